Source: an optimization exercise on an open RTL-to-GDS flow (aim: a short achievable clock period and few clock cycles per item). Production flows keep margins and buffers that such runs may drop. RTL that was checked went through simulation tests only; none was proved equivalent to the original. Runs are listed by start time; runs that overlapped did not see each other's results, and the first one shown may already differ from the original design. Not every run is shown, and edits may drop behaviour that the tests do not exercise. Only the layout flow was run in runs 4 to 6, 10 to 12 and 14 to 18; the RTL was not checked for function there. Power and IR drop assume default switching activity.

<file path="design.v">
`timescale 1ns / 1ps
`timescale 1ns / 1ps
`timescale 1ns / 1ps
`timescale 1ns / 1ps
module RegFile(
    input         clk, reset, wen,
    input  [4:0]  waddr,
    input  [31:0] wdata,
    input  [4:0]  raddr1, raddr2,
    output [31:0] rdata1, rdata2
);
    reg [31:0] regs [0:31];
    reg [31:0] valid;
    always @(posedge clk) begin
        if (reset)
            valid <= 32'd0;
        else if (wen)
            valid[waddr] <= 1'b1;
    end
    always @(posedge clk)
        if (wen)
            regs[waddr] <= wdata;
    assign rdata1 = valid[raddr1] ? regs[raddr1] : 32'd0;
    assign rdata2 = valid[raddr2] ? regs[raddr2] : 32'd0;
endmodule
`timescale 1ns / 1ps
module alu_32(
    input  [31:0] A, B,
    input         op_add, op_sub, op_slt, op_nor, op_or, op_and,
    output [31:0] Y
);
    wire        inv = op_sub | op_slt;
    wire [31:0] sum = A + (inv ? ~B : B) + {31'd0, inv};
    wire        lt  = (A[31] ^ B[31]) ? A[31] : sum[31];
    wire [31:0] orv = A | B;
    assign Y = ({32{op_add | op_sub}} & sum)
             | {31'd0, op_slt & lt}
             | ({32{op_nor}} & ~orv)
             | ({32{op_or}}  & orv)
             | ({32{op_and}} & (A & B));
endmodule
`timescale 1ns / 1ps
module Controller(
    input  [31:0] w,
    output        alu_src, mem2reg, reg_write, mem_write,
    output [31:0] imm,
    output        op_add, op_sub, op_slt, op_nor, op_or, op_and
);
    wire [6:0] opc = w[6:0];
    wire [2:0] f3  = w[14:12];
    wire [6:0] f7  = w[31:25];
    wire is_r  = (opc == 7'b0110011);
    wire is_i  = (opc == 7'b0010011);
    wire is_ld = (opc == 7'b0000011);
    wire is_st = (opc == 7'b0100011);
    wire is_mem = is_ld | is_st;
    assign alu_src   = is_i | is_mem;
    assign mem2reg   = is_ld;
    assign reg_write = is_r | is_i | is_ld;
    assign mem_write = is_st;
    assign imm = is_st ? {{20{w[31]}}, w[31:25], w[11:7]}
               : (is_i | is_ld) ? {{20{w[31]}}, w[31:20]}
               : 32'd0;
    wire f0 = (f3 == 3'd0);
    wire mem_add = (f3 == 3'd2);
    assign op_add = is_mem ? mem_add
                  : f0 & (~is_r | (f7 == 7'h00));
    assign op_sub = ~is_mem & is_r & f0 & (f7 == 7'h20);
    assign op_slt = ~is_mem & (f3 == 3'd2);
    assign op_nor = ~is_mem & (f3 == 3'd4);
    assign op_or  = ~is_mem & (f3 == 3'd6);
    assign op_and = ~(op_add | op_sub | op_slt | op_nor | op_or);
endmodule
`timescale 1ns / 1ps
`timescale 1ns / 1ps
`timescale 1ns / 1ps
module processor
(
    input clk, reset,
    output [5:0]  imem_addr,
    input  [31:0] imem_data,
    output [6:0]  dmem_addr,
    output [31:0] dmem_wdata,
    output        dmem_we,
    input  [31:0] dmem_rdata,
    output        result_valid,
    output [31:0] Result
);
    reg  [5:0] pc;
    always @(posedge clk)
        if (reset) pc <= 6'd0;
        else       pc <= pc + 6'd1;
    assign imem_addr = pc;
    wire [31:0] w = imem_data;
    wire [4:0]  rs1 = w[19:15];
    wire [4:0]  rs2 = w[24:20];
    wire        d_alu_src, d_mem2reg, d_reg_write, d_mem_write;
    wire [31:0] d_imm;
    wire        d_sub, d_slt, d_nor, d_or, d_and, d_add;
    Controller ctrl(
        .w(w), .alu_src(d_alu_src), .mem2reg(d_mem2reg), .reg_write(d_reg_write),
        .mem_write(d_mem_write), .imm(d_imm),
        .op_add(d_add), .op_sub(d_sub), .op_slt(d_slt), .op_nor(d_nor),
        .op_or(d_or), .op_and(d_and) );
    wire        e_wen;
    wire [4:0]  e_rd;
    wire [31:0] e_wdata;
    wire [31:0] rdata1, rdata2;
    RegFile RF(
        .clk(clk), .reset(reset), .wen(e_wen), .waddr(e_rd), .wdata(e_wdata),
        .raddr1(rs1), .raddr2(rs2), .rdata1(rdata1), .rdata2(rdata2) );
    reg        e_valid;
    reg [4:0]  e_rd_q;
    reg        e_reg_write, e_mem_write, e_mem2reg;
    reg        e_add, e_sub, e_slt, e_nor, e_or, e_and;
    reg [31:0] a_q, b_q, sd_q;
    reg        fa_q, fb_q, fsd_q;
    reg [31:0] wb_q;
    reg [31:0] res_q;
    reg        rv_q;
    assign e_rd = e_rd_q;
    wire e_writes = e_valid & e_reg_write;
    wire fa  = e_writes & (e_rd_q == rs1);
    wire fsd = e_writes & (e_rd_q == rs2);
    always @(posedge clk) begin
        if (reset) begin
            e_valid <= 1'b0;
            rv_q    <= 1'b0;
        end else begin
            e_valid <= 1'b1;
            rv_q    <= e_valid;
        end
        e_rd_q      <= w[11:7];
        e_reg_write <= d_reg_write;
        e_mem_write <= d_mem_write;
        e_mem2reg   <= d_mem2reg;
        e_add <= d_add; e_sub <= d_sub; e_slt <= d_slt;
        e_nor <= d_nor; e_or  <= d_or;  e_and <= d_and;
        a_q   <= rdata1;
        b_q   <= d_alu_src ? d_imm : rdata2;
        sd_q  <= rdata2;
        fa_q  <= fa;
        fb_q  <= fsd & ~d_alu_src;
        fsd_q <= fsd;
    end
    wire [31:0] A  = fa_q  ? wb_q : a_q;
    wire [31:0] B  = fb_q  ? wb_q : b_q;
    wire [31:0] SD = fsd_q ? wb_q : sd_q;
    wire [31:0] res;
    alu_32 ALU(
        .A(A), .B(B), .op_add(e_add), .op_sub(e_sub), .op_slt(e_slt),
        .op_nor(e_nor), .op_or(e_or), .op_and(e_and), .Y(res) );
    assign dmem_addr  = res[8:2];
    assign dmem_wdata = SD;
    assign dmem_we    = e_valid & e_mem_write;
    assign e_wdata = e_mem2reg ? dmem_rdata : res;
    assign e_wen   = e_writes & ~reset;
    always @(posedge clk) begin
        wb_q  <= e_wdata;
        res_q <= res;
    end
    assign Result       = res_q;
    assign result_valid = rv_q & ~reset;
endmodule  
</file>
<file path="run.sh">
#!/bin/bash
# synth_recipe.tcl (not shown) runs the flow's synth.tcl, then flattens the netlist and writes it again
# the make line also repeats each setting of config.mk as NAME=value (left out here)
make -C /OpenROAD-flow-scripts/flow DESIGN_CONFIG=/design/flow/config.mk WORK_HOME=/design/flow/orfs CLKGATE_MAP_FILE= SYNTH_SCRIPT=/design/flow/synth_recipe.tcl finish
</file>
<file path="config.mk">
export PLATFORM = sky130hd
export DESIGN_NAME = processor
export DESIGN_NICKNAME = processor
export VERILOG_FILES = /design/flow/design.v
export SDC_FILE = /design/flow/constraint.sdc
export NUM_CORES = 8
export LEC_CHECK = 0
export CAP_MARGIN = 20
export CORE_MARGIN = 2
export CORE_UTILIZATION = 40
export SLEW_MARGIN = 20
</file>
<file path="constraint.sdc">
create_clock -name core_clock -period 11.0 [get_ports {clk}]
set_input_delay 2.2000 -clock core_clock [delete_from_list [all_inputs] [get_ports {clk}]]
set_output_delay 2.2000 -clock core_clock [all_outputs]
set_load 0.01 [all_outputs]
</file>
==> metrics.cfg, run 1 <==
[timing]
slew_violations=0
skew_ps=27.0
post-route-period-util_pct=67.1
setup_viol=0
slew_headroom_pct=25.5
min_period_ps=7380
fmax_ghz=0.135
finalHoldViolCount=0
worstMarginPinSlew_ps=1110
rsz0062_at_grt=no
tns_ps=0

[cts]
clk_path_buf_depth=3
htreeDepth=4
clk_latency_ps=780
clk_pin_slew_ps=60
post_cts_buffers=0
cts_buffers=136
cts_tree=yes
cts_root_buf=clkbuf_16
cts.sinks=1241
cts_resized=0
hold_buffers=0

[synth]
ys_ff_latch=1241
ys_seq_area_share_pct=60.5
synthCells=3147
ys_warn_count=2
async_flop_share_pct=0
synth.avg_cell_area_um2=18.4
syn_nets=3251
synth-main-ff-cell=edfxtp_1
synthesis.area_mm2=0.0580
synth.distinct_cells=70
synth_edf_count=1024

[setup_path]
crit_arrival_ps=5180
worstRegToRegCells=12
r2r_slack_ps=5820
r2r-end=RF.regs[6][24]$_DFFE_PP_
crit_fanout=36
reg2reg_from=fb_q$_DFF_P_
cp-end-kind=output pin
crit_path_start_kind=flop
critPathKind=flop to output pin
cp.required_ps=8800

[power_and_ir_drop]
p_switching_w=0.00230
ir_worst_vdd_mv=0.103
p_comb_share_pct=6.7
power_leakage_nw=21.8
seq_power_share_pct=49.9
power_density_mw_per_mm2=155
clockPowerShare_pct=43.4
swShare_pct=22.4
internal_power_w=0.00796

[grt]
grt_pass1_vias=33400
grt_max_degree=118
grt-ovfl-total=0
antenna_found_initial=8
grt_usage_pct=24.2
grt_first_pass_wirelength_mm=251

[detailed_routing]
drt_iter0_markers=4013
wl_per_cell_um=33.4
drtAntennaViolNets=0
vias=33000
vias_per_cell=6.24
drt-pass1-iter-count=7
route.detailed.drc=0
drt_wl_total_mm=177

[hold_path]
holdPathEnd=pc[0]$_SDFF_PP0_
hold_class=flop to flop
hold_depth=1
hp-start=pc[0]$_SDFF_PP0_

[placed_design]
placed_area_mm2=0.0617
place_congestion=0.872
portBuffers=144
dp_hpwl_mm=99.4

[die]
die_area_mm2=0.148
die_y_um=385
pin_count=145
rows=139
start_util_pct=40.3
die_w_um=385
core_mm2=0.144

[layout]
fillers=12200
layout_common_cells=edfxtp_1, mux4_2, dfxtp_1, nor2_1, clkbuf_16
area_growth_pct=13.8
layout-drive-gt1-share_pct=32.8
finalNetCount=3376
final_cell_area_mm2=0.0660
final_common_cell=edfxtp_1

[job]
drv_cap=0

[outcome]
status=complete, no violations

-- sequential cells by signal, indices dropped and copies added, names as in the netlist, 5 cells and up --
| signal | flops |
|---|---|
| RF.regs | 1024 |
| RF.valid | 32 |
| a_q | 32 |
| b_q | 32 |
| res_q | 32 |
| sd_q | 32 |
| wb_q | 32 |
| pc | 6 |
| e_rd_q | 5 |
-- area by class of cell --
type                    instances  area (um2)  area share [%]
clock buffers                 184        3730            5.65
inverters                      35         131           0.199
repair buffers                216        2040            3.10
diodes                          4        10.0          0.0152
clock inverters                66         549           0.832
well taps                    1903        2380            3.61
flip-flops and latches       1241       35100            53.2
multi-input cells            1642       22000            33.4
-- worst max-delay path by stage --
stage | startpoint | endpoint | slack (ps) | cells past startpoint
after floorplan | fa_q$_DFF_P_ | dmem_addr[6] | 5800 | 12
after global placement | fb_q$_DFF_P_ | dmem_addr[6] | 4550 | 12
after detailed placement | fb_q$_DFF_P_ | dmem_addr[6] | 4550 | 12
after CTS | fb_q$_DFF_P_ | dmem_addr[6] | 3660 | 12
after global routing | fb_q$_DFF_P_ | dmem_addr[6] | 3480 | 12
final | fb_q$_DFF_P_ | dmem_addr[6] | 3620 | 12
-- kinds of logic after synthesis --
group	Yosys count	share of synthesized area (%)
AO/OA/AOI/OAI	243	2.72
XOR/XNOR	72	1.09
adder cells (fa/ha/maj)	38	0.833
buffers and inverters	264	2.01
flip-flops	1241	60.5
multiplexers	865	29.5
AND/OR/NAND/NOR	424	3.33
-- cells in the mapped netlist (all sizes together), types with 31 or more instances --
| library cell | count | area, um2 |
|---|---|---|
| a21oi | 84 | 454 |
| buf | 119 | 618 |
| clkbuf | 110 | 414 |
| dfxtp | 217 | 4340 |
| edfxtp | 1024 | 30700 |
| ha | 37 | 463 |
| inv | 35 | 131 |
| mux2 | 109 | 1230 |
| mux2i | 96 | 973 |
| mux4 | 660 | 14900 |
| nand2 | 101 | 379 |
| nand2b | 31 | 194 |
| nor2 | 184 | 691 |
| o21ai | 52 | 260 |
| xnor2 | 57 | 499 |
-- layer usage --
layer / part of all wire (%) / vias to the layer above / routed length, um / global-route usage (%)
li1: - / 13400 / - / -
met5: 0 / - / 0 / 0
met3: 7.8 / 249 / 13700 / 4.35
met4: 3.2 / 0 / 5670 / 7.90
met1: 41 / 17900 / 73100 / 33.7
met2: 48 / 1525 / 84300 / 38.6
-- through the flow --
step,power [W],hold slack (ps),worst slack (ps),util [%],cells
finish,0.0103,467,3620,45.9,5291
global route,0.0105,492,3480,45.9,5288
CTS,0.0103,468,3660,45.9,5287
detailed placement,0.00591,453,4550,42.9,5037
global placement,0.00591,446,4550,42.9,5037
floorplan,0.00568,445,5800,-,3147
-- critical path: stages (launching register included) --
cell	delay [ps]
dfxtp_2	310
buf_4	530
mux2_2	440
xnor2_1	160
fa_1	470
a211oi_1	300
o21bai_1	170
a21oi_1	240
o21bai_1	90
a21oi_1	180
xor2_1	90
o21ai_0	690
clkdlybuf4s50_1	690
-- power groups by stage --
| stage | sequential (W) | combinational (W) | clock, W |
|---|---|---|---|
| floorplan | 0.00521 | 0.000468 | 0 |
| global placement | 0.00522 | 0.000687 | 0 |
| detailed placement | 0.00522 | 0.000688 | 0 |
| CTS | 0.00512 | 0.000689 | 0.00451 |
| global route | 0.00512 | 0.000724 | 0.00470 |
| finish | 0.00512 | 0.000684 | 0.00445 |
Testbench counts, summed over its fixed seeds: cycles 51,360, results 51,200.
==> inputs of run 2 (changes only) <==
==> flow/run.sh (new file) <==
#!/bin/bash
set -euo pipefail
bash standard.sh SETUP_SLACK_MARGIN=6.6 ABC_CLOCK_PERIOD_IN_PS=4000 finish > standard.log 2>&1
==> standard.sh (new file) <==
#!/bin/bash
# synth_recipe.tcl (not shown) runs the flow's synth.tcl, then flattens the netlist and writes it again
# the make line also repeats each setting of config.mk as NAME=value (left out here)
make -C /OpenROAD-flow-scripts/flow DESIGN_CONFIG=/design/flow/config.mk WORK_HOME=/design/flow/orfs CLKGATE_MAP_FILE= SYNTH_SCRIPT=/design/flow/synth_recipe.tcl "${@:-finish}"
removed: run.sh
==> run 2 against run 1 <==
Net effect:
- still clean on timing, DRC and antenna
- die area is the same
- clock skew is 10 ps higher
- sequential cell count unchanged
- core utilization increased by 1.2 points
- final cell count rose by 1.5%
- sequential share of layout area is 1.4 points lower
- clock power hardly changed
- total power is 0.47% higher
- register-to-register slack improved by 830 ps
- largest cell class unchanged
- largest power group unchanged
- highest routed layer is now met5
==> metrics.cfg, run 2 <==
[synth]
synthesis.area_mm2=0.0580  ; unchanged
yosys-top-cells-count=edfxtp_1, mux4_2, dfxtp_1, nor2_1  ; unchanged
ys_ff_latch=1241  ; unchanged
synth_top_area_share_pct=53.0  ; unchanged
syn_nets=3251  ; unchanged
synth_edf_count=1024  ; unchanged
synth.distinct_cells=70  ; unchanged
ys_warn_count=2  ; unchanged
synth_most_common_cell=edfxtp_1  ; unchanged
synth.avg_cell_area_um2=18.4  ; unchanged
async_flop_share_pct=0  ; unchanged
synth-main-ff-cell=edfxtp_1  ; unchanged
synth_area_leaders=edfxtp_1, mux4_2, dfxtp_1  ; unchanged
synth_area_leader_cell=edfxtp_1  ; unchanged
synthCells=3147  ; unchanged
ys_seq_area_share_pct=60.5  ; unchanged

[setup_path]
endpoint=dmem_addr[3]  ; was dmem_addr[6]
r2r_slack_ps=6650  ; was 5820 ps
crit_path_start_kind=flop  ; unchanged
worstRegToRegCells=13  ; was 12
crit_arrival_ps=3510  ; was 5180 ps
cp.required_ps=8800  ; about the same
cp-end-kind=output pin  ; unchanged
r2r-end=RF.regs[4][26]$_DFFE_PP_  ; was RF.regs[6][24]$_DFFE_PP_
reg2reg_from=fb_q$_DFF_P_  ; unchanged
crit_fanout=5  ; was 36
crit_start=fb_q$_DFF_P_  ; unchanged
critPathKind=flop to output pin  ; unchanged

[power_and_ir_drop]
ir_worst_vdd_mv=0.0977  ; was 0.103 mV
power_density_mw_per_mm2=152  ; was 155 mW/mm2
power_leakage_nw=22.8  ; was 21.8 nW

[detailed_routing]
drt_wl_total_mm=183  ; was 177 mm
drtAntennaViolNets=0  ; unchanged
route.detailed.drc=0  ; unchanged
vias_per_cell=6.34  ; was 6.24
vias=34000  ; was 33,000
drt_iter0_markers=3964  ; was 4,013
wl_per_cell_um=34.0  ; was 33.4 um
drt-pass1-iter-count=7  ; unchanged

[die]
rows=139  ; unchanged
die_w_um=385  ; unchanged
die_area_mm2=0.148  ; unchanged
core_mm2=0.144  ; unchanged
pin_count=145  ; unchanged
start_util_pct=40.3  ; unchanged
die_y_um=385  ; unchanged

[timing]
min_period_ps=5710  ; was 7380 ps
setup_viol=0  ; unchanged
fmax_ghz=0.175  ; was 0.135 GHz
finalHoldViolCount=0  ; unchanged
slew_violations=0  ; unchanged
slew_headroom_pct=23.3  ; was 25.5%
rsz0062_at_grt=yes  ; was no
skew_ps=37.3  ; was 27.0 ps
setup_slack_ps=5290  ; was 3620 ps
post-route-period-util_pct=51.9  ; was 67.1%
worstMarginPinSlew_ps=1150  ; was 1110 ps
tns_ps=0  ; unchanged

[hold_path]
hp-start=pc[0]$_SDFF_PP0_  ; unchanged
hold_depth=1  ; unchanged
hold_class=flop to flop  ; unchanged

[cts]
clk_pin_slew_ps=60  ; about the same
cts_root_buf=clkbuf_16  ; unchanged
cts_buffers=136  ; unchanged
clk_latency_ps=780  ; about the same
clk_path_buf_depth=3  ; unchanged
cts_tree=yes  ; unchanged
cts.sinks=1241  ; unchanged
htreeDepth=4  ; unchanged

[job]
drv_cap=0  ; unchanged

[placed_design]
dp_hpwl_mm=98.6  ; was 99.4 mm
portBuffers=144  ; unchanged
place_congestion=0.865  ; was 0.872
preCtsSetupSlack_ps=4610  ; was 4550 ps

[layout]
largest_reg_flops=1024  ; unchanged
layout-drive-gt1-share_pct=37.2  ; was 32.8%
final_common_cell=edfxtp_1  ; unchanged
finalNetCount=3457  ; was 3,376
layout_common_cells=edfxtp_1, mux4_2, dfxtp_1, nor2_1, clkbuf_16  ; unchanged
top_register=RF.regs  ; unchanged
finish.utilization_pct=47.1  ; was 45.9%
area_growth_pct=16.8  ; was 13.8%
diodes=0  ; was 4

[grt]
grt_usage_pct=24.7  ; was 24.2%
grt_first_pass_wirelength_mm=256  ; was 251 mm
use_met3_pct=4.56  ; was 4.35%
grt.busiest_layer=met2  ; unchanged
use_met2_pct=38.1  ; was 38.6%
antenna_found_initial=5  ; was 8
grt-ovfl-total=0  ; unchanged
grt_max_degree=91  ; was 118
met1_usage_pct=35.9  ; was 33.7%
grt_pass1_vias=33800  ; was 33,400

[outcome]
status=complete, no violations  ; unchanged

-- run 2: cell counts after synthesis --
Identical to the previous run, type by type.
-- run 2: power by group --
part / switching [W] / internal, W / total (W)
clock network: 0.00191 / 0.00256 / 0.00447
logic: 0.000384 / 0.000331 / 0.000716
registers: 0.0000204 / 0.00510 / 0.00512
total: 0.00231 / 0.00799 / 0.0103
-- run 2: how the worst min path moves through the flow --
stage	end
after floorplan	RF.valid[22]$_SDFFE_PP0P_
after global placement	pc[0]$_SDFF_PP0_
after detailed placement	pc[0]$_SDFF_PP0_
after CTS	pc[0]$_SDFF_PP0_
after global routing	rv_q$_SDFF_PP0_
final	pc[0]$_SDFF_PP0_
-- run 2: layout make-up --
type	count	area, um2
clock inverter	63	489
sequential	1241	35100
tap	1903	2380
inverter	35	131
fill	12000	76100
clock buffer	187	3830
multi-input combinational	1651	22700
timing repair buffer	288	3070
-- run 2: metal layers --
metal | vias up | wire length [um]
li1 | 13600 | -
met2 | 1831 | 84700
met5 | - | 28
met1 | 18300 | 75400
met4 | 4 | 5490
met3 | 319 | 17100
-- run 2: through the flow --
step | power (W) | instance area [um2] | hold slack, ps | cells
floorplan | 0.00568 | 58200 | 445 | 3147
global placement | 0.00590 | 61700 | 445 | 5035
detailed placement | 0.00590 | 61700 | 454 | 5035
CTS | 0.0103 | 67200 | 468 | 5338
global route | 0.0106 | 67700 | 493 | 5368
finish | 0.0103 | 67700 | 470 | 5368
-- run 2: logic make-up after synthesis --
kind of cell    share of synthesized area (%)
fa+ha+maj                               0.833
compound gates                           2.72
flops                                    60.5
xor+xnor                                 1.09
simple gates                             3.33
mux                                      29.5
buf+inv                                  2.01
-- run 2: critical path, stage by stage, from the launching register on --
cell and delay (ps):
dfxtp_4 350, buf_12 130, mux2_4 330, xnor2_2 200
ha_4 250, a21o_1 200, a31oi_1 310, nand2_4 110
a21o_1 180, a21oi_2 130, xor2_1 220, o21ai_2 140
buf_2 210
-- run 2: repair_timing --
item                                    in CTS  in global routing
cloned                                      13                  7
pin swaps                                   29                 16
endpoints found under the setup margin    1230                788
buffers inserted                            40                 23
hold buffers                                 0                  0
resized for setup                          199                118
==> inputs of run 3 (changes only) <==
==> run.sh (new file) <==
#!/bin/bash
# synth_recipe.tcl (not shown) runs the flow's synth.tcl, then flattens the netlist and writes it again
# the make line also repeats each setting of config.mk as NAME=value (left out here)
make -C /OpenROAD-flow-scripts/flow DESIGN_CONFIG=/design/flow/config.mk WORK_HOME=/design/flow/orfs CLKGATE_MAP_FILE= SYNTH_SCRIPT=/design/flow/synth_recipe.tcl finish
--- a/config.mk
+++ b/config.mk
@@ -7,2 +7,3 @@
 export LEC_CHECK = 0
+export ABC_CLOCK_PERIOD_IN_PS = 4000
 export CAP_MARGIN = 20
@@ -10,2 +11,3 @@
 export CORE_UTILIZATION = 40
+export SETUP_SLACK_MARGIN = 5
 export SLEW_MARGIN = 20
removed: flow/run.sh
removed: standard.sh
==> run 3 against run 2 <==
Net effect:
- worst setup slack worse by 210 ps
- core utilization decreased by 1.0 points
- critical endpoint is now dmem_addr[2]
- synthesized cell count stayed put
- wire length decreased by 2.6%
- final cell count decreased by 1.1%
- sequential power barely moved
- clock skew is 2.5 ps lower
- critical path type unchanged
- sequential cell count stayed put
- global-route usage decreased by 0.43 points
- hold slack got worse by 4.1 ps
- design area decreased by 2.1%
==> metrics.cfg, run 3 <==
[setup_path]
r2r-end=RF.regs[6][24]$_DFFE_PP_  ; was RF.regs[4][26]$_DFFE_PP_
reg2reg_from=fa_q$_DFF_P_  ; was fb_q$_DFF_P_
endpoint=dmem_addr[2]  ; was dmem_addr[3]
r2r_slack_ps=6110  ; was 6650 ps
worstRegToRegCells=13  ; unchanged
crit_start=fb_q$_DFF_P_  ; unchanged
cp-end-kind=output pin  ; unchanged
crit_fanout=6  ; was 5
critPathKind=flop to output pin  ; unchanged
cp.required_ps=8800  ; about the same
crit_path_start_kind=flop  ; unchanged
slowest_delay_ps=650  ; was 350 ps
crit_chain=buf_12 -> mux2_2 -> xnor2_1 -> ha_1 -> buf_4 -> a211oi_2 -> o21ai_0 -> o21ai_1 -> clkdlybuf4s50_1  ; was buf_12 -> mux2_4 -> xnor2_2 -> ha_4 -> a21o_1 -> a31oi_1 -> nand2_4 -> a21o_1 -> a21oi_2 -> xor2_1 -> o21ai_2 -> buf_2
critPathSlowestCell=clkdlybuf4s50_1  ; was dfxtp_4
crit_arrival_ps=3720  ; was 3510 ps

[power_and_ir_drop]
internal_power_w=0.00796  ; was 0.00799 W
seq_power_share_pct=49.9  ; was 49.7%
p_comb_share_pct=6.7  ; was 6.9%
p_switching_w=0.00230  ; was 0.00231 W
ir_worst_vdd_mv=0.103  ; was 0.0977 mV
power_leakage_nw=22.0  ; was 22.8 nW
power_w=0.0103  ; about the same
power_density_mw_per_mm2=155  ; was 152 mW/mm2
swShare_pct=22.4  ; about the same
clockPowerShare_pct=43.4  ; about the same

[synth]
synthCells=3147  ; unchanged
synth.distinct_cells=70  ; unchanged
synthesis.area_mm2=0.0580  ; unchanged
synth.avg_cell_area_um2=18.4  ; unchanged
synth_edf_count=1024  ; unchanged
ys_warn_count=2  ; unchanged
synth_area_leader_cell=edfxtp_1  ; unchanged
synth_most_common_cell=edfxtp_1  ; unchanged
yosys-top-cells-count=edfxtp_1, mux4_2, dfxtp_1, nor2_1  ; unchanged
ys_seq_area_share_pct=60.5  ; unchanged
synth_top_area_share_pct=53.0  ; unchanged
ys_ff_latch=1241  ; unchanged
synth_area_leaders=edfxtp_1, mux4_2, dfxtp_1  ; unchanged
async_flop_share_pct=0  ; unchanged
synth-main-ff-cell=edfxtp_1  ; unchanged
syn_nets=3251  ; unchanged

[detailed_routing]
wl_per_cell_um=33.5  ; was 34.0 um
drt_iter0_markers=3982  ; was 3,964
drtAntennaViolNets=0  ; unchanged
drt-pass1-iter-count=5  ; was 7
drt_wl_total_mm=178  ; was 183 mm
vias=33200  ; was 34,000
route.detailed.drc=0  ; unchanged
vias_per_cell=6.24  ; was 6.34

[timing]
slew_violations=0  ; unchanged
tns_ps=0  ; unchanged
min_period_ps=5920  ; was 5710 ps
post-route-period-util_pct=53.8  ; was 51.9%
worstMarginPinSlew_ps=1110  ; was 1150 ps
setup_viol=0  ; unchanged
rsz0062_at_grt=no  ; was yes
finalHoldViolCount=0  ; unchanged
slew_headroom_pct=26.1  ; was 23.3%
fmax_ghz=0.169  ; was 0.175 GHz
skew_ps=34.8  ; was 37.3 ps

[job]
drv_cap=0  ; unchanged

[layout]
layout_common_cells=edfxtp_1, mux4_2, dfxtp_1, nor2_1, clkbuf_16  ; unchanged
final_cell_area_mm2=0.0663  ; was 0.0677 mm2
top_register=RF.regs  ; unchanged
fillers=12200  ; was 12,000
final_common_cell=edfxtp_1  ; unchanged
layout-drive-gt1-share_pct=33.7  ; was 37.2%
largest_reg_flops=1024  ; unchanged
area_growth_pct=14.3  ; was 16.8%
finalNetCount=3396  ; was 3,457
fin_cells=5310  ; was 5,368

[placed_design]
placed_area_mm2=0.0617  ; about the same
portBuffers=144  ; unchanged
place_congestion=0.872  ; was 0.865
dp_cells=5037  ; was 5,035
dp_hpwl_mm=99.4  ; was 98.6 mm

[grt]
antenna_found_initial=8  ; was 5
grt_pass1_vias=33500  ; was 33,800
grt_max_degree=118  ; was 91
grt_usage_pct=24.3  ; was 24.7%
grt-ovfl-total=0  ; unchanged
grt_first_pass_wirelength_mm=253  ; was 256 mm

[hold_path]
hold_class=flop to flop  ; unchanged
hp-start=pc[0]$_SDFF_PP0_  ; unchanged

[die]
rows=139  ; unchanged
die_area_mm2=0.148  ; unchanged
pin_count=145  ; unchanged
core_mm2=0.144  ; unchanged
die_w_um=385  ; unchanged
die_y_um=385  ; unchanged
start_util_pct=40.3  ; unchanged

[cts]
cts_root_buf=clkbuf_16  ; unchanged
clk_pin_slew_ps=60  ; about the same
htreeDepth=4  ; unchanged
clk_path_buf_depth=3  ; unchanged
cts.sinks=1241  ; unchanged
hold_buffers=0  ; unchanged
cts_tree=yes  ; unchanged
cts_buffers=136  ; unchanged
clk_latency_ps=780  ; about the same

[outcome]
status=complete, no violations  ; unchanged

==> run 3: cell counts after synthesis <==
No cell type changed its count.
==> run 3: worst min path at each step <==
| stage | end | slack, ps | cells after the start |
|---|---|---|---|
| finish | pc[0]$_SDFF_PP0_ | 470 | 1 |
| global route | pc[0]$_SDFF_PP0_ | 490 | 1 |
| CTS | pc[0]$_SDFF_PP0_ | 470 | 1 |
| detailed placement | pc[0]$_SDFF_PP0_ | 450 | 1 |
| global placement | pc[0]$_SDFF_PP0_ | 450 | 1 |
| floorplan | RF.valid[22]$_SDFFE_PP0P_ | 450 | 2 |
==> run 3: worst max-delay path, delay by kind of cell, from the launching register on <==
| family | cells | cell delay (ps) |
|---|---|---|
| buffers and inverters | 3 | 920 |
| XOR/XNOR | 1 | 140 |
| AO/OA/AOI/OAI | 3 | 830 |
| adder cells (fa/ha/maj) | 1 | 340 |
| multiplexers | 1 | 370 |
| flip-flops | 1 | 360 |
==> run 3: area by class of cell <==
cell class                      count  area [um2]  area share [%]
Sequential cell                  1241       35100            52.9
Multi-Input combinational cell   1642       22100            33.3
Clock buffer                      184        3730            5.62
Tap cell                         1903        2380            3.59
Timing Repair Buffer              236        2290            3.45
Clock inverter                     66         549           0.829
Inverter                           35         131           0.198
Antenna cell                        3        7.51          0.0113
==> run 3: metal layers <==
metal	GRT usage (%)	routed length (um)	part of all wire [%]
met5	0	0	0
met4	8.22	5590	3.1
met3	4.38	14800	8.3
met2	38.6	84800	48
met1	33.9	72700	41
==> run 3: per-stage QoR <==
| step | util [%] | hold WS (ps) | setup slack [ps] |
|---|---|---|---|
| finish | 46.1 | 466 | 5080 |
| global route | 46.1 | 492 | 5000 |
| CTS | 46.0 | 468 | 4980 |
| detailed placement | 42.9 | 453 | 4550 |
| global placement | 42.9 | 446 | 4550 |
| floorplan | - | 445 | 5800 |
==> run 3: power groups by stage <==
stage	combinational, W	clock (W)	sequential (W)
floorplan	0.000468	0	0.00521
global placement	0.000687	0	0.00522
detailed placement	0.000688	0	0.00522
CTS	0.000691	0.00451	0.00512
global route	0.000728	0.00470	0.00512
finish	0.000688	0.00445	0.00512
==> run 3: kinds of logic (layout without fill, tap and decap cells) <==
group | count (synthesis) | after routing | share of synthesized area [%]
flops | 1241 | 1241 | 60.5
mux | 865 | 865 | 29.5
simple gates | 424 | 424 | 3.33
buf+inv | 264 | 521 | 2.01
compound gates | 243 | 243 | 2.72
xor+xnor | 72 | 72 | 1.09
fa+ha+maj | 38 | 38 | 0.833
other cells | 0 | 3 | 0
==> run 3: what timing repair did <==
item                       CTS  global route
setup endpoints to repair    7             4
resized for setup           38             6
pin swaps                    7             9
gates cloned                 2             1
buffers inserted             8             9
hold endpoints to repair     0             0
==> inputs of run 4 (changes only) <==
--- a/design.v
+++ b/design.v
@@ -99,2 +99,3 @@
     wire        d_sub, d_slt, d_nor, d_or, d_and, d_add;
+    wire        d_mem_add = (w[14:12] == 3'd2);    
     Controller ctrl(
@@ -117,2 +118,4 @@
     reg        fa_q, fb_q, fsd_q;
+    reg        e_mem_add;
+    reg [6:0]  addr_f_q;
     reg [31:0] wb_q;
@@ -136,2 +139,3 @@
         e_mem2reg   <= d_mem2reg;
+        e_mem_add   <= d_mem_add;
         e_add <= d_add; e_sub <= d_sub; e_slt <= d_slt;
@@ -152,3 +156,4 @@
         .op_nor(e_nor), .op_or(e_or), .op_and(e_and), .Y(res) );
-    assign dmem_addr  = res[8:2];
+    wire [8:0] addr_nf = e_mem_add ? (a_q[8:0] + b_q[8:0]) : (a_q[8:0] & b_q[8:0]);
+    assign dmem_addr  = fa_q ? addr_f_q : addr_nf[8:2];
     assign dmem_wdata = SD;
@@ -156,3 +161,7 @@
     assign e_wdata = e_mem2reg ? dmem_rdata : res;
-    assign e_wen   = e_writes & ~reset;
+    assign e_wen   = e_writes;
+    wire [8:0] d_mem_add_sum = e_wdata[8:0] + d_imm[8:0];
+    wire [8:0] d_mem_and     = e_wdata[8:0] & d_imm[8:0];
+    always @(posedge clk)
+        addr_f_q <= d_mem_add ? d_mem_add_sum[8:2] : d_mem_and[8:2];
     always @(posedge clk) begin
==> flow/run.sh (new file) <==
#!/bin/bash
set -euo pipefail
bash standard.sh SETUP_SLACK_MARGIN=6.6 ABC_CLOCK_PERIOD_IN_PS=4000 finish > standard.log 2>&1
==> standard.sh (new file) <==
#!/bin/bash
# synth_recipe.tcl (not shown) runs the flow's synth.tcl, then flattens the netlist and writes it again
# the make line also repeats each setting of config.mk as NAME=value (left out here)
make -C /OpenROAD-flow-scripts/flow DESIGN_CONFIG=/design/flow/config.mk WORK_HOME=/design/flow/orfs CLKGATE_MAP_FILE= SYNTH_SCRIPT=/design/flow/synth_recipe.tcl "${@:-finish}"
--- a/config.mk
+++ b/config.mk
@@ -7,3 +7,2 @@
 export LEC_CHECK = 0
-export ABC_CLOCK_PERIOD_IN_PS = 4000
 export CAP_MARGIN = 20
@@ -11,3 +10,2 @@
 export CORE_UTILIZATION = 40
-export SETUP_SLACK_MARGIN = 5
 export SLEW_MARGIN = 20
removed: run.sh
==> run 4 against run 3 <==
Net effect:
- clock-buffer cell count shrank 16
- die area rose by 1.5%
- core utilization increased by 0.68 points
- critical path depth grew 2
- still clean
==> metrics.cfg, run 4 <==
[synth]
synth_most_common_cell=edfxtp_1  ; unchanged
synth.avg_cell_area_um2=18.2  ; was 18.4 um2
synth_edf_count=1024  ; unchanged
synth_top_area_share_pct=52.3  ; was 53.0%
synthesis.area_mm2=0.0588  ; was 0.0580 mm2
yosys-top-cells-count=edfxtp_1, mux4_2, dfxtp_1, nor2_1, mux2_2  ; was edfxtp_1, mux4_2, dfxtp_1, nor2_1
ys_ff_latch=1249  ; was 1,241
synth_area_leader_cell=edfxtp_1  ; unchanged
synthCells=3240  ; was 3,147
synth.distinct_cells=76  ; was 70
synth-main-ff-cell=edfxtp_1  ; unchanged
synth_area_leaders=edfxtp_1, mux4_2, dfxtp_1  ; unchanged
syn_nets=3360  ; was 3,251
async_flop_share_pct=0  ; unchanged
ys_warn_count=2  ; unchanged
ys_seq_area_share_pct=59.9  ; was 60.5%

[detailed_routing]
drtAntennaViolNets=0  ; unchanged
drt-pass1-iter-count=5  ; unchanged
drt_wl_total_mm=182  ; was 178 mm
drt_iter0_markers=4481  ; was 3,982
wl_per_cell_um=33.5  ; about the same
vias_per_cell=6.27  ; was 6.24
vias=34200  ; was 33,200
route.detailed.drc=0  ; unchanged

[setup_path]
crit_arrival_ps=2780  ; was 3720 ps
crit_path_start_kind=flop  ; unchanged
crit_fanout=2  ; was 6
critPathKind=flop to output pin  ; unchanged
crit_chain=ha_4 -> a31o_4 -> a21oi_4 -> o21bai_4 -> a21oi_4 -> o21bai_2 -> a21oi_2 -> o21bai_1 -> xnor2_1 -> o21ai_1 -> buf_2  ; was buf_12 -> mux2_2 -> xnor2_1 -> ha_1 -> buf_4 -> a211oi_2 -> o21ai_0 -> o21ai_1 -> clkdlybuf4s50_1
slowest_delay_ps=370  ; was 650 ps
r2r_slack_ps=6430  ; was 6110 ps
critPathMostFrequentCell=a21oi_4
reg2reg_from=fb_q$_DFF_P_  ; was fa_q$_DFF_P_
critPathSlowestCell=dfxtp_4  ; was clkdlybuf4s50_1
cp.required_ps=8800  ; about the same
r2r-end=addr_f_q[6]$_DFF_P_  ; was RF.regs[6][24]$_DFFE_PP_
cp-end-kind=output pin  ; unchanged
worstRegToRegCells=19  ; was 13

[timing]
min_period_ps=4980  ; was 5920 ps
fmax_ghz=0.201  ; was 0.169 GHz
finalHoldViolCount=0  ; unchanged
tns_ps=0  ; unchanged
rsz0062_at_grt=yes  ; was no
slew_violations=0  ; unchanged
slew_headroom_pct=23.3  ; was 26.1%
post-route-period-util_pct=45.3  ; was 53.8%
skew_ps=32.7  ; was 34.8 ps
worstMarginPinSlew_ps=1150  ; was 1110 ps
setup_viol=0  ; unchanged

[layout]
finalNetCount=3528  ; was 3,396
top_register=RF.regs  ; unchanged
layout_common_cells=edfxtp_1, mux4_2, dfxtp_1, clkbuf_16, nor2_1  ; was edfxtp_1, mux4_2, dfxtp_1, nor2_1, clkbuf_16
fillers=12300  ; was 12,200
largest_reg_flops=1024  ; unchanged
layout-drive-gt1-share_pct=34.8  ; was 33.7%
area_growth_pct=16.0  ; was 14.3%
fin_cells=5448  ; was 5,310
final_common_cell=edfxtp_1  ; unchanged
final_cell_area_mm2=0.0683  ; was 0.0663 mm2

[hold_path]
hold_depth=1  ; unchanged
hold_class=flop to flop  ; unchanged
hp-start=pc[0]$_SDFF_PP0_  ; unchanged
holdPathEnd=pc[0]$_SDFF_PP0_  ; unchanged

[cts]
hold_buffers=0  ; unchanged
cts.sinks=1249  ; was 1,241
clk_path_buf_depth=3  ; unchanged
clk_pin_slew_ps=70  ; was 60 ps
cts_buffers=134  ; was 136
clk_latency_ps=780  ; about the same
cts_tree=yes  ; unchanged
cts_root_buf=clkbuf_16  ; unchanged
htreeDepth=4  ; unchanged

[die]
die_w_um=388  ; was 385 um
core_mm2=0.146  ; was 0.144 mm2
die_y_um=388  ; was 385 um
rows=140  ; was 139
start_util_pct=40.3  ; about the same
pin_count=145  ; unchanged
die_area_mm2=0.150  ; was 0.148 mm2

[placed_design]
dp_cells=5150  ; was 5,037
dp_hpwl_mm=99.3  ; was 99.4 mm
placed_area_mm2=0.0627  ; was 0.0617 mm2
portBuffers=144  ; unchanged
place_congestion=0.892  ; was 0.872

[grt]
grt_first_pass_wirelength_mm=254  ; was 253 mm
grt_usage_pct=24.0  ; was 24.3%
antenna_found_initial=17  ; was 8
grt-ovfl-total=0  ; unchanged
grt_max_degree=101  ; was 118
grt_pass1_vias=34000  ; was 33,500

[outcome]
status=complete, no violations  ; unchanged

[power_and_ir_drop]
internal_power_w=0.00821  ; was 0.00796 W
seq_power_share_pct=48.7  ; was 49.9%
ir_worst_vdd_mv=0.0937  ; was 0.103 mV
p_comb_share_pct=7.4  ; was 6.7%
p_switching_w=0.00237  ; was 0.00230 W
power_leakage_nw=22.5  ; was 22.0 nW
power_density_mw_per_mm2=155  ; about the same
clockPowerShare_pct=43.9  ; was 43.4%
swShare_pct=22.4  ; about the same

[job]
drv_cap=0  ; unchanged

run 4: cell count changes after synthesis, sizes merged, moves of 14 or more:
cell and delta:
a21oi +19, ha +16, nor2 -15, nand2b +14
run 4: how the worst max path moves through the flow:
stage | start | to | slack [ps]
after floorplan | reset | result_valid | 6350
final | a_q[1]$_SDFF_PN0_ | dmem_addr[6] | 6020
after global routing | a_q[1]$_SDFF_PN0_ | dmem_addr[6] | 5920
after CTS | a_q[1]$_SDFF_PN0_ | dmem_addr[6] | 5990
after global placement | imem_data[20] | b_q[0]$_DFF_P_ | 4920
after detailed placement | imem_data[20] | b_q[0]$_DFF_P_ | 4960
run 4: power by group through the flow:
stage / Clock (W) / Sequential (W) / Combinational, W
global route: 0.00486 / 0.00515 / 0.000828
detailed placement: 0 / 0.00525 / 0.000747
floorplan: 0 / 0.00524 / 0.000514
finish: 0.00464 / 0.00515 / 0.000787
global placement: 0 / 0.00525 / 0.000747
CTS: 0.00469 / 0.00515 / 0.000778
run 4: repair_timing:
item,in CTS,in global routing
gates resized for setup,149,35
setup buffers,19,5
endpoints found under the setup margin,858,419
gates cloned,11,4
pin swaps,10,4
run 4: logic make-up after synthesis:
family	Yosys count	share of synthesized area [%]
DFF	1249	59.9
muxes	865	29.1
and+or+nand+nor	465	3.79
AOI/OAI and AO/OA	270	2.93
buffers and inverters	256	1.95
xor gates and xnor gates	81	1.21
adders and majority gates	54	1.16
run 4: through the flow:
stage | worst slack (ps) | hold slack (ps) | util [%] | power, W
after global routing | 5920 | 511 | 46.8 | 0.0108
final | 6020 | 465 | 46.8 | 0.0106
after global placement | 4920 | 446 | 42.9 | 0.00599
after detailed placement | 4960 | 456 | 43.0 | 0.00599
after floorplan | 6350 | 448 | - | 0.00576
after CTS | 5990 | 473 | 46.6 | 0.0106
run 4: layout make-up:
| type | instances | area [um2] | share of cell area (%) |
|---|---|---|---|
| timing repair buffer | 249 | 2770 | 4.05 |
| sequential | 1249 | 35300 | 51.7 |
| multi-input combinational | 1739 | 23100 | 33.9 |
| clock buffer | 168 | 3700 | 5.42 |
| clock inverter | 79 | 815 | 1.19 |
| tap | 1917 | 2400 | 3.51 |
| inverter | 35 | 134 | 0.196 |
| antenna | 12 | 30.0 | 0.0440 |
run 4: per-layer routing:
layer | vias to the layer above | global-route usage (%) | wire, um
li1 | 13800 | - | -
met1 | 18300 | 32.7 | 72600
met2 | 1793 | 38.0 | 85800
met3 | 256 | 6.61 | 19400
met4 | 8 | 6.46 | 4480
met5 | - | 0 | 49
run 4: critical path, delay by kind of cell, from the launching register on:
family          cells  cell delay, ps
xor+xnor            1             130
fa+ha+maj           1             240
flops               1             370
compound gates      8            1140
buf+inv             1             140
==> inputs of run 5 (changes only) <==
==> flow/run.sh (replaced) <==
#!/bin/bash
set -euo pipefail
bash standard.sh SETUP_SLACK_MARGIN=7.2 ABC_CLOCK_PERIOD_IN_PS=4000 finish > standard.log 2>&1
==> run 5 against run 4 <==
Net effect:
- still clean on timing, DRC and antenna
- clock-buffer cell count increased by 16
- clock skew decreased by 2.3 ps
- fmax increased by 0.47%
- sequential cell count unchanged
- register-to-register slack improved by 90 ps
- combinational power increased by 28%
- synthesized area unchanged
- wire length increased by 21%
- synthesized cell count unchanged
- clock power increased by 3%
- hold slack improved by 6.7 ps
- first-iteration DRC count increased by 33%
- critical endpoint is now dmem_addr[5]
- highest routed layer unchanged
==> metrics.cfg, run 5 <==
[synth]
synth.avg_cell_area_um2=18.2  ; unchanged
ys_warn_count=2  ; unchanged
yosys-top-cells-count=edfxtp_1, mux4_2, dfxtp_1, nor2_1, mux2_2  ; unchanged
async_flop_share_pct=0  ; unchanged
syn_nets=3360  ; unchanged
synthesis.area_mm2=0.0588  ; unchanged
synth.distinct_cells=76  ; unchanged
synth_area_leaders=edfxtp_1, mux4_2, dfxtp_1  ; unchanged
synth_top_area_share_pct=52.3  ; unchanged
ys_ff_latch=1249  ; unchanged
synth_edf_count=1024  ; unchanged
synth_most_common_cell=edfxtp_1  ; unchanged
ys_seq_area_share_pct=59.9  ; unchanged
synth-main-ff-cell=edfxtp_1  ; unchanged
synthCells=3240  ; unchanged
synth_area_leader_cell=edfxtp_1  ; unchanged

[outcome]
status=complete, no violations  ; unchanged

[setup_path]
r2r-end=RF.regs[14][31]$_DFFE_PP_  ; was addr_f_q[6]$_DFF_P_
worstRegToRegCells=17  ; was 19
r2r_slack_ps=6520  ; was 6430 ps
critPathKind=flop to output pin  ; unchanged
crit_path_start_kind=flop  ; unchanged
crit_start=b_q[1]$_DFF_P_  ; was a_q[1]$_SDFF_PN0_
cp-end-kind=output pin  ; unchanged
crit_fanout=2  ; unchanged
reg2reg_from=fb_q$_DFF_P_  ; unchanged
crit_arrival_ps=2760  ; was 2780 ps
cp.required_ps=8800  ; about the same

[layout]
final_common_cell=edfxtp_1  ; unchanged
layout_common_cells=edfxtp_1, mux4_2, dfxtp_1, buf_4, clkbuf_16  ; was edfxtp_1, mux4_2, dfxtp_1, clkbuf_16, nor2_1
largest_reg_flops=1024  ; unchanged
finish.utilization_pct=51.6  ; was 46.8%
finalNetCount=3894  ; was 3,528
layout-drive-gt1-share_pct=46.5  ; was 34.8%
top_register=RF.regs  ; unchanged
area_growth_pct=28.1  ; was 16.0%
fillers=11400  ; was 12,300

[die]
rows=140  ; unchanged
die_w_um=388  ; unchanged
core_mm2=0.146  ; unchanged
pin_count=145  ; unchanged
start_util_pct=40.3  ; unchanged
die_y_um=388  ; unchanged
die_area_mm2=0.150  ; unchanged

[cts]
cts.sinks=1249  ; unchanged
clk_pin_slew_ps=60  ; was 70 ps
clk_path_buf_depth=3  ; unchanged
htreeDepth=4  ; unchanged
clk_latency_ps=780  ; about the same
cts_root_buf=clkbuf_16  ; unchanged
hold_buffers=0  ; unchanged
cts_tree=yes  ; unchanged
cts_buffers=134  ; unchanged

[timing]
rsz0062_at_grt=yes  ; unchanged
holdWs_ps=472  ; was 465 ps
fmax_ghz=0.202  ; was 0.201 GHz
worstMarginPinSlew_ps=1130  ; was 1150 ps
post-route-period-util_pct=45.1  ; was 45.3%
slew_headroom_pct=23.2  ; was 23.3%
finalHoldViolCount=0  ; unchanged
setup_viol=0  ; unchanged
min_period_ps=4960  ; was 4980 ps
tns_ps=0  ; unchanged
slew_violations=0  ; unchanged
skew_ps=30.3  ; was 32.7 ps

[detailed_routing]
drt_iter0_markers=5960  ; was 4,481
vias_per_cell=6.60  ; was 6.27
drt_wl_total_mm=220  ; was 182 mm
drtAntennaViolNets=0  ; unchanged
route.detailed.drc=0  ; unchanged
wl_per_cell_um=37.9  ; was 33.5 um
vias=38300  ; was 34,200
drt-pass1-iter-count=6  ; was 5

[power_and_ir_drop]
power_leakage_nw=25.7  ; was 22.5 nW
power_w=0.0109  ; was 0.0106 W
ir_worst_vdd_mv=0.170  ; was 0.0937 mV
power_density_mw_per_mm2=145  ; was 155 mW/mm2

[placed_design]
portBuffers=144  ; unchanged
place_congestion=0.873  ; was 0.892
dp_hpwl_mm=97.9  ; was 99.3 mm

[grt]
antenna_found_initial=29  ; was 17
grt_pass1_vias=36200  ; was 34,000
grt_max_degree=86  ; was 101
grt_first_pass_wirelength_mm=289  ; was 254 mm
grt_usage_pct=27.6  ; was 24.0%
grt-ovfl-total=0  ; unchanged

[hold_path]
holdPathEnd=pc[0]$_SDFF_PP0_  ; unchanged
hold_depth=1  ; unchanged
hold_class=flop to flop  ; unchanged
hp-start=pc[0]$_SDFF_PP0_  ; unchanged

[job]
drv_cap=0  ; unchanged

[run 5: cell counts after synthesis]
No cell type changed its count.
[run 5: per-stage QoR]
stage | worst slack [ps] | instances | area [um2]
final | 6040 | 5810 | 75400
after global placement | 5030 | 5156 | 62900
after CTS | 5950 | 5654 | 72600
after floorplan | 6350 | 3240 | 60100
after global routing | 5910 | 5805 | 75300
after detailed placement | 5040 | 5156 | 62900
[run 5: worst max-delay path, cell delays in order, from the launching register on]
cell and delay, ps:
dfxtp_4 350, ha_4 230, a31o_4 230, a21oi_4 200, o21bai_4 80, a21oi_2 170
o21bai_2 90, a21oi_2 160, buf_4 130, xnor2_1 50, o21ai_1 140, buf_2 150
[run 5: power by group]
group	internal (W)	total (W)	switching, W
Combinational	0.000473	0.00101	0.000542
Sequential	0.00513	0.00515	0.0000170
Clock	0.00282	0.00477	0.00195
Total	0.00842	0.0109	0.00251
[run 5: timing repair]
item | CTS | global route
buffers inserted | 163 | 113
gates resized for setup | 666 | 282
gates cloned | 87 | 34
endpoints found under the setup margin | 1118 | 850
pin swaps | 56 | 109
[run 5: cell families after synthesis]
kind of cell | Yosys count | share of synthesized area (%)
simple gates | 465 | 3.79
fa+ha+maj | 54 | 1.16
compound gates | 270 | 2.93
xor+xnor | 81 | 1.21
flops | 1249 | 59.9
mux | 865 | 29.1
buf+inv | 256 | 1.95
[run 5: worst max-delay path by stage]
stage | end | slack [ps] | cells past startpoint
detailed placement | b_q[14]$_DFF_P_ | 5040 | 8
global placement | b_q[14]$_DFF_P_ | 5030 | 8
global route | dmem_addr[6] | 5910 | 11
finish | dmem_addr[5] | 6040 | 11
CTS | dmem_addr[6] | 5950 | 11
floorplan | result_valid | 6350 | 2
[run 5: final cells by class]
class / count / area [um2] / area share (%)
sequential: 1249 / 35300 / 46.8
inverter: 35 / 144 / 0.191
clock buffer: 184 / 3850 / 5.11
antenna: 7 / 17.5 / 0.0232
clock inverter: 64 / 766 / 1.02
tap: 1917 / 2400 / 3.18
multi-input combinational: 1807 / 25900 / 34.4
timing repair buffer: 546 / 6970 / 9.25
timing repair inverter: 1 / 11.3 / 0.0149
[run 5: per-layer routing]
layer | global-route usage [%] | up-vias | part of all wire [%] | wire (um)
met5 | 0 | - | 0.19 | 426
met4 | 11.0 | 14 | 4.5 | 9820
met3 | 7.47 | 527 | 14 | 30100
met2 | 42.6 | 2832 | 45 | 98600
met1 | 37.4 | 20300 | 37 | 81000
li1 | - | 14700 | - | -
==> inputs of run 6 (changes only) <==
--- a/design.v
+++ b/design.v
@@ -40,2 +40,33 @@
              | ({32{op_and}} & (A & B));
+endmodule
+module prefix9(
+    input  [8:0] g, p,
+    output [8:0] c
+);
+    wire [8:0] g1, p1, g2, p2, g3;
+    genvar i;
+    generate
+        for (i = 0; i < 9; i = i + 1) begin : pf
+            if (i >= 1) begin : l1
+                assign g1[i] = g[i] | (p[i] & g[i-1]);
+                assign p1[i] = p[i] & p[i-1];
+            end else begin : l1z
+                assign g1[i] = g[i];
+                assign p1[i] = p[i];
+            end
+            if (i >= 2) begin : l2
+                assign g2[i] = g1[i] | (p1[i] & g1[i-2]);
+                assign p2[i] = p1[i] & p1[i-2];
+            end else begin : l2z
+                assign g2[i] = g1[i];
+                assign p2[i] = p1[i];
+            end
+            if (i >= 4) begin : l3
+                assign g3[i] = g2[i] | (p2[i] & g2[i-4]);
+            end else begin : l3z
+                assign g3[i] = g2[i];
+            end
+        end
+    endgenerate
+    assign c = {g3[7:0], 1'b0};
 endmodule
@@ -118,3 +149,4 @@
     reg        fa_q, fb_q, fsd_q;
-    reg        e_mem_add;
+    reg [8:0]  na_q, nb_q;
+    reg        as_f_q, as_sum_q, as_and_q;
     reg [6:0]  addr_f_q;
@@ -139,3 +171,7 @@
         e_mem2reg   <= d_mem2reg;
-        e_mem_add   <= d_mem_add;
+        na_q     <= ~rdata1[8:0];
+        nb_q     <= ~d_imm[8:0];
+        as_f_q   <= fa;
+        as_sum_q <= ~fa & d_mem_add;
+        as_and_q <= ~fa & ~d_mem_add;
         e_add <= d_add; e_sub <= d_sub; e_slt <= d_slt;
@@ -156,4 +192,10 @@
         .op_nor(e_nor), .op_or(e_or), .op_and(e_and), .Y(res) );
-    wire [8:0] addr_nf = e_mem_add ? (a_q[8:0] + b_q[8:0]) : (a_q[8:0] & b_q[8:0]);
-    assign dmem_addr  = fa_q ? addr_f_q : addr_nf[8:2];
+    wire [8:0] ag_p = a_q[8:0] ^ b_q[8:0];
+    wire [8:0] ag_g = ~(na_q | nb_q);
+    wire [8:0] ag_c;
+    prefix9 APFX(.g(ag_g), .p(ag_p), .c(ag_c));
+    wire [8:2] ag_sum = ag_p[8:2] ^ ag_c[8:2];
+    assign dmem_addr  = ({7{as_f_q}} & addr_f_q)
+                      | ({7{as_sum_q}} & ag_sum)
+                      | ({7{as_and_q}} & ag_g[8:2]);
     assign dmem_wdata = SD;
==> flow/run.sh (replaced) <==
#!/bin/bash
set -euo pipefail
bash standard.sh SETUP_SLACK_MARGIN=6.6 TNS_END_PERCENT=5 finish > standard.log 2>&1
--- a/config.mk
+++ b/config.mk
@@ -11 +11,2 @@
 export SLEW_MARGIN = 20
+export SYNTH_HIERARCHICAL = 1
==> run 6 against run 5 <==
Net effect:
- final cell count grew 9.7%
- non-clock buffer count down 277
- sequential cell count is 19 higher
- design area down 7.7%
==> metrics.cfg, run 6 <==
[outcome]
status=complete, no violations  ; unchanged

[cts]
clk_pin_slew_ps=60  ; about the same
htreeDepth=4  ; unchanged
cts_root_buf=clkbuf_16  ; unchanged
cts.sinks=1268  ; was 1,249
cts_buffers=138  ; was 134
clk_latency_ps=800  ; was 780 ps
cts_tree=yes  ; unchanged
hold_buffers=0  ; unchanged
clk_path_buf_depth=3  ; unchanged

[detailed_routing]
wl_per_cell_um=33.9  ; was 37.9 um
vias_per_cell=6.56  ; was 6.60
drt-pass1-iter-count=5  ; was 6
drtAntennaViolNets=0  ; unchanged
drt_wl_total_mm=216  ; was 220 mm
route.detailed.drc=0  ; unchanged
drt_iter0_markers=5890  ; was 5,960
vias=41800  ; was 38,300

[placed_design]
dp_hpwl_mm=113  ; was 97.9 mm
preCtsSetupSlack_ps=5040  ; about the same
dp_cells=6063  ; was 5,156
placed_area_mm2=0.0640  ; was 0.0629 mm2
portBuffers=144  ; unchanged
place_congestion=0.854  ; was 0.873

[timing]
slew_headroom_pct=23.0  ; was 23.2%
slew_violations=0  ; unchanged
setup_slack_ps=5990  ; was 6040 ps
rsz0062_at_grt=yes  ; unchanged
worstMarginPinSlew_ps=1150  ; was 1130 ps
skew_ps=32.8  ; was 30.3 ps
finalHoldViolCount=0  ; unchanged
min_period_ps=5010  ; was 4960 ps
fmax_ghz=0.200  ; was 0.202 GHz
post-route-period-util_pct=45.6  ; was 45.1%
tns_ps=0  ; unchanged
setup_viol=0  ; unchanged

[power_and_ir_drop]
swShare_pct=24.7  ; was 23.0%
clockPowerShare_pct=41.8  ; was 43.6%
power_w=0.0110  ; was 0.0109 W
power_leakage_nw=24.1  ; was 25.7 nW
p_comb_share_pct=10.0  ; was 9.3%
internal_power_w=0.00829  ; was 0.00842 W
seq_power_share_pct=48.3  ; was 47.1%
ir_worst_vdd_mv=0.129  ; was 0.170 mV
power_density_mw_per_mm2=158  ; was 145 mW/mm2
p_switching_w=0.00272  ; was 0.00251 W

[layout]
layout-drive-gt1-share_pct=20.8  ; was 46.5%
area_growth_pct=14.3  ; was 28.1%
final_common_cell=edfxtp_1  ; unchanged
finalNetCount=4337  ; was 3,894
final_cell_area_mm2=0.0695  ; was 0.0754 mm2
layout_common_cells=edfxtp_1, mux2i_1, a221oi_1, mux4_2, dfxtp_1  ; was edfxtp_1, mux4_2, dfxtp_1, buf_4, clkbuf_16
largest_reg_flops=1024  ; unchanged
fin_cells=6371  ; was 5,810
top_register=RF.regs  ; unchanged

[die]
die_y_um=394  ; was 388 um
die_area_mm2=0.155  ; was 0.150 mm2
core_mm2=0.152  ; was 0.146 mm2
pin_count=145  ; unchanged
die_w_um=394  ; was 388 um
rows=143  ; was 140
start_util_pct=40.1  ; was 40.3%

[grt]
grt_max_degree=108  ; was 86
grt_pass1_vias=40200  ; was 36,200
grt_first_pass_wirelength_mm=301  ; was 289 mm
grt_usage_pct=27.1  ; was 27.6%
grt-ovfl-total=0  ; unchanged
antenna_found_initial=8  ; was 29

[synth]
synthCells=4132  ; was 3,240
syn_nets=4246  ; was 3,360
synthesis.area_mm2=0.0608  ; was 0.0588 mm2
synth.avg_cell_area_um2=14.7  ; was 18.2 um2
ys_warn_count=8  ; was 2

[setup_path]
crit_fanout=3  ; was 2
critPathSlowestCell=dfxtp_4  ; unchanged
crit_chain=xor2_4 -> a211oi_4 -> o31ai_2 -> a21o_1 -> a21o_2 -> xor2_1 -> a222oi_1 -> inv_1 -> buf_2  ; was ha_4 -> a31o_4 -> a21oi_4 -> o21bai_4 -> a21oi_2 -> o21bai_2 -> a21oi_2 -> buf_4 -> xnor2_1 -> o21ai_1 -> buf_2
crit_arrival_ps=2810  ; was 2760 ps
cp-end-kind=output pin  ; unchanged
cpLargestDelayFamily=compound AO/OA/AOI/OAI gates  ; unchanged
path_buf_inv=2  ; unchanged
cp.depth=9  ; was 11
worstRegToRegCells=15  ; was 17
cp.required_ps=8800  ; about the same
crit_path_start_kind=flop  ; unchanged
slowest_delay_ps=390  ; was 350 ps
critPathKind=flop to output pin  ; unchanged

[hold_path]
hold_class=flop to flop  ; unchanged
hold_depth=1  ; unchanged

[job]
drv_cap=0  ; unchanged

## run 6: changes by cell type in the layout (fill, tap and decap cells not counted), sizes merged, moves of 43 or more
cell           before  now
a21oi             103  159
a221oi              5  287
a22oi               3   67
and3                6   65
buf               423  132
clkdlybuf4s50      45  127
mux2i              83  520
mux4              660  268
nand2              97   43
nand3              39   82
nor3               23   79
o21ai              55  175
## run 6: layout make-up
cell class,instances,area (um2)
Clock buffer,213,4080
Inverter,56,219
Antenna cell,3,7.51
Sequential cell,1268,35700
Timing Repair Buffer,269,2840
Tap cell,2030,2540
Multi-Input combinational cell,2490,23800
Fill cell,13200,82000
Clock inverter,42,385
## run 6: metal layers
metal	wire [um]	vias to the layer above	share of wire (%)	track usage (%)
li1	-	16900	-	-
met1	88700	21600	41	39.2
met2	92100	2775	43	39.1
met3	26600	511	12	6.77
met4	8520	2	3.9	10.5
met5	11	-	0.0051	0
## run 6: per-stage QoR
stage	util [%]	hold WS, ps
floorplan	-	448
global placement	42.2	451
detailed placement	42.2	462
CTS	45.7	474
global route	45.9	495
finish	45.9	476
## run 6: repair_timing
action | CTS | global route
endpoints found under the hold margin | 0 | 0
pin swaps | 27 | 8
endpoints found under the setup margin | 1056 | 809
setup buffers | 30 | 2
gates resized for setup | 91 | 67
cloned | 14 | 4
## run 6: worst paths after layout
kind,start,end,slack (ps)
max,a_q[1]$_DFF_P_,dmem_addr[5],5990
min reg2reg,pc[0]$_SDFF_PP0_,pc[0]$_SDFF_PP0_,480
min,pc[0]$_SDFF_PP0_,pc[0]$_SDFF_PP0_,480
max reg2reg,fb_q$_DFF_P_,RF.regs[23][19]$_DFFE_PP_,6050
## run 6: power groups by stage
stage	Sequential (W)	Clock, W	Combinational, W
floorplan	0.00540	0	0.000663
global placement	0.00541	0	0.00101
detailed placement	0.00541	0	0.00102
CTS	0.00531	0.00464	0.00106
global route	0.00531	0.00482	0.00115
finish	0.00531	0.00460	0.00110
## run 6: worst register-to-register path: stages, from the launching register on
cell     delay [ps]
dfxtp_4         450
buf_12          200
mux2_2          400
xnor2_1         140
ha_2            430
nand4_1         200
buf_4           180
buf_4           120
buf_4           130
or3_1           320
a21oi_1         430
nor2_1          150
o21ai_1         210
xnor2_1         100
o21ai_1         470
mux2_2          700
==> inputs of run 7 (changes only) <==
==> design.v (replaced) <==
`timescale 1ns / 1ps
`timescale 1ns / 1ps
`timescale 1ns / 1ps
`timescale 1ns / 1ps
module RegFile(
    input         clk, reset, wen,
    input  [4:0]  waddr,
    input  [31:0] wdata,
    input  [4:0]  raddr1, raddr2,
    output [31:0] rdata1, rdata2
);
    reg [31:0] regs [0:31];
    reg [31:0] valid;
    always @(posedge clk) begin
        if (reset)
            valid <= 32'd0;
        else if (wen)
            valid[waddr] <= 1'b1;
    end
    always @(posedge clk)
        if (wen)
            regs[waddr] <= wdata;
    assign rdata1 = valid[raddr1] ? regs[raddr1] : 32'd0;
    assign rdata2 = valid[raddr2] ? regs[raddr2] : 32'd0;
endmodule
`timescale 1ns / 1ps
module alu_32(
    input  [31:0] A, B,
    input         op_add, op_sub, op_slt, op_nor, op_or, op_and,
    output [31:0] Y,
    output [31:0] Y_nslt,
    output        lt
);
    wire        inv = op_sub | op_slt;
    wire [31:0] sum = A + (inv ? ~B : B) + {31'd0, inv};
    assign lt = (A[31] ^ B[31]) ? A[31] : sum[31];
    wire [31:0] orv = A | B;
    assign Y_nslt = ({32{op_add | op_sub}} & sum)
                  | ({32{op_nor}} & ~orv)
                  | ({32{op_or}}  & orv)
                  | ({32{op_and}} & (A & B));
    assign Y = Y_nslt | {31'd0, op_slt & lt};
endmodule
`timescale 1ns / 1ps
module Controller(
    input  [31:0] w,
    output        alu_src, mem2reg, reg_write, mem_write,
    output [31:0] imm,
    output        op_add, op_sub, op_slt, op_nor, op_or, op_and
);
    wire [6:0] opc = w[6:0];
    wire [2:0] f3  = w[14:12];
    wire [6:0] f7  = w[31:25];
    wire is_r  = (opc == 7'b0110011);
    wire is_i  = (opc == 7'b0010011);
    wire is_ld = (opc == 7'b0000011);
    wire is_st = (opc == 7'b0100011);
    wire is_mem = is_ld | is_st;
    assign alu_src   = is_i | is_mem;
    assign mem2reg   = is_ld;
    assign reg_write = is_r | is_i | is_ld;
    assign mem_write = is_st;
    assign imm = is_st ? {{20{w[31]}}, w[31:25], w[11:7]}
               : (is_i | is_ld) ? {{20{w[31]}}, w[31:20]}
               : 32'd0;
    wire f0 = (f3 == 3'd0);
    wire mem_add = (f3 == 3'd2);
    assign op_add = is_mem ? mem_add
                  : f0 & (~is_r | (f7 == 7'h00));
    assign op_sub = ~is_mem & is_r & f0 & (f7 == 7'h20);
    assign op_slt = ~is_mem & (f3 == 3'd2);
    assign op_nor = ~is_mem & (f3 == 3'd4);
    assign op_or  = ~is_mem & (f3 == 3'd6);
    assign op_and = ~(op_add | op_sub | op_slt | op_nor | op_or);
endmodule
`timescale 1ns / 1ps
`timescale 1ns / 1ps
`timescale 1ns / 1ps
module processor
(
    input clk, reset,
    output [5:0]  imem_addr,
    input  [31:0] imem_data,
    output [6:0]  dmem_addr,
    output [31:0] dmem_wdata,
    output        dmem_we,
    input  [31:0] dmem_rdata,
    output        result_valid,
    output [31:0] Result
);
    reg  [5:0]  pc;
    reg  [31:0] ir_q;
    reg         d_valid;
    always @(posedge clk) begin
        if (reset) pc <= 6'd0;
        else       pc <= pc + 6'd1;
        d_valid <= ~reset;
        ir_q    <= imem_data;
    end
    assign imem_addr = pc;
    wire [31:0] w   = ir_q;
    wire [4:0]  rs1 = w[19:15];
    wire [4:0]  rs2 = w[24:20];
    wire        d_alu_src, d_mem2reg, d_reg_write, d_mem_write;
    wire [31:0] d_imm;
    wire        d_sub, d_slt, d_nor, d_or, d_and, d_add;
    wire        d_mem_add = (w[14:12] == 3'd2);    
    Controller ctrl(
        .w(w), .alu_src(d_alu_src), .mem2reg(d_mem2reg), .reg_write(d_reg_write),
        .mem_write(d_mem_write), .imm(d_imm),
        .op_add(d_add), .op_sub(d_sub), .op_slt(d_slt), .op_nor(d_nor),
        .op_or(d_or), .op_and(d_and) );
    wire [31:0] res, res_nslt;
    wire        res_lt;
    reg         e_valid;
    reg  [4:0]  e_rd;
    reg         e_reg_write;
    wire [31:0] e_wdata;
    wire        e_writes = e_valid & e_reg_write;
    wire [31:0] rdata1, rdata2;
    RegFile RF(
        .clk(clk), .reset(reset), .wen(e_writes), .waddr(e_rd), .wdata(e_wdata),
        .raddr1(rs1), .raddr2(rs2), .rdata1(rdata1), .rdata2(rdata2) );
    wire fa  = e_writes & (e_rd == rs1);
    wire fsd = e_writes & (e_rd == rs2);
    wire [8:0] a9_nf = d_mem_add ? (rdata1[8:0] + d_imm[8:0]) : (rdata1[8:0] & d_imm[8:0]);
    wire [8:0] a9_rd  = d_mem_add ? (dmem_rdata[8:0] + d_imm[8:0]) : (dmem_rdata[8:0] & d_imm[8:0]);
    wire [8:0] a9_alu = d_mem_add ? (res_nslt[8:0] + d_imm[8:0]) : (res_nslt[8:0] & d_imm[8:0]);
    wire [8:0] a9_lt0 = d_mem_add ? d_imm[8:0] : 9'd0;
    wire [8:0] a9_lt1 = d_mem_add ? (d_imm[8:0] + 9'd1) : {8'd0, d_imm[0]};
    wire [8:0] a9_f   = e_mem2reg ? a9_rd
                      : e_slt     ? (res_lt ? a9_lt1 : a9_lt0)
                      : a9_alu;
    reg        e_mem2reg;
    reg        e_add, e_sub, e_slt, e_nor, e_or, e_and;
    reg [31:0] a_q, b_q;
    reg        fa_q, fb_q;
    reg [6:0]  dmem_addr_q;
    reg [31:0] dmem_wdata_q;
    reg        dmem_we_q;
    reg [31:0] wb_q;
    reg [31:0] res_q;
    reg        rv_q;
    always @(posedge clk) begin
        e_valid     <= d_valid & ~reset;
        dmem_we_q   <= d_valid & d_mem_write & ~reset;
        e_rd        <= w[11:7];
        e_reg_write <= d_reg_write;
        e_mem2reg   <= d_mem2reg;
        e_add <= d_add; e_sub <= d_sub; e_slt <= d_slt;
        e_nor <= d_nor; e_or  <= d_or;  e_and <= d_and;
        a_q   <= rdata1;
        b_q   <= d_alu_src ? d_imm : rdata2;
        fa_q  <= fa;
        fb_q  <= fsd & ~d_alu_src;
        dmem_addr_q  <= fa  ? a9_f[8:2] : a9_nf[8:2];
        dmem_wdata_q <= fsd ? e_wdata   : rdata2;
    end
    wire [31:0] A = fa_q ? wb_q : a_q;
    wire [31:0] B = fb_q ? wb_q : b_q;
    alu_32 ALU(
        .A(A), .B(B), .op_add(e_add), .op_sub(e_sub), .op_slt(e_slt),
        .op_nor(e_nor), .op_or(e_or), .op_and(e_and),
        .Y(res), .Y_nslt(res_nslt), .lt(res_lt) );
    assign dmem_addr  = dmem_addr_q;
    assign dmem_wdata = dmem_wdata_q;
    assign dmem_we    = dmem_we_q;
    assign e_wdata = e_mem2reg ? dmem_rdata : res;
    always @(posedge clk) begin
        wb_q  <= e_wdata;
        res_q <= res;
        rv_q  <= e_valid & ~reset;
    end
    assign Result       = res_q;
    assign result_valid = rv_q & ~reset;
endmodule  
==> run 7 against run 6 <==
Net effect:
- core utilization is 0.19 points lower
- wire length is 5.8% lower
- design area is 0.99% higher
- fmax is 4.3% higher
- die area is 1.4% higher
- hold slack worse by 120 ps
- largest cell class unchanged
- highest routed layer unchanged
==> metrics.cfg, run 7 <==
[setup_path]
r2r_slack_ps=6500  ; was 6050 ps
crit_path_start_kind=input port  ; was flop
slowest_delay_ps=110  ; was 390 ps
crit_fanout=2  ; was 3
worstRegToRegCells=13  ; was 15
critPathKind=input port to output pin  ; was flop to output pin
crit_arrival_ps=2610  ; was 2810 ps
endpoint=result_valid  ; was dmem_addr[5]
cp-end-kind=output pin  ; unchanged
reg2reg_from=ir_q[16]$_DFF_P_  ; was fb_q$_DFF_P_
r2r-end=dmem_addr_q[6]$_DFF_P_  ; was RF.regs[23][19]$_DFFE_PP_
cp.required_ps=8800  ; about the same
critPathSlowestCell=buf_12  ; was dfxtp_4
cp.depth=4  ; was 9
path_buf_inv=3  ; was 2
cpLargestDelayFamily=buffers and inverters  ; was compound AO/OA/AOI/OAI gates
crit_start=reset  ; was a_q[1]$_DFF_P_
crit_chain=buf_8 -> buf_12 -> nor2b_4 -> buf_6  ; was xor2_4 -> a211oi_4 -> o31ai_2 -> a21o_1 -> a21o_2 -> xor2_1 -> a222oi_1 -> inv_1 -> buf_2

[grt]
grt-ovfl-total=0  ; unchanged
antenna_found_initial=7  ; was 8
grt_max_degree=115  ; was 108
grt_usage_pct=25.3  ; was 27.1%
grt_pass1_vias=40100  ; was 40,200
grt_first_pass_wirelength_mm=287  ; was 301 mm

[timing]
min_period_ps=4810  ; was 5010 ps
tns_ps=0  ; unchanged
slew_violations=0  ; unchanged
post-route-period-util_pct=43.7  ; was 45.6%
rsz0062_at_grt=yes  ; unchanged
fmax_ghz=0.208  ; was 0.200 GHz
slew_headroom_pct=24.2  ; was 23.0%
worstMarginPinSlew_ps=1140  ; was 1150 ps
setup_viol=0  ; unchanged
setup_slack_ps=6190  ; was 5990 ps
skew_ps=30.8  ; was 32.8 ps
finalHoldViolCount=0  ; unchanged

[power_and_ir_drop]
ir_worst_vdd_mv=0.171  ; was 0.129 mV
power_leakage_nw=24.4  ; was 24.1 nW
p_switching_w=0.00267  ; was 0.00272 W
p_comb_share_pct=9.3  ; was 10.0%
seq_power_share_pct=48.7  ; was 48.3%
power_density_mw_per_mm2=158  ; about the same
clockPowerShare_pct=42.0  ; was 41.8%
swShare_pct=24.1  ; was 24.7%
internal_power_w=0.00841  ; was 0.00829 W

[die]
die_y_um=397  ; was 394 um
die_w_um=397  ; was 394 um
rows=144  ; was 143
core_mm2=0.154  ; was 0.152 mm2
pin_count=145  ; unchanged
die_area_mm2=0.157  ; was 0.155 mm2
start_util_pct=40.2  ; was 40.1%

[layout]
final_common_cell=edfxtp_1  ; unchanged
finalNetCount=4376  ; was 4,337
layout-drive-gt1-share_pct=20.3  ; was 20.8%
top_register=RF.regs  ; unchanged
largest_reg_flops=1024  ; unchanged
layout_common_cells=edfxtp_1, mux2i_1, a221oi_1, mux4_2, dfxtp_1  ; unchanged
area_growth_pct=13.8  ; was 14.3%

[detailed_routing]
vias_per_cell=6.39  ; was 6.56
wl_per_cell_um=31.8  ; was 33.9 um
route.detailed.drc=0  ; unchanged
drt_iter0_markers=4929  ; was 5,890
drt_wl_total_mm=204  ; was 216 mm
vias=40900  ; was 41,800
drtAntennaViolNets=0  ; unchanged
drt-pass1-iter-count=6  ; was 5

[placed_design]
place_congestion=0.872  ; was 0.854
preCtsSetupSlack_ps=5190  ; was 5040 ps
portBuffers=144  ; unchanged
dp_hpwl_mm=109  ; was 113 mm

[cts]
cts_root_buf=clkbuf_16  ; unchanged
clk_path_buf_depth=3  ; unchanged
clk_pin_slew_ps=60  ; about the same
htreeDepth=4  ; unchanged
cts.sinks=1280  ; was 1,268
cts_tree=yes  ; unchanged
cts_buffers=136  ; was 138
clk_latency_ps=800  ; about the same

[synth]
syn_nets=4313  ; was 4,246
synthCells=4176  ; was 4,132
ys_warn_count=8  ; unchanged
synthesis.area_mm2=0.0617  ; was 0.0608 mm2
synth.avg_cell_area_um2=14.8  ; was 14.7 um2

[job]
drv_cap=0  ; unchanged

[outcome]
status=complete, no violations  ; unchanged

[hold_path]
hold_class=flop to flop  ; unchanged

-- run 7: how the worst min path moves through the flow --
stage,end,depth (start not counted),slack [ps],start
final,e_rd[4]$_DFF_P_,0,360,ir_q[11]$_DFF_P_
after global routing,e_rd[2]$_DFF_P_,0,370,ir_q[9]$_DFF_P_
after CTS,e_rd[3]$_DFF_P_,0,360,ir_q[10]$_DFF_P_
after detailed placement,e_rd[4]$_DFF_P_,0,350,ir_q[11]$_DFF_P_
after global placement,e_rd[4]$_DFF_P_,0,340,ir_q[11]$_DFF_P_
after floorplan,e_rd[3]$_DFF_P_,0,330,ir_q[10]$_DFF_P_
-- run 7: worst reg2reg max path: stages (launching register included) --
cell	delay (ps)
dfxtp_4	730
and2_4	460
buf_8	490
a221oi_1	290
nor3_1	300
a21oi_1	130
and3_1	290
ha_1	360
a21o_1	190
a21o_1	200
o211ai_1	270
a211oi_1	120
a2111oi_0	430
a221oi_1	90
-- run 7: power by group through the flow --
stage	registers [W]	clock network [W]	logic [W]
after global placement	0.00551	0	0.000951
final	0.00540	0.00465	0.00103
after floorplan	0.00545	0	0.000667
after global routing	0.00540	0.00489	0.00109
after CTS	0.00540	0.00469	0.000993
after detailed placement	0.00551	0	0.000959
-- run 7: metal layers --
metal / share of wire, % / track usage, % / wire length [um]
met1: 41 / 35.4 / 83600
met3: 10 / 5.33 / 21300
met5: 0.0039 / 0 / 8
met4: 3.9 / 9.85 / 8020
met2: 45 / 38.5 / 90700
-- run 7: final cells by class --
| class | count | area (um2) |
|---|---|---|
| clock buffers | 197 | 3940 |
| diodes | 1 | 2.50 |
| inverters | 21 | 92.6 |
| flip-flops and latches | 1280 | 35900 |
| fillers | 13300 | 83500 |
| clock inverters | 54 | 532 |
| multi-input cells | 2545 | 24400 |
| repair buffers | 255 | 2730 |
| well taps | 2044 | 2560 |
-- run 7: through the flow --
stage,instances,util (%),hold slack [ps],area (um2),power [W]
after CTS,6377,45.4,357,69800,0.0111
after global placement,6105,42.1,342,64700,0.00646
final,6397,45.7,357,70200,0.0111
after detailed placement,6105,42.1,348,64700,0.00647
after global routing,6396,45.7,370,70200,0.0114
after floorplan,4176,-,331,61800,0.00612
-- run 7: timing repair --
| action | 4_1_cts | 5_1_grt |
|---|---|---|
| endpoints found under the setup margin | 905 | 592 |
| pin swaps | 9 | 23 |
| resized for setup | 52 | 47 |
| gates cloned | 6 | 3 |
| hold buffers | 0 | 0 |
| setup buffers | 15 | 16 |
Testbench counts for the RTL of run 7, summed over its fixed seeds: cycles 51,440, results 51,200.
==> inputs of run 8 (changes only) <==
--- a/config.mk
+++ b/config.mk
@@ -11,2 +11 @@
 export SLEW_MARGIN = 20
-export SYNTH_HIERARCHICAL = 1
==> run 8 against run 7 <==
Net effect:
- still clean
- die area shrank 2.3%
- register-to-register slack got worse by 90 ps
- synthesized area decreased by 2.3%
- first-iteration DRC count fell by 13%
- critical path depth unchanged
- clock-buffer cell count is 16 lower
==> metrics.cfg, run 8 <==
[cts]
clk_latency_ps=780  ; was 800 ps
clk_pin_slew_ps=60  ; about the same
cts_tree=yes  ; unchanged
cts_buffers=134  ; was 136
cts_root_buf=clkbuf_16  ; unchanged
clk_path_buf_depth=3  ; unchanged
cts.sinks=1280  ; unchanged
hold_buffers=0  ; unchanged
htreeDepth=4  ; unchanged

[grt]
grt.busiest_layer=met2  ; unchanged
met1_usage_pct=32.6  ; was 35.4%
antenna_found_initial=2  ; was 7
use_met2_pct=39.8  ; was 38.5%
grt_first_pass_wirelength_mm=265  ; was 287 mm
use_met3_pct=4.88  ; was 5.33%
grt-ovfl-total=0  ; unchanged
grt_usage_pct=24.3  ; was 25.3%
grt_pass1_vias=35600  ; was 40,100
grt_max_degree=113  ; was 115

[setup_path]
critPathKind=input port to output pin  ; unchanged
crit_fanout=2  ; unchanged
r2r_slack_ps=6410  ; was 6500 ps
crit_chain=buf_8 -> buf_12 -> nor2b_4 -> buf_6  ; unchanged
r2r-end=dmem_wdata_q[21]$_DFF_P_  ; was dmem_addr_q[6]$_DFF_P_
path_buf_inv=3  ; unchanged
cp.required_ps=8800  ; about the same
crit_path_start_kind=input port  ; unchanged
slowest_delay_ps=110  ; about the same
cp-end-kind=output pin  ; unchanged
reg2reg_from=ir_q[21]$_DFF_P_  ; was ir_q[16]$_DFF_P_
crit_arrival_ps=2610  ; about the same
critPathSlowestCell=buf_12  ; unchanged
cpLargestDelayFamily=buffers and inverters  ; unchanged
worstRegToRegCells=8  ; was 13

[timing]
min_period_ps=4810  ; about the same
setup_viol=0  ; unchanged
worstMarginPinSlew_ps=1140  ; about the same
finalHoldViolCount=0  ; unchanged
skew_ps=24.8  ; was 30.8 ps
tns_ps=0  ; unchanged
slew_violations=0  ; unchanged
post-route-period-util_pct=43.7  ; about the same
slew_headroom_pct=23.3  ; was 24.2%
setup_slack_ps=6190  ; about the same
fmax_ghz=0.208  ; about the same
rsz0062_at_grt=yes  ; unchanged

[hold_path]
holdPathEnd=e_rd[2]$_DFF_P_  ; was e_rd[4]$_DFF_P_
hp-start=ir_q[9]$_DFF_P_  ; was ir_q[11]$_DFF_P_
hold_depth=0  ; unchanged
hold_class=flop to flop  ; unchanged

[layout]
top_register=RF.regs  ; unchanged
layout-drive-gt1-share_pct=30.7  ; was 20.3%
area_growth_pct=15.1  ; was 13.8%
largest_reg_flops=1024  ; unchanged
fillers=12600  ; was 13,300
final_cell_area_mm2=0.0694  ; was 0.0702 mm2
layout_common_cells=edfxtp_1, mux4_2, dfxtp_1, nor2_1, clkdlybuf4s50_1  ; was edfxtp_1, mux2i_1, a221oi_1, mux4_2, dfxtp_1
finalNetCount=3754  ; was 4,376
final_common_cell=edfxtp_1  ; unchanged

[detailed_routing]
drt_iter0_markers=4305  ; was 4,929
vias=35500  ; was 40,900
drt_wl_total_mm=186  ; was 204 mm
drt-pass1-iter-count=5  ; was 6
route.detailed.drc=0  ; unchanged
drtAntennaViolNets=0  ; unchanged
vias_per_cell=6.17  ; was 6.39
wl_per_cell_um=32.3  ; was 31.8 um

[synth]
synth_edf_count=1024
synth.distinct_cells=96
synth_top_area_share_pct=51.0
synthCells=3452  ; was 4,176
ys_ff_latch=1280
synth.avg_cell_area_um2=17.5  ; was 14.8 um2
synthesis.area_mm2=0.0603  ; was 0.0617 mm2
yosys-top-cells-count=edfxtp_1, mux4_2, dfxtp_1, nor2_1, nand2_1
ys_warn_count=2  ; was 8
synth-main-ff-cell=edfxtp_1
async_flop_share_pct=0
synth_area_leader_cell=edfxtp_1
synth_most_common_cell=edfxtp_1
syn_nets=3580  ; was 4,313
ys_seq_area_share_pct=59.5
synth_area_leaders=edfxtp_1, mux4_2, dfxtp_1

[placed_design]
preCtsSetupSlack_ps=5190  ; about the same
placed_area_mm2=0.0643  ; was 0.0647 mm2
portBuffers=144  ; unchanged
dp_hpwl_mm=104  ; was 109 mm
place_congestion=0.888  ; was 0.872

[die]
start_util_pct=40.3  ; was 40.2%
pin_count=145  ; unchanged
die_area_mm2=0.154  ; was 0.157 mm2
die_w_um=392  ; was 397 um
core_mm2=0.150  ; was 0.154 mm2
die_y_um=392  ; was 397 um
rows=142  ; was 144

[power_and_ir_drop]
swShare_pct=23.5  ; was 24.1%
seq_power_share_pct=49.7  ; was 48.7%
clockPowerShare_pct=41.0  ; was 42.0%
ir_worst_vdd_mv=0.171  ; about the same
internal_power_w=0.00826  ; was 0.00841 W
power_leakage_nw=23.0  ; was 24.4 nW
p_comb_share_pct=9.3  ; about the same
power_density_mw_per_mm2=156  ; was 158 mW/mm2
p_switching_w=0.00254  ; was 0.00267 W

[outcome]
status=complete, no violations  ; unchanged

[job]
drv_cap=0  ; unchanged

[run 8: what timing repair did]
action	CTS	global route
gates cloned	10	0
setup endpoints to repair	714	733
gates resized for setup	70	17
buffers inserted	14	17
pin swaps	5	8
[run 8: final cells by class]
type                       count  area (um2)  area share (%)
sequential                  1280       35900            51.7
multi-input combinational   1886       23800            34.2
clock buffer                 181        3760            5.41
timing repair buffer         258        2740            3.95
tap                         2016        2520            3.63
clock inverter                64         473           0.681
inverter                      66         248           0.357
antenna                        4        10.0          0.0144
[run 8: layer usage]
metal	up-vias	routed length, um	share of wire, %
met5	-	0	0
met4	0	5960	3.2
met3	305	16300	8.8
li1	14600	-	-
met2	1645	90300	49
met1	19000	73400	39
[run 8: stage by stage]
stage	total power, W	util (%)	hold WS [ps]	cells
floorplan	0.00607	-	331	3452
global placement	0.00641	42.9	354	5465
detailed placement	0.00641	42.9	360	5465
CTS	0.0108	46.2	368	5734
global route	0.0111	46.3	373	5751
finish	0.0108	46.4	371	5755
[run 8: worst max path at each step]
stage / end / depth (start not counted) / slack [ps] / start
global route: result_valid / 4 / 6180 / reset
CTS: result_valid / 4 / 6190 / reset
detailed placement: result_valid / 4 / 5190 / reset
finish: result_valid / 4 / 6190 / reset
floorplan: RF.regs[0][16]$_DFFE_PP_ / 16 / 6170 / fb_q$_DFF_P_
global placement: result_valid / 4 / 5190 / reset
[run 8: worst reg2reg max path: stages, from the launching register on]
cell and delay [ps]:
dfxtp_4 600, buf_4 570, buf_12 460, buf_6 1040
mux4_2 440, mux4_2 460, mux2i_1 550, nor2_1 70
mux2_2 290
[run 8: kinds of logic (layout without fill, tap and decap cells)]
family                     Yosys count  count (layout)  synth area share (%)
DFF                               1280            1280                  59.5
muxes                              859             860                  27.7
and+or+nand+nor                    534             535                  4.15
AOI/OAI and AO/OA                  342             345                  4.02
buffers and inverters              291             569                  2.05
xor gates and xnor gates            84              84                  1.25
adders and majority gates           62              62                  1.30
other                                0               4                     0
[run 8: power by group through the flow]
stage	clock, W	sequential [W]	combinational, W
finish	0.00443	0.00537	0.00100
floorplan	0	0.00544	0.000627
detailed placement	0	0.00548	0.000927
global route	0.00467	0.00537	0.00106
CTS	0.00448	0.00537	0.000979
global placement	0	0.00548	0.000923
==> inputs of run 9 (changes only) <==
--- a/design.v
+++ b/design.v
@@ -5,3 +5,3 @@
 module RegFile(
-    input         clk, reset, wen,
+    input         clk, clear, wen,
     input  [4:0]  waddr,
@@ -14,3 +14,3 @@
     always @(posedge clk) begin
-        if (reset)
+        if (clear)
             valid <= 32'd0;
@@ -90,12 +90,14 @@
 );
+    reg rst_q;
+    always @(posedge clk)
+        rst_q <= reset;
     reg  [5:0]  pc;
     reg  [31:0] ir_q;
-    reg         d_valid;
+    wire [5:0]  pc_now = rst_q ? 6'd0 : pc;
     always @(posedge clk) begin
-        if (reset) pc <= 6'd0;
-        else       pc <= pc + 6'd1;
-        d_valid <= ~reset;
-        ir_q    <= imem_data;
+        pc   <= pc_now + 6'd1;
+        ir_q <= imem_data;
     end
-    assign imem_addr = pc;
+    assign imem_addr = pc_now;
+    wire        d_valid = ~rst_q;
     wire [31:0] w   = ir_q;
@@ -119,9 +121,14 @@
     wire        e_writes = e_valid & e_reg_write;
+    reg         w_we;
+    reg  [4:0]  w_rd;
+    reg  [31:0] wb_q;
     wire [31:0] rdata1, rdata2;
     RegFile RF(
-        .clk(clk), .reset(reset), .wen(e_writes), .waddr(e_rd), .wdata(e_wdata),
+        .clk(clk), .clear(rst_q), .wen(w_we), .waddr(w_rd), .wdata(wb_q),
         .raddr1(rs1), .raddr2(rs2), .rdata1(rdata1), .rdata2(rdata2) );
+    wire [31:0] r1 = (w_we & (w_rd == rs1)) ? wb_q : rdata1;
+    wire [31:0] r2 = (w_we & (w_rd == rs2)) ? wb_q : rdata2;
     wire fa  = e_writes & (e_rd == rs1);
     wire fsd = e_writes & (e_rd == rs2);
-    wire [8:0] a9_nf = d_mem_add ? (rdata1[8:0] + d_imm[8:0]) : (rdata1[8:0] & d_imm[8:0]);
+    wire [8:0] a9_nf = d_mem_add ? (r1[8:0] + d_imm[8:0]) : (r1[8:0] & d_imm[8:0]);
     wire [8:0] a9_rd  = d_mem_add ? (dmem_rdata[8:0] + d_imm[8:0]) : (dmem_rdata[8:0] & d_imm[8:0]);
@@ -130,5 +137,2 @@
     wire [8:0] a9_lt1 = d_mem_add ? (d_imm[8:0] + 9'd1) : {8'd0, d_imm[0]};
-    wire [8:0] a9_f   = e_mem2reg ? a9_rd
-                      : e_slt     ? (res_lt ? a9_lt1 : a9_lt0)
-                      : a9_alu;
     reg        e_mem2reg;
@@ -140,7 +144,9 @@
     reg        dmem_we_q;
-    reg [31:0] wb_q;
     reg [31:0] res_q;
     reg        rv_q;
+    wire [8:0] a9_f = e_mem2reg ? a9_rd
+                    : e_slt     ? (res_lt ? a9_lt1 : a9_lt0)
+                    : a9_alu;
     always @(posedge clk) begin
-        e_valid     <= d_valid & ~reset;
+        e_valid     <= d_valid;
         dmem_we_q   <= d_valid & d_mem_write & ~reset;
@@ -151,4 +157,4 @@
         e_nor <= d_nor; e_or  <= d_or;  e_and <= d_and;
-        a_q   <= rdata1;
-        b_q   <= d_alu_src ? d_imm : rdata2;
+        a_q   <= r1;
+        b_q   <= d_alu_src ? d_imm : r2;
         fa_q  <= fa;
@@ -156,3 +162,3 @@
         dmem_addr_q  <= fa  ? a9_f[8:2] : a9_nf[8:2];
-        dmem_wdata_q <= fsd ? e_wdata   : rdata2;
+        dmem_wdata_q <= fsd ? e_wdata   : r2;
     end
@@ -170,4 +176,6 @@
         wb_q  <= e_wdata;
+        w_rd  <= e_rd;
+        w_we  <= e_writes & ~rst_q;
         res_q <= res;
-        rv_q  <= e_valid & ~reset;
+        rv_q  <= e_valid & ~rst_q & ~reset;
     end
==> run 9 against run 8 <==
Net effect:
- critical path depth decreased by 1
- sequential share of layout area down 0.17 points
- fmax up 2.3%
- core utilization fell by 0.23 points
- final cell count up 0.75%
- synthesized area grew 0.93%
- critical path type unchanged
- die area up 0.92%
- wire length down 0.96%
- largest cell class unchanged
- still clean
- combinational power is 9% lower
- design area is 0.69% higher
==> metrics.cfg, run 9 <==
[synth]
synth.avg_cell_area_um2=17.4  ; was 17.5 um2
synth_most_common_cell=edfxtp_1  ; unchanged
ys_ff_latch=1286  ; was 1,280
synth_area_leaders=edfxtp_1, mux4_2, dfxtp_1  ; unchanged
syn_nets=3621  ; was 3,580
synth.distinct_cells=87  ; was 96
synth_area_leader_cell=edfxtp_1  ; unchanged
ys_seq_area_share_pct=59.1  ; was 59.5%
synthCells=3493  ; was 3,452
yosys-top-cells-count=edfxtp_1, mux4_2, dfxtp_1, clkbuf_1, nor2_1  ; was edfxtp_1, mux4_2, dfxtp_1, nor2_1, nand2_1
ys_warn_count=2  ; unchanged
synth_edf_count=1024  ; unchanged
synth-main-ff-cell=edfxtp_1  ; unchanged
synthesis.area_mm2=0.0609  ; was 0.0603 mm2
async_flop_share_pct=0  ; unchanged
synth_top_area_share_pct=50.5  ; was 51.0%

[layout]
fin_cells=5798  ; was 5,755
largest_reg_flops=1024  ; unchanged
final_cell_area_mm2=0.0699  ; was 0.0694 mm2
diodes=0  ; was 4
layout-drive-gt1-share_pct=31.4  ; was 30.7%
finalNetCount=3786  ; was 3,754
top_register=RF.regs  ; unchanged
final_common_cell=edfxtp_1  ; unchanged
area_growth_pct=14.9  ; was 15.1%
layout_common_cells=edfxtp_1, mux4_2, dfxtp_1, clkdlybuf4s50_1, clkbuf_16  ; was edfxtp_1, mux4_2, dfxtp_1, nor2_1, clkdlybuf4s50_1

[die]
core_mm2=0.152  ; was 0.150 mm2
die_area_mm2=0.155  ; was 0.154 mm2
pin_count=145  ; unchanged
die_y_um=394  ; was 392 um
rows=143  ; was 142
die_w_um=394  ; was 392 um
start_util_pct=40.2  ; was 40.3%

[hold_path]
hold_depth=0  ; unchanged
hold_class=flop to flop  ; unchanged
holdPathEnd=e_rd[3]$_DFF_P_  ; was e_rd[2]$_DFF_P_
hp-start=ir_q[10]$_DFF_P_  ; was ir_q[9]$_DFF_P_

[cts]
cts_root_buf=clkbuf_16  ; unchanged
hold_buffers=0  ; unchanged
clk_path_buf_depth=3  ; unchanged
htreeDepth=4  ; unchanged
cts_tree=yes  ; unchanged
cts.sinks=1286  ; was 1,280
cts_buffers=134  ; unchanged
clk_pin_slew_ps=60  ; about the same
clk_latency_ps=780  ; about the same

[setup_path]
cp-end-kind=output pin  ; unchanged
reg2reg_from=fb_q$_DFF_P_  ; was ir_q[21]$_DFF_P_
crit_path_start_kind=input port  ; unchanged
critPathKind=input port to output pin  ; unchanged
slowest_delay_ps=100  ; was 110 ps
path_buf_inv=2  ; was 3
crit_chain=buf_8 -> nor2b_4 -> buf_6  ; was buf_8 -> buf_12 -> nor2b_4 -> buf_6
crit_fanout=2  ; unchanged
worstRegToRegCells=14  ; was 8
cpLargestDelayFamily=buffers and inverters  ; unchanged
r2r-end=dmem_addr_q[6]$_DFF_P_  ; was dmem_wdata_q[21]$_DFF_P_
critPathSlowestCell=buf_8  ; was buf_12
cp.required_ps=8800  ; about the same
r2r_slack_ps=6460  ; was 6410 ps
crit_arrival_ps=2500  ; was 2610 ps

[grt]
grt_pass1_vias=36100  ; was 35,600
grt_max_degree=126  ; was 113
grt-ovfl-total=0  ; unchanged
grt_usage_pct=23.6  ; was 24.3%
antenna_found_initial=3  ; was 2
grt_first_pass_wirelength_mm=264  ; was 265 mm

[detailed_routing]
vias_per_cell=6.18  ; was 6.17
drt-pass1-iter-count=5  ; unchanged
drt_wl_total_mm=184  ; was 186 mm
vias=35800  ; was 35,500
wl_per_cell_um=31.8  ; was 32.3 um
drt_iter0_markers=4189  ; was 4,305
route.detailed.drc=0  ; unchanged
drtAntennaViolNets=0  ; unchanged

[power_and_ir_drop]
power_density_mw_per_mm2=154  ; was 156 mW/mm2
ir_worst_vdd_mv=0.183  ; was 0.171 mV
power_leakage_nw=23.0  ; about the same

[placed_design]
portBuffers=144  ; unchanged
dp_cells=5528  ; was 5,465
preCtsSetupSlack_ps=5220  ; was 5190 ps
placed_area_mm2=0.0650  ; was 0.0643 mm2
dp_hpwl_mm=105  ; was 104 mm
place_congestion=0.904  ; was 0.888

[timing]
post-route-period-util_pct=42.7  ; was 43.7%
finalHoldViolCount=0  ; unchanged
slew_violations=0  ; unchanged
rsz0062_at_grt=yes  ; unchanged
slew_headroom_pct=28.9  ; was 23.3%
fmax_ghz=0.213  ; was 0.208 GHz
holdWs_ps=364  ; was 371 ps
skew_ps=29.9  ; was 24.8 ps
setup_slack_ps=6300  ; was 6190 ps
worstMarginPinSlew_ps=1070  ; was 1140 ps
tns_ps=0  ; unchanged
min_period_ps=4700  ; was 4810 ps
setup_viol=0  ; unchanged

[job]
drv_cap=0  ; unchanged

[outcome]
status=complete, no violations  ; unchanged

-- run 9: cell count changes after synthesis, moves of 10 or more --
cell	before	now
o41a_1	0	12
mux4_2	640	655
o31ai_1	17	7
xnor2_1	49	62
clkbuf_1	113	159
mux2i_1	136	95
nor2_1	204	144
buf_2	66	44
a22oi_1	13	27
mux2_2	81	97
o21ai_0	47	93
-- run 9: how the worst max path moves through the flow --
stage | start | end | slack [ps] | depth (start not counted)
finish | reset | result_valid | 6300 | 3
global route | fb_q$_DFF_P_ | dmem_addr_q[4]$_DFF_P_ | 6270 | 18
CTS | reset | result_valid | 6300 | 3
detailed placement | ir_q[15]$_DFF_P_ | dmem_addr_q[6]$_DFF_P_ | 5220 | 12
global placement | ir_q[15]$_DFF_P_ | dmem_addr_q[6]$_DFF_P_ | 5260 | 12
floorplan | reset | result_valid | 6490 | 1
-- run 9: report_power, final --
group / internal [W] / switching [W]
clock network: 0.00259 / 0.00193
logic: 0.000404 / 0.000503
registers: 0.00531 / 0.0000601
-- run 9: layout make-up --
class / count / area [um2]
clock inverters: 62 / 616
clock buffers: 184 / 3680
multi-input cells: 1903 / 24000
fillers: 12900 / 81600
well taps: 2030 / 2540
inverters: 60 / 225
repair buffers: 273 / 2780
flip-flops and latches: 1286 / 36000
-- run 9: cells by family (layout without fill, tap and decap cells) --
kind of cell | count (synthesis) | count (layout) | share of synthesized area (%)
XOR/XNOR | 101 | 101 | 1.47
flip-flops | 1286 | 1286 | 59.1
AO/OA/AOI/OAI | 397 | 398 | 4.36
buffers and inverters | 305 | 579 | 2.04
adder cells (fa/ha/maj) | 62 | 62 | 1.29
multiplexers | 850 | 850 | 27.7
AND/OR/NAND/NOR | 492 | 492 | 4.00
-- run 9: per-stage QoR --
stage | utilization (%) | total power [W]
after CTS | 46.0 | 0.0109
after detailed placement | 42.9 | 0.00635
after global routing | 46.1 | 0.0111
final | 46.1 | 0.0108
after floorplan | - | 0.00603
after global placement | 42.9 | 0.00635
-- run 9: metal layers --
layer  vias to the layer above  GRT usage (%)  part of all wire (%)
met1                     19100           32.0                    40
li1                      14800              -                     -
met3                       317           4.00                   7.9
met2                      1678           38.9                    49
met4                         0           7.48                   3.0
met5                         -              0                     0
-- run 9: worst reg2reg max path, cell delays in order, from the launching register on --
cell      delay, ps
dfxtp_4         410
buf_12          130
buf_12          150
mux2_2          400
xnor2_1         140
ha_1            400
a21oi_1         300
o21ai_0         170
a311oi_1        530
o22ai_1         320
o21a_1          320
nor4_4          560
a311o_1         250
o21ai_1          80
o31a_1          280
-- run 9: repair_timing --
| action | in CTS | in global routing |
|---|---|---|
| gates resized for setup | 46 | 25 |
| gates cloned | 6 | 0 |
| endpoints found under the setup margin | 69 | 67 |
| endpoints found under the hold margin | 0 | 0 |
| buffers inserted | 10 | 8 |
| pin swaps | 1 | 4 |
Testbench counts for the RTL of run 9, summed over its fixed seeds: cycles 51,440, results 51,200.
==> inputs of run 10 (changes only) <==
--- a/design.v
+++ b/design.v
@@ -94,11 +94,7 @@
     reg  [5:0]  pc;
-    reg  [31:0] ir_q;
     wire [5:0]  pc_now = rst_q ? 6'd0 : pc;
-    always @(posedge clk) begin
-        pc   <= pc_now + 6'd1;
-        ir_q <= imem_data;
-    end
+    always @(posedge clk)
+        pc <= pc_now + 6'd1;
     assign imem_addr = pc_now;
-    wire        d_valid = ~rst_q;
-    wire [31:0] w   = ir_q;
+    wire [31:0] w   = imem_data;
     wire [4:0]  rs1 = w[19:15];
@@ -128,4 +124,4 @@
         .raddr1(rs1), .raddr2(rs2), .rdata1(rdata1), .rdata2(rdata2) );
-    wire [31:0] r1 = (w_we & (w_rd == rs1)) ? wb_q : rdata1;
-    wire [31:0] r2 = (w_we & (w_rd == rs2)) ? wb_q : rdata2;
+    wire [31:0] r1 = rst_q ? 32'd0 : (w_we & (w_rd == rs1)) ? wb_q : rdata1;
+    wire [31:0] r2 = rst_q ? 32'd0 : (w_we & (w_rd == rs2)) ? wb_q : rdata2;
     wire fa  = e_writes & (e_rd == rs1);
@@ -150,4 +146,4 @@
     always @(posedge clk) begin
-        e_valid     <= d_valid;
-        dmem_we_q   <= d_valid & d_mem_write & ~reset;
+        e_valid     <= ~reset;
+        dmem_we_q   <= d_mem_write & ~reset;
         e_rd        <= w[11:7];
@@ -179,3 +175,3 @@
         res_q <= res;
-        rv_q  <= e_valid & ~rst_q & ~reset;
+        rv_q  <= e_valid & ~reset;
     end
==> run 10 against run 9 <==
Net effect:
- clock-buffer cell count down 22
- wire length up 0.45%
- combinational power rose by 6.0%
- non-clock buffer count rose by 6
- synthesized area is 0.94% lower
- sequential share of layout area down 0.74 points
- worst setup slack got worse by 680 ps
- die area shrank 0.93%
- core utilization increased by 0.33 points
- via count grew 1.4%
- sequential cell count down 32
==> metrics.cfg, run 10 <==
[setup_path]
crit_arrival_ps=6070  ; was 2500 ps
worstRegToRegCells=15  ; was 14
cp.required_ps=11690  ; was 8800 ps
crit_fanout=6  ; was 2
cp-end-kind=flop  ; was output pin
crit_path_start_kind=input port  ; unchanged
critPathKind=input port to flop  ; was input port to output pin

[placed_design]
dp_hpwl_mm=106  ; was 105 mm
portBuffers=144  ; unchanged
place_congestion=0.932  ; was 0.904

[detailed_routing]
wl_per_cell_um=31.7  ; was 31.8 um
route.detailed.drc=0  ; unchanged
drtAntennaViolNets=0  ; unchanged
vias_per_cell=6.22  ; was 6.18
drt_iter0_markers=4199  ; was 4,189
vias=36300  ; was 35,800
drt_wl_total_mm=185  ; was 184 mm
drt-pass1-iter-count=5  ; unchanged

[layout]
largest_reg_flops=1024  ; unchanged
final_common_cell=edfxtp_1  ; unchanged
area_growth_pct=15.4  ; was 14.9%
layout_common_cells=edfxtp_1, mux4_2, dfxtp_1, nor2_1, clkbuf_16  ; was edfxtp_1, mux4_2, dfxtp_1, clkdlybuf4s50_1, clkbuf_16
finish.utilization_pct=46.5  ; was 46.1%
fillers=12600  ; was 12,900
finalNetCount=3836  ; was 3,786
top_register=RF.regs  ; unchanged
layout-drive-gt1-share_pct=31.4  ; about the same

[grt]
grt_max_degree=99  ; was 126
grt_usage_pct=23.8  ; was 23.6%
grt_pass1_vias=36100  ; about the same
grt_first_pass_wirelength_mm=260  ; was 264 mm
grt-ovfl-total=0  ; unchanged
antenna_found_initial=2  ; was 3

[synth]
async_flop_share_pct=0  ; unchanged
synthesis.area_mm2=0.0603  ; was 0.0609 mm2
synth-main-ff-cell=edfxtp_1  ; unchanged
syn_nets=3672  ; was 3,621
synth_area_leaders=edfxtp_1, mux4_2, dfxtp_1  ; unchanged
yosys-top-cells-count=edfxtp_1, mux4_2, dfxtp_1, nor2_1, clkbuf_1  ; was edfxtp_1, mux4_2, dfxtp_1, clkbuf_1, nor2_1
synth_most_common_cell=edfxtp_1  ; unchanged
synth_area_leader_cell=edfxtp_1  ; unchanged
synthCells=3543  ; was 3,493
synth.avg_cell_area_um2=17.0  ; was 17.4 um2
ys_seq_area_share_pct=58.6  ; was 59.1%
synth_top_area_share_pct=51.0  ; was 50.5%
ys_ff_latch=1254  ; was 1,286
synth_edf_count=1024  ; unchanged
synth.distinct_cells=82  ; was 87
ys_warn_count=2  ; unchanged

[power_and_ir_drop]
power_w=0.0106  ; was 0.0108 W
power_leakage_nw=22.8  ; was 23.0 nW
power_density_mw_per_mm2=153  ; was 154 mW/mm2
ir_worst_vdd_mv=0.173  ; was 0.183 mV

[timing]
slew_headroom_pct=22.8  ; was 28.9%
min_period_ps=5370  ; was 4700 ps
tns_ps=0  ; unchanged
fmax_ghz=0.186  ; was 0.213 GHz
slew_violations=0  ; unchanged
post-route-period-util_pct=48.9  ; was 42.7%
skew_ps=23.7  ; was 29.9 ps
setup_viol=0  ; unchanged
worstMarginPinSlew_ps=1160  ; was 1070 ps
finalHoldViolCount=0  ; unchanged
rsz0062_at_grt=yes  ; unchanged

[hold_path]
hold_class=flop to flop  ; unchanged
hold_depth=0  ; unchanged

[die]
rows=142  ; was 143
start_util_pct=40.2  ; about the same
pin_count=145  ; unchanged
die_y_um=392  ; was 394 um
die_area_mm2=0.154  ; was 0.155 mm2
core_mm2=0.150  ; was 0.152 mm2
die_w_um=392  ; was 394 um

[cts]
htreeDepth=4  ; unchanged
clk_path_buf_depth=3  ; unchanged
cts.sinks=1254  ; was 1,286
cts_tree=yes  ; unchanged
clk_pin_slew_ps=60  ; about the same
cts_root_buf=clkbuf_16  ; unchanged
clk_latency_ps=780  ; about the same
cts_buffers=131  ; was 134

[job]
drv_cap=0  ; unchanged

[outcome]
status=complete, no violations  ; unchanged

## run 10: cell types whose count changed in the layout (fill, tap and decap cells not counted), sizes merged, moves of 18 or more
| cell | change |
|---|---|
| nor3 | +23 |
| o31ai | +24 |
| nor2 | +56 |
| dfxtp | -32 |
| xor2 | +18 |
| o21ai | -28 |
## run 10: worst paths after layout
check / slack [ps] / start / to
worst max-delay path: 5630 / imem_data[15] / dmem_addr_q[6]$_DFF_P_
worst min-delay path: 400 / e_rd[3]$_DFF_P_ / w_rd[3]$_DFF_P_
worst max register to register: 6000 / fb_q$_DFF_P_ / dmem_wdata_q[26]$_DFF_P_
worst min register to register: 400 / e_rd[3]$_DFF_P_ / w_rd[3]$_DFF_P_
## run 10: what timing repair did
action                                  CTS  global route
pin swaps                                14             4
hold buffers                              0             0
cloned                                   11             9
hold endpoints to repair                  0             0
endpoints found under the setup margin  125           129
resized for setup                        54            34
buffers inserted                         14             2
## run 10: area by class of cell
type | count | area [um2] | area share, %
antenna | 3 | 7.51 | 0.0108
clock buffer | 162 | 3570 | 5.13
clock inverter | 77 | 649 | 0.933
inverter | 54 | 203 | 0.291
multi-input combinational | 1987 | 24200 | 34.8
sequential | 1254 | 35400 | 50.8
tap | 2016 | 2520 | 3.63
timing repair buffer | 279 | 3060 | 4.39
## run 10: critical path, stage by stage
cell and delay [ps]:
buf_16 140, buf_16 160, mux4_2 510, mux4_2 480
mux2_4 330, a22oi_2 140, nor2_2 60, ha_1 300
and3b_1 180, o21ai_0 120, o31a_1 410, a211oi_2 280
nor3_1 70, or4b_1 470, a21oi_1 150
## run 10: through the flow
| step | setup WS (ps) | hold slack (ps) | cell area [um2] | instances |
|---|---|---|---|---|
| after floorplan | 5030 | 375 | 60600 | 3543 |
| after global placement | 3980 | 400 | 64300 | 5553 |
| after detailed placement | 4010 | 389 | 64400 | 5554 |
| after CTS | 5710 | 403 | 69200 | 5818 |
| after global routing | 5470 | 406 | 69600 | 5830 |
| final | 5630 | 405 | 69600 | 5832 |
## run 10: report_power, final
part	leakage, nW	switching, W	internal [W]
Combinational	9.48	0.000540	0.000420
Sequential	11.3	0.0000423	0.00519
Clock	2.08	0.00191	0.00251
## run 10: cell families (layout without fill, tap and decap cells)
| logic type | Yosys count | after routing | synth area share (%) |
|---|---|---|---|
| multiplexers | 852 | 852 | 27.7 |
| buffers and inverters | 306 | 572 | 2.04 |
| XOR/XNOR | 102 | 102 | 1.48 |
| adder cells (fa/ha/maj) | 63 | 63 | 1.32 |
| AO/OA/AOI/OAI | 416 | 416 | 4.60 |
| AND/OR/NAND/NOR | 550 | 554 | 4.25 |
| flip-flops | 1254 | 1254 | 58.6 |
| other | 0 | 3 | 0 |
## run 10: routing by layer
| metal | share of wire [%] | track usage (%) | vias to the layer above |
|---|---|---|---|
| li1 | - | - | 15000 |
| met1 | 39 | 31.5 | 19300 |
| met2 | 49 | 39.6 | 1740 |
| met3 | 8.0 | 4.02 | 333 |
| met4 | 3.5 | 8.28 | 0 |
| met5 | 0 | 0 | - |
==> inputs of run 11 (changes only) <==
--- a/design.v
+++ b/design.v
@@ -9,3 +9,7 @@
     input  [4:0]  raddr1, raddr2,
-    output [31:0] rdata1, rdata2
+    output [31:0] rdata1, rdata2,
+    input  [8:0]  k,
+    input         add,
+    output        valid1,
+    output [8:0]  f1
 );
@@ -24,2 +28,11 @@
     assign rdata2 = valid[raddr2] ? regs[raddr2] : 32'd0;
+    wire [8:0] fr [0:31];
+    genvar j;
+    generate
+        for (j = 0; j < 32; j = j + 1) begin : pre
+            assign fr[j] = add ? (regs[j][8:0] + k) : (regs[j][8:0] & k);
+        end
+    endgenerate
+    assign valid1 = valid[raddr1];
+    assign f1 = fr[raddr1];
 endmodule
@@ -121,5 +134,8 @@
     wire [31:0] rdata1, rdata2;
+    wire        rf_valid1;
+    wire [8:0]  rf_f1;
     RegFile RF(
         .clk(clk), .clear(rst_q), .wen(w_we), .waddr(w_rd), .wdata(wb_q),
-        .raddr1(rs1), .raddr2(rs2), .rdata1(rdata1), .rdata2(rdata2) );
+        .raddr1(rs1), .raddr2(rs2), .rdata1(rdata1), .rdata2(rdata2),
+        .k(d_imm[8:0]), .add(d_mem_add), .valid1(rf_valid1), .f1(rf_f1) );
     wire [31:0] r1 = rst_q ? 32'd0 : (w_we & (w_rd == rs1)) ? wb_q : rdata1;
@@ -128,3 +144,8 @@
     wire fsd = e_writes & (e_rd == rs2);
-    wire [8:0] a9_nf = d_mem_add ? (r1[8:0] + d_imm[8:0]) : (r1[8:0] & d_imm[8:0]);
+    wire [8:0] a9_zero = d_mem_add ? d_imm[8:0] : 9'd0;
+    wire [8:0] a9_wb   = d_mem_add ? (wb_q[8:0] + d_imm[8:0]) : (wb_q[8:0] & d_imm[8:0]);
+    wire [8:0] a9_nf   = rst_q ? a9_zero
+                       : (w_we & (w_rd == rs1)) ? a9_wb
+                       : rf_valid1 ? rf_f1
+                       : a9_zero;
     wire [8:0] a9_rd  = d_mem_add ? (dmem_rdata[8:0] + d_imm[8:0]) : (dmem_rdata[8:0] & d_imm[8:0]);
==> run 11 against run 10 <==
Net effect:
- still clean on timing, DRC and antenna
- hold slack gained 4.9 ps
- sequential share of layout area shrank 10 points
- non-clock buffer count grew 184
- sequential cell count is the same
- worst setup slack lost 540 ps
==> metrics.cfg, run 11 <==
[setup_path]
crit_path_start_kind=input port  ; unchanged
slowest_delay_ps=430  ; was 510 ps
crit_arrival_ps=6600  ; was 6070 ps
crit_fanout=31  ; was 6
reg2reg_from=fb_q$_DFF_P_  ; unchanged
critPathKind=input port to flop  ; unchanged
critPathSlowestCell=nor2b_1  ; was mux4_2
cp.required_ps=11680  ; was 11,690 ps
r2r_slack_ps=5760  ; was 6000 ps
crit_chain=buf_6 -> and3b_4 -> nand2_8 -> buf_4 -> nor2_4 -> buf_12 -> buf_12 -> ha_1 -> nor3_1 -> o21ai_0 -> a41oi_1 -> nor2b_1 -> nor3_1 -> a221oi_1 -> o21ai_0 -> a2111oi_2 -> a31oi_2 -> a211o_1  ; was buf_16 -> buf_16 -> mux4_2 -> mux4_2 -> mux2_4 -> a22oi_2 -> nor2_2 -> ha_1 -> and3b_1 -> o21ai_0 -> o31a_1 -> a211oi_2 -> nor3_1 -> or4b_1 -> a21oi_1
crit_start=imem_data[3]  ; was imem_data[15]
cp-end-kind=flop  ; unchanged

[synth]
syn_nets=5744  ; was 3,672
synth.avg_cell_area_um2=13.9  ; was 17.0 um2
synth-main-ff-cell=edfxtp_1  ; unchanged
ys_seq_area_share_pct=47.8  ; was 58.6%
synth_area_leader_cell=edfxtp_1  ; unchanged
synthesis.area_mm2=0.0739  ; was 0.0603 mm2
ys_ff_latch=1254  ; unchanged
synth_most_common_cell=edfxtp_1  ; unchanged
async_flop_share_pct=0  ; unchanged
yosys-top-cells-count=edfxtp_1, mux4_2, ha_1, nor2_1, nand2_1  ; was edfxtp_1, mux4_2, dfxtp_1, nor2_1, clkbuf_1
synth_edf_count=1024  ; unchanged
synth.distinct_cells=103  ; was 82
synth_area_leaders=edfxtp_1, mux4_2, dfxtp_1  ; unchanged
ys_warn_count=2  ; unchanged
synth_top_area_share_pct=41.6  ; was 51.0%
synthCells=5330  ; was 3,543

[power_and_ir_drop]
ir_worst_vdd_mv=0.159  ; was 0.173 mV
internal_power_w=0.00822  ; was 0.00812 W
seq_power_share_pct=47.4  ; was 49.3%
power_leakage_nw=30.4  ; was 22.8 nW
p_switching_w=0.00270  ; was 0.00249 W
swShare_pct=24.8  ; was 23.5%
power_density_mw_per_mm2=125  ; was 153 mW/mm2
clockPowerShare_pct=42.8  ; was 41.6%
p_comb_share_pct=9.8  ; was 9.0%

[layout]
fin_cells=8206  ; was 5,832
final_common_cell=edfxtp_1  ; unchanged
finalNetCount=6053  ; was 3,836
largest_reg_flops=1024  ; unchanged
layout_common_cells=edfxtp_1, mux4_2, ha_1, nor2_1, buf_4  ; was edfxtp_1, mux4_2, dfxtp_1, nor2_1, clkbuf_16
area_growth_pct=18.6  ; was 15.4%
fillers=15800  ; was 12,600
top_register=RF.regs  ; unchanged
layout-drive-gt1-share_pct=29.7  ; was 31.4%

[timing]
post-route-period-util_pct=53.8  ; was 48.9%
finalHoldViolCount=0  ; unchanged
min_period_ps=5910  ; was 5370 ps
setup_viol=0  ; unchanged
tns_ps=0  ; unchanged
rsz0062_at_grt=yes  ; unchanged
slew_violations=0  ; unchanged
skew_ps=34.9  ; was 23.7 ps
holdWs_ps=410  ; was 405 ps
worstMarginPinSlew_ps=1290  ; was 1160 ps
slew_headroom_pct=13.9  ; was 22.8%
fmax_ghz=0.169  ; was 0.186 GHz

[hold_path]
hold_class=flop to flop  ; unchanged
hp-start=e_rd[4]$_DFF_P_  ; was e_rd[3]$_DFF_P_

[grt]
grt-ovfl-total=0  ; unchanged
grt_first_pass_wirelength_mm=447  ; was 260 mm
antenna_found_initial=22  ; was 2
grt_max_degree=117  ; was 99
grt_usage_pct=34.8  ; was 23.8%
grt_pass1_vias=52900  ; was 36,100

[cts]
hold_buffers=0  ; unchanged
cts_tree=yes  ; unchanged
htreeDepth=4  ; unchanged
cts_buffers=138  ; was 131
clk_path_buf_depth=3  ; unchanged
clk_pin_slew_ps=60  ; about the same
clk_latency_ps=820  ; was 780 ps
cts.sinks=1254  ; unchanged
cts_root_buf=clkbuf_16  ; unchanged

[detailed_routing]
wl_per_cell_um=40.7  ; was 31.7 um
drt_iter0_markers=8633  ; was 4,199
vias_per_cell=6.80  ; was 6.22
vias=55800  ; was 36,300
drt-pass1-iter-count=8  ; was 5
route.detailed.drc=0  ; unchanged
drtAntennaViolNets=0  ; unchanged
drt_wl_total_mm=334  ; was 185 mm

[placed_design]
portBuffers=144  ; unchanged
dp_cells=7816  ; was 5,554
dp_hpwl_mm=226  ; was 106 mm
place_congestion=1.08  ; was 0.932

[die]
rows=157  ; was 142
core_mm2=0.183  ; was 0.150 mm2
start_util_pct=40.3  ; was 40.2%
die_y_um=434  ; was 392 um
die_w_um=434  ; was 392 um
pin_count=145  ; unchanged
die_area_mm2=0.188  ; was 0.154 mm2

[outcome]
status=complete, no violations  ; unchanged

[job]
drv_cap=0  ; unchanged

## run 11: changes by cell type in the layout (fill, tap and decap cells not counted), sizes merged, moves of 61 or more
cell	delta
a21oi	+120
xor2	+92
a22oi	+61
xnor2	+82
buf	+187
o21ai	+86
nand2	+112
ha	+285
nor2	+139
nor3	+76
nand3	+61
## run 11: power groups by stage
stage	clock network (W)	registers (W)	logic, W
floorplan	0	0.00530	0.000559
global placement	0	0.00528	0.000969
detailed placement	0	0.00528	0.000971
CTS	0.00473	0.00518	0.00101
global route	0.00490	0.00518	0.00109
finish	0.00468	0.00518	0.00107
## run 11: cell type report
| class | count | area [um2] | share of cell area, % |
|---|---|---|---|
| Antenna cell | 2 | 5.00 | 0.00571 |
| Clock buffer | 171 | 3770 | 4.31 |
| Clock inverter | 70 | 761 | 0.868 |
| Inverter | 82 | 343 | 0.391 |
| Multi-Input combinational cell | 3697 | 39300 | 44.9 |
| Sequential cell | 1254 | 35400 | 40.4 |
| Tap cell | 2464 | 3080 | 3.52 |
| Timing Repair Buffer | 463 | 4930 | 5.63 |
| Timing Repair inverter | 3 | 22.5 | 0.0257 |
## run 11: worst paths after layout
| kind | cells past startpoint | end |
|---|---|---|
| min reg2reg | 0 | w_rd[4]$_DFF_P_ |
| min | 0 | w_rd[4]$_DFF_P_ |
| max | 18 | dmem_addr_q[6]$_DFF_P_ |
| max reg2reg | 17 | dmem_addr_q[5]$_DFF_P_ |
## run 11: per-stage QoR
| stage | util (%) | area [um2] | setup slack (ps) | total power [W] |
|---|---|---|---|---|
| after floorplan | - | 74200 | 4730 | 0.00585 |
| after global placement | 43.2 | 79200 | 2330 | 0.00625 |
| after detailed placement | 43.3 | 79300 | 2250 | 0.00625 |
| after CTS | 47.2 | 86500 | 5310 | 0.0109 |
| after global routing | 47.8 | 87600 | 5180 | 0.0112 |
| final | 47.8 | 87600 | 5090 | 0.0109 |
## run 11: metal layers
layer	up-vias	global-route usage (%)	share of wire, %
li1	22400	-	-
met1	28900	48.9	40
met2	3872	49.0	42
met3	662	10.5	13
met4	8	16.3	5.4
met5	-	0	0.034
## run 11: worst max-delay path, delay by kind of cell
family,cells,cell delay [ps]
adder cells (fa/ha/maj),1,390
buffers and inverters,4,640
AND/OR/NAND/NOR,6,1230
AO/OA/AOI/OAI,7,2050
## run 11: repair_timing
item                                   CTS  global route
buffers inserted                        98            26
pin swaps                               73            45
setup endpoints to repair              118           126
endpoints found under the hold margin    0             0
cloned                                  10            11
gates resized for setup                358           123
## run 11: logic make-up (layout without fill, tap and decap cells)
family	count (synthesis)	in the layout	share of synthesized area [%]
mux	895	895	23.5
flops	1254	1254	47.8
simple gates	1155	1156	7.76
other cells	0	2	0
xor+xnor	276	276	3.27
buf+inv	380	789	2.09
compound gates	1022	1022	9.62
fa+ha+maj	348	348	5.90
==> inputs of run 12 (changes only) <==
--- a/design.v
+++ b/design.v
@@ -26,5 +26,4 @@
             regs[waddr] <= wdata;
-    assign rdata1 = valid[raddr1] ? regs[raddr1] : 32'd0;
-    assign rdata2 = valid[raddr2] ? regs[raddr2] : 32'd0;
-    wire [8:0] fr [0:31];
+    wire [1023:0] flat;
+    wire [287:0]  fr;
     genvar j;
@@ -32,7 +31,27 @@
         for (j = 0; j < 32; j = j + 1) begin : pre
-            assign fr[j] = add ? (regs[j][8:0] + k) : (regs[j][8:0] & k);
+            assign flat[32*j +: 32] = regs[j];
+            addand9 AA(.a(regs[j][8:0]), .b(k), .add(add), .y(fr[9*j +: 9]));
         end
     endgenerate
+    wire [31:0] m1, m2;
+    mux32 #(.W(32)) M1(.d(flat), .s(raddr1), .y(m1));
+    mux32 #(.W(32)) M2(.d(flat), .s(raddr2), .y(m2));
+    mux32 #(.W(9))  M3(.d(fr),   .s(raddr1), .y(f1));
+    assign rdata1 = valid[raddr1] ? m1 : 32'd0;
+    assign rdata2 = valid[raddr2] ? m2 : 32'd0;
     assign valid1 = valid[raddr1];
-    assign f1 = fr[raddr1];
+endmodule
+module mux32 #(parameter W = 32) (
+    input  [32*W-1:0] d,
+    input  [4:0]      s,
+    output [W-1:0]    y
+);
+    assign y = d[W*s +: W];
+endmodule
+module addand9(
+    input  [8:0] a, b,
+    input        add,
+    output [8:0] y
+);
+    assign y = add ? (a + b) : (a & b);
 endmodule
--- a/config.mk
+++ b/config.mk
@@ -11 +11,2 @@
 export SLEW_MARGIN = 20
+export SYNTH_HIERARCHICAL = 1
==> run 12 against run 11 <==
Net effect:
- largest cell class unchanged
- still clean on timing, DRC and antenna
- non-clock buffer count down 58
- sequential power up 2%
- critical path type unchanged
- sequential cell count unchanged
==> metrics.cfg, run 12 <==
[outcome]
status=complete, no violations  ; unchanged

[detailed_routing]
drt_iter0_markers=7296  ; was 8,633
drt-pass1-iter-count=7  ; was 8
drtAntennaViolNets=0  ; unchanged
drt_wl_total_mm=303  ; was 334 mm
route.detailed.drc=0  ; unchanged
vias=66500  ; was 55,800
vias_per_cell=6.38  ; was 6.80
wl_per_cell_um=29.0  ; was 40.7 um

[die]
die_y_um=461  ; was 434 um
rows=167  ; was 157
pin_count=145  ; unchanged
core_mm2=0.207  ; was 0.183 mm2
die_w_um=461  ; was 434 um
start_util_pct=40.3  ; about the same
die_area_mm2=0.212  ; was 0.188 mm2

[power_and_ir_drop]
swShare_pct=26.6  ; was 24.8%
power_leakage_nw=35.1  ; was 30.4 nW
p_comb_share_pct=12.7  ; was 9.8%
clockPowerShare_pct=41.5  ; was 42.8%
p_switching_w=0.00306  ; was 0.00270 W
seq_power_share_pct=45.8  ; was 47.4%
internal_power_w=0.00844  ; was 0.00822 W
ir_worst_vdd_mv=0.166  ; was 0.159 mV
power_density_mw_per_mm2=122  ; was 125 mW/mm2

[grt]
grt-ovfl-total=0  ; unchanged
grt_usage_pct=27.6  ; was 34.8%
antenna_found_initial=10  ; was 22
grt_max_degree=115  ; was 117
grt_pass1_vias=64300  ; was 52,900
grt_first_pass_wirelength_mm=436  ; was 447 mm

[cts]
cts.sinks=1254  ; unchanged
htreeDepth=4  ; unchanged
clk_pin_slew_ps=70  ; was 60 ps
cts_buffers=139  ; was 138
clk_latency_ps=810  ; was 820 ps
cts_tree=yes  ; unchanged
hold_buffers=0  ; unchanged
clk_path_buf_depth=3  ; unchanged
cts_root_buf=clkbuf_16  ; unchanged

[job]
drv_cap=0  ; unchanged

[setup_path]
crit_fanout=5  ; was 31
crit_arrival_ps=7110  ; was 6600 ps
r2r_slack_ps=5610  ; was 5760 ps
crit_path_start_kind=input port  ; unchanged
cp-end-kind=flop  ; unchanged
critPathKind=input port to flop  ; unchanged
cp.required_ps=11680  ; about the same

[hold_path]
hold_class=flop to flop  ; unchanged

[synth]
syn_nets=7917  ; was 5,744
synth.avg_cell_area_um2=11.2  ; was 13.9 um2
synthesis.area_mm2=0.0835  ; was 0.0739 mm2
synthCells=7460  ; was 5,330
ys_warn_count=8  ; was 2

[layout]
area_growth_pct=13.4  ; was 18.6%
top_register=RF.regs  ; unchanged
final_common_cell=mux2i_1  ; was edfxtp_1
largest_reg_flops=1024  ; unchanged
layout_common_cells=mux2i_1, edfxtp_1, nand2_1, a21oi_1, nand3_1  ; was edfxtp_1, mux4_2, ha_1, nor2_1, buf_4
finalNetCount=7974  ; was 6,053
layout-drive-gt1-share_pct=15.3  ; was 29.7%

[placed_design]
preCtsSetupSlack_ps=2400  ; was 2250 ps
portBuffers=144  ; unchanged
place_congestion=0.948  ; was 1.08
dp_hpwl_mm=185  ; was 226 mm

[timing]
setup_slack_ps=4580  ; was 5090 ps
finalHoldViolCount=0  ; unchanged
tns_ps=0  ; unchanged
slew_violations=0  ; unchanged
post-route-period-util_pct=58.4  ; was 53.8%
skew_ps=37.0  ; was 34.9 ps
setup_viol=0  ; unchanged
fmax_ghz=0.156  ; was 0.169 GHz
rsz0062_at_grt=yes  ; unchanged
min_period_ps=6420  ; was 5910 ps
worstMarginPinSlew_ps=1130  ; was 1290 ps
slew_headroom_pct=24.3  ; was 13.9%

run 12: cell type report:
type / count / area, um2
Antenna cell: 3 / 7.51
Clock inverter: 79 / 841
Timing Repair Buffer: 405 / 4490
Fill cell: 18900 / 113000
Clock buffer: 173 / 3710
Sequential cell: 1254 / 35400
Timing Repair inverter: 1 / 8.76
Inverter: 194 / 748
Multi-Input combinational cell: 5522 / 46000
Tap cell: 2788 / 3490
run 12: per-layer routing:
| layer | wire length (um) | share of wire, % | track usage [%] | up-vias |
|---|---|---|---|---|
| met3 | 23400 | 7.7 | 4.39 | 826 |
| met1 | 121000 | 40 | 35.4 | 33400 |
| met5 | 75 | 0.025 | 0 | - |
| li1 | - | - | - | 29000 |
| met4 | 20600 | 6.8 | 16.5 | 12 |
| met2 | 137000 | 45 | 43.7 | 3199 |
run 12: worst max-delay path, cell delays in order:
cell and delay, ps:
clkbuf_2 100, or4_4 550, nor2_4 130, and2_4 210
buf_12 150, buf_8 120, a22o_4 190, buf_12 130
ha_4 150, inv_2 40, fa_2 380, nor2b_4 140
o31a_4 180, o21a_1 130, o31ai_2 80, mux4_2 610
mux4_2 520, mux2_4 320, nand2_4 70, o31ai_4 70
a221o_1 340, o21ai_2 150, o31ai_1 90
run 12: timing repair:
| item | in CTS | in global routing |
|---|---|---|
| pin swaps | 46 | 31 |
| endpoints found under the hold margin | 0 | 0 |
| cloned | 31 | 0 |
| setup endpoints to repair | 105 | 115 |
| gates resized for setup | 207 | 100 |
| buffers inserted | 94 | 6 |
run 12: power groups by stage:
stage                     registers (W)  clock network (W)  logic [W]
after floorplan                 0.00541                  0   0.000830
after global placement          0.00537                  0    0.00137
after detailed placement        0.00537                  0    0.00138
after CTS                       0.00527            0.00481    0.00143
after global routing            0.00527            0.00500    0.00152
final                           0.00527            0.00477    0.00147
run 12: path summary, 6_finish.rpt:
check                                startpoint                      to  depth (start not counted)
worst min register to register  e_rd[4]$_DFF_P_         w_rd[4]$_DFF_P_                          0
worst max-delay path               imem_data[2]  dmem_addr_q[6]$_DFF_P_                         23
worst min-delay path            e_rd[4]$_DFF_P_         w_rd[4]$_DFF_P_                          0
worst max register to register     fb_q$_DFF_P_  dmem_addr_q[4]$_DFF_P_                         17
run 12: stage by stage:
step                      power (W)  utilization, %  hold WS [ps]  std cells  cell area, um2
after floorplan             0.00624               -           374       7460           83600
after global placement      0.00673            41.9           397      10000           86900
after detailed placement    0.00674            41.9           395      10000           86900
after CTS                    0.0115            45.4           414      10400           94100
after global routing         0.0118            45.7           413      10400           94600
final                        0.0115            45.7           417      10400           94600
==> inputs of run 13 (changes only) <==
--- a/design.v
+++ b/design.v
@@ -9,7 +9,3 @@
     input  [4:0]  raddr1, raddr2,
-    output [31:0] rdata1, rdata2,
-    input  [8:0]  k,
-    input         add,
-    output        valid1,
-    output [8:0]  f1
+    output [31:0] rdata1, rdata2
 );
@@ -26,32 +22,4 @@
             regs[waddr] <= wdata;
-    wire [1023:0] flat;
-    wire [287:0]  fr;
-    genvar j;
-    generate
-        for (j = 0; j < 32; j = j + 1) begin : pre
-            assign flat[32*j +: 32] = regs[j];
-            addand9 AA(.a(regs[j][8:0]), .b(k), .add(add), .y(fr[9*j +: 9]));
-        end
-    endgenerate
-    wire [31:0] m1, m2;
-    mux32 #(.W(32)) M1(.d(flat), .s(raddr1), .y(m1));
-    mux32 #(.W(32)) M2(.d(flat), .s(raddr2), .y(m2));
-    mux32 #(.W(9))  M3(.d(fr),   .s(raddr1), .y(f1));
-    assign rdata1 = valid[raddr1] ? m1 : 32'd0;
-    assign rdata2 = valid[raddr2] ? m2 : 32'd0;
-    assign valid1 = valid[raddr1];
-endmodule
-module mux32 #(parameter W = 32) (
-    input  [32*W-1:0] d,
-    input  [4:0]      s,
-    output [W-1:0]    y
-);
-    assign y = d[W*s +: W];
-endmodule
-module addand9(
-    input  [8:0] a, b,
-    input        add,
-    output [8:0] y
-);
-    assign y = add ? (a + b) : (a & b);
+    assign rdata1 = valid[raddr1] ? regs[raddr1] : 32'd0;
+    assign rdata2 = valid[raddr2] ? regs[raddr2] : 32'd0;
 endmodule
@@ -126,7 +94,11 @@
     reg  [5:0]  pc;
+    reg  [31:0] ir_q;
     wire [5:0]  pc_now = rst_q ? 6'd0 : pc;
-    always @(posedge clk)
-        pc <= pc_now + 6'd1;
+    always @(posedge clk) begin
+        pc   <= pc_now + 6'd1;
+        ir_q <= imem_data;
+    end
     assign imem_addr = pc_now;
-    wire [31:0] w   = imem_data;
+    wire        d_valid = ~rst_q;
+    wire [31:0] w   = ir_q;
     wire [4:0]  rs1 = w[19:15];
@@ -153,18 +125,10 @@
     wire [31:0] rdata1, rdata2;
-    wire        rf_valid1;
-    wire [8:0]  rf_f1;
     RegFile RF(
         .clk(clk), .clear(rst_q), .wen(w_we), .waddr(w_rd), .wdata(wb_q),
-        .raddr1(rs1), .raddr2(rs2), .rdata1(rdata1), .rdata2(rdata2),
-        .k(d_imm[8:0]), .add(d_mem_add), .valid1(rf_valid1), .f1(rf_f1) );
-    wire [31:0] r1 = rst_q ? 32'd0 : (w_we & (w_rd == rs1)) ? wb_q : rdata1;
-    wire [31:0] r2 = rst_q ? 32'd0 : (w_we & (w_rd == rs2)) ? wb_q : rdata2;
+        .raddr1(rs1), .raddr2(rs2), .rdata1(rdata1), .rdata2(rdata2) );
+    wire [31:0] r1 = (w_we & (w_rd == rs1)) ? wb_q : rdata1;
+    wire [31:0] r2 = (w_we & (w_rd == rs2)) ? wb_q : rdata2;
     wire fa  = e_writes & (e_rd == rs1);
     wire fsd = e_writes & (e_rd == rs2);
-    wire [8:0] a9_zero = d_mem_add ? d_imm[8:0] : 9'd0;
-    wire [8:0] a9_wb   = d_mem_add ? (wb_q[8:0] + d_imm[8:0]) : (wb_q[8:0] & d_imm[8:0]);
-    wire [8:0] a9_nf   = rst_q ? a9_zero
-                       : (w_we & (w_rd == rs1)) ? a9_wb
-                       : rf_valid1 ? rf_f1
-                       : a9_zero;
+    wire [8:0] a9_nf = d_mem_add ? (r1[8:0] + d_imm[8:0]) : (r1[8:0] & d_imm[8:0]);
     wire [8:0] a9_rd  = d_mem_add ? (dmem_rdata[8:0] + d_imm[8:0]) : (dmem_rdata[8:0] & d_imm[8:0]);
@@ -181,3 +145,3 @@
     reg [31:0] res_q;
-    reg        rv_q;
+    reg        rvn_q;    
     wire [8:0] a9_f = e_mem2reg ? a9_rd
@@ -186,4 +150,4 @@
     always @(posedge clk) begin
-        e_valid     <= ~reset;
-        dmem_we_q   <= d_mem_write & ~reset;
+        e_valid     <= d_valid;
+        dmem_we_q   <= d_valid & d_mem_write & ~reset;
         e_rd        <= w[11:7];
@@ -215,6 +179,6 @@
         res_q <= res;
-        rv_q  <= e_valid & ~reset;
+        rvn_q <= ~(e_valid & ~rst_q & ~reset);
     end
     assign Result       = res_q;
-    assign result_valid = rv_q & ~reset;
+    assign result_valid = ~(rvn_q | reset);
 endmodule  
--- a/config.mk
+++ b/config.mk
@@ -11,2 +11 @@
 export SLEW_MARGIN = 20
-export SYNTH_HIERARCHICAL = 1
==> run 13 against run 12 <==
Net effect:
- worst setup slack improved by 1800 ps
- sequential power grew 1%
- sequential share of layout area increased by 14 points
- core utilization up 1.1 points
- combinational power fell by 46%
- sequential cell count rose by 32
- die area shrank 27%
- final cell count fell by 44%
- largest cell class is now sequential cells
- hold slack worse by 36 ps
- highest routed layer is now met4
- synthesized area fell by 28%
- synthesized cell count down 53%
- register-to-register slack better by 960 ps
==> metrics.cfg, run 13 <==
[outcome]
status=complete, no violations  ; unchanged

[synth]
synth_mux_area_share_pct=27.5
yosys.area_share.simple_pct=4.12
synth.avg_cell_area_um2=17.2  ; was 11.2 um2
synth_top_area_share_pct=50.9
synthCells=3519  ; was 7,460
synth.distinct_cells=82
synth-main-ff-cell=edfxtp_1
yosys-top-cells-count=edfxtp_1, mux4_2, dfxtp_1, nand2_1, nor2_1
syn_nets=3647  ; was 7,917
synth_edf_count=1024
synth_area_leaders=edfxtp_1, mux4_2, dfxtp_1
synth_compound_area_share_pct=4.06
synthXorXnorAreaFrac_pct=1.52
synth_fa_ha_area_share_pct=1.30
async_flop_share_pct=0
synthesis.area_mm2=0.0604  ; was 0.0835 mm2
ys_seq_area_share_pct=59.6
synth_most_common_cell=edfxtp_1
ys_warn_count=2  ; was 8
synth_top_family_by_area=multiplexers
ys_ff_latch=1286
synth_area_leader_cell=edfxtp_1

[layout]
largest_reg_flops=1024  ; unchanged
final_common_cell=edfxtp_1  ; was mux2i_1
seq_area_mm2=0.0361  ; was 0.0354 mm2
multi_input_area_mm2=0.0237  ; was 0.0460 mm2
fin_cells=5848  ; was 10,400
finalNetCount=3844  ; was 7,974
area_growth_pct=16.0  ; was 13.4%
layout-drive-gt1-share_pct=31.4  ; was 15.3%
top_register=RF.regs  ; unchanged
fillers=12700  ; was 18,900
layout_common_cells=edfxtp_1, mux4_2, nand2_1, dfxtp_1, clkbuf_16  ; was mux2i_1, edfxtp_1, nand2_1, a21oi_1, nand3_1

[cts]
clk_path_buf_depth=3  ; unchanged
htreeDepth=4  ; unchanged
clk_latency_ps=800  ; was 810 ps
cts_tree=yes  ; unchanged
cts_root_buf=clkbuf_16  ; unchanged
cts_buffers=138  ; was 139
cts.sinks=1286  ; was 1,254
hold_buffers=0  ; unchanged
clk_pin_slew_ps=60  ; was 70 ps

[grt]
grt_usage_pct=23.9  ; was 27.6%
grt-ovfl-total=0  ; unchanged
grt_max_degree=112  ; was 115
antenna_found_initial=2  ; was 10
grt_pass1_vias=36000  ; was 64,300
grt_first_pass_wirelength_mm=261  ; was 436 mm

[detailed_routing]
drtAntennaViolNets=0  ; unchanged
wl_per_cell_um=31.5  ; was 29.0 um
drt_iter0_markers=3761  ; was 7,296
drt_wl_total_mm=184  ; was 303 mm
drt-pass1-iter-count=5  ; was 7
vias=35800  ; was 66,500
vias_per_cell=6.13  ; was 6.38
route.detailed.drc=0  ; unchanged

[setup_path]
r2r_slack_ps=6570  ; was 5610 ps
crit_path_start_kind=input port  ; unchanged
slowest_delay_ps=100  ; was 610 ps
r2r-end=dmem_addr_q[6]$_DFF_P_  ; was dmem_addr_q[4]$_DFF_P_
crit_chain=buf_8 -> nor2_4 -> buf_6  ; was clkbuf_2 -> or4_4 -> nor2_4 -> and2_4 -> buf_12 -> buf_8 -> a22o_4 -> buf_12 -> ha_4 -> inv_2 -> fa_2 -> nor2b_4 -> o31a_4 -> o21a_1 -> o31ai_2 -> mux4_2 -> mux4_2 -> mux2_4 -> nand2_4 -> o31ai_4 -> a221o_1 -> o21ai_2 -> o31ai_1
cp.required_ps=8800  ; was 11,680 ps
critPathKind=input port to output pin  ; was input port to flop
reg2reg_from=ir_q[15]$_DFF_P_  ; was fb_q$_DFF_P_
crit_fanout=2  ; was 5
crit_arrival_ps=2470  ; was 7110 ps
cp-end-kind=output pin  ; was flop
worstRegToRegCells=16  ; was 17
critPathSlowestCell=buf_8  ; was mux4_2

[hold_path]
hp-start=e_rd[3]$_DFF_P_  ; was e_rd[4]$_DFF_P_
holdPathEnd=w_rd[3]$_DFF_P_  ; was w_rd[4]$_DFF_P_
hold_depth=0  ; unchanged
hold_class=flop to flop  ; unchanged

[timing]
setup_slack_ps=6330  ; was 4580 ps
post-route-period-util_pct=42.4  ; was 58.4%
slew_headroom_pct=28.7  ; was 24.3%
tns_ps=0  ; unchanged
min_period_ps=4670  ; was 6420 ps
holdWs_ps=381  ; was 417 ps
finalHoldViolCount=0  ; unchanged
fmax_ghz=0.214  ; was 0.156 GHz
setup_viol=0  ; unchanged
worstMarginPinSlew_ps=1070  ; was 1130 ps
skew_ps=37.3  ; was 37.0 ps
slew_violations=0  ; unchanged
rsz0062_at_grt=yes  ; unchanged

[power_and_ir_drop]
ir_worst_vdd_mv=0.164  ; was 0.166 mV
power_density_mw_per_mm2=154  ; was 122 mW/mm2
power_leakage_nw=23.3  ; was 35.1 nW

[placed_design]
place_congestion=0.867  ; was 0.948
dp_hpwl_mm=104  ; was 185 mm
portBuffers=144  ; unchanged
dp_cells=5549  ; was 10,000
preCtsSetupSlack_ps=5490  ; was 2400 ps

[die]
die_w_um=393  ; was 461 um
pin_count=145  ; unchanged
rows=142  ; was 167
die_y_um=393  ; was 461 um
start_util_pct=40.3  ; about the same
die_area_mm2=0.154  ; was 0.212 mm2
core_mm2=0.150  ; was 0.207 mm2

[job]
drv_cap=0  ; unchanged

-- run 13: area by class of cell --
type | count | share of cell area [%]
Clock inverter | 78 | 1.05
Tap cell | 2016 | 3.60
Sequential cell | 1286 | 51.5
Inverter | 65 | 0.363
Antenna cell | 1 | 0.00357
Timing Repair Buffer | 292 | 4.37
Clock buffer | 177 | 5.34
Multi-Input combinational cell | 1933 | 33.8
-- run 13: how the worst max path moves through the flow --
stage                     startpoint      endpoint  slack [ps]  depth (start not counted)
after global routing           reset  result_valid        6330                          3
after CTS                      reset  result_valid        6310                          3
after floorplan                reset  result_valid        6520                          1
final                          reset  result_valid        6330                          3
after detailed placement       reset  result_valid        5490                          3
after global placement         reset  result_valid        5510                          3
-- run 13: metal layers --
metal  up-vias  GRT usage (%)  wire, um
met5         -              0         0
met2      1725           39.4     89800
li1      14800              -         -
met3       315           3.92     14900
met4         0           9.11      7320
met1     19000           31.9     72400
-- run 13: stage by stage --
step / power, W / cell area (um2) / utilization [%]
after floorplan: 0.00591 / 60400 / -
after global placement: 0.00619 / 64600 / 43.1
after detailed placement: 0.00619 / 64600 / 43.1
after CTS: 0.0108 / 69600 / 46.4
after global routing: 0.0110 / 70000 / 46.7
final: 0.0108 / 70000 / 46.7
-- run 13: critical path: cells and delay by family --
kind                   cells  cell delay, ps
buffers and inverters      2             200
AND/OR/NAND/NOR            1              70
-- run 13: power by group --
group          switching (W)  internal [W]  leakage (nW)
combinational       0.000432      0.000364          9.53
sequential         0.0000544       0.00527          11.6
clock                0.00201       0.00262          2.20
-- run 13: timing repair --
item	4_1_cts	5_1_grt
gates cloned	6	4
pin swaps	4	10
setup endpoints to repair	84	80
setup buffers	13	20
gates resized for setup	55	34
-- run 13: cells by family after synthesis --
kind of cell / count (synthesis)
xor+xnor: 105
buf+inv: 300
compound gates: 371
mux: 824
fa+ha+maj: 62
simple gates: 571
flops: 1286
Testbench counts for the RTL of run 13, summed over its fixed seeds: cycles 51,440, results 51,200.
==> inputs of run 14 (changes only) <==
--- a/design.v
+++ b/design.v
@@ -42,2 +42,38 @@
     assign Y = Y_nslt | {31'd0, op_slt & lt};
+endmodule
+module addr_gen(
+    input  [8:0] xn, y, yn,
+    input  [6:0] af,
+    input        s_f, s_add, s_and,
+    output [6:0] addr
+);
+    wire [8:0] g = ~(xn | yn);      
+    wire [8:0] p = ~(xn ^ y);       
+    wire [8:0] g1, p1, g2, p2, g3;
+    genvar i;
+    generate
+        for (i = 0; i < 9; i = i + 1) begin : pf
+            if (i >= 1) begin : l1
+                assign g1[i] = g[i] | (p[i] & g[i-1]);
+                assign p1[i] = p[i] & p[i-1];
+            end else begin : l1z
+                assign g1[i] = g[i];
+                assign p1[i] = p[i];
+            end
+            if (i >= 2) begin : l2
+                assign g2[i] = g1[i] | (p1[i] & g1[i-2]);
+                assign p2[i] = p1[i] & p1[i-2];
+            end else begin : l2z
+                assign g2[i] = g1[i];
+                assign p2[i] = p1[i];
+            end
+            if (i >= 4) begin : l3
+                assign g3[i] = g2[i] | (p2[i] & g2[i-4]);
+            end else begin : l3z
+                assign g3[i] = g2[i];
+            end
+        end
+    endgenerate
+    wire [8:2] sum = p[8:2] ^ g3[7:1];
+    assign addr = ({7{s_f}} & af) | ({7{s_add}} & sum) | ({7{s_and}} & g[8:2]);
 endmodule
@@ -94,11 +130,7 @@
     reg  [5:0]  pc;
-    reg  [31:0] ir_q;
     wire [5:0]  pc_now = rst_q ? 6'd0 : pc;
-    always @(posedge clk) begin
-        pc   <= pc_now + 6'd1;
-        ir_q <= imem_data;
-    end
+    always @(posedge clk)
+        pc <= pc_now + 6'd1;
     assign imem_addr = pc_now;
-    wire        d_valid = ~rst_q;
-    wire [31:0] w   = ir_q;
+    wire [31:0] w   = imem_data;
     wire [4:0]  rs1 = w[19:15];
@@ -128,7 +160,6 @@
         .raddr1(rs1), .raddr2(rs2), .rdata1(rdata1), .rdata2(rdata2) );
-    wire [31:0] r1 = (w_we & (w_rd == rs1)) ? wb_q : rdata1;
-    wire [31:0] r2 = (w_we & (w_rd == rs2)) ? wb_q : rdata2;
+    wire [31:0] r1 = rst_q ? 32'd0 : (w_we & (w_rd == rs1)) ? wb_q : rdata1;
+    wire [31:0] r2 = rst_q ? 32'd0 : (w_we & (w_rd == rs2)) ? wb_q : rdata2;
     wire fa  = e_writes & (e_rd == rs1);
     wire fsd = e_writes & (e_rd == rs2);
-    wire [8:0] a9_nf = d_mem_add ? (r1[8:0] + d_imm[8:0]) : (r1[8:0] & d_imm[8:0]);
     wire [8:0] a9_rd  = d_mem_add ? (dmem_rdata[8:0] + d_imm[8:0]) : (dmem_rdata[8:0] & d_imm[8:0]);
@@ -141,3 +172,5 @@
     reg        fa_q, fb_q;
-    reg [6:0]  dmem_addr_q;
+    reg [8:0]  xn_q, y_q, yn_q;      
+    reg        as_f_q, as_add_q, as_and_q;
+    reg [6:0]  addr_f_q;
     reg [31:0] dmem_wdata_q;
@@ -150,4 +183,4 @@
     always @(posedge clk) begin
-        e_valid     <= d_valid;
-        dmem_we_q   <= d_valid & d_mem_write & ~reset;
+        e_valid     <= ~reset;
+        dmem_we_q   <= d_mem_write & ~reset;
         e_rd        <= w[11:7];
@@ -161,4 +194,10 @@
         fb_q  <= fsd & ~d_alu_src;
-        dmem_addr_q  <= fa  ? a9_f[8:2] : a9_nf[8:2];
-        dmem_wdata_q <= fsd ? e_wdata   : r2;
+        xn_q  <= ~r1[8:0];
+        y_q   <= d_imm[8:0];
+        yn_q  <= ~d_imm[8:0];
+        as_f_q   <= fa;
+        as_add_q <= ~fa & d_mem_add;
+        as_and_q <= ~fa & ~d_mem_add;
+        addr_f_q <= a9_f[8:2];
+        dmem_wdata_q <= fsd ? e_wdata : r2;
     end
@@ -170,3 +209,5 @@
         .Y(res), .Y_nslt(res_nslt), .lt(res_lt) );
-    assign dmem_addr  = dmem_addr_q;
+    addr_gen AG(
+        .xn(xn_q), .y(y_q), .yn(yn_q), .af(addr_f_q),
+        .s_f(as_f_q), .s_add(as_add_q), .s_and(as_and_q), .addr(dmem_addr) );
     assign dmem_wdata = dmem_wdata_q;
@@ -179,3 +220,3 @@
         res_q <= res;
-        rvn_q <= ~(e_valid & ~rst_q & ~reset);
+        rvn_q <= ~(e_valid & ~reset);
     end
--- a/config.mk
+++ b/config.mk
@@ -11 +11,2 @@
 export SLEW_MARGIN = 20
+export SYNTH_HIERARCHICAL = 1
==> run 14 against run 13 <==
Net effect:
- still clean
- core utilization is 1.0 points lower
- synthesized cell count grew 27%
- hold slack improved by 3.3 ps
- via count is 19% higher
- sequential power hardly changed
- sequential cell count down 4
- total power is 0.55% higher
- clock power down 3%
- design area rose by 2.1%
- clock-buffer cell count decreased by 3
- first-iteration DRC count is 33% higher
- clock skew decreased by 12 ps
==> metrics.cfg, run 14 <==
[outcome]
status=complete, no violations  ; unchanged

[cts]
cts_tree=yes  ; unchanged
clk_path_buf_depth=3  ; unchanged
hold_buffers=0  ; unchanged
cts.sinks=1282  ; was 1,286
cts_root_buf=clkbuf_16  ; unchanged
cts_buffers=136  ; was 138
clk_latency_ps=780  ; was 800 ps
clk_pin_slew_ps=60  ; about the same
htreeDepth=4  ; unchanged

[detailed_routing]
drt_iter0_markers=4999  ; was 3,761
drt_wl_total_mm=209  ; was 184 mm
drt-pass1-iter-count=6  ; was 5
drtAntennaViolNets=0  ; unchanged
vias=42800  ; was 35,800
wl_per_cell_um=31.2  ; was 31.5 um
route.detailed.drc=0  ; unchanged
vias_per_cell=6.38  ; was 6.13

[placed_design]
dp_hpwl_mm=119  ; was 104 mm
portBuffers=144  ; unchanged
place_congestion=0.878  ; was 0.867

[setup_path]
crit_path_start_kind=input port  ; unchanged
crit_chain=dlygate4sd2_1 -> nor2_2 -> buf_2  ; was buf_8 -> nor2_4 -> buf_6
crit_fanout=4  ; was 2
reg2reg_from=e_slt$_DFF_P_  ; was ir_q[15]$_DFF_P_
critPathKind=input port to output pin  ; unchanged
r2r-end=dmem_wdata_q[28]$_DFF_P_  ; was dmem_addr_q[6]$_DFF_P_
worstRegToRegCells=15  ; was 16
cpLargestDelayFamily=buffers and inverters  ; unchanged
r2r_slack_ps=6360  ; was 6570 ps
slowest_delay_ps=280  ; was 100 ps
path_buf_inv=2  ; unchanged
cp.required_ps=8800  ; about the same
critPathSlowestCell=dlygate4sd2_1  ; was buf_8
crit_arrival_ps=2730  ; was 2470 ps
cp-end-kind=output pin  ; unchanged

[layout]
fillers=13700  ; was 12,700
layout-drive-gt1-share_pct=20.0  ; was 31.4%
layout_common_cells=edfxtp_1, mux2i_1, a221oi_1, mux4_2, dfxtp_1  ; was edfxtp_1, mux4_2, nand2_1, dfxtp_1, clkbuf_16
finish.utilization_pct=45.7  ; was 46.7%
finalNetCount=4674  ; was 3,844
largest_reg_flops=1024  ; unchanged
top_register=RF.regs  ; unchanged
multi_input_area_mm2=0.0256  ; was 0.0237 mm2
final_common_cell=edfxtp_1  ; unchanged
seq_area_mm2=0.0359  ; was 0.0361 mm2
area_growth_pct=13.0  ; was 16.0%

[die]
rows=145  ; was 142
start_util_pct=40.4  ; was 40.3%
die_area_mm2=0.161  ; was 0.154 mm2
pin_count=145  ; unchanged
die_y_um=402  ; was 393 um
die_w_um=402  ; was 393 um
core_mm2=0.157  ; was 0.150 mm2

[synth]
ys_warn_count=8  ; was 2
syn_nets=4605  ; was 3,647
synth.avg_cell_area_um2=14.1  ; was 17.2 um2
synthesis.area_mm2=0.0632  ; was 0.0604 mm2
synthCells=4476  ; was 3,519

[grt]
grt_usage_pct=25.5  ; was 23.9%
grt_max_degree=109  ; was 112
antenna_found_initial=7  ; was 2
grt_pass1_vias=42500  ; was 36,000
grt_first_pass_wirelength_mm=300  ; was 261 mm
grt-ovfl-total=0  ; unchanged

[job]
drv_cap=0  ; unchanged

[timing]
slew_violations=0  ; unchanged
skew_ps=25.5  ; was 37.3 ps
setup_viol=0  ; unchanged
rsz0062_at_grt=yes  ; unchanged
tns_ps=0  ; unchanged
min_period_ps=4930  ; was 4670 ps
slew_headroom_pct=28.1  ; was 28.7%
worstMarginPinSlew_ps=1080  ; was 1070 ps
finalHoldViolCount=0  ; unchanged
post-route-period-util_pct=44.8  ; was 42.4%
fmax_ghz=0.203  ; was 0.214 GHz

[power_and_ir_drop]
power_density_mw_per_mm2=151  ; was 154 mW/mm2
ir_worst_vdd_mv=0.194  ; was 0.164 mV
power_leakage_nw=24.7  ; was 23.3 nW

[hold_path]
hold_class=flop to flop  ; unchanged
hp-start=e_valid$_DFF_P_  ; was e_rd[3]$_DFF_P_
holdPathEnd=rvn_q$_DFF_P_  ; was w_rd[3]$_DFF_P_
hold_depth=1  ; was 0

run 14: area by class of cell:
type / count / area share (%)
clock inverter: 65 / 0.756
multi-input combinational: 2784 / 35.8
inverter: 46 / 0.245
timing repair buffer: 295 / 4.09
tap: 2058 / 3.60
antenna: 3 / 0.0105
clock buffer: 174 / 5.19
sequential: 1282 / 50.3
run 14: metal layers:
layer	global-route usage (%)	up-vias	part of all wire, %
met1	34.3	22000	40
met2	40.3	2241	47
li1	-	18100	-
met3	4.07	489	8.3
met5	0	-	0
met4	11.9	0	4.9
run 14: timing repair:
item                       4_1_cts  5_1_grt
buffers inserted                27        2
pin swaps                       15        7
cloned                           4        1
setup endpoints to repair      137      131
resized for setup               68       42
run 14: how the worst max path moves through the flow:
stage / slack (ps) / cells after the start / to / from
floorplan: 6450 / 11 / addr_f_q[6]$_DFF_P_ / imem_data[2]
global placement: 5040 / 11 / dmem_wdata_q[0]$_DFF_P_ / imem_data[22]
detailed placement: 4990 / 11 / dmem_wdata_q[7]$_DFF_P_ / imem_data[22]
CTS: 6080 / 3 / result_valid / reset
global route: 6000 / 8 / dmem_addr[4] / y_q[1]$_DFF_P_
finish: 6070 / 3 / result_valid / reset
run 14: report_power, final:
group / switching (W) / internal (W) / leakage, nW
Sequential: 0.0000518 / 0.00529 / 11.6
Combinational: 0.000626 / 0.000366 / 11.1
Clock: 0.00193 / 0.00255 / 2.08
Total: 0.00261 / 0.00820 / 24.7
run 14: per-stage QoR:
step                total power (W)  hold slack, ps  cells  instance area [um2]  setup slack (ps)
global route                 0.0111             397   6704                71500              6000
finish                       0.0108             384   6707                71500              6070
detailed placement          0.00641             372   6431                66600              4990
floorplan                   0.00605             358   4476                63300              6450
CTS                          0.0109             386   6701                71300              6080
global placement            0.00641             373   6431                66600              5040
==> inputs of run 15 (changes only) <==
--- a/design.v
+++ b/design.v
@@ -148,3 +148,2 @@
     wire        res_lt;
-    reg         e_valid;
     reg  [4:0]  e_rd;
@@ -152,3 +151,3 @@
     wire [31:0] e_wdata;
-    wire        e_writes = e_valid & e_reg_write;
+    wire        e_writes = e_reg_write & ~rst_q;
     reg         w_we;
@@ -183,3 +182,2 @@
     always @(posedge clk) begin
-        e_valid     <= ~reset;
         dmem_we_q   <= d_mem_write & ~reset;
@@ -218,5 +216,5 @@
         w_rd  <= e_rd;
-        w_we  <= e_writes & ~rst_q;
+        w_we  <= e_writes;
         res_q <= res;
-        rvn_q <= ~(e_valid & ~reset);
+        rvn_q <= ~(~rst_q & ~reset);
     end
==> flow/run.sh (replaced) <==
#!/bin/bash
set -euo pipefail
bash standard.sh SETUP_SLACK_MARGIN=6.4 TNS_END_PERCENT=100 finish > standard.log 2>&1
==> run 15 against run 14 <==
Net effect:
- clock-buffer cell count rose by 10
- via count is 1.3% higher
- clock skew up 7.0 ps
- synthesized cell count is essentially flat
- register-to-register slack improved by 120 ps
- largest cell class unchanged
- final cell count up 0.25%
- still clean on timing, DRC and antenna
- non-clock buffer count grew 10
- sequential cell count decreased by 1
- worst setup slack gained 42 ps
- core utilization rose by 0.30 points
- wire length rose by 4.2%
- combinational power rose by 4%
==> metrics.cfg, run 15 <==
[detailed_routing]
drt_wl_total_mm=218  ; was 209 mm
vias=43400  ; was 42,800
vias_per_cell=6.45  ; was 6.38
drt_iter0_markers=4918  ; was 4,999
drt-pass1-iter-count=7  ; was 6
drtAntennaViolNets=0  ; unchanged
route.detailed.drc=0  ; unchanged
wl_per_cell_um=32.4  ; was 31.2 um

[setup_path]
reg2reg_from=fb_q$_DFF_P_  ; was e_slt$_DFF_P_
crit_fanout=6  ; was 4
cp.required_ps=8800  ; about the same
worstRegToRegCells=18  ; was 15
critPathKind=flop to output pin  ; was input port to output pin
slowest_delay_ps=480  ; was 280 ps
crit_arrival_ps=2690  ; was 2730 ps
r2r-end=addr_f_q[4]$_DFF_P_  ; was dmem_wdata_q[28]$_DFF_P_
cp-end-kind=output pin  ; unchanged
critPathSlowestCell=dfxtp_1  ; was dlygate4sd2_1
r2r_slack_ps=6480  ; was 6360 ps
crit_path_start_kind=flop  ; was input port
crit_chain=xor2_1 -> nor3_1 -> o311ai_4 -> and3_2 -> o31ai_1 -> dlygate4sd2_1  ; was dlygate4sd2_1 -> nor2_2 -> buf_2

[grt]
antenna_found_initial=2  ; was 7
grt_first_pass_wirelength_mm=308  ; was 300 mm
grt_usage_pct=26.3  ; was 25.5%
grt_pass1_vias=42800  ; was 42,500
grt-ovfl-total=0  ; unchanged
grt_max_degree=94  ; was 109

[layout]
layout-drive-gt1-share_pct=21.2  ; was 20.0%
finish.utilization_pct=46.0  ; was 45.7%
final_common_cell=edfxtp_1  ; unchanged
fin_cells=6724  ; was 6,707
top_register=RF.regs  ; unchanged
finalNetCount=4687  ; was 4,674
layout_common_cells=edfxtp_1, mux2i_1, a221oi_1, mux4_2, dfxtp_1  ; unchanged
area_growth_pct=13.8  ; was 13.0%
final_cell_area_mm2=0.0720  ; was 0.0715 mm2
largest_reg_flops=1024  ; unchanged

[placed_design]
placed_area_mm2=0.0666  ; about the same
dp_cells=6439  ; was 6,431
dp_hpwl_mm=122  ; was 119 mm
place_congestion=0.878  ; about the same
portBuffers=144  ; unchanged

[cts]
clk_latency_ps=800  ; was 780 ps
hold_buffers=0  ; unchanged
cts_root_buf=clkbuf_16  ; unchanged
htreeDepth=4  ; unchanged
clk_pin_slew_ps=60  ; about the same
cts_tree=yes  ; unchanged
cts_buffers=137  ; was 136
clk_path_buf_depth=3  ; unchanged
cts.sinks=1281  ; was 1,282

[timing]
holdWs_ps=405  ; was 384 ps
skew_ps=32.5  ; was 25.5 ps
setup_viol=0  ; unchanged
rsz0062_at_grt=yes  ; unchanged
slew_headroom_pct=27.5  ; was 28.1%
finalHoldViolCount=0  ; unchanged
post-route-period-util_pct=44.4  ; was 44.8%
worstMarginPinSlew_ps=1090  ; was 1080 ps
slew_violations=0  ; unchanged
fmax_ghz=0.205  ; was 0.203 GHz
tns_ps=0  ; unchanged
min_period_ps=4890  ; was 4930 ps

[die]
die_w_um=402  ; about the same
die_y_um=402  ; about the same
rows=145  ; unchanged
core_mm2=0.157  ; unchanged
die_area_mm2=0.161  ; about the same
start_util_pct=40.4  ; about the same
pin_count=145  ; unchanged

[synth]
ys_warn_count=8  ; unchanged
synthCells=4475  ; was 4,476
synthesis.area_mm2=0.0632  ; about the same
syn_nets=4604  ; was 4,605
synth.avg_cell_area_um2=14.1  ; about the same

[power_and_ir_drop]
ir_worst_vdd_mv=0.119  ; was 0.194 mV
power_leakage_nw=25.0  ; was 24.7 nW
power_density_mw_per_mm2=152  ; was 151 mW/mm2

[hold_path]
hold_depth=0  ; was 1
hold_class=flop to flop  ; unchanged
holdPathEnd=w_rd[4]$_DFF_P_  ; was rvn_q$_DFF_P_
hp-start=e_rd[4]$_DFF_P_  ; was e_valid$_DFF_P_

[outcome]
status=complete, no violations  ; unchanged

[job]
drv_cap=0  ; unchanged

run 15: metal layers:
layer | part of all wire (%) | vias up | global-route usage (%)
met5 | 0 | - | 0
met4 | 5.5 | 0 | 14.1
met3 | 8.9 | 484 | 4.21
met2 | 46 | 2367 | 41.7
met1 | 39 | 22400 | 34.8
li1 | - | 18100 | -
run 15: worst max-delay path, delay by kind of cell, from the launching register on:
family	cells	cell delay (ps)
xor+xnor	1	190
buf+inv	1	330
flops	1	480
compound gates	2	360
simple gates	2	540
run 15: where the power goes:
| part | switching (W) | internal, W | total, W |
|---|---|---|---|
| sequential | 0.0000462 | 0.00529 | 0.00533 |
| clock | 0.00199 | 0.00258 | 0.00457 |
| combinational | 0.000659 | 0.000375 | 0.00103 |
| total | 0.00269 | 0.00824 | 0.0109 |
run 15: final cells by class:
type / count / area (um2)
diodes: 1 / 2.50
clock buffers: 184 / 3760
clock inverters: 62 / 599
fillers: 13700 / 84600
inverters: 47 / 186
multi-input cells: 2786 / 25900
flip-flops and latches: 1281 / 35900
well taps: 2058 / 2570
repair buffers: 305 / 3020
run 15: repair_timing:
action | 4_1_cts | 5_1_grt
buffers inserted | 11 | 20
resized for setup | 104 | 112
setup endpoints to repair | 120 | 81
gates cloned | 4 | 3
hold endpoints to repair | 0 | 0
pin swaps | 16 | 22
run 15: worst max-delay path by stage:
stage	from	to	cells past startpoint
final	xn_q[4]$_DFF_P_	dmem_addr[5]	6
after detailed placement	imem_data[20]	dmem_wdata_q[19]$_DFF_P_	11
after global routing	xn_q[1]$_DFF_P_	dmem_addr[2]	8
after CTS	xn_q[1]$_DFF_P_	dmem_addr[2]	8
after global placement	imem_data[20]	dmem_wdata_q[19]$_DFF_P_	11
after floorplan	imem_data[2]	addr_f_q[6]$_DFF_P_	11
run 15: per-stage QoR:
step	setup slack, ps	power, W
after floorplan	6270	0.00605
after detailed placement	4820	0.00642
after global routing	6000	0.0112
after global placement	4830	0.00641
after CTS	6050	0.0110
final	6110	0.0109
==> inputs of run 16 (changes only) <==
--- a/config.mk
+++ b/config.mk
@@ -11,2 +11 @@
 export SLEW_MARGIN = 20
-export SYNTH_HIERARCHICAL = 1
==> run 16 against run 15 <==
Net effect:
- still clean on timing, DRC and antenna
- global-route usage is 2.7 points lower
- critical endpoint is now dmem_addr[6]
- largest cell class unchanged
- sequential cell count unchanged
- synthesized area down 3.5%
- sequential share of layout area increased by 1.2 points
- clock-buffer cell count fell by 22
- sequential power decreased by 0.9%
- final cell count fell by 13%
- fmax fell by 6.9%
==> metrics.cfg, run 16 <==
[outcome]
status=complete, no violations  ; unchanged

[placed_design]
portBuffers=144  ; unchanged
dp_hpwl_mm=106  ; was 122 mm
dp_cells=5607  ; was 6,439
place_congestion=0.906  ; was 0.878

[timing]
fmax_ghz=0.190  ; was 0.205 GHz
rsz0062_at_grt=yes  ; unchanged
tns_ps=0  ; unchanged
worstMarginPinSlew_ps=1180  ; was 1090 ps
post-route-period-util_pct=47.7  ; was 44.4%
finalHoldViolCount=0  ; unchanged
setup_viol=0  ; unchanged
slew_violations=0  ; unchanged
slew_headroom_pct=20.9  ; was 27.5%
skew_ps=23.7  ; was 32.5 ps
holdWs_ps=385  ; was 405 ps
min_period_ps=5250  ; was 4890 ps

[layout]
layout_common_cells=edfxtp_1, mux4_2, dfxtp_1, nor2_1, clkbuf_16  ; was edfxtp_1, mux2i_1, a221oi_1, mux4_2, dfxtp_1
final_common_cell=edfxtp_1  ; unchanged
top_register=RF.regs  ; unchanged
area_growth_pct=15.1  ; was 13.8%
multi_input_area_mm2=0.0243  ; was 0.0259 mm2
layout-drive-gt1-share_pct=31.8  ; was 21.2%
largest_reg_flops=1024  ; unchanged
diodes=0  ; was 1
finalNetCount=3866  ; was 4,687
fillers=12900  ; was 13,700
seq_area_mm2=0.0359  ; about the same
fin_cells=5883  ; was 6,724

[detailed_routing]
vias=36300  ; was 43,400
route.detailed.drc=0  ; unchanged
wl_per_cell_um=31.4  ; was 32.4 um
vias_per_cell=6.16  ; was 6.45
drt-pass1-iter-count=5  ; was 7
drt_iter0_markers=4020  ; was 4,918
drt_wl_total_mm=185  ; was 218 mm
drtAntennaViolNets=0  ; unchanged

[die]
die_y_um=395  ; was 402 um
rows=143  ; was 145
start_util_pct=40.2  ; was 40.4%
die_w_um=395  ; was 402 um
pin_count=145  ; unchanged
die_area_mm2=0.156  ; was 0.161 mm2
core_mm2=0.152  ; was 0.157 mm2

[grt]
grt_pass1_vias=36400  ; was 42,800
antenna_found_initial=4  ; was 2
grt_first_pass_wirelength_mm=265  ; was 308 mm
grt_max_degree=95  ; was 94
grt_usage_pct=23.6  ; was 26.3%
grt-ovfl-total=0  ; unchanged

[setup_path]
crit_fanout=2  ; was 6
critPathSlowestCell=dfxtp_2  ; was dfxtp_1
critPathKind=flop to output pin  ; unchanged
crit_path_start_kind=flop  ; unchanged
path_buf_inv=1  ; unchanged
crit_chain=nand4bb_1 -> o221ai_2 -> a41oi_2 -> a211oi_2 -> o21ai_2 -> nand2_2 -> a211oi_2 -> nor2_2 -> or3_1 -> a31o_2 -> buf_6  ; was xor2_1 -> nor3_1 -> o311ai_4 -> and3_2 -> o31ai_1 -> dlygate4sd2_1
slowest_delay_ps=360  ; was 480 ps
cp.required_ps=8800  ; about the same
cp-end-kind=output pin  ; unchanged
critPathMostFrequentCell=a211oi_2
crit_arrival_ps=3050  ; was 2690 ps
cpLargestDelayFamily=compound AO/OA/AOI/OAI gates  ; was simple AND/OR/NAND/NOR gates

[synth]
synth_top_family_by_area=multiplexers
yosys.area_share.simple_pct=4.46
ys_warn_count=2  ; was 8
synth_area_leader_cell=edfxtp_1
synth_mux_area_share_pct=27.4
synth_compound_area_share_pct=4.50
synthCells=3588  ; was 4,475
synthesis.area_mm2=0.0610  ; was 0.0632 mm2
synth_fa_ha_area_share_pct=1.12
synth_area_leaders=edfxtp_1, mux4_2, dfxtp_1
synth-main-ff-cell=edfxtp_1
synth_most_common_cell=edfxtp_1
async_flop_share_pct=0
synth_edf_count=1024
synth_top_area_share_pct=50.4
synth.avg_cell_area_um2=17.0  ; was 14.1 um2
syn_nets=3708  ; was 4,604
ys_ff_latch=1281
synthXorXnorAreaFrac_pct=1.46
yosys-top-cells-count=edfxtp_1, mux4_2, dfxtp_1, nor2_1, clkbuf_1
synth.distinct_cells=86
ys_seq_area_share_pct=58.8

[cts]
htreeDepth=4  ; unchanged
cts_tree=yes  ; unchanged
clk_latency_ps=780  ; was 800 ps
hold_buffers=0  ; unchanged
cts.sinks=1281  ; unchanged
cts_root_buf=clkbuf_16  ; unchanged
clk_path_buf_depth=3  ; unchanged
clk_pin_slew_ps=60  ; about the same
cts_buffers=133  ; was 137

[job]
drv_cap=0  ; unchanged

[hold_path]
hold_class=flop to flop  ; unchanged

[power_and_ir_drop]
power_density_mw_per_mm2=150  ; was 152 mW/mm2
ir_worst_vdd_mv=0.176  ; was 0.119 mV
power_leakage_nw=23.4  ; was 25.0 nW

run 16: cell count changes in the layout (fill, tap and decap cells not counted), moves of 54 or more:
cell,before,now
o21ai_0,151,71
mux2_2,163,56
mux2i_1,559,103
a22oi_1,72,4
a21oi_1,189,135
nand3_1,117,36
and3_1,66,12
mux4_2,268,660
a221oi_1,278,3
nor2_1,210,146
nand2_1,44,113
run 16: worst paths after layout:
| check | start | to | slack, ps | cells past startpoint |
|---|---|---|---|---|
| min | e_rd[1]$_DFF_P_ | w_rd[1]$_DFF_P_ | 390 | 0 |
| max | xn_q[0]$_DFF_P_ | dmem_addr[6] | 5750 | 11 |
| max reg2reg | as_f_q$_DFF_P_ | addr_f_q[4]$_DFF_P_ | 6670 | 13 |
| min reg2reg | e_rd[1]$_DFF_P_ | w_rd[1]$_DFF_P_ | 390 | 0 |
run 16: power breakdown:
group / total (W) / internal, W / switching, W
clock: 0.00446 / 0.00252 / 0.00194
sequential: 0.00528 / 0.00525 / 0.0000322
combinational: 0.000811 / 0.000363 / 0.000448
total: 0.0106 / 0.00814 / 0.00242
run 16: cell families after synthesis:
| family | Yosys count |
|---|---|
| multiplexers | 839 |
| adder cells (fa/ha/maj) | 54 |
| buffers and inverters | 326 |
| AO/OA/AOI/OAI | 417 |
| flip-flops | 1281 |
| XOR/XNOR | 102 |
| AND/OR/NAND/NOR | 569 |
run 16: cell type report:
class                      instances  share of cell area [%]
multi-input combinational       1981                    34.6
clock inverter                    80                   0.971
sequential                      1281                    51.1
inverter                          72                   0.436
timing repair buffer             275                    4.13
tap                             2030                    3.62
clock buffer                     162                    5.06
timing repair inverter             2                  0.0249
run 16: worst reg2reg max path: cells and delay by family, from the launching register on:
kind	cells	cell delay, ps
AOI/OAI and AO/OA	5	1480
DFF	1	450
and+or+nand+nor	4	700
adders and majority gates	1	370
buffers and inverters	1	260
muxes	2	940
run 16: per-layer routing:
metal / vias up / track usage (%) / routed length [um]
met4: 2 / 7.10 / 5340
li1: 15100 / - / -
met2: 1752 / 38.7 / 90200
met5: - / 0 / 13
met1: 19200 / 32.0 / 72700
met3: 275 / 4.69 / 16400
run 16: per-stage QoR:
stage          setup slack, ps  cell area (um2)  utilization, %  total power [W]
6_report                  5750            70200            46.3           0.0106
4_1_cts                   5700            69900            46.1           0.0106
3_3_place_gp              4760            65100            42.9          0.00616
3_5_place_dp              4720            65100            42.9          0.00616
5_1_grt                   5570            70200            46.3           0.0108
2_1_floorplan             6120            61300               -          0.00589
run 16: what timing repair did:
item / CTS / global route
cloned: 10 / 1
resized for setup: 112 / 63
setup buffers: 14 / 9
setup endpoints to repair: 122 / 63
pin swaps: 23 / 23
==> inputs of run 17 (changes only) <==
--- a/design.v
+++ b/design.v
@@ -22,4 +22,5 @@
             regs[waddr] <= wdata;
-    assign rdata1 = valid[raddr1] ? regs[raddr1] : 32'd0;
-    assign rdata2 = valid[raddr2] ? regs[raddr2] : 32'd0;
+    wire [31:0] readable = clear ? 32'd0 : valid;
+    assign rdata1 = readable[raddr1] ? regs[raddr1] : 32'd0;
+    assign rdata2 = readable[raddr2] ? regs[raddr2] : 32'd0;
 endmodule
@@ -152,11 +153,7 @@
     wire        e_writes = e_reg_write & ~rst_q;
-    reg         w_we;
-    reg  [4:0]  w_rd;
     reg  [31:0] wb_q;
-    wire [31:0] rdata1, rdata2;
+    wire [31:0] r1, r2;
     RegFile RF(
-        .clk(clk), .clear(rst_q), .wen(w_we), .waddr(w_rd), .wdata(wb_q),
-        .raddr1(rs1), .raddr2(rs2), .rdata1(rdata1), .rdata2(rdata2) );
-    wire [31:0] r1 = rst_q ? 32'd0 : (w_we & (w_rd == rs1)) ? wb_q : rdata1;
-    wire [31:0] r2 = rst_q ? 32'd0 : (w_we & (w_rd == rs2)) ? wb_q : rdata2;
+        .clk(clk), .clear(rst_q), .wen(e_writes), .waddr(e_rd), .wdata(e_wdata),
+        .raddr1(rs1), .raddr2(rs2), .rdata1(r1), .rdata2(r2) );
     wire fa  = e_writes & (e_rd == rs1);
@@ -215,4 +212,2 @@
         wb_q  <= e_wdata;
-        w_rd  <= e_rd;
-        w_we  <= e_writes;
         res_q <= res;
--- a/config.mk
+++ b/config.mk
@@ -11 +11,2 @@
 export SLEW_MARGIN = 20
+export SYNTH_HIERARCHICAL = 1
==> run 17 against run 16 <==
Net effect:
- die area decreased by 0.12%
- fmax increased by 8.7%
- global-route usage increased by 1.7 points
- largest power group unchanged
- highest routed layer is now met4
==> metrics.cfg, run 17 <==
[hold_path]
hold_class=flop to flop  ; unchanged
hold_depth=1  ; was 0

[detailed_routing]
vias_per_cell=6.41  ; was 6.16
drt_iter0_markers=4921  ; was 4,020
route.detailed.drc=0  ; unchanged
drtAntennaViolNets=0  ; unchanged
vias=38900  ; was 36,300
drt_wl_total_mm=202  ; was 185 mm
drt-pass1-iter-count=8  ; was 5
wl_per_cell_um=33.3  ; was 31.4 um

[grt]
grt-ovfl-total=0  ; unchanged
grt_max_degree=108  ; was 95
grt_pass1_vias=38200  ; was 36,400
antenna_found_initial=7  ; was 4
grt_usage_pct=25.3  ; was 23.6%
grt_first_pass_wirelength_mm=283  ; was 265 mm

[setup_path]
critPathSlowestCell=dfxtp_4  ; was dfxtp_2
path_buf_inv=2  ; was 1
cpLargestDelayFamily=compound AO/OA/AOI/OAI gates  ; unchanged
cp.depth=8  ; was 11
crit_chain=nor4bb_4 -> o31a_1 -> buf_6 -> o311ai_4 -> a21oi_2 -> o21a_1 -> o31ai_2 -> buf_2  ; was nand4bb_1 -> o221ai_2 -> a41oi_2 -> a211oi_2 -> o21ai_2 -> nand2_2 -> a211oi_2 -> nor2_2 -> or3_1 -> a31o_2 -> buf_6
crit_fanout=3  ; was 2
cp.required_ps=8800  ; about the same
worstRegToRegCells=15  ; was 13
cp-end-kind=output pin  ; unchanged
slowest_delay_ps=360  ; about the same
critPathKind=flop to output pin  ; unchanged
crit_path_start_kind=flop  ; unchanged
crit_arrival_ps=2630  ; was 3050 ps

[die]
core_mm2=0.152  ; unchanged
die_w_um=394  ; was 395 um
start_util_pct=40.2  ; about the same
pin_count=145  ; unchanged
die_y_um=394  ; was 395 um
die_area_mm2=0.156  ; about the same
rows=143  ; unchanged

[power_and_ir_drop]
p_comb_share_pct=11.2  ; was 7.7%
power_density_mw_per_mm2=162  ; was 150 mW/mm2
clockPowerShare_pct=40.9  ; was 42.3%
ir_worst_vdd_mv=0.167  ; was 0.176 mV
internal_power_w=0.00853  ; was 0.00814 W
power_leakage_nw=23.1  ; was 23.4 nW
seq_power_share_pct=48.0  ; was 50.0%
p_switching_w=0.00276  ; was 0.00242 W
swShare_pct=24.5  ; was 22.9%

[timing]
rsz0062_at_grt=yes  ; unchanged
finalHoldViolCount=0  ; unchanged
slew_headroom_pct=12.8  ; was 20.9%
fmax_ghz=0.207  ; was 0.190 GHz
slew_violations=0  ; unchanged
min_period_ps=4830  ; was 5250 ps
skew_ps=35.3  ; was 23.7 ps
worstMarginPinSlew_ps=1310  ; was 1180 ps
setup_viol=0  ; unchanged
tns_ps=0  ; unchanged
post-route-period-util_pct=43.9  ; was 47.7%

[cts]
clk_pin_slew_ps=60  ; about the same
clk_latency_ps=800  ; was 780 ps
hold_buffers=0  ; unchanged
htreeDepth=4  ; unchanged
cts_buffers=132  ; was 133
clk_path_buf_depth=3  ; unchanged
cts_tree=yes  ; unchanged
cts.sinks=1275  ; was 1,281
cts_root_buf=clkbuf_16  ; unchanged

[layout]
finalNetCount=4063  ; was 3,866
area_growth_pct=14.7  ; was 15.1%
layout_common_cells=edfxtp_1, mux4_2, dfxtp_1, a22oi_1, mux2i_1  ; was edfxtp_1, mux4_2, dfxtp_1, nor2_1, clkbuf_16
top_register=RF.regs  ; unchanged
layout-drive-gt1-share_pct=27.8  ; was 31.8%
largest_reg_flops=1024  ; unchanged
final_common_cell=edfxtp_1  ; unchanged
fin_cells=6078  ; was 5,883

[job]
drv_cap=0  ; unchanged

[placed_design]
place_congestion=0.898  ; was 0.906
portBuffers=144  ; unchanged
dp_hpwl_mm=113  ; was 106 mm
dp_cells=5789  ; was 5,607

[outcome]
status=complete, no violations  ; unchanged

[synth]
synth.avg_cell_area_um2=15.9  ; was 17.0 um2
synthesis.area_mm2=0.0610  ; about the same
syn_nets=3955  ; was 3,708
synthCells=3826  ; was 3,588
ys_warn_count=8  ; was 2

==> run 17: timing repair <==
action / CTS / global route
gates cloned: 9 / 5
endpoints found under the hold margin: 0 / 0
buffers inserted: 14 / 13
endpoints found under the setup margin: 970 / 459
resized for setup: 105 / 59
pin swaps: 23 / 21
==> run 17: layout make-up <==
type                            instances  area (um2)
Tap cell                             2030        2540
Multi-Input combinational cell       2205       24300
Clock inverter                         60         661
Fill cell                           13100       81800
Antenna cell                            3        7.51
Clock buffer                          185        3770
Inverter                               59         223
Timing Repair Buffer                  261        2620
Sequential cell                      1275       35800
==> run 17: worst paths after layout <==
| path | end | startpoint | slack [ps] |
|---|---|---|---|
| max | dmem_addr[6] | xn_q[1]$_DFF_P_ | 6170 |
| min | pc[0]$_DFF_P_ | pc[0]$_DFF_P_ | 420 |
| max reg2reg | RF.regs[9][24]$_DFFE_PP_ | fb_q$_DFF_P_ | 6420 |
| min reg2reg | pc[0]$_DFF_P_ | pc[0]$_DFF_P_ | 420 |
==> run 17: metrics by stage <==
step | hold WS, ps | worst slack (ps) | power (W) | instance area (um2) | utilization [%]
2_1_floorplan | 387 | 6280 | 0.00626 | 61000 | -
3_3_place_gp | 404 | 5130 | 0.00668 | 64400 | 42.5
3_5_place_dp | 407 | 5100 | 0.00669 | 64400 | 42.5
4_1_cts | 422 | 6060 | 0.0113 | 69400 | 45.8
5_1_grt | 456 | 6060 | 0.0116 | 69900 | 46.1
6_report | 416 | 6170 | 0.0113 | 69900 | 46.1
==> run 17: layer usage <==
metal	wire, um	GRT usage, %
met4	7400	9.48
met1	77900	33.6
met3	19700	4.94
met2	97100	41.4
met5	0	0
==> run 17: power by group through the flow <==
| stage | Clock, W | Combinational, W | Sequential (W) |
|---|---|---|---|
| floorplan | 0 | 0.000753 | 0.00550 |
| global placement | 0 | 0.00116 | 0.00552 |
| detailed placement | 0 | 0.00117 | 0.00552 |
| CTS | 0.00466 | 0.00120 | 0.00542 |
| global route | 0.00485 | 0.00133 | 0.00542 |
| finish | 0.00462 | 0.00126 | 0.00542 |
==> inputs of run 18 (changes only) <==
--- a/design.v
+++ b/design.v
@@ -46,36 +46,63 @@
     input  [8:0] xn, y, yn,
-    input  [6:0] af,
-    input        s_f, s_add, s_and,
+    input  [6:0] npre,
+    input        ns_add,
     output [6:0] addr
 );
-    wire [8:0] g = ~(xn | yn);      
-    wire [8:0] p = ~(xn ^ y);       
-    wire [8:0] g1, p1, g2, p2, g3;
+    wire [8:0] g, p;             
     genvar i;
     generate
-        for (i = 0; i < 9; i = i + 1) begin : pf
-            if (i >= 1) begin : l1
-                assign g1[i] = g[i] | (p[i] & g[i-1]);
-                assign p1[i] = p[i] & p[i-1];
-            end else begin : l1z
-                assign g1[i] = g[i];
-                assign p1[i] = p[i];
-            end
-            if (i >= 2) begin : l2
-                assign g2[i] = g1[i] | (p1[i] & g1[i-2]);
-                assign p2[i] = p1[i] & p1[i-2];
-            end else begin : l2z
-                assign g2[i] = g1[i];
-                assign p2[i] = p1[i];
-            end
-            if (i >= 4) begin : l3
-                assign g3[i] = g2[i] | (p2[i] & g2[i-4]);
-            end else begin : l3z
-                assign g3[i] = g2[i];
-            end
-        end
-    endgenerate
-    wire [8:2] sum = p[8:2] ^ g3[7:1];
-    assign addr = ({7{s_f}} & af) | ({7{s_add}} & sum) | ({7{s_and}} & g[8:2]);
-endmodule
+        for (i = 0; i < 9; i = i + 1) begin : pg
+            c_nor2  G (.a(xn[i]), .b(yn[i]), .y(g[i]));
+            c_xnor2 P (.a(xn[i]), .b(y[i]),  .y(p[i]));
+        end
+    endgenerate
+    wire [8:1] nG1, nP1;
+    generate
+        for (i = 1; i < 9; i = i + 1) begin : l1
+            c_a21oi G (.a1(p[i]), .a2(g[i-1]), .b1(g[i]), .y(nG1[i]));
+            c_nand2 P (.a(p[i]), .b(p[i-1]), .y(nP1[i]));
+        end
+    endgenerate
+    wire nG1_0, nP1_0;
+    c_or2   G10 (.a(xn[0]), .b(yn[0]), .y(nG1_0));    
+    c_xor2  P10 (.a(xn[0]), .b(y[0]),  .y(nP1_0));    
+    wire [8:2] G2, P2;
+    c_o21ai G22 (.a1(nP1[2]), .a2(nG1_0), .b1(nG1[2]), .y(G2[2]));
+    c_nor2  P22 (.a(nP1[2]), .b(nP1_0), .y(P2[2]));
+    generate
+        for (i = 3; i < 9; i = i + 1) begin : l2
+            c_o21ai G (.a1(nP1[i]), .a2(nG1[i-2]), .b1(nG1[i]), .y(G2[i]));
+            c_nor2  P (.a(nP1[i]), .b(nP1[i-2]), .y(P2[i]));
+        end
+    endgenerate
+    wire G1_1;
+    c_inv I11 (.a(nG1[1]), .y(G1_1));
+    wire [7:4] nG3;
+    c_a21oi G34 (.a1(P2[4]), .a2(g[0]), .b1(G2[4]), .y(nG3[4]));
+    c_a21oi G35 (.a1(P2[5]), .a2(G1_1), .b1(G2[5]), .y(nG3[5]));
+    c_a21oi G36 (.a1(P2[6]), .a2(G2[2]), .b1(G2[6]), .y(nG3[6]));
+    c_a21oi G37 (.a1(P2[7]), .a2(G2[3]), .b1(G2[7]), .y(nG3[7]));
+    wire [8:2] nsum;
+    c_xor2  S2 (.a(p[2]), .b(nG1[1]), .y(nsum[2]));
+    c_xnor2 S3 (.a(p[3]), .b(G2[2]),  .y(nsum[3]));
+    c_xnor2 S4 (.a(p[4]), .b(G2[3]),  .y(nsum[4]));
+    generate
+        for (i = 5; i < 9; i = i + 1) begin : sm
+            c_xor2 S (.a(p[i]), .b(nG3[i-1]), .y(nsum[i]));
+        end
+    endgenerate
+    generate
+        for (i = 0; i < 7; i = i + 1) begin : sel
+            c_o21ai O (.a1(ns_add), .a2(nsum[i+2]), .b1(npre[i]), .y(addr[i]));
+        end
+    endgenerate
+endmodule
+module c_inv  (input a, output y);            assign y = ~a;                  endmodule
+module c_nand2(input a, b, output y);         assign y = ~(a & b);            endmodule
+module c_nor2 (input a, b, output y);         assign y = ~(a | b);            endmodule
+module c_or2  (input a, b, output y);         assign y = a | b;               endmodule
+module c_xor2 (input a, b, output y);         assign y = a ^ b;               endmodule
+module c_xnor2(input a, b, output y);         assign y = ~(a ^ b);            endmodule
+module c_a21oi(input a1, a2, b1, output y);   assign y = ~((a1 & a2) | b1);   endmodule
+module c_o21ai(input a1, a2, b1, output y);   assign y = ~((a1 | a2) & b1);   endmodule
 `timescale 1ns / 1ps
@@ -169,4 +196,4 @@
     reg [8:0]  xn_q, y_q, yn_q;      
-    reg        as_f_q, as_add_q, as_and_q;
-    reg [6:0]  addr_f_q;
+    reg        nas_add_q;
+    reg [6:0]  npre_q;       
     reg [31:0] dmem_wdata_q;
@@ -192,6 +219,4 @@
         yn_q  <= ~d_imm[8:0];
-        as_f_q   <= fa;
-        as_add_q <= ~fa & d_mem_add;
-        as_and_q <= ~fa & ~d_mem_add;
-        addr_f_q <= a9_f[8:2];
+        nas_add_q <= ~(~fa & d_mem_add);
+        npre_q    <= ~(fa ? a9_f[8:2] : d_mem_add ? 7'd0 : (r1[8:2] & d_imm[8:2]));
         dmem_wdata_q <= fsd ? e_wdata : r2;
@@ -205,4 +230,4 @@
     addr_gen AG(
-        .xn(xn_q), .y(y_q), .yn(yn_q), .af(addr_f_q),
-        .s_f(as_f_q), .s_add(as_add_q), .s_and(as_and_q), .addr(dmem_addr) );
+        .xn(xn_q), .y(y_q), .yn(yn_q), .npre(npre_q), .ns_add(nas_add_q),
+        .addr(dmem_addr) );
     assign dmem_wdata = dmem_wdata_q;
==> run 18 against run 17 <==
Net effect:
- sequential share of layout area grew 0.35 points
- still clean on timing, DRC and antenna
- largest power group unchanged
- fmax grew 3.5%
- sequential power is essentially flat
==> metrics.cfg, run 18 <==
[outcome]
status=complete, no violations  ; unchanged

[setup_path]
slowest_delay_ps=100  ; was 360 ps
crit_path_start_kind=input port  ; was flop
cp.required_ps=8800  ; about the same
critPathSlowestCell=buf_8  ; was dfxtp_4
cpLargestDelayFamily=buffers and inverters  ; was compound AO/OA/AOI/OAI gates
critPathKind=input port to output pin  ; was flop to output pin
path_buf_inv=2  ; unchanged
crit_chain=buf_8 -> nor2_4 -> buf_6  ; was nor4bb_4 -> o31a_1 -> buf_6 -> o311ai_4 -> a21oi_2 -> o21a_1 -> o31ai_2 -> buf_2
crit_arrival_ps=2470  ; was 2630 ps
r2r_slack_ps=6490  ; was 6420 ps
crit_fanout=2  ; was 3
cp-end-kind=output pin  ; unchanged

[layout]
finalNetCount=4010  ; was 4,063
layout-drive-gt1-share_pct=28.0  ; was 27.8%
final_common_cell=edfxtp_1  ; unchanged
finish.utilization_pct=46.2  ; was 46.1%
layout_common_cells=edfxtp_1, mux4_2, dfxtp_1, mux2i_1, a22oi_1  ; was edfxtp_1, mux4_2, dfxtp_1, a22oi_1, mux2i_1
top_register=RF.regs  ; unchanged
fin_cells=6004  ; was 6,078
fillers=12900  ; was 13,100
area_growth_pct=14.3  ; was 14.7%
largest_reg_flops=1024  ; unchanged

[synth]
ys_warn_count=8  ; unchanged
synthCells=3774  ; was 3,826
synthesis.area_mm2=0.0607  ; was 0.0610 mm2
syn_nets=3903  ; was 3,955
synth.avg_cell_area_um2=16.1  ; was 15.9 um2

[detailed_routing]
drt-pass1-iter-count=6  ; was 8
vias_per_cell=6.33  ; was 6.41
wl_per_cell_um=32.4  ; was 33.3 um
drt_wl_total_mm=194  ; was 202 mm
vias=38000  ; was 38,900
drtAntennaViolNets=0  ; unchanged
drt_iter0_markers=4797  ; was 4,921
route.detailed.drc=0  ; unchanged

[power_and_ir_drop]
power_density_mw_per_mm2=161  ; was 162 mW/mm2
power_leakage_nw=23.0  ; was 23.1 nW
ir_worst_vdd_mv=0.153  ; was 0.167 mV

[hold_path]
hold_class=flop to flop  ; unchanged

[job]
drv_cap=0  ; unchanged

[cts]
clk_path_buf_depth=3  ; unchanged
clk_pin_slew_ps=60  ; about the same
cts.sinks=1273  ; was 1,275
clk_latency_ps=780  ; was 800 ps
cts_root_buf=clkbuf_16  ; unchanged
cts_tree=yes  ; unchanged
cts_buffers=132  ; unchanged
hold_buffers=0  ; unchanged
htreeDepth=4  ; unchanged

[timing]
slew_violations=0  ; unchanged
slew_headroom_pct=27.7  ; was 12.8%
tns_ps=0  ; unchanged
setup_slack_ps=6330  ; was 6170 ps
min_period_ps=4670  ; was 4830 ps
finalHoldViolCount=0  ; unchanged
setup_viol=0  ; unchanged
post-route-period-util_pct=42.5  ; was 43.9%
rsz0062_at_grt=yes  ; unchanged
fmax_ghz=0.214  ; was 0.207 GHz
worstMarginPinSlew_ps=1080  ; was 1310 ps
skew_ps=26.3  ; was 35.3 ps

[placed_design]
dp_cells=5724  ; was 5,789
preCtsSetupSlack_ps=5050  ; was 5100 ps
place_congestion=0.907  ; was 0.898
dp_hpwl_mm=113  ; about the same
portBuffers=144  ; unchanged

[grt]
grt-ovfl-total=0  ; unchanged
antenna_found_initial=13  ; was 7
grt_usage_pct=24.5  ; was 25.3%
grt_max_degree=101  ; was 108
grt_pass1_vias=37500  ; was 38,200
grt_first_pass_wirelength_mm=275  ; was 283 mm

[die]
die_y_um=393  ; was 394 um
pin_count=145  ; unchanged
die_w_um=393  ; was 394 um
die_area_mm2=0.155  ; was 0.156 mm2
core_mm2=0.150  ; was 0.152 mm2
rows=142  ; was 143
start_util_pct=40.4  ; was 40.2%

## run 18: what timing repair did
action / in CTS / in global routing
pin swaps: 13 / 17
setup buffers: 18 / 11
gates resized for setup: 72 / 58
endpoints found under the setup margin: 685 / 366
cloned: 5 / 5
## run 18: power breakdown
| group | total [W] | switching (W) | internal [W] |
|---|---|---|---|
| Combinational | 0.00124 | 0.000764 | 0.000475 |
| Sequential | 0.00542 | 0.0000558 | 0.00536 |
| Clock | 0.00450 | 0.00189 | 0.00261 |
## run 18: through the flow
step | power (W) | hold WS [ps] | cell area, um2
final | 0.0112 | 428 | 69300
after global routing | 0.0115 | 443 | 69300
after CTS | 0.0112 | 428 | 69000
after detailed placement | 0.00669 | 413 | 64100
after global placement | 0.00668 | 406 | 64100
after floorplan | 0.00624 | 387 | 60700
## run 18: layout make-up
cell class / instances / area, um2 / area share (%)
inverters: 46 / 173 / 0.249
repair buffers: 270 / 2800 / 4.03
flip-flops and latches: 1273 / 35800 / 51.6
well taps: 2016 / 2520 / 3.64
clock buffers: 196 / 3850 / 5.56
clock inverters: 43 / 435 / 0.628
multi-input cells: 2158 / 23800 / 34.3
diodes: 2 / 5.00 / 0.00722
## run 18: worst reg2reg max path, stage by stage (launching register included)
cell and delay, ps:
dfxtp_4 390, buf_12 150, buf_12 170, mux2_2 380
xnor2_1 140, ha_1 370, and4_4 220, o21a_1 120
o211a_1 140, a211o_1 280, a221oi_4 280, buf_12 170
buf_4 130, o21ai_2 50, xor2_1 140, a221o_2 520
mux2_2 520
## run 18: worst paths after layout
| kind | startpoint | cells after the start | end |
|---|---|---|---|
| worst min-delay path | pc[0]$_DFF_P_ | 1 | pc[0]$_DFF_P_ |
| worst min register to register | pc[0]$_DFF_P_ | 1 | pc[0]$_DFF_P_ |
| worst max-delay path | reset | 3 | result_valid |
| worst max register to register | fb_q$_DFF_P_ | 16 | RF.regs[21][19]$_DFFE_PP_ |
## run 18: routing by layer
layer / share of wire [%] / vias up / wire length (um) / global-route usage [%]
li1: - / 15600 / - / -
met4: 3.9 / 4 / 7540 / 8.68
met2: 47 / 2061 / 91700 / 39.3
met1: 40 / 19900 / 77000 / 33.3
met5: 0.014 / - / 28 / 0
met3: 9.3 / 379 / 18100 / 4.64
==> inputs of run 19 (changes only) <==
--- a/design.v
+++ b/design.v
@@ -46,4 +46,4 @@
     input  [8:0] xn, y, yn,
-    input  [6:0] npre,
-    input        ns_add,
+    input  [6:0] af,
+    input        s_f, s_and, ns_add,
     output [6:0] addr
@@ -93,4 +93,6 @@
     endgenerate
+    wire [6:0] npre;
     generate
         for (i = 0; i < 7; i = i + 1) begin : sel
+            c_a22oi A (.a1(s_f), .a2(af[i]), .b1(s_and), .b2(g[i+2]), .y(npre[i]));
             c_o21ai O (.a1(ns_add), .a2(nsum[i+2]), .b1(npre[i]), .y(addr[i]));
@@ -107,2 +109,3 @@
 module c_o21ai(input a1, a2, b1, output y);   assign y = ~((a1 | a2) & b1);   endmodule
+module c_a22oi(input a1, a2, b1, b2, output y); assign y = ~((a1 & a2) | (b1 & b2)); endmodule
 `timescale 1ns / 1ps
@@ -196,4 +199,4 @@
     reg [8:0]  xn_q, y_q, yn_q;      
-    reg        nas_add_q;
-    reg [6:0]  npre_q;       
+    reg        as_f_q, as_and_q, nas_add_q;
+    reg [6:0]  addr_f_q;
     reg [31:0] dmem_wdata_q;
@@ -219,4 +222,6 @@
         yn_q  <= ~d_imm[8:0];
+        as_f_q    <= fa;
+        as_and_q  <= ~fa & ~d_mem_add;
         nas_add_q <= ~(~fa & d_mem_add);
-        npre_q    <= ~(fa ? a9_f[8:2] : d_mem_add ? 7'd0 : (r1[8:2] & d_imm[8:2]));
+        addr_f_q  <= a9_f[8:2];
         dmem_wdata_q <= fsd ? e_wdata : r2;
@@ -230,3 +235,4 @@
     addr_gen AG(
-        .xn(xn_q), .y(y_q), .yn(yn_q), .npre(npre_q), .ns_add(nas_add_q),
+        .xn(xn_q), .y(y_q), .yn(yn_q), .af(addr_f_q),
+        .s_f(as_f_q), .s_and(as_and_q), .ns_add(nas_add_q),
         .addr(dmem_addr) );
==> run 19 against run 18 <==
Net effect:
- hold slack got worse by 9.2 ps
- non-clock buffer count shrank 2
- synthesized cell count increased by 0.45%
- via count is 1.1% higher
- clock skew is 1.4 ps higher
==> metrics.cfg, run 19 <==
[cts]
htreeDepth=4  ; unchanged
clk_pin_slew_ps=60  ; about the same
cts_tree=yes  ; unchanged
clk_latency_ps=780  ; about the same
cts_buffers=132  ; unchanged
hold_buffers=0  ; unchanged
clk_path_buf_depth=3  ; unchanged
cts_root_buf=clkbuf_16  ; unchanged
cts.sinks=1275  ; was 1,273

[hold_path]
hold_class=flop to flop  ; unchanged

[placed_design]
dp_hpwl_mm=110  ; was 113 mm
placed_area_mm2=0.0643  ; was 0.0641 mm2
dp_cells=5759  ; was 5,724
portBuffers=144  ; unchanged
place_congestion=0.864  ; was 0.907

[power_and_ir_drop]
power_density_mw_per_mm2=161  ; about the same
power_w=0.0112  ; about the same
swShare_pct=24.3  ; about the same
p_comb_share_pct=10.8  ; was 11.1%
p_switching_w=0.00273  ; was 0.00271 W
ir_worst_vdd_mv=0.149  ; was 0.153 mV
internal_power_w=0.00848  ; was 0.00845 W
clockPowerShare_pct=40.9  ; was 40.3%
seq_power_share_pct=48.3  ; was 48.5%
power_leakage_nw=23.1  ; was 23.0 nW

[setup_path]
crit_arrival_ps=2540  ; was 2470 ps
crit_fanout=4  ; was 2
crit_path_start_kind=input port  ; unchanged
critPathKind=input port to output pin  ; unchanged
cp.required_ps=8800  ; about the same
cp-end-kind=output pin  ; unchanged

[detailed_routing]
wl_per_cell_um=32.6  ; was 32.4 um
drt_wl_total_mm=197  ; was 194 mm
vias=38400  ; was 38,000
vias_per_cell=6.36  ; was 6.33
route.detailed.drc=0  ; unchanged
drt-pass1-iter-count=6  ; unchanged
drt_iter0_markers=4494  ; was 4,797
drtAntennaViolNets=0  ; unchanged

[die]
rows=143  ; was 142
die_y_um=394  ; was 393 um
start_util_pct=40.2  ; was 40.4%
core_mm2=0.151  ; was 0.150 mm2
pin_count=145  ; unchanged
die_area_mm2=0.155  ; about the same
die_w_um=394  ; was 393 um

[timing]
slew_headroom_pct=28.3  ; was 27.7%
setup_viol=0  ; unchanged
tns_ps=0  ; unchanged
holdWs_ps=418  ; was 428 ps
skew_ps=27.6  ; was 26.3 ps
rsz0062_at_grt=yes  ; unchanged
slew_violations=0  ; unchanged
worstMarginPinSlew_ps=1060  ; was 1080 ps
min_period_ps=4740  ; was 4670 ps
post-route-period-util_pct=43.1  ; was 42.5%
fmax_ghz=0.211  ; was 0.214 GHz
finalHoldViolCount=0  ; unchanged

[outcome]
status=complete, no violations  ; unchanged

[layout]
final_cell_area_mm2=0.0696  ; was 0.0693 mm2
largest_reg_flops=1024  ; unchanged
fillers=13000  ; was 12,900
area_growth_pct=14.5  ; was 14.3%
top_register=RF.regs  ; unchanged
layout-drive-gt1-share_pct=28.3  ; was 28.0%
multi_input_area_mm2=0.0240  ; was 0.0238 mm2
final_common_cell=edfxtp_1  ; unchanged
finalNetCount=4032  ; was 4,010
fin_cells=6041  ; was 6,004
seq_area_mm2=0.0358  ; about the same
layout_common_cells=edfxtp_1, mux4_2, dfxtp_1, mux2i_1, a22oi_1  ; unchanged

[grt]
grt-ovfl-total=0  ; unchanged
antenna_found_initial=10  ; was 13
grt_max_degree=134  ; was 101
grt_usage_pct=24.9  ; was 24.5%
grt_pass1_vias=37700  ; was 37,500
grt_first_pass_wirelength_mm=278  ; was 275 mm

[synth]
syn_nets=3920  ; was 3,903
synthCells=3791  ; was 3,774
synthesis.area_mm2=0.0608  ; was 0.0607 mm2
synth.avg_cell_area_um2=16.0  ; was 16.1 um2
ys_warn_count=8  ; unchanged

[job]
drv_cap=0  ; unchanged

run 19: cell count changes in the layout (fill, tap and decap cells not counted), sizes merged, moves of 7 or more:
cell,previous run,this run
xor2,35,25
a21o,20,13
mux2i,157,164
clkbuf,204,190
inv,49,59
a22oi,155,165
run 19: what timing repair did:
| item | 4_1_cts | 5_1_grt |
|---|---|---|
| resized for setup | 84 | 49 |
| gates cloned | 5 | 3 |
| pin swaps | 10 | 25 |
| buffers inserted | 12 | 20 |
| setup endpoints to repair | 688 | 358 |
| hold endpoints to repair | 0 | 0 |
run 19: cell type report:
cell class                      count  share of cell area (%)
Antenna cell                        1                 0.00359
Multi-Input combinational cell   2175                    34.5
Inverter                           51                   0.275
Tap cell                         2030                    3.65
Clock buffer                      185                    5.43
Clock inverter                     56                   0.887
Timing Repair Buffer              268                    3.88
Sequential cell                  1275                    51.4
run 19: path summary, 6_finish.rpt:
path                               to  depth (start not counted)           from  slack (ps)
hold / removal          pc[0]$_DFF_P_                          1  pc[0]$_DFF_P_         420
setup / recovery         result_valid                          3          reset        6260
setup reg to reg  addr_f_q[4]$_DFF_P_                         17   fb_q$_DFF_P_        6460
hold reg to reg         pc[0]$_DFF_P_                          1  pc[0]$_DFF_P_         420
run 19: power groups by stage:
stage               Combinational, W  Sequential (W)  Clock, W
global placement             0.00115         0.00552         0
detailed placement           0.00116         0.00552         0
global route                 0.00128         0.00542   0.00480
floorplan                   0.000749         0.00550         0
CTS                          0.00118         0.00542   0.00464
finish                       0.00121         0.00542   0.00458
run 19: per-stage QoR:
stage / worst slack (ps) / util [%]
finish: 6260 / 46.0
global route: 6240 / 46.0
CTS: 6140 / 45.8
detailed placement: 5050 / 42.5
global placement: 5040 / 42.5
floorplan: 6290 / -
run 19: layer usage:
metal  vias up  GRT usage [%]  share of wire [%]
met5         -          0.677              0.074
met2      2130           40.4                 48
met1     20100           33.1                 39
met4         2           9.86                4.3
li1      15800              -                  -
met3       411           4.52                9.0
run 19: worst max-delay path: stages:
cell,delay (ps)
buf_2,130
nor2_1,80
buf_2,130
Testbench counts for the RTL of run 19, summed over its fixed seeds: cycles 51,360, results 51,200.
==> inputs of run 20 (changes only) <==
==> flow/run.sh (replaced) <==
#!/bin/bash
set -euo pipefail
bash standard.sh SETUP_SLACK_MARGIN=6.6 TNS_END_PERCENT=5 finish > standard.log 2>&1
==> run 20 against run 19 <==
Net effect:
- total power is essentially flat
- synthesized cell count did not move
- hold slack about the same
- critical path depth unchanged
- critical path type unchanged
- register-to-register slack lost 70 ps
- still clean
==> metrics.cfg, run 20 <==
[timing]
post-route-period-util_pct=42.8  ; was 43.1%
setup_viol=0  ; unchanged
tns_ps=0  ; unchanged
fmax_ghz=0.213  ; was 0.211 GHz
min_period_ps=4700  ; was 4740 ps
worstMarginPinSlew_ps=1070  ; was 1060 ps
finalHoldViolCount=0  ; unchanged
rsz0062_at_grt=yes  ; unchanged
skew_ps=32.4  ; was 27.6 ps
slew_violations=0  ; unchanged
slew_headroom_pct=28.0  ; was 28.3%

[synth]
synth.avg_cell_area_um2=16.0  ; unchanged
ys_warn_count=8  ; unchanged
syn_nets=3920  ; unchanged
synthCells=3791  ; unchanged
synthesis.area_mm2=0.0608  ; unchanged

[grt]
antenna_found_initial=9  ; was 10
grt_usage_pct=25.0  ; was 24.9%
grt_pass1_vias=37800  ; was 37,700
grt-ovfl-total=0  ; unchanged
grt_max_degree=134  ; unchanged
grt_first_pass_wirelength_mm=279  ; was 278 mm

[setup_path]
r2r_slack_ps=6390  ; was 6460 ps
r2r-end=dmem_wdata_q[30]$_DFF_P_  ; was addr_f_q[4]$_DFF_P_
cp.required_ps=8800  ; about the same
cp-end-kind=output pin  ; unchanged
crit_arrival_ps=2500  ; was 2540 ps
endpoint=result_valid  ; unchanged
crit_fanout=2  ; was 4
worstRegToRegCells=14  ; was 17
crit_start=reset  ; unchanged
critPathKind=input port to output pin  ; unchanged
crit_path_start_kind=input port  ; unchanged
reg2reg_from=fb_q$_DFF_P_  ; unchanged

[cts]
clk_latency_ps=780  ; about the same
cts_buffers=132  ; unchanged
cts_tree=yes  ; unchanged
clk_path_buf_depth=3  ; unchanged
hold_buffers=0  ; unchanged
htreeDepth=4  ; unchanged
cts_root_buf=clkbuf_16  ; unchanged
cts.sinks=1275  ; unchanged
clk_pin_slew_ps=60  ; about the same

[layout]
final_common_cell=edfxtp_1  ; unchanged
area_growth_pct=14.6  ; was 14.5%
finalNetCount=4030  ; was 4,032
largest_reg_flops=1024  ; unchanged
top_register=RF.regs  ; unchanged
layout_common_cells=edfxtp_1, mux4_2, dfxtp_1, mux2i_1, a22oi_1  ; unchanged
final_cell_area_mm2=0.0697  ; was 0.0696 mm2
layout-drive-gt1-share_pct=28.1  ; was 28.3%

[placed_design]
placed_area_mm2=0.0643  ; unchanged
dp_hpwl_mm=110  ; unchanged
place_congestion=0.864  ; unchanged
portBuffers=144  ; unchanged

[power_and_ir_drop]
clockPowerShare_pct=40.9  ; about the same
internal_power_w=0.00849  ; was 0.00848 W
ir_worst_vdd_mv=0.149  ; about the same
swShare_pct=24.3  ; about the same
power_leakage_nw=23.1  ; about the same
p_comb_share_pct=10.8  ; about the same
p_switching_w=0.00272  ; was 0.00273 W
power_density_mw_per_mm2=161  ; about the same
seq_power_share_pct=48.3  ; about the same

[detailed_routing]
drt_iter0_markers=4389  ; was 4,494
drt_wl_total_mm=197  ; about the same
route.detailed.drc=0  ; unchanged
drtAntennaViolNets=0  ; unchanged
vias=38300  ; was 38,400
vias_per_cell=6.34  ; was 6.36
wl_per_cell_um=32.6  ; about the same
drt-pass1-iter-count=5  ; was 6

[hold_path]
hold_class=flop to flop  ; unchanged
hp-start=pc[0]$_DFF_P_  ; unchanged

[die]
rows=143  ; unchanged
die_w_um=394  ; unchanged
die_area_mm2=0.155  ; unchanged
pin_count=145  ; unchanged
die_y_um=394  ; unchanged
start_util_pct=40.2  ; unchanged
core_mm2=0.151  ; unchanged

[job]
drv_cap=0  ; unchanged

[outcome]
status=complete, no violations  ; unchanged

-- run 20: area by class of cell --
class	count	area, um2
antenna	3	7.51
clock buffer	185	3780
clock inverter	56	618
fill	13000	81700
inverter	51	191
multi-input combinational	2174	24000
sequential	1275	35800
tap	2030	2540
timing repair buffer	267	2820
-- run 20: worst max-delay path, stage by stage --
cell    delay, ps
buf_8          90
nor2_1         80
buf_2         140
-- run 20: timing repair --
| action | CTS | global route |
|---|---|---|
| pin swaps | 35 | 0 |
| endpoints found under the setup margin | 840 | 551 |
| resized for setup | 114 | 30 |
| buffers inserted | 28 | 2 |
| gates cloned | 7 | 1 |
-- run 20: worst min-delay path by stage --
stage | to | slack, ps | depth (start not counted)
after floorplan | pc[0]$_DFF_P_ | 390 | 1
after global placement | pc[0]$_DFF_P_ | 400 | 1
after detailed placement | pc[0]$_DFF_P_ | 400 | 1
after CTS | pc[0]$_DFF_P_ | 420 | 1
after global routing | pc[0]$_DFF_P_ | 430 | 1
final | pc[0]$_DFF_P_ | 420 | 1
-- run 20: routing by layer --
metal | track usage (%) | up-vias | part of all wire (%)
met1 | 33.2 | 20100 | 39
met3 | 4.52 | 418 | 9.0
met4 | 9.87 | 2 | 4.3
li1 | - | 15800 | -
met2 | 40.6 | 2089 | 48
met5 | 0.677 | - | 0.074
-- run 20: power by group through the flow --
| stage | clock [W] | sequential [W] | combinational (W) |
|---|---|---|---|
| detailed placement | 0 | 0.00552 | 0.00116 |
| global route | 0.00480 | 0.00542 | 0.00128 |
| CTS | 0.00464 | 0.00542 | 0.00119 |
| finish | 0.00458 | 0.00542 | 0.00121 |
| floorplan | 0 | 0.00550 | 0.000749 |
| global placement | 0 | 0.00552 | 0.00115 |
-- run 20: through the flow --
stage               cells  hold slack [ps]  util (%)  worst slack (ps)  total power [W]
floorplan            3791              387         -              6290          0.00625
CTS                  6035              420      46.0              6300           0.0112
finish               6041              418      46.1              6300           0.0112
detailed placement   5759              402      42.5              5050          0.00668
global route         6038              435      46.1              6250           0.0115
global placement     5758              403      42.5              5040          0.00667
==> inputs of run 21 (changes only) <==
==> flow/run.sh (replaced) <==
#!/bin/bash
set -euo pipefail
bash standard.sh SETUP_SLACK_MARGIN=6.6 TNS_END_PERCENT=100 finish > standard.log 2>&1
==> run 21 against run 20 <==
Net effect:
- first-iteration DRC count grew 3.3%
- still clean on timing, DRC and antenna
- non-clock buffer count grew 34
- sequential cell count is the same
- critical path type unchanged
- die area is the same
- total power grew 1.4%
- register-to-register slack gained 270 ps
- core utilization grew 0.55 points
- sequential power is essentially flat
- clock-buffer cell count shrank 13
- highest routed layer is now met4
- critical endpoint unchanged
- synthesized cell count is the same
- combinational power grew 5%
==> metrics.cfg, run 21 <==
[grt]
grt_pass1_vias=37800  ; about the same
grt-ovfl-total=0  ; unchanged
grt_first_pass_wirelength_mm=283  ; was 279 mm
antenna_found_initial=5  ; was 9
grt_usage_pct=25.4  ; was 25.0%
grt_max_degree=103  ; was 134

[power_and_ir_drop]
seq_power_share_pct=47.7  ; was 48.3%
power_leakage_nw=23.4  ; was 23.1 nW
clockPowerShare_pct=41.1  ; was 40.9%
ir_worst_vdd_mv=0.157  ; was 0.149 mV
power_density_mw_per_mm2=161  ; about the same
internal_power_w=0.00860  ; was 0.00849 W
swShare_pct=24.4  ; was 24.3%
p_switching_w=0.00277  ; was 0.00272 W
p_comb_share_pct=11.2  ; was 10.8%

[cts]
clk_path_buf_depth=3  ; unchanged
clk_pin_slew_ps=60  ; about the same
htreeDepth=4  ; unchanged
cts_buffers=134  ; was 132
cts.sinks=1275  ; unchanged
clk_latency_ps=780  ; about the same
cts_root_buf=clkbuf_16  ; unchanged
cts_tree=yes  ; unchanged

[timing]
slew_violations=0  ; unchanged
holdWs_ps=420  ; was 418 ps
min_period_ps=4670  ; was 4700 ps
skew_ps=27.4  ; was 32.4 ps
finalHoldViolCount=0  ; unchanged
worstMarginPinSlew_ps=1190  ; was 1070 ps
tns_ps=0  ; unchanged
post-route-period-util_pct=42.5  ; was 42.8%
setup_viol=0  ; unchanged
fmax_ghz=0.214  ; was 0.213 GHz
rsz0062_at_grt=yes  ; unchanged
slew_headroom_pct=20.6  ; was 28.0%

[die]
start_util_pct=40.2  ; unchanged
die_area_mm2=0.155  ; unchanged
die_y_um=394  ; unchanged
core_mm2=0.151  ; unchanged
die_w_um=394  ; unchanged
pin_count=145  ; unchanged
rows=143  ; unchanged

[placed_design]
dp_hpwl_mm=114  ; was 110 mm
place_congestion=0.874  ; was 0.864
portBuffers=144  ; unchanged
dp_cells=5759  ; unchanged
placed_area_mm2=0.0643  ; about the same

[synth]
synthCells=3791  ; unchanged
syn_nets=3920  ; unchanged
synthesis.area_mm2=0.0608  ; unchanged
synth.avg_cell_area_um2=16.0  ; unchanged
ys_warn_count=8  ; unchanged

[detailed_routing]
drtAntennaViolNets=0  ; unchanged
route.detailed.drc=0  ; unchanged
vias=38600  ; was 38,300
wl_per_cell_um=33.1  ; was 32.6 um
drt_wl_total_mm=202  ; was 197 mm
vias_per_cell=6.34  ; about the same
drt_iter0_markers=4536  ; was 4,389
drt-pass1-iter-count=9  ; was 5

[job]
drv_cap=0  ; unchanged

[outcome]
status=complete, no violations  ; unchanged

[layout]
final_common_cell=edfxtp_1  ; unchanged
layout_common_cells=edfxtp_1, mux4_2, dfxtp_1, mux2i_1, a22oi_1  ; unchanged
top_register=RF.regs  ; unchanged
largest_reg_flops=1024  ; unchanged
layout-drive-gt1-share_pct=30.3  ; was 28.1%
finish.utilization_pct=46.6  ; was 46.1%
final_cell_area_mm2=0.0706  ; was 0.0697 mm2
area_growth_pct=16.0  ; was 14.6%
fin_cells=6089  ; was 6,041
fillers=12900  ; was 13,000
finalNetCount=4073  ; was 4,030

[setup_path]
crit_fanout=2  ; unchanged
crit_path_start_kind=input port  ; unchanged
cp-end-kind=output pin  ; unchanged
crit_arrival_ps=2470  ; was 2500 ps
cp.required_ps=8800  ; about the same
critPathKind=input port to output pin  ; unchanged

[hold_path]
hold_class=flop to flop  ; unchanged

-- run 21: cell type report --
cell class                      instances  area (um2)  share of cell area (%)
Clock buffer                          172        3730                    5.29
Antenna cell                            4        10.0                  0.0142
Inverter                               51         194                   0.275
Timing Repair Buffer                  301        3070                    4.35
Sequential cell                      1275       35800                    50.8
Multi-Input combinational cell       2181       24400                    34.6
Clock inverter                         75         776                    1.10
Tap cell                             2030        2540                    3.60
-- run 21: through the flow --
stage	power (W)	worst slack (ps)
after floorplan	0.00625	6290
after global placement	0.00667	4940
after detailed placement	0.00668	4940
after CTS	0.0114	6300
after global routing	0.0117	6300
final	0.0114	6330
-- run 21: power by group through the flow --
stage / sequential (W) / clock, W / combinational [W]
global placement: 0.00552 / 0 / 0.00115
CTS: 0.00542 / 0.00472 / 0.00122
finish: 0.00542 / 0.00468 / 0.00127
floorplan: 0.00550 / 0 / 0.000749
detailed placement: 0.00552 / 0 / 0.00116
global route: 0.00542 / 0.00491 / 0.00134
-- run 21: what timing repair did --
action	CTS	global route
gates cloned	9	6
buffers inserted	43	21
hold buffers	0	0
pin swaps	44	47
resized for setup	159	92
setup endpoints to repair	827	392
-- run 21: worst max-delay path, cell delays in order --
cell	delay, ps
buf_8	100
nor2_4	70
buf_6	100
-- run 21: layer usage --
metal,track usage (%),up-vias,wire length (um)
li1,-,15900,-
met1,34.0,20300,78900
met2,41.0,2069,95700
met3,5.13,388,19400
met4,9.31,0,7730
met5,0,-,0
-- run 21: path summary, 6_finish.rpt --
| kind | start | cells after the start | endpoint | slack (ps) |
|---|---|---|---|---|
| max reg2reg | fb_q$_DFF_P_ | 14 | dmem_wdata_q[22]$_DFF_P_ | 6660 |
| max | reset | 3 | result_valid | 6330 |
| min reg2reg | pc[0]$_DFF_P_ | 1 | pc[0]$_DFF_P_ | 420 |
| min | pc[0]$_DFF_P_ | 1 | pc[0]$_DFF_P_ | 420 |
==> inputs of run 22 (changes only) <==
==> flow/run.sh (replaced) <==
#!/bin/bash
set -euo pipefail
bash standard.sh SETUP_SLACK_MARGIN=6.6 TNS_END_PERCENT=100 \
  "BUFFER_PORTS_ARGS=-buffer_cell sky130_fd_sc_hd__buf_4" finish > standard.log 2>&1
==> run 22 against run 21 <==
Net effect:
- still clean
- sequential power barely moved
- design area fell by 1.3%
- non-clock buffer count fell by 28
- sequential share of layout area rose by 0.67 points
- clock-buffer cell count rose by 5
- critical path type unchanged
- critical endpoint unchanged
- largest power group unchanged
- highest routed layer is now met5
==> metrics.cfg, run 22 <==
[setup_path]
crit_fanout=2  ; unchanged
r2r-end=addr_f_q[6]$_DFF_P_  ; was dmem_wdata_q[22]$_DFF_P_
critPathKind=input port to output pin  ; unchanged
crit_path_start_kind=input port  ; unchanged
cp-end-kind=output pin  ; unchanged
critPathSlowestCell=buf_8  ; unchanged
crit_chain=buf_8 -> nor2_4 -> buf_6  ; unchanged
r2r_slack_ps=6620  ; was 6660 ps
reg2reg_from=fb_q$_DFF_P_  ; unchanged
cp.required_ps=8800  ; about the same
crit_arrival_ps=2480  ; was 2470 ps
worstRegToRegCells=14  ; unchanged
slowest_delay_ps=100  ; about the same

[cts]
cts_tree=yes  ; unchanged
clk_path_buf_depth=3  ; unchanged
cts_root_buf=clkbuf_16  ; unchanged
clk_pin_slew_ps=60  ; about the same
cts.sinks=1275  ; unchanged
hold_buffers=0  ; unchanged
htreeDepth=4  ; unchanged
clk_latency_ps=790  ; was 780 ps
cts_buffers=134  ; unchanged

[detailed_routing]
drt-pass1-iter-count=6  ; was 9
top_layer=met5  ; was met4
wl_met2_mm=97.1  ; was 95.7 mm
wl_met1_mm=78.1  ; was 78.9 mm
vias=38800  ; was 38,600
wl_per_cell_um=33.3  ; was 33.1 um
dr_wl_met3_mm=18.6  ; was 19.4 mm
vias_per_cell=6.40  ; was 6.34
drtAntennaViolNets=0  ; unchanged
route.detailed.drc=0  ; unchanged
drt_iter0_markers=4307  ; was 4,536
drt_wl_total_mm=202  ; about the same

[timing]
tns_ps=0  ; unchanged
finalHoldViolCount=0  ; unchanged
fmax_ghz=0.214  ; about the same
worstMarginPinSlew_ps=1170  ; was 1190 ps
rsz0062_at_grt=yes  ; unchanged
min_period_ps=4680  ; was 4670 ps
post-route-period-util_pct=42.5  ; about the same
slew_headroom_pct=21.7  ; was 20.6%
slew_violations=0  ; unchanged
setup_viol=0  ; unchanged
skew_ps=30.2  ; was 27.4 ps

[die]
die_w_um=394  ; unchanged
rows=143  ; unchanged
start_util_pct=40.2  ; unchanged
die_y_um=394  ; unchanged
die_area_mm2=0.155  ; unchanged
pin_count=145  ; unchanged
core_mm2=0.151  ; unchanged

[layout]
final_common_cell=edfxtp_1  ; unchanged
finalNetCount=4042  ; was 4,073
layout_common_cells=edfxtp_1, mux4_2, dfxtp_1, buf_4, mux2i_1  ; was edfxtp_1, mux4_2, dfxtp_1, mux2i_1, a22oi_1
area_growth_pct=14.5  ; was 16.0%
final_cell_area_mm2=0.0696  ; was 0.0706 mm2
largest_reg_flops=1024  ; unchanged
top_register=RF.regs  ; unchanged
layout-drive-gt1-share_pct=32.4  ; was 30.3%

[grt]
grt_usage_pct=25.6  ; was 25.4%
grt-ovfl-total=0  ; unchanged
grt_first_pass_wirelength_mm=284  ; was 283 mm
grt_pass1_vias=38000  ; was 37,800
antenna_found_initial=7  ; was 5
grt_max_degree=101  ; was 103

[synth]
synthCells=3791  ; unchanged
syn_nets=3920  ; unchanged
ys_warn_count=8  ; unchanged
synth.avg_cell_area_um2=16.0  ; unchanged
synthesis.area_mm2=0.0608  ; unchanged

[hold_path]
hold_depth=1  ; unchanged
holdPathEnd=pc[0]$_DFF_P_  ; unchanged
hold_class=flop to flop  ; unchanged
hp-start=pc[0]$_DFF_P_  ; unchanged

[power_and_ir_drop]
ir_worst_vdd_mv=0.191  ; was 0.157 mV
power_density_mw_per_mm2=161  ; about the same
power_w=0.0112  ; was 0.0114 W
power_leakage_nw=23.2  ; was 23.4 nW

[placed_design]
dp_hpwl_mm=113  ; was 114 mm
placed_area_mm2=0.0639  ; was 0.0643 mm2
place_congestion=0.865  ; was 0.874
portBuffers=144  ; unchanged

[outcome]
status=complete, no violations  ; unchanged

[job]
drv_cap=0  ; unchanged

## run 22: cell count changes in the layout (fill, tap and decap cells not counted), sizes merged, moves of 2 or more
| cell | previous run | this run |
|---|---|---|
| clkbuf | 175 | 179 |
| clkinv | 50 | 43 |
| clkdlybuf4s50 | 122 | 0 |
| clkinvlp | 5 | 10 |
| buf | 165 | 268 |
| dlygate4sd2 | 6 | 0 |
| diode | 4 | 2 |
| bufinv | 14 | 11 |
| mux2 | 168 | 165 |
## run 22: worst max-delay path: cells and delay by family
kind	cells	cell delay (ps)
buffers and inverters	2	200
and+or+nand+nor	1	70
## run 22: cell type report
class	instances	area (um2)
antenna	2	5.00
clock buffer	177	3700
clock inverter	70	699
fill	13000	81800
inverter	51	191
multi-input combinational	2178	24300
sequential	1275	35800
tap	2030	2540
timing repair buffer	273	2410
## run 22: how the worst max path moves through the flow
stage / start / depth (start not counted) / end
finish: reset / 3 / result_valid
global route: reset / 3 / result_valid
CTS: reset / 3 / result_valid
detailed placement: imem_data[15] / 8 / a_q[8]$_DFF_P_
global placement: imem_data[15] / 8 / a_q[8]$_DFF_P_
floorplan: imem_data[2] / 11 / addr_f_q[6]$_DFF_P_
## run 22: report_power, final
group | switching, W | total [W] | leakage [nW] | internal [W]
clock network | 0.00195 | 0.00458 | 2.12 | 0.00264
logic | 0.000765 | 0.00123 | 9.61 | 0.000463
registers | 0.0000521 | 0.00542 | 11.5 | 0.00537
## run 22: layer usage
layer  vias up  GRT usage [%]
li1      15800              -
met3       450           4.48
met4         2           9.82
met5         -              0
met1     20400           33.9
met2      2127           42.0
## run 22: metrics by stage
| step | instances | hold slack [ps] | setup slack [ps] | util (%) |
|---|---|---|---|---|
| floorplan | 3791 | 387 | 6290 | - |
| global placement | 5754 | 414 | 5150 | 42.2 |
| detailed placement | 5754 | 417 | 5140 | 42.2 |
| CTS | 6027 | 432 | 6300 | 45.6 |
| global route | 6054 | 465 | 6310 | 46.0 |
| finish | 6056 | 426 | 6320 | 46.0 |
## run 22: repair_timing
item                       4_1_cts  5_1_grt
resized for setup               91       72
cloned                           8        2
pin swaps                       26       27
setup endpoints to repair      986      512
buffers inserted                18       25

-- static timing again, ports no longer ideal --
Ports are ideal in the flow. The routed layouts listed here were re-timed in OpenROAD. Step 1 assumes that a clkbuf_16 drives the clock port and a buf_2 every other input. Step 2 moves the port delays by t, midway between the first and last clock arrival at a register: inputs arrive t later, outputs are due t later. That takes back most of the time a late clock gives input paths. Three values: no drivers, after step 1, after step 2; two values: the first two.
| run | t (ns) | slack for setup (ns) | worst setup path after step 2 | worst register clock-pin slew, ns | cell pins on the clock port's net |
|---|---|---|---|---|---|
| run 1 | 0.845 | 3.615 / 3.537 / 4.381 | register to output | 0.07 / 0.07 | 1 |
| run 2 | 0.833 | 5.291 / 5.214 / 5.860 | input to register | 0.07 / 0.07 | 1 |
| run 3 | 0.843 | 5.080 / 5.000 / 5.022 | input to register | 0.07 / 0.07 | 1 |
| run 4 | 0.837 | 6.019 / 5.945 / 5.687 | input to register | 0.07 / 0.07 | 1 |
| run 5 | 0.853 | 6.043 / 5.958 / 5.987 | input to register | 0.07 / 0.07 | 1 |
| run 6 | 0.871 | 5.988 / 5.902 / 5.533 | input to register | 0.06 / 0.06 | 1 |
| run 7 | 0.864 | 6.194 / 6.148 / 6.148 | input to output | 0.07 / 0.07 | 1 |
| run 8 | 0.855 | 6.191 / 6.153 / 5.919 | input to register | 0.07 / 0.07 | 1 |
| run 9 | 0.848 | 6.301 / 6.262 / 6.104 | input to register | 0.07 / 0.07 | 1 |
| run 10 | 0.848 | 5.626 / 5.409 / 4.561 | input to register | 0.07 / 0.07 | 1 |
| run 11 | 0.895 | 5.086 / 5.126 / 4.231 | input to register | 0.07 / 0.07 | 1 |
| run 12 | 0.874 | 4.576 / 4.637 / 3.763 | input to register | 0.07 / 0.07 | 1 |
| run 13 | 0.873 | 6.333 / 6.289 / 5.851 | input to register | 0.07 / 0.07 | 1 |
| run 14 | 0.851 | 6.071 / 6.049 / 5.306 | input to register | 0.07 / 0.07 | 1 |
| run 15 | 0.863 | 6.114 / 6.037 / 5.489 | input to register | 0.07 / 0.07 | 1 |
| run 16 | 0.850 | 5.749 / 5.662 / 5.539 | input to register | 0.07 / 0.07 | 1 |
| run 17 | 0.863 | 6.167 / 6.083 / 5.520 | input to register | 0.08 / 0.08 | 1 |
| run 18 | 0.846 | 6.330 / 6.292 / 5.630 | input to register | 0.07 / 0.07 | 1 |
| run 19 | 0.848 | 6.258 / 6.234 / 5.625 | input to register | 0.07 / 0.07 | 1 |
| run 20 | 0.849 | 6.296 / 6.254 / 5.656 | input to register | 0.07 / 0.07 | 1 |
| run 21 | 0.851 | 6.327 / 6.289 / 5.777 | input to register | 0.07 / 0.07 | 1 |
| run 22 | 0.860 | 6.324 / 6.280 / 5.759 | input to register | 0.07 / 0.07 | 1 |
After both steps setup and hold are still met in every run listed. The setup slack of run 10, which loses most, moves by -0.217 ns with the drivers and by -1.065 ns with both steps.
